This is an optimization exercise on Yosys and OpenROAD, whose aim is a short achievable clock period and few clock cycles, not a production implementation. Where RTL was checked, it was by simulation tests only, not by an equivalence proof against the original. Order is by start time. A run may have started before the one above it ended, and the first run may already hold edits. The series may have gaps, and a smaller design here may also do less where the tests do not look. Function not checked in run 2: the RTL went through the layout flow alone. Power figures rest on the tool's default switching activity, not on a simulated workload.

===== design/flow/run.sh =====
#!/bin/bash
# synth_recipe.tcl (not shown) runs the flow's synth.tcl, then flattens the netlist and writes it again
# the make line also repeats each setting of config.mk as NAME=value (left out here)
make -C /OpenROAD-flow-scripts/flow DESIGN_CONFIG=/design/flow/config.mk WORK_HOME=/design/flow/orfs CLKGATE_MAP_FILE= SYNTH_SCRIPT=/design/flow/synth_recipe.tcl finish

===== design/flow/config.mk =====
export PLATFORM = sky130hd
export DESIGN_NAME = core
export DESIGN_NICKNAME = core
export VERILOG_FILES = /design/flow/design.v
export SDC_FILE = /design/flow/constraint.sdc
export NUM_CORES = 4
export LEC_CHECK = 0
export CAP_MARGIN = 20
export CORE_MARGIN = 2
export CORE_UTILIZATION = 40
export SLEW_MARGIN = 20

===== design/flow/constraint.sdc =====
create_clock -name core_clock -period 10.0 [get_ports {clk}]
set_input_delay 2.0000 -clock core_clock [delete_from_list [all_inputs] [get_ports {clk}]]
set_output_delay 2.0000 -clock core_clock [all_outputs]
set_load 0.01 [all_outputs]

===== design/flow/design.v =====
/*verilator lint_off NULLPORT*/
module adder_for_auipc (
    input [31:0] pc_for_auipc,    
    input [31:0] imm_for_btype,   
    output [31:0] pc_plus_imm_for_auipc 
);
    assign pc_plus_imm_for_auipc = pc_for_auipc + imm_for_btype; 
endmodule
module ID_EX (
    input wire clk,rst,
    input wire [3:0] alu_sel_in,
    input wire [31:0] pc_w_in,
    input wire [31:0] instruction_in,
    input wire wenb_in,rs2_imm_sel_in,load_enb_in,jal_enb_in,branch_enb_in,lui_enb_in,auipc_wenb_in,sb_in,sh_in,sw_in,store_enb_in,
    input wire [31:0] rs1_data_in,rs2_data_in,imm_in,pcplus4_in,pc_plus_imm_in,
    input wire [4:0] rd_in,rs1_in,rs2_in,
    input wire [31:0] current_pc_in,jal_return_add_in,
    input wire lb_in,lh_in,lw_in,lbu_in,lhu_in,ins_valid_pin_in,
    input wire we_in,
    input wire [3:0] wmask_in,
    output reg [3:0] alu_sel_out,
    output reg wenb_out,rs2_imm_sel_out,load_enb_out,jal_enb_out,branch_enb_out,lui_enb_out,auipc_wenb_out,sb_out,sh_out,sw_out,store_enb_out,
    output reg [31:0] rs1_data_out,rs2_data_out,imm_out,pcplus4_out,pc_plus_imm_out,
    output reg [4:0] rd_out,rs1_out,rs2_out,
    output reg [31:0] current_pc_out,jal_return_add_out,
    output reg lb_out,lh_out,lw_out,lbu_out,lhu_out,ins_valid_pin_out,
    output reg we_out,
    output reg [3:0] wmask_out,
    output reg [31:0] instruction_out,
    output reg [31:0] pc_w_out,
    input wire stall,flush
);
    always @(posedge clk) begin
        if (rst || flush) begin
            alu_sel_out <= 4'b0;
            wenb_out <= 1'b0; rs2_imm_sel_out <= 1'b0; load_enb_out <= 1'b0; jal_enb_out <= 1'b0; branch_enb_out <= 1'b0; lui_enb_out <= 1'b0;
            auipc_wenb_out <= 1'b0; sb_out <= 1'b0; sw_out <= 1'b0; sh_out <= 1'b0;
            rs1_data_out <= 32'b0; rs2_data_out <= 32'b0; imm_out <= 32'b0; pcplus4_out <= 32'b0;
            rd_out <= 5'b0; rs1_out<=0;rs2_out<=0;store_enb_out<=0;pc_plus_imm_out<=32'b0;
            current_pc_out <= 32'b0;jal_return_add_out<=32'b0;
            lb_out <= 1'b0; lh_out <= 1'b0; lw_out <= 1'b0;
            lhu_out <= 1'b0; lbu_out <= 1'b0;ins_valid_pin_out<=1'b0;
            we_out <= 1'b0; wmask_out <= 4'b0;instruction_out <= 32'b0;
            pc_w_out<=32'b0;
        end
        else if (!stall) begin
            alu_sel_out <= alu_sel_in;
            wenb_out <= wenb_in; rs2_imm_sel_out <= rs2_imm_sel_in; load_enb_out <= load_enb_in; jal_enb_out <= jal_enb_in; branch_enb_out <= branch_enb_in;
            lui_enb_out <= lui_enb_in;
            auipc_wenb_out <= auipc_wenb_in; sb_out <= sb_in; sw_out <= sw_in; sh_out <= sh_in;
            rs1_data_out <= rs1_data_in; rs2_data_out <= rs2_data_in; imm_out <= imm_in; pcplus4_out <= pcplus4_in;
            rd_out <= rd_in;rs1_out<=rs1_in;rs2_out<=rs2_in;store_enb_out<=store_enb_in;pc_plus_imm_out<=pc_plus_imm_in;
            current_pc_out <= current_pc_in;jal_return_add_out<=jal_return_add_in;
            lb_out <= lb_in; lw_out <= lw_in; lh_out <= lh_in;
            lbu_out <= lbu_in; lhu_out<= lhu_in;ins_valid_pin_out<=ins_valid_pin_in;
            we_out <= we_in; wmask_out <= wmask_in;instruction_out <= instruction_in;
            pc_w_out<=pc_w_in;
        end
    end
endmodule
module alu(
  input [31:0] dataA, dataB,
    input [3:0] sel,
    output reg [31:0] out,
    output reg branch_taken  
);
    always @(*) begin
        branch_taken = 1'b0;  
        case(sel)
            4'b0000: out = dataA + dataB;  
            4'b0001: out = dataA << dataB[4:0];  
            4'b0010: out = ($signed(dataA) < $signed(dataB)) ? 32'b1 : 32'b0;  
            4'b0011: out = ($unsigned(dataA) < $unsigned(dataB)) ? 32'b1 : 32'b0;  
            4'b0100: out = dataA ^ dataB;  
            4'b0101: out = dataA >> dataB[4:0];  
            4'b0110: out = dataA | dataB;  
            4'b0111: out = dataA & dataB;  
            4'b1000: out = dataA - dataB;  
            4'b1001: out = $signed(dataA) >>> dataB[4:0];  
            4'b1010: begin  
                out = (dataA == dataB) ? 32'b1 : 32'b0;
                branch_taken = (dataA == dataB) ? 1'b1 : 1'b0;
            end
            4'b1011: begin  
                out = (dataA != dataB) ? 32'b1 : 32'b0;
                branch_taken = (dataA != dataB) ? 1'b1 : 1'b0;
            end
            4'b1100: begin  
                out = ($signed(dataA) < $signed(dataB)) ? 32'b1 : 32'b0;
                branch_taken = ($signed(dataA) < $signed(dataB)) ? 1'b1 : 1'b0;
            end
            4'b1101: begin  
                out = ($signed(dataA) >= $signed(dataB)) ? 32'b1 : 32'b0;
                branch_taken = ($signed(dataA) >= $signed(dataB)) ? 1'b1 : 1'b0;
            end
            4'b1110: begin  
                out = (dataA < dataB) ? 32'b1 : 32'b0;
                branch_taken = (dataA < dataB) ? 1'b1 : 1'b0;
            end
            4'b1111: begin  
                out = (dataA >= dataB) ? 32'b1 : 32'b0;
                branch_taken = (dataA >= dataB) ? 1'b1 : 1'b0;
            end
            default: out = 32'b0;
        endcase
    end
endmodule
module control_unit (
    input clk,rst,
    input [31:0] instruction,
    input wire branch_taken,
    input wire [31:0]current_pc,imm_for_jal,pcplus4,
    output reg [3:0] sel,
    output reg [1:0] sel_bit_mux,
    output addr, sub, sllr, sltr, sltur, xorr, srlr, srar, orr, andr,
    output addi,addi2, slli, slti, sltui, xori, srli, srai, ori, andi,
    output sw, sh, sb, lb, lh, lw, lbu, lhu,
    output jal, jalr,
    output beq, bne, blt, bge, bltu, bgeu,
    output wenb, rs2_imm_sel,
    output wire [31:0] jal_jump_target,jal_return_add, pcplusimm,
    output lui_enb, auipc_wenb, load_enb, jal_enb, branch_enb, in_to_pr,store_enb,
    output wire we,
    output wire [3:0] wmask,
    output wire valid_pin
);
    wire [6:0] opcode = instruction[6:0];
    wire [2:0] funct3 = instruction[14:12];
    wire [9:0] opcode_funct3 = {opcode,funct3};
    wire i0, i1, i2, i3, i4, i5, i6, i7, i8;
    wire [8:0] selected_bits;
    wire out0, out1, out2, out3;
    wire orrr, andd,add, sll, slt, sltu, xorrr, srl, sra;
    assign i0 = instruction[2];
    assign i1 = instruction[3];
    assign i2 = instruction[4];
    assign i3 = instruction[5];
    assign i4 = instruction[6];
    assign i5 = instruction[12];
    assign i6 = instruction[13];
    assign i7 = instruction[14];
    assign i8 = instruction[30];
    assign addr = (~i0)&(~i1)&(i2)&(i3)&(~i4)&(~i5)&(~i6)&(~i7)&(~i8);
    assign sub = (~i0)&(~i1)&(i2)&(i3)&(~i4)&(~i5)&(~i6)&(~i7)&(i8);
    assign sllr = (~i0)&(~i1)&(i2)&(i3)&(~i4)&(i5)&(~i6)&(~i7)&(~i8);
    assign sltr = (~i0)&(~i1)&(i2)&(i3)&(~i4)&(~i5)&(i6)&(~i7)&(~i8);
    assign sltur = (~i0)&(~i1)&(i2)&(i3)&(~i4)&(i5)&(i6)&(~i7)&(~i8);
    assign xorr = (~i0)&(~i1)&(i2)&(i3)&(~i4)&(~i5)&(~i6)&(i7)&(~i8);
    assign srlr = (~i0)&(~i1)&(i2)&(i3)&(~i4)&(i5)&(~i6)&(i7)&(~i8);
    assign srar = (~i0)&(~i1)&(i2)&(i3)&(~i4)&(i5)&(~i6)&(i7)&(i8);
    assign orr = (~i0)&(~i1)&(i2)&(i3)&(~i4)&(~i5)&(i6)&(i7)&(~i8);
    assign andr = (~i0)&(~i1)&(i2)&(i3)&(~i4)&(i5)&(i6)&(i7)&(~i8);
    assign addi = (~i0)&(~i1)&(i2)&(~i3)&(~i4)&(~i5)&(~i6)&(~i7);
    assign addi2 = (~i0)&(~i1)&(i2)&(~i3)&(~i4)&(~i5)&(~i6)&(~i7)&(i8);
    assign slli = (~i0)&(~i1)&(i2)&(~i3)&(~i4)&(i5)&(~i6)&(~i7)&(~i8); 
    assign slti = (~i0)&(~i1)&(i2)&(~i3)&(~i4)&(~i5)&(i6)&(~i7);
    assign sltui = (~i0)&(~i1)&(i2)&(~i3)&(~i4)&(i5)&(i6)&(~i7);
    assign xori = (~i0)&(~i1)&(i2)&(~i3)&(~i4)&(~i5)&(~i6)&(i7);
    assign srli = (~i0)&(~i1)&(i2)&(~i3)&(~i4)&(i5)&(~i6)&(i7)&(~i8);
    assign srai = (~i0)&(~i1)&(i2)&(~i3)&(~i4)&(i5)&(~i6)&(i7)&(i8);
    assign ori = (~i0)&(~i1)&(i2)&(~i3)&(~i4)&(~i5)&(i6)&(i7);
    assign andi = (~i0)&(~i1)&(i2)&(~i3)&(~i4)&(i5)&(i6)&(i7);
    assign sw = (~i0)&(~i1)&(~i2)&(i3)&(~i4)&(~i5)&(i6)&(~i7);
    assign sh = (~i0)&(~i1)&(~i2)&(i3)&(~i4)&(i5)&(~i6)&(~i7);
    assign sb = (~i0)&(~i1)&(~i2)&(i3)&(~i4)&(~i5)&(~i6)&(~i7);
    assign lb = (opcode == 7'b0000011 && funct3 == 3'b000);
    assign lh = (~i0)&(~i1)&(~i2)&(~i3)&(~i4)&(i5)&(~i6)&(~i7);
    assign lw = (~i0)&(~i1)&(~i2)&(~i3)&(~i4)&(~i5)&(i6)&(~i7);
    assign lbu = (~i0)&(~i1)&(~i2)&(~i3)&(~i4)&(~i5)&(~i6)&(i7);
    assign lhu = (~i0)&(~i1)&(~i2)&(~i3)&(~i4)&(i5)&(~i6)&(i7);
    assign load_enb = (lb) | (lh) | (lw) | (lbu) | (lhu);
    assign store_enb = (sb) | (sh) | (sw);
    assign jal = (opcode == 7'b1101111);
    assign jalr = (i0)&(~i1)&(~i2)&(i3)&(i4)&(~i5)&(~i6)&(~i7);
    assign jal_enb = jal | (jalr);
    assign lui_enb = (i0)&(~i1)&(i2)&(i3)&(~i4);
    assign auipc_wenb = (i0)&(~i1)&(i2)&(~i3)&(~i4);
    assign beq = (~i0)&(~i1)&(~i2)&(i3)&(i4)&(~i5)&(~i6)&(~i7);
    assign bne = (~i0)&(~i1)&(~i2)&(i3)&(i4)&(i5)&(~i6)&(~i7);
    assign blt = (~i0)&(~i1)&(~i2)&(i3)&(i4)&(~i5)&(~i6)&(i7);
    assign bge = (~i0)&(~i1)&(~i2)&(i3)&(i4)&(i5)&(~i6)&(i7);
    assign bltu = (~i0)&(~i1)&(~i2)&(i3)&(i4)&(~i5)&(i6)&(i7);
    assign bgeu = (~i0)&(~i1)&(~i2)&(i3)&(i4)&(i5)&(i6)&(i7);
    assign branch_enb = (beq) | (bne) | (blt) | (bge) | (bltu) | (bgeu);
    assign add = (addr) | (addi);
    assign sll = (sllr) | (slli);
    assign slt = (sltr) | (slti);
    assign sltu = (sltur) | (sltui);
    assign xorrr = (xorr) | (xori);
    assign srl = (srlr) | (srli);
    assign sra = (srar) | (srai);
    assign orrr = (orr) | (ori);
    assign andd = (andr) | (andi);
    assign out0 = (sub)| (sra) | (beq) | (bne) | (blt) | (bge) | (bltu) | (bgeu);
    assign out1 = (xorrr) | (orrr) | (andd) | (blt)  | (bge) | (bltu) | (bgeu) | (srl);
    assign out2 =  (orrr) | (andd) | (beq)  | (bne) | (bltu) | (bgeu) | (slt) | (sltu) ;
    assign out3 =  (sra) | (bne)  | (bge) | (bgeu) | (andd) | (sll) | (srl) | (sltu) ;
    always @(*) begin
        sel = {out0, out1, out2, out3};
    end 
    assign wenb = (lw) | (jal) | (lh) | (lb) | (addr) | (sub) | (srar) | (sllr) | (orr) | (andr) | (sltur) | (sltr) | (srai) | (xorr) | (srlr) | (andi) | (auipc_wenb) | (ori) | (xori) | (sltui) | (srli) | (slli) | (addi) | (slti) | (lbu) | (lhu) | (jalr) | (lui_enb) | (addi2);
    assign rs2_imm_sel = (lui_enb) | (jal) | (lb) | (lh) |(addi) | (sh) | (sb) | (sw) | (slli) | (srai) | (auipc_wenb) | (ori) | (andi) | (srli) | (xori) | (sltui) | (slti) | (lbu) | (lhu) | (jalr) | (lw) | (addi2);
    assign in_to_pr = ~(jal | jalr | branch_taken);
    always @(*) 
    begin
      casez({branch_taken, jal, jalr, in_to_pr})
    		4'b1??? : sel_bit_mux = 2'b11;
    		4'b01?? : sel_bit_mux = 2'b10;
    		4'b001? : sel_bit_mux = 2'b01;
            default:  sel_bit_mux = 2'b00;
    	endcase
    end
    assign jal_jump_target =  current_pc + imm_for_jal;
    assign jal_return_add = pcplus4;
    assign pcplusimm = pcplus4 + imm_for_jal;
    assign we = sb | sh | sw;
    assign wmask[0] = sb | sh | sw;
    assign wmask[1] = sh | sw;
    assign wmask[2] = sw;
    assign wmask[3] = sw;
    assign valid_pin = (opcode != 7'h0);
endmodule
module decoder(
    input [31:0] instruction,
    output [4:0] rs1, rs2, rdi
);
    assign rs1 = instruction[19:15];
    assign rs2 = instruction[24:20];
    assign rdi = instruction[11:7];
endmodule
module IF_ID (
    input wire clk,rst,
    input wire [31:0] pc_w_in,
    input wire [31:0] instruction_in,pcplus4_in,current_pc_in,
    input wire ins_valid_pin_in,
    output reg [31:0] instruction_out,pcplus4_out,current_pc_out,
    output reg [31:0] pc_w_out,
    input wire stall,flush,flush_for_if,
    output reg ins_valid_pin_out
);
    always @(posedge clk) begin
        if (rst || (flush_for_if)) begin
            instruction_out <= 32'b0;
            pcplus4_out <= 32'b0;
            current_pc_out <= 32'b0;
            ins_valid_pin_out <= 1'b0;
            pc_w_out <= 32'b0;
        end
        else if (!stall) begin
            instruction_out <= instruction_in;
            pcplus4_out <= pcplus4_in;
            current_pc_out <= current_pc_in;
            ins_valid_pin_out <= ins_valid_pin_in;
            pc_w_out <= pc_w_in;
        end
    end
endmodule
module forwarding_unit (
    input wire [4:0] ex_rs1,ex_rs2,id_rs1,id_rs2,
    input wire [4:0] mem_rd,wb_rd,
    input wire mem_wenb,wb_wenb,mem_wb,
    output reg [1:0] forward_a,forward_b,forward_c,forward_d1,forward_d2
);
    always @(*) begin
        if ((mem_wenb || mem_wb) && mem_rd != 0 && mem_rd == ex_rs1) begin 
            forward_a = 2'b10;
        end
        else if (wb_wenb &&  wb_rd != 0 && wb_rd == ex_rs1) begin
            forward_a = 2'b01;
        end
        else begin
            forward_a = 2'b00;
        end
        if ((mem_wenb || mem_wb) && mem_rd != 0 && mem_rd == ex_rs2) begin
            forward_b = 2'b10;
        end
        else if (wb_wenb && wb_rd !=0 && wb_rd == ex_rs2) begin
            forward_b = 2'b01;
        end
        else begin
            forward_b = 2'b00;
        end
        if (id_rs1 == mem_rd && mem_rd != 0 && mem_wenb) begin
            forward_c = 2'b10;
        end
        else if (wb_wenb && wb_rd != 0 && wb_rd == id_rs1) begin
            forward_c = 2'b01;
        end
        else begin
            forward_c = 2'b00;
        end
        if (wb_wenb && wb_rd != 0 && wb_rd == id_rs1) begin
            forward_d1 = 2'b11;
        end
        else begin
            forward_d1 = 2'b00;
        end
        if (wb_wenb && wb_rd != 0 && wb_rd == id_rs2) begin
            forward_d2 = 2'b11;
        end
        else begin
            forward_d2 = 2'b00;
        end
    end
endmodule
module hazard_detction(
    input wire [4:0] id_rs1,id_rs2,
    input wire [4:0] ex_rd,
    input wire ex_load_enb,
    input wire branch_taken,jal_enb,
    output reg stall,flush,flush_for_if
);
    always @(*) begin
        stall = 0;
        flush = 0;
        flush_for_if = 0;
         if (branch_taken) begin
            flush_for_if = 1;
            flush = 1;
        end
        else if (jal_enb) begin
            flush_for_if = 1;
        end
        else if (ex_load_enb) begin
            flush = 1; 
            stall =1;
        end
    end
endmodule
module immediate_generator(
  input [31:0] instruction,
  output reg [31:0] imm,
  output reg [3:0] sel
);
  always @(*) begin
    casez (instruction[6:0])
      7'b0010011: sel = 4'b0000;  
      7'b0100011: sel = 4'b0001;  
      7'b1100011: sel = 4'b0010;  
      7'b0110111: sel = 4'b0011;  
      7'b1101111: sel = 4'b0100;  
      7'b0110011: sel = 4'b0101;  
      7'b0000011: sel = 4'b0110;  
      7'b1100111: sel = 4'b0111;  
      7'b0010111: sel = 4'b0011;  
      default: sel = 4'b1111;  
    endcase
  end
  always @(*) begin
    case (sel)
      4'b0000: imm = {{20{instruction[31]}}, instruction[31:20]};  
      4'b0001: imm = {{20{instruction[31]}}, instruction[31:25], instruction[11:7]};  
      4'b0010: imm = {{19{instruction[31]}}, instruction[31], instruction[7], instruction[30:25], instruction[11:8], 1'b0};  
      4'b0011: imm = {instruction[31:12], 12'b0};  
      4'b0100: imm = {{11{instruction[31]}}, instruction[31], instruction[19:12], instruction[20], instruction[30:21], 1'b0};  
      4'b0101: imm = 32'b0;  
      4'b0110: imm = {{20{instruction[31]}}, instruction[31:20]};  
      4'b0111: imm = {{20{instruction[31]}}, instruction[31:20]};  
      default: imm = 32'b0;  
    endcase
  end
endmodule
module EX_MEM (
    input wire clk,rst,
    input wire [31:0] current_pc_in,
    input wire [31:0] jal_return_add_in,
    input wire [1:0] sel_bit_mux_in,
    input wire we_in,
    input wire [3:0] wmask_in,
    input wire wb_in,load_enb_in,sb_in,sh_in,sw_in,store_enb_in,jal_enb_in,auipc_wenb_in,lui_enb_in,
    input wire [31:0] alu_result_in, store_data_in,pc_plus_imm_in,
    input wire [4:0] rd_in,rs1_in,rs2_in,
    input wire lb_in,lh_in,lw_in,lbu_in,lhu_in,ins_valid_pin_in,
    output reg wb_out,load_enb_out,sb_out,sh_out,sw_out,store_enb_out,jal_enb_out,
    output reg [31:0] alu_result_out,store_data_out,pc_plus_imm_out,
    output reg [4:0] rd_out,rs1_out,rs2_out,
    output reg [1:0] sel_bit_mux_out,
    output reg [31:0] jal_return_add_out,
    output reg lb_out,lh_out,lw_out,lbu_out,lhu_out,auipc_wenb_out,lui_enb_out,
    output reg ins_valid_pin_out,
    output reg we_out,
    output reg [3:0] wmask_out,
    output reg [31:0] current_pc_out,
    input wire flush
);
    always @(posedge clk) begin
        if (rst) begin
            wb_out <= 1'b0; load_enb_out <= 1'b0; sb_out <= 1'b0; sh_out <= 1'b0; sw_out <= 1'b0;
            alu_result_out <= 32'b0; store_data_out <= 32'b0;
            rd_out <= 5'b0;rs1_out<=5'b0;store_enb_out<=0;jal_enb_out<=0;pc_plus_imm_out<=32'b0;sel_bit_mux_out<=2'b0;jal_return_add_out<=32'b0;
            lb_out <= 1'b0; lh_out <= 1'b0; lw_out <= 1'b0;
            lhu_out <= 1'b0; lbu_out <= 1'b0; rs1_out <= 5'b0; rs2_out <= 5'b0;
            auipc_wenb_out <= 1'b0; lui_enb_out <= 1'b0;ins_valid_pin_out <= 1'b0;
            we_out <= 1'b0; wmask_out <= 4'b0;current_pc_out<=32'b0;
        end
        else begin 
            wb_out <= wb_in; load_enb_out <= load_enb_in; sb_out <= sb_in; sh_out <= sh_in; sw_out <= sw_in;
            alu_result_out <= alu_result_in; store_data_out <= store_data_in;
            rd_out <=rd_in;store_enb_out<=store_enb_in;jal_enb_out<=jal_enb_in;pc_plus_imm_out<=pc_plus_imm_in;sel_bit_mux_out<=sel_bit_mux_in;
            jal_return_add_out <= jal_return_add_in;
            lb_out <= lb_in; lw_out <= lw_in; lh_out <= lh_in;
            lbu_out <= lbu_in; lhu_out<= lhu_in;
            rs1_out <= rs1_in; rs2_out <= rs2_in;
            auipc_wenb_out <= auipc_wenb_in; lui_enb_out <= lui_enb_in;ins_valid_pin_out<=ins_valid_pin_in;
            we_out <= we_in; wmask_out <= wmask_in;current_pc_out<=current_pc_in;
        end
    end
endmodule
module MEM_WB (
    input wire clk,rst,
    input wire [1:0] sel_bit_mux_in,
    input wire [31:0] jal_return_add_in,
    input wire wenb_in,load_enb_in, jal_enb_in,lui_enb_in,auipc_wenb_in,
    input wire [31:0] mem_data_in,alu_result_in,pcplus4_in,pc_plus_imm_in,
    input wire [4:0] rd_in,
    input wire ins_valid_pin_in,
    output reg wenb_out,load_enb_out,jal_enb_out,lui_enb_out,auipc_wenb_out,
    output reg [31:0] mem_data_out, alu_result_out, pcplus4_out,pc_plus_imm_out,
    output reg [4:0] rd_out,
    output reg [1:0] sel_bit_mux_out,
    output reg [31:0] jal_return_add_out,
    output reg ins_valid_pin_out
);
    always @(posedge clk) begin
        if (rst) begin
            wenb_out <= 1'b0; load_enb_out <= 1'b0; jal_enb_out <= 1'b0; lui_enb_out <= 1'b0;
            auipc_wenb_out <= 1'b0;
            mem_data_out <= 32'b0; alu_result_out <= 32'b0; pcplus4_out <= 32'b0;
            rd_out <= 5'b0;pc_plus_imm_out<=32'b0;sel_bit_mux_out<=2'b0;
            jal_return_add_out <= 32'b0;ins_valid_pin_out <= 1'b0;
        end
        else begin
            wenb_out <= wenb_in; load_enb_out <= load_enb_in; jal_enb_out <= jal_enb_in; lui_enb_out <= lui_enb_in; auipc_wenb_out <= auipc_wenb_in;
            mem_data_out <= mem_data_in; alu_result_out <= alu_result_in; pcplus4_out <= pcplus4_in;
            rd_out <= rd_in;pc_plus_imm_out<=pc_plus_imm_in;sel_bit_mux_out<=sel_bit_mux_in;
            jal_return_add_out <= jal_return_add_in;ins_valid_pin_out <= ins_valid_pin_in;
        end
    end
endmodule
module pc_plus_4(
    input wire [31:0] pc,        
    output wire [31:0] pc_plus4  
);
    assign pc_plus4 = pc + 32'd4;  
endmodule
module mux_rs2 (
    input [31:0] rs2,   
    input [3:0] sel_bit, 
    output reg [31:0] output_data_forstore 
);
    always @(*) begin
      case (sel_bit)
            4'b1000: output_data_forstore = rs2;                 
            4'b0010: output_data_forstore = {24'b0, rs2[7:0]};   
            4'b0100: output_data_forstore = {16'b0, rs2[15:0]};  
            default: output_data_forstore = 32'b0;               
        endcase
    end
endmodule
module mux2to1(
	input wire [31:0] imm_input,
  input wire [31:0] reg_input,
	input select,
	output wire [31:0] out
);
	assign out = select ? imm_input : reg_input;
endmodule	
module mux_4to1(
  	input [1:0] sel,
    input [31:0] pc_plus_4,
  	input [31:0] pc_plus_imm, pc_plus_imm_2,
    input [31:0] rs1_plus_imm_for_jalr,
    output reg [31:0] out
);
    always @(*) begin
        case (sel)
            2'b00: out = pc_plus_4;
            2'b01: out = rs1_plus_imm_for_jalr;
            2'b10: out = pc_plus_imm;
            2'b11: out = pc_plus_imm_2; 
            default: out = 32'b0; 
        endcase
    end
endmodule
module mux8to1(
    input wire [31:0] alu_result, load_result, pc_plus_4, pc_plus_imm, imm_for_b_type,  
    input wire [2:0] sel,  
    output reg [31:0] out  
);
    always @(*) begin
        case (sel)
            3'b000: out = alu_result;      
            3'b001: out = load_result;     
            3'b010: out = pc_plus_4;       
            3'b011: out = pc_plus_imm;     
            3'b100: out = imm_for_b_type;  
            default: out = 32'b0;          
        endcase
    end
endmodule
module pc (
    input wire clk,             
    input wire rst,             
    input wire [31:0] pc_next,  
    input wire pc_write,        
    output reg [31:0] pc_out    
);
    always @(posedge clk) begin
        if (rst)
            pc_out <= 32'h00000000; 
        else if (pc_write)
            pc_out <= pc_next;      
    end
endmodule
module prienc(
	input wire enable,
	output wire mux_select
);
	assign mux_select = enable;
endmodule
module priority_encoder_8to3 (
    input wire alu_result,     
    input wire load_enable,    
    input wire jal_enb,        
    input wire enable_for_auipc,
    input wire lui_enable,      
    output reg [2:0] sel        
);
    wire [4:0] input_concat = {lui_enable, enable_for_auipc, jal_enb, load_enable, alu_result};
    always @(*) begin
        casez (input_concat)
            5'b10000: sel = 3'b100;  
            5'b01000: sel = 3'b011;  
            5'b00100: sel = 3'b010;  
            5'b00010: sel = 3'b001;  
            5'b00001: sel = 3'b000;  
            default:  sel = 3'b000;  
        endcase
    end
endmodule
module regfile (
    input clk, reset, enable,
    input [31:0] data_in,
    input [4:0] rs1, rs2, rd_select,
  	output reg [31:0] data_out1, data_out2
);
    reg [31:0] registers[31:0] ;
    integer i; 
    always @(*) begin
        data_out1 = (rs1 == 0) ? 32'b0 : registers[rs1];
        data_out2 = (rs2 == 0) ? 32'b0 : registers[rs2];
    end   
    always @(posedge clk) begin
        if (reset) begin
            for (i = 0; i < 32; i = i + 1)
                registers[i] <= 32'b0;
        end
        else if (enable && rd_select != 0) begin
            registers[rd_select] <= data_in;   
        end
    end
endmodule
module rs1_plus_imm(
	input [31:0] rs1, imm_input,
	output reg [31:0] rs1_plus_im
);
	always @(*) begin 
        rs1_plus_im = rs1+imm_input;
    end 
endmodule
module rs2orimm(
	input [31:0] rs2, imm,
	input select,
	output reg [31:0] dataB
);
	always @(*)
	begin
		dataB = select ? imm : rs2;
	end
endmodule
/*verilator lint_off PINMISSING*/
/*verilator lint_off NULLPORT*/
module core (
    input wire clk,rst,
    output wire [31:0] imem_addr,
    input  wire [31:0] imem_rdata,
    output wire [31:0] dmem_addr,
    output wire [31:0] dmem_wdata,
    output wire [3:0]  dmem_wmask,
    output wire        dmem_we,
    input  wire [31:0] dmem_rdata,
    output wire rvfi_o_valid_0,
    output wire [31:0] rvfi_o_insn_0,
    output wire [4:0] rvfi_o_rd_addr_0,
    output wire [31:0] rvfi_o_rd_wdata_0, rvfi_o_pc_rdata_0,
    output wire [31:0] rvfi_o_pc_wdata_0,rvfi_o_mem_addr_0,
    output wire [3:0] rvfi_o_mem_wmask_0,
    output wire [31:0] rvfi_o_mem_wdata_0
);
    wire [31:0] if_instruction,id_instruction;
    wire [4:0] id_rs1, id_rs2, id_rd,wb_rd;
    wire [31:0] id_rs1_data, id_rs2_data,ex_alu_result,mem_read_data;
    wire [31:0] wb_data;
    wire stall,flush,flush_for_if;
    wire [1:0] forward_a,forward_b,forward_c,forward_d1,forward_d2;
    wire [31:0] if_pc,if_pcplus4,if_pc_next;
    wire [31:0] id_pcplus4,id_current_pc;
    wire [4:0] ex_rd,ex_rs1,ex_rs2,mem_rd;
    wire [31:0] id_imm;
    wire [3:0] id_alu_sel,ex_alu_sel;
    wire id_wenb,id_rs2_imm_sel,id_load_enb,id_jal_enb,id_branch_enb;
    wire id_lui_enb,id_auipc_wenb,id_sb,id_sw,id_sh,id_store_enb;
    wire id_jal, id_jalr;
    wire id_lb,id_lh,id_lhu,id_lbu,id_lw;
    wire ex_branch_taken,ex_jal_enb,ex_wenb,ex_rs2_imm_sel,ex_branch_enb,ex_lui_enb,ex_auipc_wenb,ex_sb,ex_sh,ex_sw;
    wire [31:0] ex_alu_data_B,ex_rs1_data,ex_rs2_data,ex_imm,ex_pcplus4,ex_rs1_forwarded,ex_rs2_forwarded;
    wire [31:0] ex_current_pc,ex_instruction,ex_store_data;
    wire ex_store_enb,ex_lb,ex_lh,ex_lw,ex_lbu,ex_lhu,ex_load_enb;
    wire [31:0] id_rs1_forwarded,id_rs2_forwarded;
    wire mem_wenb,mem_load_enb,mem_lb,mem_lh,mem_lw,mem_lbu,mem_lhu,mem_we;
    wire [31:0] mem_alu_result,mem_store_data,mem_current_pc;
    wire [3:0] mem_wmask;
    wire wb_wenb,wb_load_enb;
    wire [31:0] wb_mem_data,wb_alu_result;
    wire if_id_ins_valid_pin,id_ex_ins_valid_pin,ex_mem_ins_valid_pin,mem_wb_ins_valid_pin;
    wire [3:0] id_wmask, ex_wmask;
    wire id_we, ex_we;
    wire [31:0] mem_instruction, mem_pc;
    wire [31:0] wb_next_pc, wb_pc, wb_instruction;
    pc PC (
        .clk(clk),
        .rst(rst),
        .pc_next(if_pc_next),
        .pc_write(!stall),
        .pc_out(if_pc)
    );
    pc_plus_4 pcplus4(
        .pc(if_pc),
        .pc_plus4(if_pcplus4)
    );
    assign imem_addr = if_pc;
    assign if_instruction = imem_rdata;
    IF_ID if_id(
        .clk(clk),
        .rst(rst),
        .instruction_in(if_instruction),
        .pcplus4_in(if_pcplus4),
        .instruction_out(id_instruction),
        .pcplus4_out(id_pcplus4),
        .stall(stall),
        .flush(flush),
        .flush_for_if(flush_for_if),
        .current_pc_in(if_pc),
        .current_pc_out(id_current_pc),
        .pc_w_in(32'b0),
        .pc_w_out()
    );
    decoder decoder(
        .instruction(id_instruction),
        .rs1(id_rs1),
        .rs2(id_rs2),
        .rdi(id_rd)
    );
    regfile regfile(
        .clk(clk),
        .reset(rst),
        .enable(wb_wenb),
        .data_in(wb_data),
        .rs1(id_rs1),
        .rs2(id_rs2),
        .rd_select(wb_rd),
        .data_out1(id_rs1_data),
        .data_out2(id_rs2_data)
    );
    immediate_generator immediate_generator(
        .instruction(id_instruction),
        .imm(id_imm),
        .sel()
    );
    control_unit control_unit(
        .clk(clk), .rst(rst),
        .valid_pin(if_id_ins_valid_pin),
        .instruction(id_instruction),
        .branch_taken(1'b0),
        .sel(id_alu_sel),
        .sel_bit_mux(),
        .sw(id_sw), .sh(id_sh), .sb(id_sb), .lb(id_lb), .lh(id_lh), .lw(id_lw), .lbu(id_lbu), .lhu(id_lhu),
        .jal(id_jal), .jalr(id_jalr),
        .wenb(id_wenb),
        .rs2_imm_sel(id_rs2_imm_sel),
        .lui_enb(id_lui_enb),
        .auipc_wenb(id_auipc_wenb),
        .load_enb(id_load_enb),
        .jal_enb(id_jal_enb),
        .branch_enb(id_branch_enb),
        .in_to_pr(),.store_enb(id_store_enb),
        .jal_jump_target(),
        .current_pc(id_current_pc),
        .imm_for_jal(id_imm),
        .jal_return_add(),
        .pcplus4(id_pcplus4),
        .pcplusimm(),
        .we(id_we),
        .wmask(id_wmask)
    );
    wire ex_jalr = ex_jal_enb & ~ex_instruction[3];
    wire ex_jal  = ex_jal_enb &  ex_instruction[3];
    wire ex_redirect = ex_branch_taken | ex_jalr;
    hazard_detction hazard_detction(
        .id_rs1(id_rs1),
        .id_rs2(id_rs2),.ex_rd(ex_rd),
        .ex_load_enb(ex_load_enb),
        .branch_taken(ex_redirect),
        .jal_enb(id_jal),
        .stall(stall),
        .flush(flush),
        .flush_for_if(flush_for_if)
    );
    wire [31:0] id_jal_target = id_current_pc + id_imm;
    wire [31:0] ex_pc_plus_imm = ex_current_pc + ex_imm;
    wire [31:0] ex_jalr_target = {ex_alu_result[31:1], 1'b0};
    wire [31:0] ex_redirect_target = ex_jalr ? ex_jalr_target : ex_pc_plus_imm;
    assign if_pc_next = ex_redirect ? ex_redirect_target :
                        id_jal      ? id_jal_target :
                                      if_pcplus4;
    ID_EX id_ex(
        .clk(clk),
        .rst(rst),
        .alu_sel_in(id_alu_sel),
        .wenb_in(id_wenb),
        .rs2_imm_sel_in(id_rs2_imm_sel),
        .load_enb_in(id_load_enb),
        .jal_enb_in(id_jal_enb),
        .branch_enb_in(id_branch_enb),
        .lui_enb_in(id_lui_enb),
        .auipc_wenb_in(id_auipc_wenb),
        .sb_in(id_sb),
        .sh_in(id_sh),
        .sw_in(id_sw),
        .rs1_data_in(id_rs1_forwarded),
        .rs2_data_in(id_rs2_forwarded),
        .imm_in(id_imm),.store_enb_in(id_store_enb),
        .pcplus4_in(id_pcplus4),.pc_plus_imm_in(32'b0),
        .rd_in(id_rd),.rs1_in(id_rs1),.rs2_in(id_rs2),
        .rs1_out(ex_rs1),.rs2_out(ex_rs2),
        .alu_sel_out(ex_alu_sel),
        .wenb_out(ex_wenb),
        .rs2_imm_sel_out(ex_rs2_imm_sel),
        .load_enb_out(ex_load_enb),.jal_enb_out(ex_jal_enb),.branch_enb_out(ex_branch_enb),
        .lui_enb_out(ex_lui_enb),.auipc_wenb_out(ex_auipc_wenb),.sb_out(ex_sb),.sh_out(ex_sh),.sw_out(ex_sw),
        .rs1_data_out(ex_rs1_data),.rs2_data_out(ex_rs2_data),.imm_out(ex_imm),
        .pcplus4_out(ex_pcplus4),.pc_plus_imm_out(),.rd_out(ex_rd),.stall(stall),.flush(flush),.store_enb_out(ex_store_enb),
        .current_pc_in(id_current_pc),
        .current_pc_out(ex_current_pc),
        .jal_return_add_in(32'b0),
        .jal_return_add_out(),
        .lb_in(id_lb), .lh_in(id_lh), .lw_in(id_lw),
        .lhu_in(id_lhu), .lbu_in(id_lbu),
        .lb_out(ex_lb), .lh_out(ex_lh), .lw_out(ex_lw),
        .lbu_out(ex_lbu), .lhu_out(ex_lhu),
        .ins_valid_pin_in(if_id_ins_valid_pin),.ins_valid_pin_out(id_ex_ins_valid_pin),
        .we_in(id_we), .wmask_in(id_wmask),
        .we_out(ex_we), .wmask_out(ex_wmask),
        .instruction_in(id_instruction), .instruction_out(ex_instruction),
        .pc_w_in(32'b0),.pc_w_out()
    );
    forwarding_unit forwarding_unit(
        .ex_rs1(ex_rs1),.ex_rs2(ex_rs2),.id_rs1(id_rs1),.id_rs2(id_rs2),
        .mem_rd(mem_rd),.wb_rd(wb_rd),
        .mem_wenb(1'b0),.wb_wenb(wb_wenb),.mem_wb(mem_wenb),
        .forward_a(forward_a),.forward_b(forward_b),.forward_c(forward_c),
        .forward_d1(forward_d1),.forward_d2(forward_d2)
    );
    assign ex_rs1_forwarded = (forward_a == 2'b10) ? mem_alu_result : (forward_a == 2'b01) ? wb_data : ex_rs1_data;
    assign ex_rs2_forwarded = (forward_b == 2'b10) ? mem_alu_result : (forward_b == 2'b01) ? wb_data : ex_rs2_data;
    assign id_rs1_forwarded = (forward_d1 == 2'b11) ? wb_data : id_rs1_data;
    assign id_rs2_forwarded = (forward_d2 == 2'b11) ? wb_data : id_rs2_data;
    rs2orimm rs2orimm(
        .rs2(ex_rs2_forwarded),.imm(ex_imm),
        .select(ex_rs2_imm_sel),.dataB(ex_alu_data_B)
    );
    alu alu(
        .dataA(ex_rs1_forwarded),.dataB(ex_alu_data_B),
        .sel(ex_alu_sel),.out(ex_alu_result),
        .branch_taken(ex_branch_taken)
    );
    wire [31:0] ex_result = ex_lui_enb    ? ex_imm :
                            ex_auipc_wenb ? ex_pc_plus_imm :
                            ex_jal_enb    ? ex_pcplus4 :
                                            ex_alu_result;
    mux_rs2 mux_rs2(
        .rs2(ex_rs2_forwarded),.sel_bit({ex_sw,ex_sh,ex_sb,1'b0}),
        .output_data_forstore(ex_store_data)
    );
    wire [31:0] ex_next_pc = ex_redirect ? ex_redirect_target :
                             ex_jal      ? ex_pc_plus_imm :
                                           ex_pcplus4;
    EX_MEM ex_mem(
        .clk(clk),
        .rst(rst),
        .wb_in(ex_wenb),.jal_enb_in(ex_jal_enb),.jal_enb_out(),
        .load_enb_in(ex_load_enb),
        .sb_in(ex_sb),.pc_plus_imm_in(ex_next_pc),.pc_plus_imm_out(mem_current_pc),
        .sh_in(ex_sh),.sel_bit_mux_in(2'b0),.sel_bit_mux_out(),
        .sw_in(ex_sw),.store_enb_in(ex_store_enb),
        .alu_result_in(ex_result),.store_data_in(ex_store_data),
        .rd_in(ex_rd),.rs1_in(ex_rs1),.rs2_in(ex_rs2),
        .wb_out(mem_wenb),.load_enb_out(mem_load_enb),.sb_out(),
        .sh_out(),.sw_out(),
        .alu_result_out(mem_alu_result),.store_data_out(mem_store_data),
        .rd_out(mem_rd),.flush(flush),.store_enb_out(),
        .jal_return_add_in(ex_instruction),
        .jal_return_add_out(mem_instruction),
        .lb_in(ex_lb), .lh_in(ex_lh), .lw_in(ex_lw),
        .lbu_in(ex_lbu), .lhu_in(ex_lhu),
        .lb_out(mem_lb), .lh_out(mem_lh), .lw_out(mem_lw),
        .lbu_out(mem_lbu), .lhu_out(mem_lhu),
        .rs1_out(), .rs2_out(),
        .auipc_wenb_in(1'b0), .auipc_wenb_out(),
        .lui_enb_in(1'b0), .lui_enb_out(),
        .ins_valid_pin_in(id_ex_ins_valid_pin),.ins_valid_pin_out(ex_mem_ins_valid_pin),
        .we_in(ex_we), .wmask_in(ex_wmask),
        .we_out(mem_we), .wmask_out(mem_wmask),
        .current_pc_in(ex_current_pc),.current_pc_out(mem_pc)
    );
    wire [1:0] mem_off = mem_alu_result[1:0];
    wire [3:0] mem_lanes = mem_wmask << mem_off;
    wire [31:0] mem_lane_data = mem_wmask[2] ? mem_store_data :
                                mem_wmask[1] ? {2{mem_store_data[15:0]}} :
                                               {4{mem_store_data[7:0]}};
    assign dmem_addr  = mem_alu_result;
    assign dmem_we    = mem_we;
    assign dmem_wmask = mem_we ? mem_lanes : 4'b0;
    assign dmem_wdata = mem_lane_data;
    wire [31:0] mem_shifted = dmem_rdata >> {mem_off, 3'b000};
    assign mem_read_data = mem_lw  ? dmem_rdata :
                           mem_lh  ? {{16{mem_shifted[15]}}, mem_shifted[15:0]} :
                           mem_lhu ? {16'b0, mem_shifted[15:0]} :
                           mem_lb  ? {{24{mem_shifted[7]}}, mem_shifted[7:0]} :
                                     {24'b0, mem_shifted[7:0]};
    MEM_WB mem_wb(
        .clk(clk),
        .rst(rst),
        .load_enb_in(mem_load_enb),.wenb_in(mem_wenb),
        .jal_enb_in(1'b0), .pc_plus_imm_in(mem_current_pc),.pc_plus_imm_out(wb_next_pc),
        .lui_enb_in(1'b0),.sel_bit_mux_in(2'b0),.sel_bit_mux_out(),
        .auipc_wenb_in(1'b0),
        .mem_data_in(mem_read_data),.alu_result_in(mem_alu_result),
        .pcplus4_in(mem_pc),.rd_in(mem_rd),
        .load_enb_out(wb_load_enb),
        .jal_enb_out(),
        .lui_enb_out(),
        .auipc_wenb_out(),
        .mem_data_out(wb_mem_data),.alu_result_out(wb_alu_result),
        .pcplus4_out(wb_pc),.rd_out(wb_rd),.wenb_out(wb_wenb),
        .jal_return_add_in(mem_instruction),
        .jal_return_add_out(wb_instruction),
        .ins_valid_pin_in(ex_mem_ins_valid_pin),.ins_valid_pin_out(mem_wb_ins_valid_pin)
    );
    assign wb_data = wb_load_enb ? wb_mem_data : wb_alu_result;
    reg [31:0] wb_mem_addr, wb_mem_wdata;
    reg [3:0]  wb_mem_wmask;
    reg        wb_mem_access;
    always @(posedge clk) begin
        if (rst) begin
            wb_mem_addr <= 32'b0; wb_mem_wdata <= 32'b0; wb_mem_wmask <= 4'b0; wb_mem_access <= 1'b0;
        end else begin
            wb_mem_addr <= mem_alu_result;
            wb_mem_wdata <= mem_we ? mem_lane_data : 32'b0;
            wb_mem_wmask <= dmem_wmask;
            wb_mem_access <= mem_we | mem_load_enb;
        end
    end
    wire wb_writes = wb_wenb && (wb_rd != 5'd0);
    assign rvfi_o_valid_0     = mem_wb_ins_valid_pin;
    assign rvfi_o_insn_0      = wb_instruction;
    assign rvfi_o_pc_rdata_0  = wb_pc;
    assign rvfi_o_pc_wdata_0  = wb_next_pc;
    assign rvfi_o_rd_addr_0   = wb_writes ? wb_rd : 5'd0;
    assign rvfi_o_rd_wdata_0  = wb_writes ? wb_data : 32'b0;
    assign rvfi_o_mem_addr_0  = wb_mem_access ? wb_mem_addr : 32'b0;
    assign rvfi_o_mem_wmask_0 = wb_mem_wmask;
    assign rvfi_o_mem_wdata_0 = wb_mem_wdata;
endmodule

==> summary.txt, run 1 <==
status=timing/DRC/antenna clean; RSZ-0062 raised after global routing=no; DRT antenna net count=0; Die ar.=0.232 mm²; Setup Buffers After CTS=0; startpoint types=flop; sequential fraction of the synthesis area=0.494; post-synth top area cell=edfxtp_1; number of synthesized flops with an enable pin=1024; Starting Density=0.402; DIE WIDTH=482 µm; total gr overflow=0; final instance area=0.105 mm²; cell with the most instances after synthesis=nor2_1; final core utilization=0.461; Reg clk slew, reported paths=60 ps; Cell Pwr Density=209 mW/mm²; Setup CP Type=reg2reg; Detail Placement HPWL=274000 µm; Overall Power=21.9 mW; CTS tree=yes; Yosys cell types=109; DR vias=72200; post-synth top area share=0.337; CP endpoint kind=flop; drt pass-1 iters=10; routed wire length=391000 µm; CTS Root Cell=clkbuf_16; Avg Inst Size Synth=11.3 µm²; Slew headroom=0.180; Die H=482 µm; crit-path max cell delay=870 ps; hold crit path type=reg2reg; # hold bufs at CTS=0; Worst-Skew Late Latency=910 ps; critical path arrival=9060 ps; # rows=175; fmax=0.120 GHz; ys async rst share=0; WP data required=10740 ps; IO Pins=369; wire length per cell=34.3 µm; # resized after CTS=0; Slowest cell on crit path=nor4_1; Syn Inst Count=8087; 1st-iter DRT viols=11200; Max Cap Viol=0; clock skew=96.1 ps; Worst Max-Slew Pin Slew=1220 ps; global-route wire length before repair=539000 µm; largest net degree at the start of global routing=111; Area contributors post-synth=edfxtp_1 34%, mux4_2 16%, dfxtp_1 16%; CORE AREA=0.227 mm²; Vias/cell=6.35; Synth Register Bits=1740; Sum Neg Setup Slack=0 ps; synth warn=14; Post-Syn Area=0.0913 mm²; Post-synth top cells=1354 x nor2_1, 1024 x edfxtp_1, 716 x dfxtp_1, 648 x mux4_2, 569 x clkbuf_1; worst vdd ir=191 µV; critical path peak fanout=67; layout cells sized above 1=0.170; vias in the first global route=69400; Clock Sink Count=1740; Max clock buf depth=3; Max Slew Vio Count=0; htree depth=4; endpoints failing hold=0; Post-synth top flop=edfxtp_1; Worst Hold Margin=424 ps; Final setup viols=0; GRT Util Overall=0.329; PortBufs=368; period utilisation layout=0.832; initial antenna violation count=29; CTS Buf Count=188; cell area after placement=0.0985 mm²; DRC Markers=0; area grow syn2layout=14.7%; minimum clock period=8320 ps; fin nets=8418; GP Congestion=1.06; crit-path cells=or4_4 -> o21a_1 -> and3_2 -> buf_4 -> o21ai_0 -> mux2i_1 -> ha_1 -> nor2b_1 -> nand3b_1 -> or3_1 -> nor4_1 -> a311oi_1 -> a21oi_1 -> o221a_2 -> or3_4 -> buf_4 -> nor2_1 -> nor4_1; P_leak=37.0 nW
routing by layer:
metal,vias up,GRT usage,wire length (µm)
met4,22,0.198,28200
met5,-,0,149
li1,30100,-,-
met1,36400,0.407,141000
met3,1040,0.0710,39200
met2,4617,0.528,182000
power by group:
part / switching (mW) / internal, mW
clock network: 3.12 / 3.96
logic: 4.03 / 2.14
registers: 0.670 / 8.00
total: 7.83 / 14.1
layout make-up:
| type | count | area [µm²] |
|---|---|---|
| Multi-Input combinational cell | 5510 | 43500 |
| Clock inverter | 92 | 1060 |
| Timing Repair Buffer | 614 | 5600 |
| Tap cell | 3009 | 3760 |
| Clock buffer | 256 | 5180 |
| Inverter | 134 | 504 |
| Fill cell | 20700 | 122000 |
| Antenna cell | 18 | 45.0 |
| Sequential cell | 1740 | 45100 |
registers in the layout, indices dropped and copies added (netlist names), 20 cells and up, named ones only:
name                       cells
regfile.registers           1024
PC.pc_out                     32
ex_mem.alu_result_out         32
ex_mem.current_pc_out         32
ex_mem.pc_plus_imm_out        32
ex_mem.store_data_out         32
id_ex.current_pc_out          32
id_ex.imm_out                 32
id_ex.rs1_data_out            32
id_ex.rs2_data_out            32
if_id.current_pc_out          32
if_id.instruction_out         32
mem_wb.alu_result_out         32
mem_wb.mem_data_out           32
mem_wb.pc_plus_imm_out        32
mem_wb.pcplus4_out            32
wb_mem_wdata                  32
id_ex.pcplus4_out             30
if_id.pcplus4_out             30
ex_mem.jal_return_add_out     28
mem_wb.jal_return_add_out     28
id_ex.instruction_out         20
critical path, delay by kind of cell (launching register included):
family / cells / cell delay, ps
AO/OA/AOI/OAI: 5 / 2080
adder cells (fa/ha/maj): 1 / 580
buffers and inverters: 2 / 750
flip-flops: 1 / 350
multiplexers: 1 / 340
AND/OR/NAND/NOR: 9 / 3990
metrics by stage:
stage,setup slack [ps],cells
final,1680,11400
after global routing,1280,11400
after CTS,1890,11400
after detailed placement,1950,11000
after global placement,2110,11000
after floorplan,3970,8118
final timing paths:
kind                            slack (ps)                           endpoint                                  from  depth (start not counted)
worst max-delay path                  1680         PC.pc_out[11]$_SDFFE_PP0N_           ex_mem.rd_out[0]$_SDFF_PP0_                         18
worst min-delay path                   420  mem_wb.pcplus4_out[27]$_SDFF_PP0_  ex_mem.current_pc_out[27]$_SDFF_PP0_                          1
worst max register to register        1680         PC.pc_out[11]$_SDFFE_PP0N_           ex_mem.rd_out[0]$_SDFF_PP0_                         18
worst min register to register         420  mem_wb.pcplus4_out[27]$_SDFF_PP0_  ex_mem.current_pc_out[27]$_SDFF_PP0_                          1
placed cells by master, fill, tap and decap left out, drive strengths merged, types with 24 or more instances in the layout:
master / n
a211oi: 71
a21o: 67
a21oi: 375
a221oi: 24
a31oi: 42
and2: 114
and3: 222
buf: 247
clkbuf: 256
clkdlybuf4s50: 367
clkinv: 65
conb: 32
dfxtp: 716
edfxtp: 1024
ha: 160
inv: 141
mux2: 27
mux2i: 199
mux4: 648
nand2: 567
nand2b: 29
nand3: 124
nand4: 36
nor2: 1354
nor2b: 234
nor3: 95
o211ai: 107
o21a: 28
o21ai: 316
o21bai: 27
o221ai: 33
o22ai: 90
o31ai: 36
or3: 35
xnor2: 80
xor2: 55
cells by family after synthesis:
logic type,Yosys count,synth area share
flip-flops,1740,0.494
XOR/XNOR,135,0.0129
other,1,0.0000411
buffers and inverters,868,0.0385
AO/OA/AOI/OAI,1428,0.104
adder cells (fa/ha/maj),164,0.0228
AND/OR/NAND/NOR,2877,0.143
multiplexers,874,0.185
Testbench counts, summed over its fixed seeds: cycles 46,801.
==> inputs of run 2 (changes only) <==
==> design/flow/design.v (replaced) <==
module core (
    input wire clk,rst,
    output wire [31:0] imem_addr,
    input  wire [31:0] imem_rdata,
    output wire [31:0] dmem_addr,
    output wire [31:0] dmem_wdata,
    output wire [3:0]  dmem_wmask,
    output wire        dmem_we,
    input  wire [31:0] dmem_rdata,
    output wire rvfi_o_valid_0,
    output wire [31:0] rvfi_o_insn_0,
    output wire [4:0] rvfi_o_rd_addr_0,
    output wire [31:0] rvfi_o_rd_wdata_0, rvfi_o_pc_rdata_0,
    output wire [31:0] rvfi_o_pc_wdata_0,rvfi_o_mem_addr_0,
    output wire [3:0] rvfi_o_mem_wmask_0,
    output wire [31:0] rvfi_o_mem_wdata_0
);
    reg  [31:0] pc;
    reg         d_valid;
    reg  [31:0] d_insn, d_pc;
    reg         x_valid, x_wen, x_load, x_store, x_branch, x_pred, x_jalr_slow, x_jalr, x_jal, x_is_pre;
    reg  [4:0]  x_rd;
    reg  [31:0] x_insn, x_pc, x_pc4, x_imm, x_rs1v, x_rs2v, x_pre, x_alt, x_tgt;
    reg         x_fa_m, x_fa_w, x_fb_m, x_fb_w, x_use_imm, x_inv;
    reg         x_op_add, x_op_slt, x_op_sltu, x_op_xor, x_op_or, x_op_and, x_op_sll, x_op_srl, x_op_sra;
    reg  [2:0]  x_f3;
    reg         m_valid, m_wen, m_load, m_store;
    reg  [4:0]  m_rd;
    reg  [31:0] m_result, m_wdata, m_insn, m_pc, m_npc;
    reg  [3:0]  m_wmask;
    reg         m_lw, m_lh, m_lb, m_lsign;
    reg         w_valid, w_wen;
    reg  [4:0]  w_rd, w_rd_tr;
    reg  [31:0] w_result, w_rdata_tr, w_insn, w_pc, w_npc, w_maddr, w_mwdata;
    reg  [3:0]  w_mwmask;
    reg  [31:0] rf [1:31];
    wire [4:0] d_opc = d_insn[6:2];
    wire [4:0] d_rs1 = d_insn[19:15];
    wire [4:0] d_rs2 = d_insn[24:20];
    wire [4:0] d_rd  = d_insn[11:7];
    wire [2:0] d_f3  = d_insn[14:12];
    wire d_lui   = d_opc == 5'b01101;
    wire d_auipc = d_opc == 5'b00101;
    wire d_jal   = d_opc == 5'b11011;
    wire d_jalr  = d_opc == 5'b11001;
    wire d_br    = d_opc == 5'b11000;
    wire d_load  = d_opc == 5'b00000;
    wire d_store = d_opc == 5'b01000;
    wire d_opimm = d_opc == 5'b00100;
    wire d_op    = d_opc == 5'b01100;
    wire d_use1 = d_jalr | d_br | d_load | d_store | d_opimm | d_op;
    wire d_use2 = d_br | d_store | d_op;
    wire d_wen  = (d_lui | d_auipc | d_jal | d_jalr | d_load | d_opimm | d_op) & (d_rd != 5'd0);
    wire [31:0] d_imm_i = {{20{d_insn[31]}}, d_insn[31:20]};
    wire [31:0] d_imm_s = {{20{d_insn[31]}}, d_insn[31:25], d_insn[11:7]};
    wire [31:0] d_imm_b = {{20{d_insn[31]}}, d_insn[7], d_insn[30:25], d_insn[11:8], 1'b0};
    wire [31:0] d_imm_u = {d_insn[31:12], 12'b0};
    wire [31:0] d_imm_j = {{12{d_insn[31]}}, d_insn[19:12], d_insn[20], d_insn[30:21], 1'b0};
    wire [31:0] d_pcimm = d_pc + (d_jal ? d_imm_j : d_br ? d_imm_b : d_imm_u);
    wire [31:0] d_pc4   = d_pc + 32'd4;
    wire [31:0] d_pre   = d_lui ? d_imm_u : d_auipc ? d_pcimm : d_pc4;
    wire [31:0] d_rf1 = (d_rs1 == 5'd0) ? 32'b0 : rf[d_rs1];
    wire [31:0] d_rf2 = (d_rs2 == 5'd0) ? 32'b0 : rf[d_rs2];
    wire [31:0] d_rs1v = (w_wen && w_rd == d_rs1) ? w_result : d_rf1;
    wire [31:0] d_rs2v = (w_wen && w_rd == d_rs2) ? w_result : d_rf2;
    wire d_x1 = x_wen && x_rd == d_rs1;
    wire d_x2 = x_wen && x_rd == d_rs2;
    wire d_m1 = m_wen && m_rd == d_rs1;
    wire d_m2 = m_wen && m_rd == d_rs2;
    wire stall = d_valid && x_load && ((d_use1 && d_x1) || (d_use2 && d_x2));
    wire d_jb_x = d_x1 && x_is_pre;
    wire d_jb_m = !d_x1 && d_m1 && !m_load;
    wire d_jb_z = d_rs1 == 5'd0;
    wire d_jalr_fast = d_jalr && (d_jb_x || d_jb_m || d_jb_z);
    wire [31:0] d_jbase = d_jb_x ? x_pre : d_jb_m ? m_result : 32'b0;
    wire [31:0] d_jsum  = d_jbase + d_imm_i;
    wire [31:0] d_jtgt  = {d_jsum[31:1], 1'b0};
    wire d_pred = d_br && d_insn[31];
    wire d_redirect = d_valid && (d_jal || d_pred || d_jalr_fast);
    wire [31:0] d_rtgt = d_jalr ? d_jtgt : d_pcimm;
    wire d_alu = d_opimm | d_op;
    wire d_sub = d_op && d_insn[30] && d_f3 == 3'b000;
    wire d_op_add  = (d_alu && d_f3 == 3'b000) | d_load | d_store;
    wire d_op_sll  = d_alu && d_f3 == 3'b001;
    wire d_op_slt  = d_alu && d_f3 == 3'b010;
    wire d_op_sltu = d_alu && d_f3 == 3'b011;
    wire d_op_xor  = d_alu && d_f3 == 3'b100;
    wire d_op_srl  = d_alu && d_f3 == 3'b101 && !d_insn[30];
    wire d_op_sra  = d_alu && d_f3 == 3'b101 && d_insn[30];
    wire d_op_or   = d_alu && d_f3 == 3'b110;
    wire d_op_and  = d_alu && d_f3 == 3'b111;
    wire [31:0] x_a  = x_fa_m ? m_result : x_fa_w ? w_result : x_rs1v;
    wire [31:0] x_b  = x_fb_m ? m_result : x_fb_w ? w_result : x_rs2v;
    wire [31:0] x_b2 = x_use_imm ? x_imm : x_b;
    wire [31:0] x_sum = x_a + (x_inv ? ~x_b2 : x_b2) + {31'b0, x_inv};
    wire x_eq  = x_a == x_b;
    wire x_lt  = $signed(x_a) < $signed(x_b2);
    wire x_ltu = x_a < x_b2;
    wire [31:0] x_sll = x_a << x_b2[4:0];
    wire [31:0] x_srl = x_a >> x_b2[4:0];
    wire [31:0] x_sra = $signed(x_a) >>> x_b2[4:0];
    wire [31:0] x_alu = ({32{x_op_add}}  & x_sum)
                      | ({32{x_op_slt}}  & {31'b0, x_lt})
                      | ({32{x_op_sltu}} & {31'b0, x_ltu})
                      | ({32{x_op_xor}}  & (x_a ^ x_b2))
                      | ({32{x_op_or}}   & (x_a | x_b2))
                      | ({32{x_op_and}}  & (x_a & x_b2))
                      | ({32{x_op_sll}}  & x_sll)
                      | ({32{x_op_srl}}  & x_srl)
                      | ({32{x_op_sra}}  & x_sra)
                      | ({32{x_is_pre}}  & x_pre);
    reg x_taken;
    always @(*) begin
        case (x_f3)
            3'b000: x_taken = x_eq;
            3'b001: x_taken = !x_eq;
            3'b100: x_taken = x_lt;
            3'b101: x_taken = !x_lt;
            3'b110: x_taken = x_ltu;
            3'b111: x_taken = !x_ltu;
            default: x_taken = 1'b0;
        endcase
    end
    wire [31:0] x_jtgt = {x_sum[31:1], 1'b0};
    wire x_mispredict = x_branch && (x_taken != x_pred);
    wire x_redirect = x_mispredict || x_jalr_slow;
    wire [31:0] x_rtgt = x_jalr_slow ? x_jtgt : x_alt;
    wire [31:0] x_npc = x_jalr ? x_jtgt :
                        x_jal ? x_tgt :
                        (x_branch && x_taken) ? x_tgt : x_pc4;
    wire [1:0] x_off = x_sum[1:0];
    wire [3:0] x_size = (x_f3[1:0] == 2'b00) ? 4'b0001 : (x_f3[1:0] == 2'b01) ? 4'b0011 : 4'b1111;
    wire [3:0] x_wmask = x_store ? (x_size << x_off) : 4'b0;
    wire [31:0] x_wdata = (x_f3[1:0] == 2'b00) ? {4{x_b[7:0]}} :
                          (x_f3[1:0] == 2'b01) ? {2{x_b[15:0]}} : x_b;
    wire [1:0] m_off = m_result[1:0];
    wire [7:0] m_byte = m_off == 2'd0 ? dmem_rdata[7:0] :
                        m_off == 2'd1 ? dmem_rdata[15:8] :
                        m_off == 2'd2 ? dmem_rdata[23:16] : dmem_rdata[31:24];
    wire [15:0] m_half = m_off[1] ? dmem_rdata[31:16] : dmem_rdata[15:0];
    wire [31:0] m_ld = m_lw ? dmem_rdata :
                       m_lh ? {{16{m_lsign & m_half[15]}}, m_half} :
                              {{24{m_lsign & m_byte[7]}}, m_byte};
    wire [31:0] m_res2 = m_load ? m_ld : m_result;
    assign dmem_addr  = m_result;
    assign dmem_we    = m_store;
    assign dmem_wmask = m_wmask;
    assign dmem_wdata = m_wdata;
    wire [31:0] f_pc4 = pc + 32'd4;
    wire [31:0] f_next = stall ? pc : d_redirect ? d_rtgt : f_pc4;
    always @(posedge clk) begin
        if (rst) pc <= 32'b0;
        else pc <= x_redirect ? x_rtgt : f_next;
        if (rst || x_redirect || (d_redirect && !stall)) d_valid <= 1'b0;
        else if (!stall) d_valid <= 1'b1;
        if (!stall) begin
            d_insn <= imem_rdata;
            d_pc   <= pc;
        end
        begin : idex
            reg go;
            go = !rst && !x_redirect && !stall && d_valid;
            x_valid     <= go;
            x_wen       <= go && d_wen;
            x_load      <= go && d_load;
            x_store     <= go && d_store;
            x_branch    <= go && d_br;
            x_jalr_slow <= go && d_jalr && !d_jalr_fast;
        end
        x_jalr   <= d_jalr;
        x_jal    <= d_jal;
        x_is_pre <= d_lui | d_auipc | d_jal | d_jalr;
        x_pred   <= d_pred;
        x_rd     <= d_rd;
        x_insn   <= d_insn;
        x_pc     <= d_pc;
        x_pc4    <= d_pc4;
        x_imm    <= d_store ? d_imm_s : d_imm_i;
        x_rs1v   <= d_rs1v;
        x_rs2v   <= d_rs2v;
        x_pre    <= d_pre;
        x_tgt    <= d_jalr ? d_jtgt : d_pcimm;
        x_alt    <= d_pred ? d_pc4 : d_pcimm;
        x_fa_m   <= d_x1;
        x_fa_w   <= !d_x1 && d_m1;
        x_fb_m   <= d_x2;
        x_fb_w   <= !d_x2 && d_m2;
        x_use_imm <= !(d_op | d_br);
        x_inv    <= d_sub;
        x_op_add <= d_op_add;
        x_op_sll <= d_op_sll;
        x_op_slt <= d_op_slt;
        x_op_sltu <= d_op_sltu;
        x_op_xor <= d_op_xor;
        x_op_srl <= d_op_srl;
        x_op_sra <= d_op_sra;
        x_op_or  <= d_op_or;
        x_op_and <= d_op_and;
        x_f3     <= d_f3;
        m_valid  <= !rst && x_valid;
        m_wen    <= !rst && x_wen;
        m_load   <= !rst && x_load;
        m_store  <= !rst && x_store;
        m_rd     <= x_rd;
        m_result <= x_alu;
        m_wdata  <= x_wdata;
        m_wmask  <= x_wmask;
        m_insn   <= x_insn;
        m_pc     <= x_pc;
        m_npc    <= x_npc;
        m_lw     <= x_f3[1];
        m_lh     <= x_f3[0];
        m_lb     <= !x_f3[1] && !x_f3[0];
        m_lsign  <= !x_f3[2];
        w_valid    <= !rst && m_valid;
        w_wen      <= !rst && m_wen;
        w_rd       <= m_rd;
        w_rd_tr    <= m_wen ? m_rd : 5'd0;
        w_result   <= m_res2;
        w_rdata_tr <= m_wen ? m_res2 : 32'b0;
        w_insn     <= m_insn;
        w_pc       <= m_pc;
        w_npc      <= m_npc;
        w_maddr    <= (m_load || m_store) ? m_result : 32'b0;
        w_mwmask   <= m_wmask;
        w_mwdata   <= m_store ? m_wdata : 32'b0;
    end
    integer i;
    always @(posedge clk) begin
        if (rst) begin
            for (i = 1; i < 32; i = i + 1) rf[i] <= 32'b0;
        end else if (w_wen) begin
            rf[w_rd] <= w_result;
        end
    end
    assign imem_addr = pc;
    assign rvfi_o_valid_0     = w_valid;
    assign rvfi_o_insn_0      = w_insn;
    assign rvfi_o_pc_rdata_0  = w_pc;
    assign rvfi_o_pc_wdata_0  = w_npc;
    assign rvfi_o_rd_addr_0   = w_rd_tr;
    assign rvfi_o_rd_wdata_0  = w_rdata_tr;
    assign rvfi_o_mem_addr_0  = w_maddr;
    assign rvfi_o_mem_wmask_0 = w_mwmask;
    assign rvfi_o_mem_wdata_0 = w_mwdata;
endmodule
--- a/design/flow/config.mk
+++ b/design/flow/config.mk
@@ -6,6 +6,8 @@
 export NUM_CORES = 4
 export LEC_CHECK = 0
+export ABC_CLOCK_PERIOD_IN_PS = 2800
 export CAP_MARGIN = 20
 export CORE_MARGIN = 2
 export CORE_UTILIZATION = 40
+export SETUP_SLACK_MARGIN = 5
 export SLEW_MARGIN = 20
==> run 2 against run 1 <==
  * Still clean
  * First-iteration DRC count is 17% lower
  * Sequential share of layout area up 1.3 points
  * Total power decreased by 14%
  * Wire length is 3.4% lower
  * Cell area grew 1.9%
  * Critical path type unchanged
  * Largest cell class unchanged
  * Largest power group unchanged
==> summary.txt, run 2 <==
final core utilization=0.466 (was 0.461); worst reg2reg endpoint=pc[14]$_SDFFE_PP0P_ (was PC.pc_out[11]$_SDFFE_PP0N_); sequential fraction of the synthesis area=0.514 (was 0.494); largest net degree at the start of global routing=120 (was 111); wire length per cell=35.1 µm (was 34.3 µm); ys async rst share=0 (unchanged); pre-CTS setup slack=3660 ps (was 1950 ps); fin nets=7793 (was 8418); critical path arrival=5820 ps (was 9060 ps); synth warn=1 (was 14); area grow syn2layout=16.1% (was 14.7%); final instance area=0.107 mm² (was 0.105 mm²); Max Cap Viol=0 (unchanged); cells on worst reg2reg path=16 (was 18); most common cell after layout, fill and taps aside=edfxtp_1 (was nor2_1); global-route wire length before repair=518000 µm (was 539000 µm); Starting Density=0.401 (was 0.402); Die ar.=0.234 mm² (was 0.232 mm²); DIE WIDTH=484 µm (was 482 µm); crit-path max cell delay=540 ps (was 870 ps); status=timing/DRC/antenna clean (unchanged); Area contributors post-synth=edfxtp_1 36%, dfxtp_1 16%, mux4_2 16% (was edfxtp_1 34%, mux4_2 16%, dfxtp_1 16%); Final setup viols=0 (unchanged); GP Congestion=1.04 (was 1.06); Slew headroom=0.101 (was 0.180); hold worst-path end=m_insn[15]$_DFF_P_ (was mem_wb.pcplus4_out[27]$_SDFF_PP0_); Die H=484 µm (was 482 µm); routed wire length=377000 µm (was 391000 µm); worst vdd ir=134 µV (was 191 µV); DRC Markers=0 (unchanged); Reg clk slew, reported paths=70 ps (was 60 ps); CP endpoint kind=flop (unchanged); GRT Util Overall=0.314 (was 0.329); Worst-Skew Late Latency=890 ps (was 910 ps); Overall Power=18.8 mW (was 21.9 mW); # rows=176 (was 175); endpoints failing hold=0 (unchanged); Max Slew Vio Count=0 (unchanged); Slowest cell on crit path=mux2i_1 (was nor4_1); Yosys cell types=93 (was 109); period utilisation layout=0.505 (was 0.832); Synth Register Bits=1818 (was 1740); flop2flop setup slack=4950 ps (was 1680 ps); crit path buf inv count=2 (unchanged); crit-path cells=buf_4 -> mux2_2 -> mux2i_1 -> o21ai_1 -> inv_1 -> ha_1 -> and4_1 -> a221oi_1 -> nor2_1 -> nor3_4 -> mux2i_1 -> o21a_2 -> or3_4 -> nand2_8 -> mux2_2 -> o41ai_1 (was or4_4 -> o21a_1 -> and3_2 -> buf_4 -> o21ai_0 -> mux2i_1 -> ha_1 -> nor2b_1 -> nand3b_1 -> or3_1 -> nor4_1 -> a311oi_1 -> a21oi_1 -> o221a_2 -> or3_4 -> buf_4 -> nor2_1 -> nor4_1); CTS tree=yes (unchanged); crit path launch=x_fb_w$_DFF_P_ (was ex_mem.rd_out[0]$_SDFF_PP0_); CORE AREA=0.229 mm² (was 0.227 mm²); post-synth top area share=0.355 (was 0.337); total gr overflow=0 (unchanged); WP data required=10760 ps (was 10740 ps); hold crit path type=reg2reg (unchanged); 1st-iter DRT viols=9315 (was 11200); r2r startpoint=x_fb_w$_DFF_P_ (was ex_mem.rd_out[0]$_SDFF_PP0_); cell with the most instances after synthesis=edfxtp_1 (was nor2_1); minimum clock period=5050 ps (was 8320 ps); Hold Path Depth=0 (was 1); P_leak=40.0 nW (was 37.0 nW); CP delay by family, top=multiplexers (was simple AND/OR/NAND/NOR gates); Syn Inst Count=7307 (was 8087); vias in the first global route=64600 (was 69400); Detail Placement HPWL=253000 µm (was 274000 µm); Avg Inst Size Synth=12.6 µm² (was 11.3 µm²); critical path peak fanout=12 (was 67); DR vias=66700 (was 72200); drt pass-1 iters=6 (was 10); post-route setup slack=4950 ps (was 1680 ps); # hold bufs at CTS=0 (unchanged); Setup CP Type=reg2reg (unchanged); Sum Neg Setup Slack=0 ps (unchanged); Clock Sink Count=1818 (was 1740); IO Pins=369 (unchanged); Biggest register=rf (was regfile.registers); Cell Pwr Density=176 mW/mm² (was 209 mW/mm²); PortBufs=368 (unchanged); hold path startpoint=x_insn[15]$_DFF_P_ (was ex_mem.current_pc_out[27]$_SDFF_PP0_); htree depth=4 (unchanged); Post-synth top flop=edfxtp_1 (unchanged); Vias/cell=6.21 (was 6.35); CTS Root Cell=clkbuf_16 (unchanged); highest-count cells in the layout ignoring fill and taps=1088 x edfxtp_1, 1081 x and2_1, 686 x dfxtp_1 (was 1349 x nor2_1, 1024 x edfxtp_1, 702 x dfxtp_1); DRT antenna net count=0 (unchanged); Post-Syn Area=0.0920 mm² (was 0.0913 mm²); fmax=0.198 GHz (was 0.120 GHz); Worst Hold Margin=312 ps (was 424 ps); Post-synth top cells=1088 x edfxtp_1, 1081 x and2_1, 730 x dfxtp_1, 644 x mux4_2, 465 x nand2_1 (was 1354 x nor2_1, 1024 x edfxtp_1, 716 x dfxtp_1, 648 x mux4_2, 569 x clkbuf_1); cell area after placement=0.0993 mm² (was 0.0985 mm²); Worst Max-Slew Pin Slew=1340 ps (was 1220 ps); Max clock buf depth=3 (unchanged); startpoint types=flop (unchanged); post-synth top area cell=edfxtp_1 (unchanged); clock skew=66.3 ps (was 96.1 ps); layout cells sized above 1=0.194 (was 0.170); max reg flops=1024 (unchanged); number of synthesized flops with an enable pin=1088 (was 1024); initial antenna violation count=35 (was 29); CTS Buf Count=194 (was 188); dpl cells=10300 (was 11000); non-filler instance count after layout=10700 (was 11400); RSZ-0062 raised after global routing=no (unchanged)
[run 2: cell count changes after synthesis, sizes merged, moves of 81 or more]
cell,delta
clkbuf,-106
mux2i,+109
a21oi,-155
and2,+968
and3,-186
o211ai,-81
nor2b,-191
nor2,-1054
nand2,-101
[run 2: where the power goes]
part	internal, mW	switching (mW)	total, mW
Clock	4.05	3.18	7.24
Combinational	1.04	1.92	2.96
Sequential	8.25	0.343	8.59
Total	13.3	5.45	18.8
[run 2: area by class of cell]
| class | count | area (µm²) |
|---|---|---|
| clock inverter | 92 | 917 |
| inverter | 159 | 604 |
| multi-input combinational | 4740 | 42800 |
| tap | 3026 | 3790 |
| sequential | 1818 | 47400 |
| antenna | 14 | 35.0 |
| timing repair buffer | 623 | 5850 |
| clock buffer | 271 | 5430 |
| fill | 20300 | 122000 |
[run 2: logic make-up after synthesis]
family,share of synthesized area
AO/OA/AOI/OAI,0.0776
buffers and inverters,0.0320
multiplexers,0.201
flip-flops,0.514
XOR/XNOR,0.0220
adder cells (fa/ha/maj),0.0262
AND/OR/NAND/NOR,0.127
[run 2: timing repair]
item,in CTS,in global routing
pin swaps,5,12
gates cloned,2,2
setup buffers,12,35
resized for setup,93,92
endpoints found under the setup margin,109,92
[run 2: worst max-delay path by stage]
stage / endpoint / slack, ps / depth (start not counted)
after detailed placement: pc[14]$_SDFFE_PP0P_ / 3660 / 16
after global placement: pc[14]$_SDFFE_PP0P_ / 3620 / 16
after global routing: pc[27]$_SDFFE_PP0P_ / 4920 / 18
after CTS: m_npc[31]$_DFF_P_ / 4950 / 17
after floorplan: rf[12][0]$_SDFFCE_PN0P_ / 4430 / 6
final: pc[14]$_SDFFE_PP0P_ / 4950 / 16
[run 2: layer usage]
layer  part of all wire  vias to the layer above  track usage
li1                   -                    27500            -
met1               0.38                    34000        0.405
met2               0.45                     4299        0.487
met3               0.10                      972       0.0695
met4              0.071                       10        0.185
met5            0.00016                        -            0
[run 2: worst register-to-register path: stages, from the launching register on]
cell and delay, ps:
dfxtp_4 440, buf_4 140, mux2_2 340, mux2i_1 540
o21ai_1 300, inv_1 150, ha_1 250, and4_1 200
a221oi_1 400, nor2_1 140, nor3_4 300, mux2i_1 120
o21a_2 300, or3_4 480, nand2_8 200, mux2_2 370
o41ai_1 320
==> inputs of run 3 (changes only) <==
==> design/flow/design.v (replaced) <==
module core (
    input wire clk,rst,
    output wire [31:0] imem_addr,
    input  wire [31:0] imem_rdata,
    output wire [31:0] dmem_addr,
    output wire [31:0] dmem_wdata,
    output wire [3:0]  dmem_wmask,
    output wire        dmem_we,
    input  wire [31:0] dmem_rdata,
    output wire rvfi_o_valid_0,
    output wire [31:0] rvfi_o_insn_0,
    output wire [4:0] rvfi_o_rd_addr_0,
    output wire [31:0] rvfi_o_rd_wdata_0, rvfi_o_pc_rdata_0,
    output wire [31:0] rvfi_o_pc_wdata_0,rvfi_o_mem_addr_0,
    output wire [3:0] rvfi_o_mem_wmask_0,
    output wire [31:0] rvfi_o_mem_wdata_0
);
    reg rst_r;
    always @(posedge clk) rst_r <= rst;
    reg  [31:0] pc;
    reg         d_valid;
    reg  [31:0] d_insn, d_pc, d_pc4;
    reg         d_bhit;
    reg  [31:0] d_btgt;
    reg  [31:0] d_rs1_raw, d_rs2_raw;  
    reg  [31:0] d_rs1_oh, d_rs2_oh;    
    reg  [7:0]  bt_v;
    reg  [6:0]  bt_tag [0:7];
    reg  [29:0] bt_tgt [0:7];
    reg         x_valid, x_kill, x_wen, x_load, x_store, x_ctl, x_jalr_slow, x_jalr, x_jal, x_is_pre;
    reg         x_beq, x_bne, x_blt, x_bge, x_bltu, x_bgeu, x_isbr, x_bpt, x_bok;
    reg  [4:0]  x_rd;
    reg  [31:0] x_insn, x_pc, x_pc4, x_a, x_bv, x_rs2v, x_pre, x_tgt, x_btgt;
    reg  [31:0] x_ca, x_cb;        
    reg  [31:0] x_sa;              
    reg  [4:0]  x_shl, x_shr;
    reg         x_op_add, x_op_sub, x_op_slt, x_op_sltu, x_op_xor, x_op_or, x_op_and;
    reg         x_op_sll, x_op_srl, x_op_sra;
    reg  [1:0]  x_size;
    reg         m_valid, m_wen, m_load, m_store, m_jalr, m_to_tgt, m_ctl;
    reg  [4:0]  m_rd;
    reg  [31:0] m_result, m_addr, m_wdata, m_insn, m_pc, m_pc4, m_tgt, m_jtgt;
    reg  [3:0]  m_wmask;
    reg  [3:0]  m_bsel;            
    reg         m_hsel0, m_hsel1;  
    reg         m_word, m_sb, m_sh;
    reg         w_valid, w_wen;
    reg  [4:0]  w_rd, w_rd_tr;
    reg  [31:1] w_we;
    reg  [31:0] w_result, w_rdata_tr, w_insn, w_pc, w_npc, w_maddr, w_mwdata;
    reg  [3:0]  w_mwmask;
    reg  [31:0] rf [1:31];
    reg  [31:1] rf_v;              
    wire [4:0] d_opc = d_insn[6:2];
    wire [4:0] d_rs1 = d_insn[19:15];
    wire [4:0] d_rs2 = d_insn[24:20];
    wire [4:0] d_rd  = d_insn[11:7];
    wire [2:0] d_f3  = d_insn[14:12];
    wire d_lui   = d_opc == 5'b01101;
    wire d_auipc = d_opc == 5'b00101;
    wire d_jal   = d_opc == 5'b11011;
    wire d_jalr  = d_opc == 5'b11001;
    wire d_br    = d_opc == 5'b11000;
    wire d_load  = d_opc == 5'b00000;
    wire d_store = d_opc == 5'b01000;
    wire d_opimm = d_opc == 5'b00100;
    wire d_op    = d_opc == 5'b01100;
    wire d_use1 = d_jalr | d_br | d_load | d_store | d_opimm | d_op;
    wire d_use2 = d_br | d_store | d_op;
    wire d_wen  = (d_lui | d_auipc | d_jal | d_jalr | d_load | d_opimm | d_op) & (d_rd != 5'd0);
    wire [31:0] d_imm_i = {{20{d_insn[31]}}, d_insn[31:20]};
    wire [31:0] d_imm_s = {{20{d_insn[31]}}, d_insn[31:25], d_insn[11:7]};
    wire [31:0] d_imm_b = {{20{d_insn[31]}}, d_insn[7], d_insn[30:25], d_insn[11:8], 1'b0};
    wire [31:0] d_imm_u = {d_insn[31:12], 12'b0};
    wire [31:0] d_imm_j = {{12{d_insn[31]}}, d_insn[19:12], d_insn[20], d_insn[30:21], 1'b0};
    wire [31:0] d_tj = d_pc + d_imm_j;
    wire [31:0] d_tb = d_pc + d_imm_b;
    wire [31:0] d_tu = d_pc + d_imm_u;
    wire [31:0] d_pcimm = ({32{d_jal}} & d_tj) | ({32{!d_jal}} & d_tb);
    wire [31:0] d_pre   = d_lui ? d_imm_u : d_auipc ? d_tu : d_pc4;
    wire x_wen_e  = x_wen && !x_kill;
    wire x_load_e = x_load && !x_kill;
    wire d_x1 = x_wen_e && x_rd == d_rs1;
    wire d_x2 = x_wen_e && x_rd == d_rs2;
    wire d_m1 = m_wen && m_rd == d_rs1;
    wire d_m2 = m_wen && m_rd == d_rs2;
    wire d_w1 = w_wen && w_rd == d_rs1;
    wire d_w2 = w_wen && w_rd == d_rs2;
    wire [31:0] m_res2;
    reg  [31:0] d_rf1, d_rf2;
    integer k;
    always @(*) begin
        d_rf1 = 32'b0;
        d_rf2 = 32'b0;
        for (k = 1; k < 32; k = k + 1) begin
            d_rf1 = d_rf1 | ({32{d_rs1_oh[k]}} & rf[k]);
            d_rf2 = d_rf2 | ({32{d_rs2_oh[k]}} & rf[k]);
        end
    end
    wire [31:0] d_rs1e = d_w1 ? w_result : d_rf1;
    wire [31:0] d_rs2e = d_w2 ? w_result : d_rf2;
    wire stall = d_valid && x_load_e && ((d_use1 && d_x1) || (d_use2 && d_x2));
    wire d_jb_x = d_x1 && x_is_pre;
    wire d_jb_m = !d_x1 && d_m1 && !m_load;
    wire d_jb_z = d_rs1 == 5'd0;
    wire d_jalr_fast = d_jalr && (d_jb_x || d_jb_m || d_jb_z);
    wire [31:0] d_js_x = x_pre + d_imm_i;
    wire [31:0] d_js_m = m_result + d_imm_i;
    wire [31:0] d_jsum = ({32{d_jb_x}} & d_js_x) | ({32{d_jb_m}} & d_js_m)
                       | ({32{!d_jb_x && !d_jb_m}} & d_imm_i);
    wire [31:0] d_jtgt = {d_jsum[31:1], 1'b0};
    wire d_pred = d_br && d_insn[31];
    wire d_static = d_jal || d_pred || d_jalr_fast;
    wire d_bok = d_bhit && (d_jal || d_br);
    wire d_redirect = d_valid && !d_bok && (d_static || d_bhit);
    wire [31:0] d_rtgt = ({32{!d_static}} & d_pc4) | ({32{d_static && d_jalr}} & d_jtgt)
                       | ({32{d_static && !d_jalr}} & d_pcimm);
    wire d_alu = d_opimm | d_op;
    wire d_sub = d_op && d_insn[30] && d_f3 == 3'b000;
    wire d_op_add  = (d_alu && d_f3 == 3'b000 && !d_sub) | d_load | d_store;
    wire d_op_sll  = d_alu && d_f3 == 3'b001;
    wire d_op_slt  = d_alu && d_f3 == 3'b010;
    wire d_op_sltu = d_alu && d_f3 == 3'b011;
    wire d_op_xor  = d_alu && d_f3 == 3'b100;
    wire d_op_srl  = d_alu && d_f3 == 3'b101 && !d_insn[30];
    wire d_op_sra  = d_alu && d_f3 == 3'b101 && d_insn[30];
    wire d_op_or   = d_alu && d_f3 == 3'b110;
    wire d_op_and  = d_alu && d_f3 == 3'b111;
    wire d_bimm = !(d_op | d_br);
    wire [31:0] d_bearly = !d_bimm ? d_rs2e : d_store ? d_imm_s : d_imm_i;
    wire [31:0] x_sum  = x_a + x_bv;
    wire [31:0] x_diff = x_a - x_bv;
    wire x_slt  = $signed(x_a) < $signed(x_bv);
    wire x_sltu = x_a < x_bv;
    wire [31:0] x_sll = x_sa << x_shl;
    wire [31:0] x_srl = x_sa >> x_shr;
    wire [31:0] x_sra = $signed(x_sa) >>> x_shr;
    wire [31:0] x_alu = ({32{x_op_add}}  & x_sum)
                      | ({32{x_op_sub}}  & x_diff)
                      | ({32{x_op_slt}}  & {31'b0, x_slt})
                      | ({32{x_op_sltu}} & {31'b0, x_sltu})
                      | ({32{x_op_xor}}  & (x_a ^ x_bv))
                      | ({32{x_op_or}}   & (x_a | x_bv))
                      | ({32{x_op_and}}  & (x_a & x_bv))
                      | ({32{x_op_sll}}  & x_sll)
                      | ({32{x_op_srl}}  & x_srl)
                      | ({32{x_op_sra}}  & x_sra)
                      | ({32{x_is_pre}}  & x_pre);
    wire x_eq  = x_ca == x_cb;
    wire x_lt  = $signed(x_ca) < $signed(x_cb);
    wire x_ltu = x_ca < x_cb;
    wire x_taken = (x_beq & x_eq) | (x_bne & !x_eq) | (x_blt & x_lt) | (x_bge & !x_lt)
                 | (x_bltu & x_ltu) | (x_bgeu & !x_ltu);
    wire x_mis   = !x_kill && x_isbr && (x_taken != x_bpt);
    wire [31:0] x_alt = x_bpt ? x_pc4 : x_tgt;
    wire x_js    = !x_kill && x_jalr_slow;
    wire x_bad   = !x_kill && x_bok && (x_btgt[31:2] != x_tgt[31:2]);
    wire x_to_tgt = x_jal || x_taken;
    wire [31:0] x_jtgt = {x_sum[31:1], 1'b0};
    wire x_redirect = x_mis || x_js || x_bad;
    wire [1:0] x_off = x_sum[1:0];
    wire [3:0] x_lanes = (x_size == 2'b00) ? 4'b0001 : (x_size == 2'b01) ? 4'b0011 : 4'b1111;
    wire [3:0] x_wmask = (x_store && !x_kill) ? (x_lanes << x_off) : 4'b0;
    wire [31:0] x_wdata = (x_size == 2'b00) ? {4{x_rs2v[7:0]}} :
                          (x_size == 2'b01) ? {2{x_rs2v[15:0]}} : x_rs2v;
    wire [3:0] x_bsel = (x_size == 2'b10) ? 4'b0001 :
                        (x_size == 2'b01) ? (x_off[1] ? 4'b0100 : 4'b0001) :
                                            (4'b0001 << x_off);
    wire [7:0] m_b = ({8{m_bsel[0]}} & dmem_rdata[7:0])  | ({8{m_bsel[1]}} & dmem_rdata[15:8])
                   | ({8{m_bsel[2]}} & dmem_rdata[23:16]) | ({8{m_bsel[3]}} & dmem_rdata[31:24]);
    wire [7:0] m_h = ({8{m_hsel0}} & dmem_rdata[15:8]) | ({8{m_hsel1}} & dmem_rdata[31:24]);
    wire m_fill = (m_sb & m_b[7]) | (m_sh & m_h[7]);
    wire [31:0] m_ld = {m_word ? dmem_rdata[31:16] : {16{m_fill}},
                        (m_hsel0 | m_hsel1) ? m_h : {8{m_fill}},
                        m_b};
    assign m_res2 = m_load ? m_ld : m_result;
    wire [31:0] m_npc = m_jalr ? m_jtgt : m_to_tgt ? m_tgt : m_pc4;
    assign dmem_addr  = m_addr;
    assign dmem_we    = m_store;
    assign dmem_wmask = m_wmask;
    assign dmem_wdata = m_wdata;
    wire [31:0] f_pc4  = pc + 32'd4;
    wire [2:0]  f_idx  = pc[4:2];
    wire        f_hit  = bt_v[f_idx] && bt_tag[f_idx] == pc[11:5];
    wire [31:0] f_btgt = {bt_tgt[f_idx], 2'b00};
    wire [31:0] f_next = stall ? pc : d_redirect ? d_rtgt : f_hit ? f_btgt : f_pc4;
    wire [31:0] f_next2 = x_js ? x_jtgt : x_bad ? x_tgt : f_next;
    always @(posedge clk) begin
        if (rst_r) pc <= 32'b0;
        else pc <= x_mis ? x_alt : f_next2;
        begin : rsdec
            reg [31:0] n1, n2;
            n1 = stall ? d_rs1_raw : (32'b1 << imem_rdata[19:15]);
            n2 = stall ? d_rs2_raw : (32'b1 << imem_rdata[24:20]);
            d_rs1_raw <= n1;
            d_rs2_raw <= n2;
            d_rs1_oh  <= rst_r ? 32'b0 : n1 & {rf_v | w_we, 1'b0};
            d_rs2_oh  <= rst_r ? 32'b0 : n2 & {rf_v | w_we, 1'b0};
        end
        if (rst_r || x_redirect || (d_redirect && !stall)) d_valid <= 1'b0;
        else if (!stall) d_valid <= 1'b1;
        if (!stall) begin
            d_insn <= imem_rdata;
            d_pc   <= pc;
            d_pc4  <= f_pc4;
            d_bhit <= f_hit;
            d_btgt <= f_btgt;
        end
        begin : idex
            reg go;
            go = !rst_r && !stall && d_valid;
            x_valid     <= go;
            x_kill      <= x_redirect;
            x_wen       <= go && d_wen;
            x_load      <= go && d_load;
            x_store     <= go && d_store;
            x_ctl       <= go && (d_jal || d_br);
            x_jalr_slow <= go && d_jalr && !d_jalr_fast;
            x_isbr      <= go && d_br;
            x_beq       <= go && d_br && d_f3 == 3'b000;
            x_bne       <= go && d_br && d_f3 == 3'b001;
            x_blt       <= go && d_br && d_f3 == 3'b100;
            x_bge       <= go && d_br && d_f3 == 3'b101;
            x_bltu      <= go && d_br && d_f3 == 3'b110;
            x_bgeu      <= go && d_br && d_f3 == 3'b111;
            x_bok       <= go && d_bok;
        end
        x_btgt   <= d_btgt;
        x_bpt    <= d_bok || d_pred;
        x_jalr   <= d_jalr;
        x_jal    <= d_jal;
        x_is_pre <= d_lui | d_auipc | d_jal | d_jalr;
        x_rd     <= d_rd;
        x_insn   <= d_insn;
        x_pc     <= d_pc;
        x_pc4    <= d_pc4;
        x_a      <= d_x1 ? x_alu : d_m1 ? m_res2 : d_rs1e;
        x_rs2v   <= d_x2 ? x_alu : d_m2 ? m_res2 : d_rs2e;
        if (d_op_sll || d_op_srl || d_op_sra)
            x_sa <= d_x1 ? x_alu : d_m1 ? m_res2 : d_rs1e;
        if (d_op_sll)
            x_shl <= (d_bimm || !d_x2) ? ((d_bimm || !d_m2) ? d_bearly[4:0] : m_res2[4:0]) : x_alu[4:0];
        if (d_op_srl || d_op_sra)
            x_shr <= (d_bimm || !d_x2) ? ((d_bimm || !d_m2) ? d_bearly[4:0] : m_res2[4:0]) : x_alu[4:0];
        if (d_br) begin
            x_ca <= d_x1 ? x_alu : d_m1 ? m_res2 : d_rs1e;
            x_cb <= d_x2 ? x_alu : d_m2 ? m_res2 : d_rs2e;
        end
        x_bv     <= (d_bimm || !d_x2) ? ((d_bimm || !d_m2) ? d_bearly : m_res2) : x_alu;
        x_pre    <= d_pre;
        x_tgt    <= ({32{d_jalr}} & d_jtgt) | ({32{!d_jalr}} & d_pcimm);
        x_op_add <= d_op_add;
        x_op_sub <= d_sub;
        x_op_sll <= d_op_sll;
        x_op_slt <= d_op_slt;
        x_op_sltu <= d_op_sltu;
        x_op_xor <= d_op_xor;
        x_op_srl <= d_op_srl;
        x_op_sra <= d_op_sra;
        x_op_or  <= d_op_or;
        x_op_and <= d_op_and;
        x_size   <= d_f3[1:0];
        m_valid  <= !rst_r && x_valid && !x_kill;
        m_wen    <= !rst_r && x_wen_e;
        m_load   <= !rst_r && x_load_e;
        m_store  <= !rst_r && x_store && !x_kill;
        m_rd     <= x_rd;
        m_result <= x_alu;
        m_addr   <= x_sum;
        m_wdata  <= x_wdata;
        m_wmask  <= x_wmask;
        m_insn   <= x_insn;
        m_pc     <= x_pc;
        m_pc4    <= x_pc4;
        m_tgt    <= x_tgt;
        m_jtgt   <= x_jtgt;
        m_jalr   <= x_jalr;
        m_to_tgt <= x_to_tgt;
        m_ctl    <= !rst_r && x_ctl && !x_kill;
        m_bsel   <= x_bsel;
        m_hsel0  <= x_size == 2'b10 || (x_size == 2'b01 && !x_off[1]);
        m_hsel1  <= x_size == 2'b01 && x_off[1];
        m_word   <= x_size == 2'b10;
        m_sb     <= x_size == 2'b00 && !x_insn[14];
        m_sh     <= x_size == 2'b01 && !x_insn[14];
        w_valid    <= !rst_r && m_valid;
        w_wen      <= !rst_r && m_wen;
        w_we       <= (!rst_r && m_wen) ? (31'b1 << (m_rd - 5'd1)) : 31'b0;
        w_rd       <= m_rd;
        w_rd_tr    <= m_wen ? m_rd : 5'd0;
        w_result   <= m_res2;
        w_rdata_tr <= m_wen ? m_res2 : 32'b0;
        w_insn     <= m_insn;
        w_pc       <= m_pc;
        w_npc      <= m_npc;
        w_maddr    <= (m_load || m_store) ? m_addr : 32'b0;
        w_mwmask   <= m_wmask;
        w_mwdata   <= m_store ? m_wdata : 32'b0;
    end
    always @(posedge clk) begin
        if (rst_r) bt_v <= 8'b0;
        else if (m_ctl) begin
            bt_v[m_pc[4:2]] <= m_to_tgt;
            bt_tag[m_pc[4:2]] <= m_pc[11:5];
            bt_tgt[m_pc[4:2]] <= m_tgt[31:2];
        end
    end
    always @(posedge clk) begin
        if (rst_r) rf_v <= 31'b0;
        else rf_v <= rf_v | w_we;
    end
    genvar r;
    generate
        for (r = 1; r < 32; r = r + 1) begin : regs
            always @(posedge clk) begin
                if (w_we[r]) rf[r] <= w_result;
            end
        end
    endgenerate
    assign imem_addr = pc;
    assign rvfi_o_valid_0     = w_valid;
    assign rvfi_o_insn_0      = w_insn;
    assign rvfi_o_pc_rdata_0  = w_pc;
    assign rvfi_o_pc_wdata_0  = w_npc;
    assign rvfi_o_rd_addr_0   = w_rd_tr;
    assign rvfi_o_rd_wdata_0  = w_rdata_tr;
    assign rvfi_o_mem_addr_0  = w_maddr;
    assign rvfi_o_mem_wmask_0 = w_mwmask;
    assign rvfi_o_mem_wdata_0 = w_mwdata;
endmodule
==> design/flow/flow/run.sh (new file) <==
#!/bin/bash
# Own flow: the standard layout (standard.sh: unchanged SDC and synthesis) with
#  - port buffers of a real drive strength (buffer_ports picks a delay cell otherwise);
#  - sizing not limited to cells of the same footprint;
#  - one site of padding around cells in placement, for routability.
set -uo pipefail
bash standard.sh SETUP_SLACK_MARGIN=6.8 TNS_END_PERCENT=30 ABC_CLOCK_PERIOD_IN_PS=2500 \
    MATCH_CELL_FOOTPRINT=0 "BUFFER_PORTS_ARGS=-buffer_cell sky130_fd_sc_hd__buf_8" \
    CELL_PAD_IN_SITES_GLOBAL_PLACEMENT=1 CELL_PAD_IN_SITES_DETAIL_PLACEMENT=1 \
    finish > make_finish.log 2>&1
rc=$?
cp -r orfs/logs flow_logs 2>/dev/null || true
cp -r orfs/reports flow_reports 2>/dev/null || true
exit $rc
==> design/flow/standard.sh (new file) <==
#!/bin/bash
# synth_recipe.tcl (not shown) runs the flow's synth.tcl, then flattens the netlist and writes it again
# the make line also repeats each setting of config.mk as NAME=value (left out here)
make -C /OpenROAD-flow-scripts/flow DESIGN_CONFIG=/design/flow/config.mk WORK_HOME=/design/flow/orfs CLKGATE_MAP_FILE= SYNTH_SCRIPT=/design/flow/synth_recipe.tcl "${@:-finish}"
--- a/design/flow/config.mk
+++ b/design/flow/config.mk
@@ -6,8 +6,6 @@
 export NUM_CORES = 4
 export LEC_CHECK = 0
-export ABC_CLOCK_PERIOD_IN_PS = 2800
 export CAP_MARGIN = 20
 export CORE_MARGIN = 2
 export CORE_UTILIZATION = 40
-export SETUP_SLACK_MARGIN = 5
 export SLEW_MARGIN = 20
removed: design/flow/run.sh
==> run 3 against run 2 <==
  * Sequential cell count grew 722
  * Hold slack gained 1.1 ps
  * Wire length grew 48%
  * Still clean on timing, DRC and antenna
  * Highest routed layer unchanged
  * Total power grew 26%
  * Clock-buffer cell count grew 106
  * Sequential power grew 34%
  * Final cell count grew 24%
  * Largest cell class unchanged
  * Critical path type unchanged
  * Worst setup slack gained 1200 ps
  * Synthesized cell count grew 18%
  * Clock skew grew 22 ps
  * Cell area grew 29%
==> summary.txt, run 3 <==
initial antenna violation count=49 (was 35); largest net degree at the start of global routing=67 (was 120); Sum Neg Setup Slack=0 ps (unchanged); WP data required=10580 ps (was 10760 ps); CP delay by family, top=compound AO/OA/AOI/OAI gates (was multiplexers); Starting Density=0.401 (about the same); GRT Util Overall=0.395 (was 0.314); status=timing/DRC/antenna clean (unchanged); Biggest register=rf (unchanged); htree depth=5 (was 4); fin nets=9798 (was 7793); Worst Max-Slew Pin Slew=1240 ps (was 1340 ps); global-route wire length before repair=744000 µm (was 518000 µm); IO Pins=369 (unchanged); Final setup viols=0 (unchanged); # rows=190 (was 176); GP Congestion=0.974 (was 1.04); Clock Sink Count=2540 (was 1818); crit-path cells=buf_4 -> a22o_1 -> a221oi_1 -> nand4_1 -> nor3_2 -> nand2_1 -> o21ai_0 -> nor2_1 -> a211oi_2 -> a21oi_4 (was buf_4 -> mux2_2 -> mux2i_1 -> o21ai_1 -> inv_1 -> ha_1 -> and4_1 -> a221oi_1 -> nor2_1 -> nor3_4 -> mux2i_1 -> o21a_2 -> or3_4 -> nand2_8 -> mux2_2 -> o41ai_1); dpl cells=12300 (was 10300); DR vias=89700 (was 66700); DRC Markers=0 (unchanged); DRT antenna net count=0 (unchanged); fmax=0.262 GHz (was 0.198 GHz); worst vdd ir=200 µV (was 134 µV); hold crit path type=reg2reg (unchanged); Max Slew Vio Count=0 (unchanged); Cell Pwr Density=172 mW/mm² (was 176 mW/mm²); CORE AREA=0.267 mm² (was 0.229 mm²); sequential fraction of the synthesis area=0.615 (was 0.514); FILL cells=26500 (was 20300); startpoint types=flop (unchanged); max reg flops=992 (was 1024); Avg Inst Size Synth=12.4 µm² (was 12.6 µm²); RSZ-0062 raised after global routing=yes (was no); area grow syn2layout=28.0% (was 16.1%); Post-synth top cells=1519 x edfxtp_1, 1021 x dfxtp_1, 640 x nand2_1, 440 x nor2_1, 429 x clkbuf_1 (was 1088 x edfxtp_1, 1081 x and2_1, 730 x dfxtp_1, 644 x mux4_2, 465 x nand2_1); P_leak=49.9 nW (was 40.0 nW); register area=0.0665 mm² (was 0.0474 mm²); non-filler instance count after layout=13300 (was 10700); Vias/cell=6.75 (was 6.21); Die H=522 µm (was 484 µm); Detail Placement HPWL=352000 µm (was 253000 µm); Max clock buf depth=4 (was 3); CTS Buf Count=285 (was 194); synth warn=2 (was 1); cells on worst reg2reg path=10 (was 16); Setup CP Type=reg2reg (unchanged); Slowest cell on crit path=nor3_2 (was mux2i_1); Post-Syn Area=0.107 mm² (was 0.0920 mm²); Max Cap Viol=0 (unchanged); final core utilization=0.514 (was 0.466); critical path arrival=4400 ps (was 5820 ps); cell with the most instances after synthesis=edfxtp_1 (unchanged); final instance area=0.137 mm² (was 0.107 mm²); Area contributors post-synth=edfxtp_1 42%, dfxtp_1 19%, a221oi_1 3.1% (was edfxtp_1 36%, dfxtp_1 16%, mux4_2 16%); crit path buf inv count=1 (was 2); CP endpoint kind=flop (unchanged); crit-path max cell delay=720 ps (was 540 ps); CTS Root Cell=clkbuf_16 (unchanged); layout cells sized above 1=0.273 (was 0.194); highest-count cells in the layout ignoring fill and taps=1519 x edfxtp_1, 846 x dfxtp_1, 614 x nand2_1 (was 1088 x edfxtp_1, 1081 x and2_1, 686 x dfxtp_1); DIE WIDTH=522 µm (was 484 µm); vias in the first global route=87100 (was 64600); Slew headroom=0.176 (was 0.101); Synth Register Bits=2540 (was 1818); Levels on crit path=10 (was 16); period utilisation layout=0.382 (was 0.505); multi-input logic area=0.0438 mm² (was 0.0428 mm²); Overall Power=23.7 mW (was 18.8 mW); cell area after placement=0.117 mm² (was 0.0993 mm²); ys async rst share=0 (unchanged); Syn Inst Count=8644 (was 7307); endpoints failing hold=0 (unchanged); drt pass-1 iters=10 (was 6); number of synthesized flops with an enable pin=1519 (was 1088); most common cell after layout, fill and taps aside=edfxtp_1 (unchanged); Reg clk slew, reported paths=60 ps (was 70 ps); total gr overflow=0 (unchanged); wire length per cell=42.1 µm (was 35.1 µm); post-synth top area cell=edfxtp_1 (unchanged); Hold Path Depth=0 (unchanged); post-synth top area share=0.425 (was 0.355); Die ar.=0.273 mm² (was 0.234 mm²); minimum clock period=3820 ps (was 5050 ps); critical path peak fanout=32 (was 12); CTS tree=yes (unchanged); routed wire length=560000 µm (was 377000 µm); Post-synth top flop=edfxtp_1 (unchanged); Worst-Skew Late Latency=940 ps (was 890 ps); Yosys cell types=111 (was 93); clock skew=88.4 ps (was 66.3 ps); 1st-iter DRT viols=13700 (was 9315); PortBufs=368 (unchanged)
==> run 3: cell count changes in the layout (fill, tap and decap cells not counted), sizes merged, moves of 129 or more <==
cell / previous run / this run
clkdlybuf4s50: 368 / 0
a221oi: 24 / 380
and2: 1082 / 148
dfxtp: 730 / 1021
a22oi: 9 / 299
nor2: 300 / 440
nand2: 467 / 640
buf: 252 / 1060
a22o: 45 / 323
edfxtp: 1088 / 1519
nand4: 31 / 160
mux4: 644 / 119
mux2i: 308 / 179
==> run 3: worst paths after layout <==
check,end,slack (ps),from
max,x_cb[30]$_DFFE_PP_,6180,d_rs2_oh[20]$_SDFF_PP0_
min,w_pc[0]$_DFF_P_,310,m_pc4[0]$_DFF_P_
max reg2reg,x_cb[30]$_DFFE_PP_,6180,d_rs2_oh[20]$_SDFF_PP0_
min reg2reg,w_pc[0]$_DFF_P_,310,m_pc4[0]$_DFF_P_
==> run 3: what timing repair did <==
item | in CTS | in global routing
setup buffers | 274 | 187
hold buffers | 0 | 0
setup endpoints to repair | 906 | 656
pin swaps | 265 | 227
cloned | 25 | 3
gates resized for setup | 976 | 424
==> run 3: area by class of cell <==
class,count,area share
clock buffers,377,0.0587
well taps,3552,0.0323
inverters,252,0.00738
clock inverters,147,0.00912
repair buffers,1083,0.0897
multi-input cells,5314,0.319
flip-flops and latches,2540,0.484
diodes,24,0.000437
==> run 3: per-layer routing <==
layer | global-route usage | share of wire | vias up | wire (µm)
met5 | 0 | 0.00046 | - | 257
met4 | 0.261 | 0.082 | 40 | 45700
met3 | 0.0993 | 0.11 | 1901 | 62000
met2 | 0.595 | 0.43 | 6626 | 243000
met1 | 0.504 | 0.37 | 45900 | 208000
li1 | - | - | 35200 | -
==> run 3: worst reg2reg max path, cell delays in order (launching register included) <==
cell      delay [ps]
dfxtp_4          330
buf_4            440
a22o_1           400
a221oi_1         240
nand4_1          140
nor3_2           720
nand2_1          360
o21ai_0          160
nor2_1            70
a211oi_2         560
a21oi_4           50
==> run 3: power breakdown <==
part           leakage, nW  switching (mW)  internal [mW]
Combinational         22.7           0.898          0.615
Clock                 4.58            4.54           6.10
Sequential            22.7           0.268           11.2
Total                 49.9            5.71           17.9
==> run 3: cell families after synthesis <==
group                    after synthesis  share of synthesized area
multiplexers                         364                     0.0486
buffers and inverters                793                     0.0287
AO/OA/AOI/OAI                       2481                      0.170
flip-flops                          2540                      0.615
AND/OR/NAND/NOR                     1975                     0.0884
adder cells (fa/ha/maj)              256                     0.0303
XOR/XNOR                             235                     0.0192
==> run 3: stage by stage <==
step / hold slack (ps) / worst slack (ps)
floorplan: 310 / 5880
global placement: 311 / 4770
detailed placement: 313 / 4970
CTS: 313 / 6270
global route: 305 / 6140
finish: 313 / 6180
Testbench counts for the RTL of run 3, summed over its fixed seeds: cycles 40,599.
==> inputs of run 4 (changes only) <==
--- a/design/flow/design.v
+++ b/design/flow/design.v
@@ -25,7 +25,7 @@
     reg  [31:0] d_rs1_raw, d_rs2_raw;  
     reg  [31:0] d_rs1_oh, d_rs2_oh;    
-    reg  [7:0]  bt_v;
-    reg  [6:0]  bt_tag [0:7];
-    reg  [29:0] bt_tgt [0:7];
+    reg  [15:0] bt_v;
+    reg  [5:0]  bt_tag [0:15];
+    reg  [29:0] bt_tgt [0:15];
     reg         x_valid, x_kill, x_wen, x_load, x_store, x_ctl, x_jalr_slow, x_jalr, x_jal, x_is_pre;
     reg         x_beq, x_bne, x_blt, x_bge, x_bltu, x_bgeu, x_isbr, x_bpt, x_bok;
@@ -181,6 +181,6 @@
     assign dmem_wdata = m_wdata;
     wire [31:0] f_pc4  = pc + 32'd4;
-    wire [2:0]  f_idx  = pc[4:2];
-    wire        f_hit  = bt_v[f_idx] && bt_tag[f_idx] == pc[11:5];
+    wire [3:0]  f_idx  = pc[5:2];
+    wire        f_hit  = bt_v[f_idx] && bt_tag[f_idx] == pc[11:6];
     wire [31:0] f_btgt = {bt_tgt[f_idx], 2'b00};
     wire [31:0] f_next = stall ? pc : d_redirect ? d_rtgt : f_hit ? f_btgt : f_pc4;
@@ -299,9 +299,9 @@
     end
     always @(posedge clk) begin
-        if (rst_r) bt_v <= 8'b0;
+        if (rst_r) bt_v <= 16'b0;
         else if (m_ctl) begin
-            bt_v[m_pc[4:2]] <= m_to_tgt;
-            bt_tag[m_pc[4:2]] <= m_pc[11:5];
-            bt_tgt[m_pc[4:2]] <= m_tgt[31:2];
+            bt_v[m_pc[5:2]] <= m_to_tgt;
+            bt_tag[m_pc[5:2]] <= m_pc[11:6];
+            bt_tgt[m_pc[5:2]] <= m_tgt[31:2];
         end
     end
==> run 4 against run 3 <==
  * Worst setup slack worse by 200 ps
  * Clock power is about 10% higher
  * Global-route usage fell by 3.0 points
  * Still clean
  * Final cell count increased by 6.1%
  * Die area grew 9.8%
  * Non-clock buffer count rose by 7
  * Core utilization shrank 0.44 points
  * Highest routed layer unchanged
  * Combinational power is 5% higher
  * Sequential power grew 12%
  * First-iteration DRC count grew 4.8%
  * Maximum frequency is 5.0% lower
  * Largest cell class unchanged
==> summary.txt, run 4 <==
GP Congestion=0.948 (was 0.974); CTS Root Cell=clkbuf_16 (unchanged); RSZ-0062 raised after global routing=yes (unchanged); clock skew=76.3 ps (was 88.4 ps); Final setup viols=0 (unchanged); initial antenna violation count=54 (was 49); Synth Area in XOR/XNOR=0.0182 (was 0.0192); status=timing/DRC/antenna clean (unchanged); Worst Max-Slew Pin Slew=1240 ps (about the same); global-route wire length before repair=765000 µm (was 744000 µm); Syn Inst Count=9064 (was 8644); # rows=199 (was 190); Vias/cell=6.65 (was 6.75); worst vdd ir=156 µV (was 200 µV); Max Cap Viol=0 (unchanged); Setup CP Type=reg2reg (unchanged); Worst-Skew Late Latency=970 ps (was 940 ps); Reg clk slew, reported paths=60 ps (about the same); Clock Sink Count=2829 (was 2540); post-synth top area share=0.458 (was 0.425); wire length per cell=40.4 µm (was 42.1 µm); WP data required=10700 ps (was 10580 ps); fmax=0.249 GHz (was 0.262 GHz); DRC Markers=0 (unchanged); post-synthesis adder-cell area fraction=0.0279 (was 0.0303); IO Pins=369 (unchanged); endpoints failing hold=0 (unchanged); minimum clock period=4020 ps (was 3820 ps); register area=0.0751 mm² (was 0.0665 mm²); CORE AREA=0.294 mm² (was 0.267 mm²); hold crit path type=reg2reg (unchanged); Cell Pwr Density=175 mW/mm² (was 172 mW/mm²); Detail Placement HPWL=353000 µm (was 352000 µm); Sum Neg Setup Slack=0 ps (unchanged); Area contributors post-synth=edfxtp_1 46%, dfxtp_1 17%, mux4_2 4.1% (was edfxtp_1 42%, dfxtp_1 19%, a221oi_1 3.1%); crit path launch=d_rs2_oh[12]$_SDFF_PP0_ (was d_rs2_oh[20]$_SDFF_PP0_); Post-synth top flop=edfxtp_1 (unchanged); critical path arrival=4720 ps (was 4400 ps); DR vias=93800 (was 89700); combinational power share=0.060 (was 0.064); Synth Register Bits=2829 (was 2540); compound-gate portion of the synthesized area=0.154 (was 0.170); max reg flops=992 (unchanged); FILL cells=28600 (was 26500); total gr overflow=0 (unchanged); period utilisation layout=0.402 (was 0.382); Synth Area in Simple Gates=0.0815 (was 0.0884); Biggest register=rf (unchanged); Die H=547 µm (was 522 µm); routed wire length=570000 µm (was 560000 µm); Post-synth top cells=1799 x edfxtp_1, 1030 x dfxtp_1, 625 x nand2_1, 464 x nor2_1, 461 x clkbuf_1 (was 1519 x edfxtp_1, 1021 x dfxtp_1, 640 x nand2_1, 440 x nor2_1, 429 x clkbuf_1); Overall Power=26.1 mW (was 23.7 mW); PortBufs=368 (unchanged); post-synth top area cell=edfxtp_1 (unchanged); sw power=6.21 mW (was 5.71 mW); cell with the most instances after synthesis=edfxtp_1 (unchanged); most common cell after layout, fill and taps aside=edfxtp_1 (unchanged); ys async rst share=0 (unchanged); vias in the first global route=92000 (was 87100); GRT Util Overall=0.365 (was 0.395); layout cells sized above 1=0.267 (was 0.273); Sw Ratio=0.238 (was 0.241); Die ar.=0.299 mm² (was 0.273 mm²); CP endpoint kind=flop (unchanged); area grow syn2layout=26.8% (was 28.0%); largest net degree at the start of global routing=108 (was 67); fin nets=10200 (was 9798); 1st-iter DRT viols=14400 (was 13700); sequential fraction of the synthesis area=0.633 (was 0.615); proportion of synthesized area in mux cells=0.0597 (was 0.0486); drt pass-1 iters=10 (unchanged); CTS Buf Count=306 (was 285); P_leak=53.5 nW (was 49.9 nW); r2r startpoint=d_rs2_oh[12]$_SDFF_PP0_ (was d_rs2_oh[20]$_SDFF_PP0_); CTS tree=yes (unchanged); hold path startpoint=x_insn[15]$_DFF_P_ (was m_pc4[0]$_DFF_P_); Max clock buf depth=4 (unchanged); Max Slew Vio Count=0 (unchanged); Slew headroom=0.168 (was 0.176); number of synthesized flops with an enable pin=1799 (was 1519); Yosys cell types=91 (was 111); critical path peak fanout=19 (was 32); Avg Inst Size Synth=13.0 µm² (was 12.4 µm²); largest family of logic cells by synthesized area=compound AO/OA/AOI/OAI gates (unchanged); Sequential Power Share=0.493 (was 0.486); DRT antenna net count=0 (unchanged); Internal=19.9 mW (was 17.9 mW); htree depth=5 (unchanged); Clk pwr share=0.447 (was 0.450); synth warn=2 (unchanged); Post-Syn Area=0.118 mm² (was 0.107 mm²); DIE WIDTH=547 µm (was 522 µm); multi-input logic area=0.0458 mm² (was 0.0438 mm²); highest-count cells in the layout ignoring fill and taps=1799 x edfxtp_1, 860 x dfxtp_1, 589 x nand2_1 (was 1519 x edfxtp_1, 846 x dfxtp_1, 614 x nand2_1); Starting Density=0.402 (was 0.401); startpoint types=flop (unchanged)
run 4: logic make-up after synthesis:
logic type / after synthesis
mux: 430
simple gates: 2004
fa+ha+maj: 259
xor+xnor: 245
compound gates: 2485
flops: 2829
buf+inv: 812
run 4: per-layer routing:
layer	track usage	wire, µm	vias to the layer above
met5	0	188	-
met4	0.207	40700	28
met3	0.0879	62000	1926
met2	0.565	253000	6809
met1	0.470	214000	48000
li1	-	-	37100
run 4: layout make-up:
type                            count  area share
Timing Repair Buffer             1090      0.0842
Multi-Input combinational cell   5424       0.306
Inverter                          252     0.00652
Sequential cell                  2829       0.502
Clock buffer                      409      0.0571
Antenna cell                       21    0.000351
Clock inverter                    160      0.0110
Tap cell                         3919      0.0328
run 4: repair_timing:
item	CTS	global route
hold buffers	0	0
pin swaps	229	214
buffers inserted	260	181
gates resized for setup	934	440
setup endpoints to repair	957	807
cloned	21	6
hold endpoints to repair	0	0
run 4: power groups by stage:
stage / sequential [mW] / combinational, mW / clock (mW)
global route: 12.9 / 1.64 / 12.2
detailed placement: 13.2 / 1.22 / 0
global placement: 13.1 / 1.20 / 0
floorplan: 13.0 / 0.674 / 0
CTS: 12.9 / 1.45 / 11.8
finish: 12.9 / 1.58 / 11.7
run 4: worst paths after layout:
| kind | endpoint | slack, ps | cells past startpoint |
|---|---|---|---|
| min reg2reg | m_insn[15]$_DFF_P_ | 320 | 0 |
| max | x_shl[0]$_DFFE_PP_ | 5980 | 10 |
| min | m_insn[15]$_DFF_P_ | 320 | 0 |
| max reg2reg | x_shl[0]$_DFFE_PP_ | 5980 | 10 |
run 4: stage by stage:
step	utilization	cells	instance area [µm²]	setup slack [ps]	hold WS [ps]
after floorplan	-	9064	118000	5840	310
after global placement	0.439	13000	129000	4140	310
after detailed placement	0.439	13000	129000	4680	313
after CTS	0.497	13900	146000	6080	304
after global routing	0.509	14100	150000	6000	320
final	0.510	14100	150000	5980	321
run 4: worst max-delay path, stage by stage (launching register included):
cell	delay, ps
dfxtp_4	450
buf_4	430
buf_4	590
a222oi_1	210
nand4_1	140
nor3_1	70
a211oi_1	1020
a21oi_1	270
mux2i_4	260
nand2_2	90
o21ai_4	150
Testbench counts for the RTL of run 4, summed over its fixed seeds: cycles 40,325.
==> inputs of run 5 (changes only) <==
--- a/design/flow/design.v
+++ b/design/flow/design.v
@@ -34,5 +34,5 @@
     reg  [31:0] x_ca, x_cb;        
     reg  [31:0] x_sa;              
-    reg  [4:0]  x_shl, x_shr;
+    reg  [4:0]  x_shl, x_shr;      
     reg         x_op_add, x_op_sub, x_op_slt, x_op_sltu, x_op_xor, x_op_or, x_op_and;
     reg         x_op_sll, x_op_srl, x_op_sra;
@@ -44,5 +44,6 @@
     reg  [3:0]  m_bsel;            
     reg         m_hsel0, m_hsel1;  
-    reg         m_word, m_sb, m_sh;
+    reg         m_word, m_fill_b;
+    reg  [3:0]  m_ssel;            
     reg         w_valid, w_wen;
     reg  [4:0]  w_rd, w_rd_tr;
@@ -85,7 +86,9 @@
     wire d_m1 = m_wen && m_rd == d_rs1;
     wire d_m2 = m_wen && m_rd == d_rs2;
+    wire d_m1l = d_m1 && m_load;
+    wire d_m2l = d_m2 && m_load;
     wire d_w1 = w_wen && w_rd == d_rs1;
     wire d_w2 = w_wen && w_rd == d_rs2;
-    wire [31:0] m_res2;
+    wire [31:0] m_ld;
     reg  [31:0] d_rf1, d_rf2;
     integer k;
@@ -98,6 +101,4 @@
         end
     end
-    wire [31:0] d_rs1e = d_w1 ? w_result : d_rf1;
-    wire [31:0] d_rs2e = d_w2 ? w_result : d_rf2;
     wire stall = d_valid && x_load_e && ((d_use1 && d_x1) || (d_use2 && d_x2));
     wire d_jb_x = d_x1 && x_is_pre;
@@ -128,5 +129,22 @@
     wire d_op_and  = d_alu && d_f3 == 3'b111;
     wire d_bimm = !(d_op | d_br);
-    wire [31:0] d_bearly = !d_bimm ? d_rs2e : d_store ? d_imm_s : d_imm_i;
+    wire [31:0] d_immv = d_store ? d_imm_s : d_imm_i;
+    wire s1_x  = d_x1;
+    wire s1_ml = !d_x1 && d_m1l;
+    wire s1_ma = !d_x1 && d_m1 && !m_load;
+    wire s1_w  = !d_x1 && !d_m1 && d_w1;
+    wire s1_rf = !d_x1 && !d_m1 && !d_w1;
+    wire s2_x  = d_x2;
+    wire s2_ml = !d_x2 && d_m2l;
+    wire s2_ma = !d_x2 && d_m2 && !m_load;
+    wire s2_w  = !d_x2 && !d_m2 && d_w2;
+    wire s2_rf = !d_x2 && !d_m2 && !d_w2;
+    wire [31:0] d_v1 = ({32{s1_x}} & x_alu) | ({32{s1_ml}} & m_ld) | ({32{s1_ma}} & m_result)
+                     | ({32{s1_w}} & w_result) | ({32{s1_rf}} & d_rf1);
+    wire [31:0] d_v2 = ({32{s2_x}} & x_alu) | ({32{s2_ml}} & m_ld) | ({32{s2_ma}} & m_result)
+                     | ({32{s2_w}} & w_result) | ({32{s2_rf}} & d_rf2);
+    wire [31:0] d_vb = ({32{!d_bimm && s2_x}} & x_alu) | ({32{!d_bimm && s2_ml}} & m_ld)
+                     | ({32{!d_bimm && s2_ma}} & m_result) | ({32{!d_bimm && s2_w}} & w_result)
+                     | ({32{!d_bimm && s2_rf}} & d_rf2) | ({32{d_bimm}} & d_immv);
     wire [31:0] x_sum  = x_a + x_bv;
     wire [31:0] x_diff = x_a - x_bv;
@@ -134,6 +152,6 @@
     wire x_sltu = x_a < x_bv;
     wire [31:0] x_sll = x_sa << x_shl;
-    wire [31:0] x_srl = x_sa >> x_shr;
-    wire [31:0] x_sra = $signed(x_sa) >>> x_shr;
+    wire [32:0] x_srx33 = $signed({x_op_sra & x_sa[31], x_sa}) >>> x_shr;
+    wire [31:0] x_srx = x_srx33[31:0];
     wire [31:0] x_alu = ({32{x_op_add}}  & x_sum)
                       | ({32{x_op_sub}}  & x_diff)
@@ -144,6 +162,5 @@
                       | ({32{x_op_and}}  & (x_a & x_bv))
                       | ({32{x_op_sll}}  & x_sll)
-                      | ({32{x_op_srl}}  & x_srl)
-                      | ({32{x_op_sra}}  & x_sra)
+                      | ({32{x_op_srl | x_op_sra}} & x_srx)
                       | ({32{x_is_pre}}  & x_pre);
     wire x_eq  = x_ca == x_cb;
@@ -169,10 +186,9 @@
     wire [7:0] m_b = ({8{m_bsel[0]}} & dmem_rdata[7:0])  | ({8{m_bsel[1]}} & dmem_rdata[15:8])
                    | ({8{m_bsel[2]}} & dmem_rdata[23:16]) | ({8{m_bsel[3]}} & dmem_rdata[31:24]);
-    wire [7:0] m_h = ({8{m_hsel0}} & dmem_rdata[15:8]) | ({8{m_hsel1}} & dmem_rdata[31:24]);
-    wire m_fill = (m_sb & m_b[7]) | (m_sh & m_h[7]);
-    wire [31:0] m_ld = {m_word ? dmem_rdata[31:16] : {16{m_fill}},
-                        (m_hsel0 | m_hsel1) ? m_h : {8{m_fill}},
-                        m_b};
-    assign m_res2 = m_load ? m_ld : m_result;
+    wire m_fill = |(m_ssel & {dmem_rdata[31], dmem_rdata[23], dmem_rdata[15], dmem_rdata[7]});
+    wire [7:0] m_h = ({8{m_hsel0}} & dmem_rdata[15:8]) | ({8{m_hsel1}} & dmem_rdata[31:24])
+                   | ({8{m_fill_b}} & {8{m_fill}});
+    assign m_ld = {({16{m_word}} & dmem_rdata[31:16]) | ({16{!m_word}} & {16{m_fill}}), m_h, m_b};
+    wire [31:0] m_res2 = m_load ? m_ld : m_result;
     wire [31:0] m_npc = m_jalr ? m_jtgt : m_to_tgt ? m_tgt : m_pc4;
     assign dmem_addr  = m_addr;
@@ -235,17 +251,19 @@
         x_pc     <= d_pc;
         x_pc4    <= d_pc4;
-        x_a      <= d_x1 ? x_alu : d_m1 ? m_res2 : d_rs1e;
-        x_rs2v   <= d_x2 ? x_alu : d_m2 ? m_res2 : d_rs2e;
+        x_a      <= d_v1;
+        x_rs2v   <= d_v2;
         if (d_op_sll || d_op_srl || d_op_sra)
-            x_sa <= d_x1 ? x_alu : d_m1 ? m_res2 : d_rs1e;
-        if (d_op_sll)
-            x_shl <= (d_bimm || !d_x2) ? ((d_bimm || !d_m2) ? d_bearly[4:0] : m_res2[4:0]) : x_alu[4:0];
-        if (d_op_srl || d_op_sra)
-            x_shr <= (d_bimm || !d_x2) ? ((d_bimm || !d_m2) ? d_bearly[4:0] : m_res2[4:0]) : x_alu[4:0];
+            x_sa <= d_v1;
+        begin : shamt
+            reg [4:0] a;
+            a = d_vb[4:0];
+            if (d_op_sll) x_shl <= a;
+            if (d_op_srl || d_op_sra) x_shr <= a;
+        end
         if (d_br) begin
-            x_ca <= d_x1 ? x_alu : d_m1 ? m_res2 : d_rs1e;
-            x_cb <= d_x2 ? x_alu : d_m2 ? m_res2 : d_rs2e;
+            x_ca <= d_v1;
+            x_cb <= d_v2;
         end
-        x_bv     <= (d_bimm || !d_x2) ? ((d_bimm || !d_m2) ? d_bearly : m_res2) : x_alu;
+        x_bv     <= d_vb;
         x_pre    <= d_pre;
         x_tgt    <= ({32{d_jalr}} & d_jtgt) | ({32{!d_jalr}} & d_pcimm);
@@ -282,6 +300,8 @@
         m_hsel1  <= x_size == 2'b01 && x_off[1];
         m_word   <= x_size == 2'b10;
-        m_sb     <= x_size == 2'b00 && !x_insn[14];
-        m_sh     <= x_size == 2'b01 && !x_insn[14];
+        m_fill_b <= x_size == 2'b00;
+        m_ssel   <= x_insn[14] ? 4'b0000 :
+                    (x_size == 2'b00) ? x_bsel :
+                    (x_size == 2'b01) ? (x_off[1] ? 4'b1000 : 4'b0010) : 4'b0000;
         w_valid    <= !rst_r && m_valid;
         w_wen      <= !rst_r && m_wen;
==> run 5 against run 4 <==
  * Synthesized cell count fell by 2.4%
  * Largest power group unchanged
  * Still clean
  * Cell area barely moved
  * Sequential share of layout area up 0.051 points
  * Wire length up 1.2%
==> summary.txt, run 5 <==
Max Cap Viol=0 (unchanged); Cell Pwr Density=177 mW/mm² (was 175 mW/mm²); routed wire length=577000 µm (was 570000 µm); Die H=547 µm (about the same); RSZ-0062 raised after global routing=yes (unchanged); Post-Syn Area=0.118 mm² (about the same); largest family of logic cells by synthesized area=compound AO/OA/AOI/OAI gates (unchanged); Max Slew Vio Count=0 (unchanged); largest net degree at the start of global routing=70 (was 108); crit path buf inv count=2 (unchanged); Die ar.=0.299 mm² (about the same); ys async rst share=0 (unchanged); Sum Neg Setup Slack=0 ps (unchanged); Worst Max-Slew Pin Slew=1260 ps (was 1240 ps); Reg clk slew, reported paths=60 ps (about the same); CTS Root Cell=clkbuf_16 (unchanged); Synth Area in Simple Gates=0.0788 (was 0.0815); crit-path cells=inv_4 -> ha_4 -> fa_2 -> o21bai_4 -> a21oi_4 -> o21ai_2 -> and4b_2 -> o311ai_4 -> buf_4 -> a211oi_4 -> nor2_2 -> o21a_1 -> a311o_2 -> o21a_4 -> a21o_4 (was buf_4 -> buf_4 -> a222oi_1 -> nand4_1 -> nor3_1 -> a211oi_1 -> a21oi_1 -> mux2i_4 -> nand2_2 -> o21ai_4); CP endpoint kind=flop (unchanged); fmax=0.255 GHz (was 0.249 GHz); period utilisation layout=0.393 (was 0.402); Slowest cell on crit path=a311o_2 (was a211oi_1); worst vdd ir=189 µV (was 156 µV); Worst-Skew Late Latency=950 ps (was 970 ps); final core utilization=0.510 (about the same); Post-synth top flop=edfxtp_1 (unchanged); number of synthesized flops with an enable pin=1799 (unchanged); drt pass-1 iters=7 (was 10); Detail Placement HPWL=355000 µm (was 353000 µm); startpoint types=flop (unchanged); flop2flop setup slack=6070 ps (was 5980 ps); compound-gate portion of the synthesized area=0.149 (was 0.154); Setup CP Type=reg2reg (unchanged); DR vias=93400 (was 93800); initial antenna violation count=51 (was 54); htree depth=5 (unchanged); IO Pins=369 (unchanged); Synth Register Bits=2832 (was 2829); 1st-iter DRT viols=14600 (was 14400); area grow syn2layout=26.8% (about the same); global-route wire length before repair=777000 µm (was 765000 µm); Final setup viols=0 (unchanged); cell with the most instances after synthesis=edfxtp_1 (unchanged); GRT Util Overall=0.373 (was 0.365); GP Congestion=0.960 (was 0.948); Synth Area in XOR/XNOR=0.0176 (was 0.0182); Biggest register=rf (unchanged); Vias/cell=6.70 (was 6.65); crit-path max cell delay=440 ps (was 1020 ps); total gr overflow=0 (unchanged); CORE AREA=0.294 mm² (unchanged); hold path startpoint=m_insn[12]$_DFF_P_ (was x_insn[15]$_DFF_P_); post-synth top area share=0.458 (about the same); proportion of synthesized area in mux cells=0.0681 (was 0.0597); crit path launch=x_a[0]$_DFF_P_ (was d_rs2_oh[12]$_SDFF_PP0_); DIE WIDTH=547 µm (about the same); DRT antenna net count=0 (unchanged); synth warn=2 (unchanged); critical path arrival=4540 ps (was 4720 ps); post-synth top area cell=edfxtp_1 (unchanged); CTS tree=yes (unchanged); Yosys cell types=102 (was 91); highest-count cells in the layout ignoring fill and taps=1799 x edfxtp_1, 849 x dfxtp_1, 517 x buf_4 (was 1799 x edfxtp_1, 860 x dfxtp_1, 589 x nand2_1); # rows=199 (unchanged); WP data required=10610 ps (was 10700 ps); PortBufs=368 (unchanged); CP delay by family, top=compound AO/OA/AOI/OAI gates (unchanged); Syn Inst Count=8849 (was 9064); Area contributors post-synth=edfxtp_1 46%, dfxtp_1 18%, mux4_2 4.3% (was edfxtp_1 46%, dfxtp_1 17%, mux4_2 4.1%); critical path peak fanout=3 (was 19); post-synthesis adder-cell area fraction=0.0277 (was 0.0279); # hold bufs at CTS=0 (unchanged); status=timing/DRC/antenna clean (unchanged); Starting Density=0.402 (about the same); CTS Buf Count=315 (was 306); most common cell after layout, fill and taps aside=edfxtp_1 (unchanged); DRC Markers=0 (unchanged); wire length per cell=41.4 µm (was 40.4 µm); P_leak=53.4 nW (was 53.5 nW); sequential fraction of the synthesis area=0.633 (about the same); Clock Sink Count=2832 (was 2829); fin nets=10000 (was 10200); minimum clock period=3930 ps (was 4020 ps); max reg flops=992 (unchanged); hold crit path type=reg2reg (unchanged); Avg Inst Size Synth=13.3 µm² (was 13.0 µm²); layout cells sized above 1=0.285 (was 0.267); Max clock buf depth=4 (unchanged); endpoints failing hold=0 (unchanged); clock skew=73.9 ps (was 76.3 ps); r2r startpoint=x_a[0]$_DFF_P_ (was d_rs2_oh[12]$_SDFF_PP0_); Post-synth top cells=1799 x edfxtp_1, 1033 x dfxtp_1, 492 x nand2_1, 492 x nor2_1, 392 x clkbuf_1 (was 1799 x edfxtp_1, 1030 x dfxtp_1, 625 x nand2_1, 464 x nor2_1, 461 x clkbuf_1); vias in the first global route=92200 (was 92000); Slew headroom=0.157 (was 0.168)
==> run 5: layout make-up <==
cell class              instances  area [µm²]
fillers                     28500      144000
flip-flops and latches       2832       75200
multi-input cells            5274       45900
repair buffers               1077       12400
clock buffers                 422        8760
well taps                    3919        4900
clock inverters               163        1620
inverters                     216         838
diodes                         26        65.1
==> run 5: worst paths after layout <==
| check | cells after the start | endpoint |
|---|---|---|
| max | 15 | x_shr[0]$_DFFE_PP_ |
| min | 0 | w_insn[12]$_DFF_P_ |
| max reg2reg | 15 | x_shr[0]$_DFFE_PP_ |
| min reg2reg | 0 | w_insn[12]$_DFF_P_ |
==> run 5: through the flow <==
step	cells	worst slack, ps	power, mW	hold slack (ps)	cell area [µm²]
final	13900	6070	26.5	305	150000
after global routing	13900	6050	27.1	316	150000
after global placement	12800	4490	14.5	311	129000
after floorplan	8849	5930	13.8	310	119000
after CTS	13800	6160	26.5	306	147000
after detailed placement	12800	4550	14.5	313	129000
==> run 5: cell families (layout without fill, tap and decap cells) <==
family,count (synthesis),in the layout
buffers and inverters,754,1878
AND/OR/NAND/NOR,1906,1910
XOR/XNOR,236,236
flip-flops,2832,2832
adder cells (fa/ha/maj),257,257
AO/OA/AOI/OAI,2356,2356
multiplexers,508,515
other,0,26
==> run 5: per-layer routing <==
layer / wire length, µm / vias to the layer above / track usage
met4: 41800 / 28 / 0.224
met1: 217000 / 48100 / 0.479
met5: 287 / - / 0.00253
li1: - / 36600 / -
met3: 64000 / 1934 / 0.0970
met2: 253000 / 6770 / 0.564
==> run 5: power by group <==
part / switching, mW / internal (mW)
clock network: 5.07 / 6.76
registers: 0.320 / 12.6
logic: 0.998 / 0.722
total: 6.39 / 20.1
==> run 5: repair_timing <==
item / in CTS / in global routing
cloned: 26 / 1
gates resized for setup: 949 / 306
setup endpoints to repair: 878 / 661
pin swaps: 225 / 139
setup buffers: 334 / 114
Testbench counts for the RTL of run 5, summed over its fixed seeds: cycles 40,325.
==> inputs of run 6 (changes only) <==
--- a/design/flow/design.v
+++ b/design/flow/design.v
@@ -34,5 +34,5 @@
     reg  [31:0] x_ca, x_cb;        
     reg  [31:0] x_sa;              
-    reg  [4:0]  x_shl, x_shr;      
+    reg  [4:0]  x_shl, x_shr;
     reg         x_op_add, x_op_sub, x_op_slt, x_op_sltu, x_op_xor, x_op_or, x_op_and;
     reg         x_op_sll, x_op_srl, x_op_sra;
@@ -44,6 +44,5 @@
     reg  [3:0]  m_bsel;            
     reg         m_hsel0, m_hsel1;  
-    reg         m_word, m_fill_b;
-    reg  [3:0]  m_ssel;            
+    reg         m_word, m_sb, m_sh;
     reg         w_valid, w_wen;
     reg  [4:0]  w_rd, w_rd_tr;
@@ -86,9 +85,7 @@
     wire d_m1 = m_wen && m_rd == d_rs1;
     wire d_m2 = m_wen && m_rd == d_rs2;
-    wire d_m1l = d_m1 && m_load;
-    wire d_m2l = d_m2 && m_load;
     wire d_w1 = w_wen && w_rd == d_rs1;
     wire d_w2 = w_wen && w_rd == d_rs2;
-    wire [31:0] m_ld;
+    wire [31:0] m_res2;
     reg  [31:0] d_rf1, d_rf2;
     integer k;
@@ -101,4 +98,6 @@
         end
     end
+    wire [31:0] d_rs1e = d_w1 ? w_result : d_rf1;
+    wire [31:0] d_rs2e = d_w2 ? w_result : d_rf2;
     wire stall = d_valid && x_load_e && ((d_use1 && d_x1) || (d_use2 && d_x2));
     wire d_jb_x = d_x1 && x_is_pre;
@@ -113,5 +112,5 @@
     wire d_pred = d_br && d_insn[31];
     wire d_static = d_jal || d_pred || d_jalr_fast;
-    wire d_bok = d_bhit && (d_jal || d_br);
+    wire d_bok = d_bhit && (d_jal || d_br || d_jalr_fast);
     wire d_redirect = d_valid && !d_bok && (d_static || d_bhit);
     wire [31:0] d_rtgt = ({32{!d_static}} & d_pc4) | ({32{d_static && d_jalr}} & d_jtgt)
@@ -129,22 +128,5 @@
     wire d_op_and  = d_alu && d_f3 == 3'b111;
     wire d_bimm = !(d_op | d_br);
-    wire [31:0] d_immv = d_store ? d_imm_s : d_imm_i;
-    wire s1_x  = d_x1;
-    wire s1_ml = !d_x1 && d_m1l;
-    wire s1_ma = !d_x1 && d_m1 && !m_load;
-    wire s1_w  = !d_x1 && !d_m1 && d_w1;
-    wire s1_rf = !d_x1 && !d_m1 && !d_w1;
-    wire s2_x  = d_x2;
-    wire s2_ml = !d_x2 && d_m2l;
-    wire s2_ma = !d_x2 && d_m2 && !m_load;
-    wire s2_w  = !d_x2 && !d_m2 && d_w2;
-    wire s2_rf = !d_x2 && !d_m2 && !d_w2;
-    wire [31:0] d_v1 = ({32{s1_x}} & x_alu) | ({32{s1_ml}} & m_ld) | ({32{s1_ma}} & m_result)
-                     | ({32{s1_w}} & w_result) | ({32{s1_rf}} & d_rf1);
-    wire [31:0] d_v2 = ({32{s2_x}} & x_alu) | ({32{s2_ml}} & m_ld) | ({32{s2_ma}} & m_result)
-                     | ({32{s2_w}} & w_result) | ({32{s2_rf}} & d_rf2);
-    wire [31:0] d_vb = ({32{!d_bimm && s2_x}} & x_alu) | ({32{!d_bimm && s2_ml}} & m_ld)
-                     | ({32{!d_bimm && s2_ma}} & m_result) | ({32{!d_bimm && s2_w}} & w_result)
-                     | ({32{!d_bimm && s2_rf}} & d_rf2) | ({32{d_bimm}} & d_immv);
+    wire [31:0] d_bearly = !d_bimm ? d_rs2e : d_store ? d_imm_s : d_imm_i;
     wire [31:0] x_sum  = x_a + x_bv;
     wire [31:0] x_diff = x_a - x_bv;
@@ -152,6 +134,6 @@
     wire x_sltu = x_a < x_bv;
     wire [31:0] x_sll = x_sa << x_shl;
-    wire [32:0] x_srx33 = $signed({x_op_sra & x_sa[31], x_sa}) >>> x_shr;
-    wire [31:0] x_srx = x_srx33[31:0];
+    wire [31:0] x_srl = x_sa >> x_shr;
+    wire [31:0] x_sra = $signed(x_sa) >>> x_shr;
     wire [31:0] x_alu = ({32{x_op_add}}  & x_sum)
                       | ({32{x_op_sub}}  & x_diff)
@@ -162,5 +144,6 @@
                       | ({32{x_op_and}}  & (x_a & x_bv))
                       | ({32{x_op_sll}}  & x_sll)
-                      | ({32{x_op_srl | x_op_sra}} & x_srx)
+                      | ({32{x_op_srl}}  & x_srl)
+                      | ({32{x_op_sra}}  & x_sra)
                       | ({32{x_is_pre}}  & x_pre);
     wire x_eq  = x_ca == x_cb;
@@ -173,5 +156,5 @@
     wire x_js    = !x_kill && x_jalr_slow;
     wire x_bad   = !x_kill && x_bok && (x_btgt[31:2] != x_tgt[31:2]);
-    wire x_to_tgt = x_jal || x_taken;
+    wire x_to_tgt = x_jal || x_jalr || x_taken;
     wire [31:0] x_jtgt = {x_sum[31:1], 1'b0};
     wire x_redirect = x_mis || x_js || x_bad;
@@ -186,9 +169,10 @@
     wire [7:0] m_b = ({8{m_bsel[0]}} & dmem_rdata[7:0])  | ({8{m_bsel[1]}} & dmem_rdata[15:8])
                    | ({8{m_bsel[2]}} & dmem_rdata[23:16]) | ({8{m_bsel[3]}} & dmem_rdata[31:24]);
-    wire m_fill = |(m_ssel & {dmem_rdata[31], dmem_rdata[23], dmem_rdata[15], dmem_rdata[7]});
-    wire [7:0] m_h = ({8{m_hsel0}} & dmem_rdata[15:8]) | ({8{m_hsel1}} & dmem_rdata[31:24])
-                   | ({8{m_fill_b}} & {8{m_fill}});
-    assign m_ld = {({16{m_word}} & dmem_rdata[31:16]) | ({16{!m_word}} & {16{m_fill}}), m_h, m_b};
-    wire [31:0] m_res2 = m_load ? m_ld : m_result;
+    wire [7:0] m_h = ({8{m_hsel0}} & dmem_rdata[15:8]) | ({8{m_hsel1}} & dmem_rdata[31:24]);
+    wire m_fill = (m_sb & m_b[7]) | (m_sh & m_h[7]);
+    wire [31:0] m_ld = {m_word ? dmem_rdata[31:16] : {16{m_fill}},
+                        (m_hsel0 | m_hsel1) ? m_h : {8{m_fill}},
+                        m_b};
+    assign m_res2 = m_load ? m_ld : m_result;
     wire [31:0] m_npc = m_jalr ? m_jtgt : m_to_tgt ? m_tgt : m_pc4;
     assign dmem_addr  = m_addr;
@@ -231,5 +215,5 @@
             x_load      <= go && d_load;
             x_store     <= go && d_store;
-            x_ctl       <= go && (d_jal || d_br);
+            x_ctl       <= go && (d_jal || d_br || d_jalr_fast);
             x_jalr_slow <= go && d_jalr && !d_jalr_fast;
             x_isbr      <= go && d_br;
@@ -251,19 +235,17 @@
         x_pc     <= d_pc;
         x_pc4    <= d_pc4;
-        x_a      <= d_v1;
-        x_rs2v   <= d_v2;
+        x_a      <= d_x1 ? x_alu : d_m1 ? m_res2 : d_rs1e;
+        x_rs2v   <= d_x2 ? x_alu : d_m2 ? m_res2 : d_rs2e;
         if (d_op_sll || d_op_srl || d_op_sra)
-            x_sa <= d_v1;
-        begin : shamt
-            reg [4:0] a;
-            a = d_vb[4:0];
-            if (d_op_sll) x_shl <= a;
-            if (d_op_srl || d_op_sra) x_shr <= a;
-        end
+            x_sa <= d_x1 ? x_alu : d_m1 ? m_res2 : d_rs1e;
+        if (d_op_sll)
+            x_shl <= (d_bimm || !d_x2) ? ((d_bimm || !d_m2) ? d_bearly[4:0] : m_res2[4:0]) : x_alu[4:0];
+        if (d_op_srl || d_op_sra)
+            x_shr <= (d_bimm || !d_x2) ? ((d_bimm || !d_m2) ? d_bearly[4:0] : m_res2[4:0]) : x_alu[4:0];
         if (d_br) begin
-            x_ca <= d_v1;
-            x_cb <= d_v2;
+            x_ca <= d_x1 ? x_alu : d_m1 ? m_res2 : d_rs1e;
+            x_cb <= d_x2 ? x_alu : d_m2 ? m_res2 : d_rs2e;
         end
-        x_bv     <= d_vb;
+        x_bv     <= (d_bimm || !d_x2) ? ((d_bimm || !d_m2) ? d_bearly : m_res2) : x_alu;
         x_pre    <= d_pre;
         x_tgt    <= ({32{d_jalr}} & d_jtgt) | ({32{!d_jalr}} & d_pcimm);
@@ -300,8 +282,6 @@
         m_hsel1  <= x_size == 2'b01 && x_off[1];
         m_word   <= x_size == 2'b10;
-        m_fill_b <= x_size == 2'b00;
-        m_ssel   <= x_insn[14] ? 4'b0000 :
-                    (x_size == 2'b00) ? x_bsel :
-                    (x_size == 2'b01) ? (x_off[1] ? 4'b1000 : 4'b0010) : 4'b0000;
+        m_sb     <= x_size == 2'b00 && !x_insn[14];
+        m_sh     <= x_size == 2'b01 && !x_insn[14];
         w_valid    <= !rst_r && m_valid;
         w_wen      <= !rst_r && m_wen;
==> run 6 against run 5 <==
  * Non-clock buffer count fell by 83
  * Clock power barely moved
  * Sequential power barely moved
  * Clock skew rose by 12 ps
  * Sequential cell count fell by 3
  * Die area rose by 0.19%
  * Global-route usage fell by 0.31 points
  * Via count rose by 0.76%
  * Combinational power rose by 3%
  * Largest cell class unchanged
  * Largest power group unchanged
  * Highest routed layer unchanged
==> summary.txt, run 6 <==
status=timing/DRC/antenna clean (unchanged); most common cell after layout, fill and taps aside=edfxtp_1 (unchanged); synth warn=2 (unchanged); Worst-Skew Late Latency=970 ps (was 950 ps); Post-Syn Area=0.118 mm² (about the same); fin nets=10200 (was 10000); WP data required=10790 ps (was 10610 ps); DR vias=94100 (was 93400); CTS Root Cell=clkbuf_16 (unchanged); global-route wire length before repair=772000 µm (was 777000 µm); GP Congestion=0.961 (was 0.960); clock skew=86.2 ps (was 73.9 ps); Detail Placement HPWL=353000 µm (was 355000 µm); CTS Buf Count=311 (was 315); max reg flops=992 (unchanged); htree depth=5 (unchanged); layout cells sized above 1=0.258 (was 0.285); post-synth top area cell=edfxtp_1 (unchanged); register area=0.0751 mm² (was 0.0752 mm²); Die H=548 µm (was 547 µm); Die ar.=0.300 mm² (was 0.299 mm²); Vias/cell=6.70 (about the same); period utilisation layout=0.401 (was 0.393); final instance area=0.149 mm² (was 0.150 mm²); drt pass-1 iters=10 (was 7); GRT Util Overall=0.370 (was 0.373); highest-count cells in the layout ignoring fill and taps=1799 x edfxtp_1, 845 x dfxtp_1, 601 x nand2_1 (was 1799 x edfxtp_1, 849 x dfxtp_1, 517 x buf_4); Biggest register=rf (unchanged); post-synth top area share=0.457 (was 0.458); minimum clock period=4010 ps (was 3930 ps); final core utilization=0.506 (was 0.510); cell area after placement=0.129 mm² (about the same); sequential fraction of the synthesis area=0.632 (was 0.633); Synth Register Bits=2829 (was 2832); RSZ-0062 raised after global routing=yes (unchanged); vias in the first global route=91900 (was 92200); Setup CP Type=reg2reg (unchanged); 1st-iter DRT viols=14700 (was 14600); cell with the most instances after synthesis=edfxtp_1 (unchanged); number of synthesized flops with an enable pin=1799 (unchanged); area grow syn2layout=25.9% (was 26.8%); hold crit path type=reg2reg (unchanged); critical path peak fanout=5 (was 3); crit path buf inv count=2 (unchanged); total gr overflow=0 (unchanged); CORE AREA=0.294 mm² (about the same); endpoints failing hold=0 (unchanged); multi-input logic area=0.0454 mm² (was 0.0459 mm²); # rows=199 (unchanged); CP endpoint kind=flop (unchanged); Max clock buf depth=4 (unchanged); Final setup viols=0 (unchanged); FILL cells=28700 (was 28500); post-route setup slack=5990 ps (was 6070 ps); critical path arrival=4800 ps (was 4540 ps); crit-path cells=ha_4 -> nand4_1 -> nor4_2 -> or4b_4 -> nor3_4 -> mux2_4 -> o21bai_4 -> o211a_4 -> or2_4 -> buf_4 -> nor2_4 -> inv_2 -> o221ai_2 -> a21oi_1 (was inv_4 -> ha_4 -> fa_2 -> o21bai_4 -> a21oi_4 -> o21ai_2 -> and4b_2 -> o311ai_4 -> buf_4 -> a211oi_4 -> nor2_2 -> o21a_1 -> a311o_2 -> o21a_4 -> a21o_4); Clock Sink Count=2829 (was 2832); Reg clk slew, reported paths=60 ps (about the same); startpoint types=flop (unchanged); Slew headroom=0.161 (was 0.157); flop2flop setup slack=5990 ps (was 6070 ps); worst vdd ir=182 µV (was 189 µV); PortBufs=368 (unchanged); largest net degree at the start of global routing=85 (was 70); Worst Max-Slew Pin Slew=1260 ps (about the same); Post-synth top flop=edfxtp_1 (unchanged); initial antenna violation count=50 (was 51); Max Cap Viol=0 (unchanged); crit-path max cell delay=540 ps (was 440 ps); Max Slew Vio Count=0 (unchanged); Slowest cell on crit path=edfxtp_1 (was a311o_2); Starting Density=0.402 (about the same); # hold bufs at CTS=0 (unchanged); ys async rst share=0 (unchanged); DIE WIDTH=548 µm (was 547 µm); Avg Inst Size Synth=13.0 µm² (was 13.3 µm²); wire length per cell=40.9 µm (was 41.4 µm); DRT antenna net count=0 (unchanged); Syn Inst Count=9090 (was 8849); Yosys cell types=88 (was 102); IO Pins=369 (unchanged); Sum Neg Setup Slack=0 ps (unchanged); DRC Markers=0 (unchanged); P_leak=52.9 nW (was 53.4 nW); Post-synth top cells=1799 x edfxtp_1, 1030 x dfxtp_1, 628 x nand2_1, 436 x clkbuf_1, 434 x nor2_1 (was 1799 x edfxtp_1, 1033 x dfxtp_1, 492 x nand2_1, 492 x nor2_1, 392 x clkbuf_1); Area contributors post-synth=edfxtp_1 46%, dfxtp_1 17%, mux4_2 4.0% (was edfxtp_1 46%, dfxtp_1 18%, mux4_2 4.3%); Cell Pwr Density=180 mW/mm² (was 177 mW/mm²); CTS tree=yes (unchanged); CP delay by family, top=simple AND/OR/NAND/NOR gates (was compound AO/OA/AOI/OAI gates); pre-CTS setup slack=4820 ps (was 4550 ps); fmax=0.250 GHz (was 0.255 GHz); routed wire length=575000 µm (was 577000 µm)
[run 6: logic make-up (layout without fill, tap and decap cells)]
kind of cell / count (synthesis) / in the layout / share of synthesized area
adder cells (fa/ha/maj): 259 / 259 / 0.0279
AND/OR/NAND/NOR: 1995 / 1999 / 0.0811
buffers and inverters: 800 / 1816 / 0.0262
flip-flops: 2829 / 2829 / 0.632
multiplexers: 452 / 452 / 0.0608
AO/OA/AOI/OAI: 2527 / 2527 / 0.155
other: 0 / 23 / 0
XOR/XNOR: 228 / 228 / 0.0170
[run 6: metrics by stage]
stage / hold WS, ps / power [mW] / instances
final: 308 / 26.8 / 14100
after global routing: 316 / 27.4 / 14000
after CTS: 297 / 26.7 / 13900
after detailed placement: 313 / 14.7 / 13000
after global placement: 311 / 14.6 / 13000
after floorplan: 310 / 13.9 / 9090
[run 6: path summary, 6_finish.rpt]
path	start	endpoint	cells after the start
worst max-delay path	x_ca[17]$_DFFE_PP_	pc[0]$_SDFFE_PP0P_	14
worst min-delay path	x_pc[30]$_DFF_P_	m_pc[30]$_DFF_P_	0
worst max register to register	x_ca[17]$_DFFE_PP_	pc[0]$_SDFFE_PP0P_	14
worst min register to register	x_pc[30]$_DFF_P_	m_pc[30]$_DFF_P_	0
[run 6: timing repair]
action	CTS	global route
pin swaps	220	169
cloned	18	7
setup endpoints to repair	1017	983
endpoints found under the hold margin	0	0
buffers inserted	226	159
resized for setup	771	484
[run 6: where the power goes]
group          leakage (nW)  total, mW  switching [mW]  internal [mW]
combinational          22.5       1.77            1.03          0.737
clock                  5.13       12.0            5.09           6.93
sequential             25.3       13.0           0.355           12.6
total                  52.9       26.8            6.48           20.3
[run 6: layout make-up]
class                      instances  area share
tap                             3919      0.0330
clock inverter                   180      0.0138
antenna                           23    0.000387
inverter                         246     0.00649
multi-input combinational       5465       0.305
timing repair buffer             994      0.0787
clock buffer                     396      0.0573
sequential                      2829       0.505
[run 6: worst reg2reg max path: stages (launching register included)]
cell and delay (ps):
edfxtp_1 540, ha_4 350, nand4_1 130, nor4_2 310, or4b_4 540, nor3_4 250, mux2_4 330, o21bai_4 230
o211a_4 290, or2_4 310, buf_4 170, nor2_4 100, inv_2 80, o221ai_2 180, a21oi_1 90
[run 6: routing by layer]
layer	track usage	routed length (µm)	up-vias
li1	-	-	37100
met1	0.481	220000	48400
met2	0.563	254000	6658
met3	0.0797	58600	1926
met4	0.230	42800	34
met5	0	251	-
Testbench counts for the RTL of run 6, summed over its fixed seeds: cycles 39,914.
==> inputs of run 7 (changes only) <==
--- a/design/flow/design.v
+++ b/design/flow/design.v
@@ -34,5 +34,5 @@
     reg  [31:0] x_ca, x_cb;        
     reg  [31:0] x_sa;              
-    reg  [4:0]  x_shl, x_shr;
+    reg  [4:0]  x_shl, x_shr;      
     reg         x_op_add, x_op_sub, x_op_slt, x_op_sltu, x_op_xor, x_op_or, x_op_and;
     reg         x_op_sll, x_op_srl, x_op_sra;
@@ -44,5 +44,6 @@
     reg  [3:0]  m_bsel;            
     reg         m_hsel0, m_hsel1;  
-    reg         m_word, m_sb, m_sh;
+    reg         m_word, m_fill_b;
+    reg  [3:0]  m_ssel;            
     reg         w_valid, w_wen;
     reg  [4:0]  w_rd, w_rd_tr;
@@ -85,7 +86,9 @@
     wire d_m1 = m_wen && m_rd == d_rs1;
     wire d_m2 = m_wen && m_rd == d_rs2;
+    wire d_m1l = d_m1 && m_load;
+    wire d_m2l = d_m2 && m_load;
     wire d_w1 = w_wen && w_rd == d_rs1;
     wire d_w2 = w_wen && w_rd == d_rs2;
-    wire [31:0] m_res2;
+    wire [31:0] m_ld;
     reg  [31:0] d_rf1, d_rf2;
     integer k;
@@ -98,6 +101,4 @@
         end
     end
-    wire [31:0] d_rs1e = d_w1 ? w_result : d_rf1;
-    wire [31:0] d_rs2e = d_w2 ? w_result : d_rf2;
     wire stall = d_valid && x_load_e && ((d_use1 && d_x1) || (d_use2 && d_x2));
     wire d_jb_x = d_x1 && x_is_pre;
@@ -128,5 +129,22 @@
     wire d_op_and  = d_alu && d_f3 == 3'b111;
     wire d_bimm = !(d_op | d_br);
-    wire [31:0] d_bearly = !d_bimm ? d_rs2e : d_store ? d_imm_s : d_imm_i;
+    wire [31:0] d_immv = d_store ? d_imm_s : d_imm_i;
+    wire s1_x  = d_x1;
+    wire s1_ml = !d_x1 && d_m1l;
+    wire s1_ma = !d_x1 && d_m1 && !m_load;
+    wire s1_w  = !d_x1 && !d_m1 && d_w1;
+    wire s1_rf = !d_x1 && !d_m1 && !d_w1;
+    wire s2_x  = d_x2;
+    wire s2_ml = !d_x2 && d_m2l;
+    wire s2_ma = !d_x2 && d_m2 && !m_load;
+    wire s2_w  = !d_x2 && !d_m2 && d_w2;
+    wire s2_rf = !d_x2 && !d_m2 && !d_w2;
+    wire [31:0] d_v1 = ({32{s1_x}} & x_alu) | ({32{s1_ml}} & m_ld) | ({32{s1_ma}} & m_result)
+                     | ({32{s1_w}} & w_result) | ({32{s1_rf}} & d_rf1);
+    wire [31:0] d_v2 = ({32{s2_x}} & x_alu) | ({32{s2_ml}} & m_ld) | ({32{s2_ma}} & m_result)
+                     | ({32{s2_w}} & w_result) | ({32{s2_rf}} & d_rf2);
+    wire [31:0] d_vb = ({32{!d_bimm && s2_x}} & x_alu) | ({32{!d_bimm && s2_ml}} & m_ld)
+                     | ({32{!d_bimm && s2_ma}} & m_result) | ({32{!d_bimm && s2_w}} & w_result)
+                     | ({32{!d_bimm && s2_rf}} & d_rf2) | ({32{d_bimm}} & d_immv);
     wire [31:0] x_sum  = x_a + x_bv;
     wire [31:0] x_diff = x_a - x_bv;
@@ -134,6 +152,6 @@
     wire x_sltu = x_a < x_bv;
     wire [31:0] x_sll = x_sa << x_shl;
-    wire [31:0] x_srl = x_sa >> x_shr;
-    wire [31:0] x_sra = $signed(x_sa) >>> x_shr;
+    wire [32:0] x_srx33 = $signed({x_op_sra & x_sa[31], x_sa}) >>> x_shr;
+    wire [31:0] x_srx = x_srx33[31:0];
     wire [31:0] x_alu = ({32{x_op_add}}  & x_sum)
                       | ({32{x_op_sub}}  & x_diff)
@@ -144,6 +162,5 @@
                       | ({32{x_op_and}}  & (x_a & x_bv))
                       | ({32{x_op_sll}}  & x_sll)
-                      | ({32{x_op_srl}}  & x_srl)
-                      | ({32{x_op_sra}}  & x_sra)
+                      | ({32{x_op_srl | x_op_sra}} & x_srx)
                       | ({32{x_is_pre}}  & x_pre);
     wire x_eq  = x_ca == x_cb;
@@ -169,10 +186,9 @@
     wire [7:0] m_b = ({8{m_bsel[0]}} & dmem_rdata[7:0])  | ({8{m_bsel[1]}} & dmem_rdata[15:8])
                    | ({8{m_bsel[2]}} & dmem_rdata[23:16]) | ({8{m_bsel[3]}} & dmem_rdata[31:24]);
-    wire [7:0] m_h = ({8{m_hsel0}} & dmem_rdata[15:8]) | ({8{m_hsel1}} & dmem_rdata[31:24]);
-    wire m_fill = (m_sb & m_b[7]) | (m_sh & m_h[7]);
-    wire [31:0] m_ld = {m_word ? dmem_rdata[31:16] : {16{m_fill}},
-                        (m_hsel0 | m_hsel1) ? m_h : {8{m_fill}},
-                        m_b};
-    assign m_res2 = m_load ? m_ld : m_result;
+    wire m_fill = |(m_ssel & {dmem_rdata[31], dmem_rdata[23], dmem_rdata[15], dmem_rdata[7]});
+    wire [7:0] m_h = ({8{m_hsel0}} & dmem_rdata[15:8]) | ({8{m_hsel1}} & dmem_rdata[31:24])
+                   | ({8{m_fill_b}} & {8{m_fill}});
+    assign m_ld = {({16{m_word}} & dmem_rdata[31:16]) | ({16{!m_word}} & {16{m_fill}}), m_h, m_b};
+    wire [31:0] m_res2 = m_load ? m_ld : m_result;
     wire [31:0] m_npc = m_jalr ? m_jtgt : m_to_tgt ? m_tgt : m_pc4;
     assign dmem_addr  = m_addr;
@@ -235,17 +251,19 @@
         x_pc     <= d_pc;
         x_pc4    <= d_pc4;
-        x_a      <= d_x1 ? x_alu : d_m1 ? m_res2 : d_rs1e;
-        x_rs2v   <= d_x2 ? x_alu : d_m2 ? m_res2 : d_rs2e;
+        x_a      <= d_v1;
+        x_rs2v   <= d_v2;
         if (d_op_sll || d_op_srl || d_op_sra)
-            x_sa <= d_x1 ? x_alu : d_m1 ? m_res2 : d_rs1e;
-        if (d_op_sll)
-            x_shl <= (d_bimm || !d_x2) ? ((d_bimm || !d_m2) ? d_bearly[4:0] : m_res2[4:0]) : x_alu[4:0];
-        if (d_op_srl || d_op_sra)
-            x_shr <= (d_bimm || !d_x2) ? ((d_bimm || !d_m2) ? d_bearly[4:0] : m_res2[4:0]) : x_alu[4:0];
+            x_sa <= d_v1;
+        begin : shamt
+            reg [4:0] a;
+            a = d_vb[4:0];
+            if (d_op_sll) x_shl <= a;
+            if (d_op_srl || d_op_sra) x_shr <= a;
+        end
         if (d_br) begin
-            x_ca <= d_x1 ? x_alu : d_m1 ? m_res2 : d_rs1e;
-            x_cb <= d_x2 ? x_alu : d_m2 ? m_res2 : d_rs2e;
+            x_ca <= d_v1;
+            x_cb <= d_v2;
         end
-        x_bv     <= (d_bimm || !d_x2) ? ((d_bimm || !d_m2) ? d_bearly : m_res2) : x_alu;
+        x_bv     <= d_vb;
         x_pre    <= d_pre;
         x_tgt    <= ({32{d_jalr}} & d_jtgt) | ({32{!d_jalr}} & d_pcimm);
@@ -282,6 +300,8 @@
         m_hsel1  <= x_size == 2'b01 && x_off[1];
         m_word   <= x_size == 2'b10;
-        m_sb     <= x_size == 2'b00 && !x_insn[14];
-        m_sh     <= x_size == 2'b01 && !x_insn[14];
+        m_fill_b <= x_size == 2'b00;
+        m_ssel   <= x_insn[14] ? 4'b0000 :
+                    (x_size == 2'b00) ? x_bsel :
+                    (x_size == 2'b01) ? (x_off[1] ? 4'b1000 : 4'b0010) : 4'b0000;
         w_valid    <= !rst_r && m_valid;
         w_wen      <= !rst_r && m_wen;
==> run 7 against run 6 <==
  * Via count rose by 0.41%
  * Worst setup slack improved by 270 ps
  * Critical endpoint is now pc[7]$_SDFFE_PP0N_
  * Largest cell class unchanged
  * Final cell count rose by 0.23%
  * Total power fell by 0.78%
  * Non-clock buffer count rose by 144
  * Global-route usage rose by 0.19 points
  * Synthesized cell count fell by 0.91%
  * Sequential power barely moved
  * Sequential cell count rose by 3
  * Maximum frequency rose by 7.3%
==> summary.txt, run 7 <==
routed wire length=582000 µm (was 575000 µm); post-route setup slack=6270 ps (was 5990 ps); hold crit path type=reg2reg (unchanged); Clk pwr share=0.444 (was 0.449); DIE WIDTH=548 µm (about the same); WP data required=10860 ps (was 10790 ps); Die ar.=0.300 mm² (about the same); GP Congestion=0.962 (was 0.961); critical path peak fanout=6 (was 5); global-route wire length before repair=776000 µm (was 772000 µm); P_leak=54.0 nW (was 52.9 nW); Max Slew Vio Count=0 (unchanged); endpoints failing hold=0 (unchanged); IO Pins=369 (unchanged); period utilisation layout=0.373 (was 0.401); critical path arrival=4590 ps (was 4800 ps); final instance area=0.151 mm² (was 0.149 mm²); 1st-iter DRT viols=14400 (was 14700); Starting Density=0.402 (about the same); cell area after placement=0.129 mm² (about the same); worst vdd ir=199 µV (was 182 µV); Detail Placement HPWL=357000 µm (was 353000 µm); cell with the most instances after synthesis=edfxtp_1 (unchanged); Sum Neg Setup Slack=0 ps (unchanged); number of synthesized flops with an enable pin=1799 (unchanged); pre-CTS setup slack=4320 ps (was 4820 ps); Sequential Power Share=0.489 (was 0.485); PortBufs=368 (unchanged); fin nets=10200 (about the same); status=timing/DRC/antenna clean (unchanged); Vias/cell=6.71 (was 6.70); FILL cells=28500 (was 28700); area grow syn2layout=27.9% (was 25.9%); Overall Power=26.6 mW (was 26.8 mW); initial antenna violation count=41 (was 50); Final setup viols=0 (unchanged); most common cell after layout, fill and taps aside=edfxtp_1 (unchanged); CP endpoint kind=flop (unchanged); Yosys cell types=99 (was 88); combinational power share=0.067 (was 0.066); # hold bufs at CTS=0 (unchanged); dpl cells=13000 (about the same); Area contributors post-synth=edfxtp_1 46%, dfxtp_1 17%, mux4_2 4.1% (was edfxtp_1 46%, dfxtp_1 17%, mux4_2 4.0%); Post-Syn Area=0.118 mm² (about the same); drt pass-1 iters=10 (unchanged); Biggest register=rf (unchanged); Synth Register Bits=2832 (was 2829); Worst Hold Margin=290 ps (was 308 ps); Worst Max-Slew Pin Slew=1180 ps (was 1260 ps); vias in the first global route=91600 (was 91900); minimum clock period=3730 ps (was 4010 ps); Slew headroom=0.212 (was 0.161); Max clock buf depth=4 (unchanged); Cell Pwr Density=176 mW/mm² (was 180 mW/mm²); final core utilization=0.514 (was 0.506); Max Cap Viol=0 (unchanged); sequential fraction of the synthesis area=0.632 (about the same); DR vias=94500 (was 94100); DRC Markers=0 (unchanged); Syn Inst Count=9007 (was 9090); sw power=6.42 mW (was 6.48 mW); Avg Inst Size Synth=13.1 µm² (was 13.0 µm²); CORE AREA=0.294 mm² (unchanged); Reg clk slew, reported paths=60 ps (about the same); clock skew=77.9 ps (was 86.2 ps); total gr overflow=0 (unchanged); synth warn=2 (unchanged); Die H=548 µm (about the same); CTS tree=yes (unchanged); post-synth top area share=0.457 (about the same); Internal=20.2 mW (was 20.3 mW); CTS Buf Count=312 (was 311); RSZ-0062 raised after global routing=yes (unchanged); htree depth=5 (unchanged); fmax=0.268 GHz (was 0.250 GHz); # rows=199 (unchanged); Post-synth top flop=edfxtp_1 (unchanged); Setup CP Type=reg2reg (unchanged); ys async rst share=0 (unchanged); largest net degree at the start of global routing=109 (was 85); wire length per cell=41.3 µm (was 40.9 µm); GRT Util Overall=0.372 (was 0.370); CTS Root Cell=clkbuf_16 (unchanged); Worst-Skew Late Latency=960 ps (was 970 ps); post-synth top area cell=edfxtp_1 (unchanged); max reg flops=992 (unchanged); startpoint types=flop (unchanged); DRT antenna net count=0 (unchanged); non-filler instance count after layout=14100 (about the same); layout cells sized above 1=0.286 (was 0.258); Clock Sink Count=2832 (was 2829); Sw Ratio=0.242 (about the same); highest-count cells in the layout ignoring fill and taps=1799 x edfxtp_1, 822 x dfxtp_1, 558 x buf_4 (was 1799 x edfxtp_1, 845 x dfxtp_1, 601 x nand2_1); Post-synth top cells=1799 x edfxtp_1, 1033 x dfxtp_1, 499 x nand2_1, 482 x clkbuf_1, 430 x nor2_1 (was 1799 x edfxtp_1, 1030 x dfxtp_1, 628 x nand2_1, 436 x clkbuf_1, 434 x nor2_1)
-- run 7: cells by family after synthesis --
family,after synthesis,share of synthesized area
compound gates,2505,0.154
flops,2832,0.632
buf+inv,810,0.0264
simple gates,1885,0.0781
xor+xnor,236,0.0176
mux,482,0.0645
fa+ha+maj,257,0.0276
-- run 7: layout make-up --
cell class / instances / area [µm²] / area share
Antenna cell: 21 / 52.6 / 0.000348
Clock buffer: 427 / 8820 / 0.0583
Clock inverter: 139 / 1520 / 0.0101
Inverter: 242 / 961 / 0.00636
Multi-Input combinational cell: 5367 / 46600 / 0.308
Sequential cell: 2832 / 75200 / 0.498
Tap cell: 3919 / 4900 / 0.0324
Timing Repair Buffer: 1138 / 13100 / 0.0867
-- run 7: final timing paths --
check / startpoint / to / slack (ps) / depth (start not counted)
worst max-delay path: x_ca[23]$_DFFE_PP_ / pc[7]$_SDFFE_PP0N_ / 6270 / 12
worst min-delay path: x_pc[23]$_DFF_P_ / m_pc[23]$_DFF_P_ / 290 / 0
worst max register to register: x_ca[23]$_DFFE_PP_ / pc[7]$_SDFFE_PP0N_ / 6270 / 12
worst min register to register: x_pc[23]$_DFF_P_ / m_pc[23]$_DFF_P_ / 290 / 0
-- run 7: metal layers --
metal | track usage | up-vias | routed length [µm]
li1 | - | 37100 | -
met1 | 0.486 | 48800 | 221000
met2 | 0.569 | 6652 | 257000
met3 | 0.0779 | 1935 | 60400
met4 | 0.223 | 12 | 43700
met5 | 0 | - | 81
-- run 7: power by group through the flow --
stage | registers (mW) | logic (mW) | clock network, mW
after floorplan | 13.1 | 0.756 | 0
after global placement | 13.2 | 1.35 | 0
after detailed placement | 13.3 | 1.36 | 0
after CTS | 13.0 | 1.60 | 11.9
after global routing | 13.0 | 1.85 | 12.3
final | 13.0 | 1.79 | 11.8
-- run 7: worst max-delay path, stage by stage (launching register included) --
cell	delay [ps]
edfxtp_1	410
ha_4	300
nand4_1	130
or4_4	640
nor4_4	450
mux2i_2	380
nand3_4	180
mux2i_4	230
buf_6	140
buf_12	140
buf_4	150
a2111oi_0	320
a32o_1	200
-- run 7: what timing repair did --
item	in CTS	in global routing
gates resized for setup	832	719
setup buffers	214	269
endpoints found under the setup margin	897	818
pin swaps	203	294
gates cloned	29	9
Testbench counts for the RTL of run 7, summed over its fixed seeds: cycles 39,914.

-- what the ideal ports hide --
In the flow no input, the clock included, has a driving cell. The finished layouts below were timed again as built, in two steps.
Step 1: set_driving_cell puts a clkbuf_16 on clk and a buf_2 on each other input, an assumption about the parent block.
Step 2 also shifts input and output timing later by t, the mid clock arrival at the registers, as if the neighbouring blocks saw the same clock.
Slacks: ideal ports / drivers / drivers and shift; pairs: ideal ports / drivers.
run | shift t [ns] | slack for setup (ns) | hold WS [ns] | worst setup path after step 2 | slew at the worst register clock pin (ns)
run 1 | 0.960 | 1.684 / 1.684 / 1.684 | 0.424 / 0.424 / 0.424 | register to register | 0.07 / 0.07
run 2 | 0.944 | 4.947 / 4.947 / 4.095 | 0.312 / 0.312 / 0.312 | input to register | 0.08 / 0.08
run 3 | 1.002 | 6.181 / 6.181 / 5.348 | 0.313 / 0.313 / 0.313 | input to register | 0.07 / 0.07
run 4 | 1.040 | 5.982 / 5.982 / 5.386 | 0.321 / 0.321 / 0.321 | input to register | 0.08 / 0.08
run 5 | 1.028 | 6.074 / 6.074 / 5.595 | 0.305 / 0.305 / 0.305 | input to register | 0.07 / 0.07
run 6 | 1.014 | 5.994 / 5.994 / 5.328 | 0.308 / 0.308 / 0.308 | input to register | 0.07 / 0.07
run 7 | 1.025 | 6.267 / 6.267 / 5.479 | 0.290 / 0.290 / 0.290 | input to register | 0.07 / 0.07
After both steps every run listed still meets setup and hold. For run 2, which loses most, drivers alone change the setup slack by 0.000 ns; drivers and shift together by -0.852 ns.
